Context: an optimization exercise on an open-source flow, tuned for a short achievable clock period and few clock cycles. The choices shown serve that exercise and are no tape-out recipe.
In this exercise RTL edits were held to simulation tests only and were not proved equivalent to the original.
Order is by start time. A run may have started before the one above it ended, and the first run may already hold edits.
Not every run is shown, and edits may drop behaviour that the tests do not exercise.
Power and IR drop assume default switching activity.

$ cat flow/config.mk
export PLATFORM = sky130hd
export DESIGN_NAME = cpu
export DESIGN_NICKNAME = cpu
export VERILOG_FILES = /design/flow/design.v
export SDC_FILE = /design/flow/constraint.sdc
export NUM_CORES = 8
export LEC_CHECK = 0
export CAP_MARGIN = 40
export CORE_MARGIN = 2
export CORE_UTILIZATION = 40
export SETUP_SLACK_MARGIN = 0.4
export SLEW_MARGIN = 30
$ cat flow/constraint.sdc
create_clock -name core_clock -period 13.5 [get_ports {clk}]
set_input_delay 2.7000 -clock core_clock [delete_from_list [all_inputs] [get_ports {clk}]]
set_output_delay 2.7000 -clock core_clock [all_outputs]
set_load 0.01 [all_outputs]
$ cat flow/design.v
`timescale 1ns / 1ps
`timescale 1ns / 1ps
module booth_enc(input [32:0] b, output [16:0] one, output [16:0] two, output [16:0] neg);
  wire [35:0] x = {b[32], b[32], b, 1'b0};
  genvar i;
  generate for (i = 0; i < 17; i = i + 1) begin : g
    wire b0 = x[2*i], b1 = x[2*i+1], b2 = x[2*i+2];
    assign one[i] = b1 ^ b0;
    assign two[i] = (b2 & ~b1 & ~b0) | (~b2 & b1 & b0);
    assign neg[i] = b2;
  end endgenerate
endmodule
module mul_tree(input [32:0] a, input [16:0] one, input [16:0] two, input [16:0] neg, output [63:0] s, output [63:0] c);
  wire t1 = ((one[0] & a[0])) ^ neg[0];
  wire t2 = ((one[0] & a[1]) | (two[0] & a[0])) ^ neg[0];
  wire t3 = ((one[0] & a[2]) | (two[0] & a[1])) ^ neg[0];
  wire t4 = ((one[0] & a[3]) | (two[0] & a[2])) ^ neg[0];
  wire t5 = ((one[0] & a[4]) | (two[0] & a[3])) ^ neg[0];
  wire t6 = ((one[0] & a[5]) | (two[0] & a[4])) ^ neg[0];
  wire t7 = ((one[0] & a[6]) | (two[0] & a[5])) ^ neg[0];
  wire t8 = ((one[0] & a[7]) | (two[0] & a[6])) ^ neg[0];
  wire t9 = ((one[0] & a[8]) | (two[0] & a[7])) ^ neg[0];
  wire t10 = ((one[0] & a[9]) | (two[0] & a[8])) ^ neg[0];
  wire t11 = ((one[0] & a[10]) | (two[0] & a[9])) ^ neg[0];
  wire t12 = ((one[0] & a[11]) | (two[0] & a[10])) ^ neg[0];
  wire t13 = ((one[0] & a[12]) | (two[0] & a[11])) ^ neg[0];
  wire t14 = ((one[0] & a[13]) | (two[0] & a[12])) ^ neg[0];
  wire t15 = ((one[0] & a[14]) | (two[0] & a[13])) ^ neg[0];
  wire t16 = ((one[0] & a[15]) | (two[0] & a[14])) ^ neg[0];
  wire t17 = ((one[0] & a[16]) | (two[0] & a[15])) ^ neg[0];
  wire t18 = ((one[0] & a[17]) | (two[0] & a[16])) ^ neg[0];
  wire t19 = ((one[0] & a[18]) | (two[0] & a[17])) ^ neg[0];
  wire t20 = ((one[0] & a[19]) | (two[0] & a[18])) ^ neg[0];
  wire t21 = ((one[0] & a[20]) | (two[0] & a[19])) ^ neg[0];
  wire t22 = ((one[0] & a[21]) | (two[0] & a[20])) ^ neg[0];
  wire t23 = ((one[0] & a[22]) | (two[0] & a[21])) ^ neg[0];
  wire t24 = ((one[0] & a[23]) | (two[0] & a[22])) ^ neg[0];
  wire t25 = ((one[0] & a[24]) | (two[0] & a[23])) ^ neg[0];
  wire t26 = ((one[0] & a[25]) | (two[0] & a[24])) ^ neg[0];
  wire t27 = ((one[0] & a[26]) | (two[0] & a[25])) ^ neg[0];
  wire t28 = ((one[0] & a[27]) | (two[0] & a[26])) ^ neg[0];
  wire t29 = ((one[0] & a[28]) | (two[0] & a[27])) ^ neg[0];
  wire t30 = ((one[0] & a[29]) | (two[0] & a[28])) ^ neg[0];
  wire t31 = ((one[0] & a[30]) | (two[0] & a[29])) ^ neg[0];
  wire t32 = ((one[0] & a[31]) | (two[0] & a[30])) ^ neg[0];
  wire t33 = ((one[0] & a[32]) | (two[0] & a[31])) ^ neg[0];
  wire t34 = ~(((one[0] & a[32]) | (two[0] & a[32])) ^ neg[0]);
  wire t35 = ((one[1] & a[0])) ^ neg[1];
  wire t36 = ((one[1] & a[1]) | (two[1] & a[0])) ^ neg[1];
  wire t37 = ((one[1] & a[2]) | (two[1] & a[1])) ^ neg[1];
  wire t38 = ((one[1] & a[3]) | (two[1] & a[2])) ^ neg[1];
  wire t39 = ((one[1] & a[4]) | (two[1] & a[3])) ^ neg[1];
  wire t40 = ((one[1] & a[5]) | (two[1] & a[4])) ^ neg[1];
  wire t41 = ((one[1] & a[6]) | (two[1] & a[5])) ^ neg[1];
  wire t42 = ((one[1] & a[7]) | (two[1] & a[6])) ^ neg[1];
  wire t43 = ((one[1] & a[8]) | (two[1] & a[7])) ^ neg[1];
  wire t44 = ((one[1] & a[9]) | (two[1] & a[8])) ^ neg[1];
  wire t45 = ((one[1] & a[10]) | (two[1] & a[9])) ^ neg[1];
  wire t46 = ((one[1] & a[11]) | (two[1] & a[10])) ^ neg[1];
  wire t47 = ((one[1] & a[12]) | (two[1] & a[11])) ^ neg[1];
  wire t48 = ((one[1] & a[13]) | (two[1] & a[12])) ^ neg[1];
  wire t49 = ((one[1] & a[14]) | (two[1] & a[13])) ^ neg[1];
  wire t50 = ((one[1] & a[15]) | (two[1] & a[14])) ^ neg[1];
  wire t51 = ((one[1] & a[16]) | (two[1] & a[15])) ^ neg[1];
  wire t52 = ((one[1] & a[17]) | (two[1] & a[16])) ^ neg[1];
  wire t53 = ((one[1] & a[18]) | (two[1] & a[17])) ^ neg[1];
  wire t54 = ((one[1] & a[19]) | (two[1] & a[18])) ^ neg[1];
  wire t55 = ((one[1] & a[20]) | (two[1] & a[19])) ^ neg[1];
  wire t56 = ((one[1] & a[21]) | (two[1] & a[20])) ^ neg[1];
  wire t57 = ((one[1] & a[22]) | (two[1] & a[21])) ^ neg[1];
  wire t58 = ((one[1] & a[23]) | (two[1] & a[22])) ^ neg[1];
  wire t59 = ((one[1] & a[24]) | (two[1] & a[23])) ^ neg[1];
  wire t60 = ((one[1] & a[25]) | (two[1] & a[24])) ^ neg[1];
  wire t61 = ((one[1] & a[26]) | (two[1] & a[25])) ^ neg[1];
  wire t62 = ((one[1] & a[27]) | (two[1] & a[26])) ^ neg[1];
  wire t63 = ((one[1] & a[28]) | (two[1] & a[27])) ^ neg[1];
  wire t64 = ((one[1] & a[29]) | (two[1] & a[28])) ^ neg[1];
  wire t65 = ((one[1] & a[30]) | (two[1] & a[29])) ^ neg[1];
  wire t66 = ((one[1] & a[31]) | (two[1] & a[30])) ^ neg[1];
  wire t67 = ((one[1] & a[32]) | (two[1] & a[31])) ^ neg[1];
  wire t68 = ~(((one[1] & a[32]) | (two[1] & a[32])) ^ neg[1]);
  wire t69 = ((one[2] & a[0])) ^ neg[2];
  wire t70 = ((one[2] & a[1]) | (two[2] & a[0])) ^ neg[2];
  wire t71 = ((one[2] & a[2]) | (two[2] & a[1])) ^ neg[2];
  wire t72 = ((one[2] & a[3]) | (two[2] & a[2])) ^ neg[2];
  wire t73 = ((one[2] & a[4]) | (two[2] & a[3])) ^ neg[2];
  wire t74 = ((one[2] & a[5]) | (two[2] & a[4])) ^ neg[2];
  wire t75 = ((one[2] & a[6]) | (two[2] & a[5])) ^ neg[2];
  wire t76 = ((one[2] & a[7]) | (two[2] & a[6])) ^ neg[2];
  wire t77 = ((one[2] & a[8]) | (two[2] & a[7])) ^ neg[2];
  wire t78 = ((one[2] & a[9]) | (two[2] & a[8])) ^ neg[2];
  wire t79 = ((one[2] & a[10]) | (two[2] & a[9])) ^ neg[2];
  wire t80 = ((one[2] & a[11]) | (two[2] & a[10])) ^ neg[2];
  wire t81 = ((one[2] & a[12]) | (two[2] & a[11])) ^ neg[2];
  wire t82 = ((one[2] & a[13]) | (two[2] & a[12])) ^ neg[2];
  wire t83 = ((one[2] & a[14]) | (two[2] & a[13])) ^ neg[2];
  wire t84 = ((one[2] & a[15]) | (two[2] & a[14])) ^ neg[2];
  wire t85 = ((one[2] & a[16]) | (two[2] & a[15])) ^ neg[2];
  wire t86 = ((one[2] & a[17]) | (two[2] & a[16])) ^ neg[2];
  wire t87 = ((one[2] & a[18]) | (two[2] & a[17])) ^ neg[2];
  wire t88 = ((one[2] & a[19]) | (two[2] & a[18])) ^ neg[2];
  wire t89 = ((one[2] & a[20]) | (two[2] & a[19])) ^ neg[2];
  wire t90 = ((one[2] & a[21]) | (two[2] & a[20])) ^ neg[2];
  wire t91 = ((one[2] & a[22]) | (two[2] & a[21])) ^ neg[2];
  wire t92 = ((one[2] & a[23]) | (two[2] & a[22])) ^ neg[2];
  wire t93 = ((one[2] & a[24]) | (two[2] & a[23])) ^ neg[2];
  wire t94 = ((one[2] & a[25]) | (two[2] & a[24])) ^ neg[2];
  wire t95 = ((one[2] & a[26]) | (two[2] & a[25])) ^ neg[2];
  wire t96 = ((one[2] & a[27]) | (two[2] & a[26])) ^ neg[2];
  wire t97 = ((one[2] & a[28]) | (two[2] & a[27])) ^ neg[2];
  wire t98 = ((one[2] & a[29]) | (two[2] & a[28])) ^ neg[2];
  wire t99 = ((one[2] & a[30]) | (two[2] & a[29])) ^ neg[2];
  wire t100 = ((one[2] & a[31]) | (two[2] & a[30])) ^ neg[2];
  wire t101 = ((one[2] & a[32]) | (two[2] & a[31])) ^ neg[2];
  wire t102 = ~(((one[2] & a[32]) | (two[2] & a[32])) ^ neg[2]);
  wire t103 = ((one[3] & a[0])) ^ neg[3];
  wire t104 = ((one[3] & a[1]) | (two[3] & a[0])) ^ neg[3];
  wire t105 = ((one[3] & a[2]) | (two[3] & a[1])) ^ neg[3];
  wire t106 = ((one[3] & a[3]) | (two[3] & a[2])) ^ neg[3];
  wire t107 = ((one[3] & a[4]) | (two[3] & a[3])) ^ neg[3];
  wire t108 = ((one[3] & a[5]) | (two[3] & a[4])) ^ neg[3];
  wire t109 = ((one[3] & a[6]) | (two[3] & a[5])) ^ neg[3];
  wire t110 = ((one[3] & a[7]) | (two[3] & a[6])) ^ neg[3];
  wire t111 = ((one[3] & a[8]) | (two[3] & a[7])) ^ neg[3];
  wire t112 = ((one[3] & a[9]) | (two[3] & a[8])) ^ neg[3];
  wire t113 = ((one[3] & a[10]) | (two[3] & a[9])) ^ neg[3];
  wire t114 = ((one[3] & a[11]) | (two[3] & a[10])) ^ neg[3];
  wire t115 = ((one[3] & a[12]) | (two[3] & a[11])) ^ neg[3];
  wire t116 = ((one[3] & a[13]) | (two[3] & a[12])) ^ neg[3];
  wire t117 = ((one[3] & a[14]) | (two[3] & a[13])) ^ neg[3];
  wire t118 = ((one[3] & a[15]) | (two[3] & a[14])) ^ neg[3];
  wire t119 = ((one[3] & a[16]) | (two[3] & a[15])) ^ neg[3];
  wire t120 = ((one[3] & a[17]) | (two[3] & a[16])) ^ neg[3];
  wire t121 = ((one[3] & a[18]) | (two[3] & a[17])) ^ neg[3];
  wire t122 = ((one[3] & a[19]) | (two[3] & a[18])) ^ neg[3];
  wire t123 = ((one[3] & a[20]) | (two[3] & a[19])) ^ neg[3];
  wire t124 = ((one[3] & a[21]) | (two[3] & a[20])) ^ neg[3];
  wire t125 = ((one[3] & a[22]) | (two[3] & a[21])) ^ neg[3];
  wire t126 = ((one[3] & a[23]) | (two[3] & a[22])) ^ neg[3];
  wire t127 = ((one[3] & a[24]) | (two[3] & a[23])) ^ neg[3];
  wire t128 = ((one[3] & a[25]) | (two[3] & a[24])) ^ neg[3];
  wire t129 = ((one[3] & a[26]) | (two[3] & a[25])) ^ neg[3];
  wire t130 = ((one[3] & a[27]) | (two[3] & a[26])) ^ neg[3];
  wire t131 = ((one[3] & a[28]) | (two[3] & a[27])) ^ neg[3];
  wire t132 = ((one[3] & a[29]) | (two[3] & a[28])) ^ neg[3];
  wire t133 = ((one[3] & a[30]) | (two[3] & a[29])) ^ neg[3];
  wire t134 = ((one[3] & a[31]) | (two[3] & a[30])) ^ neg[3];
  wire t135 = ((one[3] & a[32]) | (two[3] & a[31])) ^ neg[3];
  wire t136 = ~(((one[3] & a[32]) | (two[3] & a[32])) ^ neg[3]);
  wire t137 = ((one[4] & a[0])) ^ neg[4];
  wire t138 = ((one[4] & a[1]) | (two[4] & a[0])) ^ neg[4];
  wire t139 = ((one[4] & a[2]) | (two[4] & a[1])) ^ neg[4];
  wire t140 = ((one[4] & a[3]) | (two[4] & a[2])) ^ neg[4];
  wire t141 = ((one[4] & a[4]) | (two[4] & a[3])) ^ neg[4];
  wire t142 = ((one[4] & a[5]) | (two[4] & a[4])) ^ neg[4];
  wire t143 = ((one[4] & a[6]) | (two[4] & a[5])) ^ neg[4];
  wire t144 = ((one[4] & a[7]) | (two[4] & a[6])) ^ neg[4];
  wire t145 = ((one[4] & a[8]) | (two[4] & a[7])) ^ neg[4];
  wire t146 = ((one[4] & a[9]) | (two[4] & a[8])) ^ neg[4];
  wire t147 = ((one[4] & a[10]) | (two[4] & a[9])) ^ neg[4];
  wire t148 = ((one[4] & a[11]) | (two[4] & a[10])) ^ neg[4];
  wire t149 = ((one[4] & a[12]) | (two[4] & a[11])) ^ neg[4];
  wire t150 = ((one[4] & a[13]) | (two[4] & a[12])) ^ neg[4];
  wire t151 = ((one[4] & a[14]) | (two[4] & a[13])) ^ neg[4];
  wire t152 = ((one[4] & a[15]) | (two[4] & a[14])) ^ neg[4];
  wire t153 = ((one[4] & a[16]) | (two[4] & a[15])) ^ neg[4];
  wire t154 = ((one[4] & a[17]) | (two[4] & a[16])) ^ neg[4];
  wire t155 = ((one[4] & a[18]) | (two[4] & a[17])) ^ neg[4];
  wire t156 = ((one[4] & a[19]) | (two[4] & a[18])) ^ neg[4];
  wire t157 = ((one[4] & a[20]) | (two[4] & a[19])) ^ neg[4];
  wire t158 = ((one[4] & a[21]) | (two[4] & a[20])) ^ neg[4];
  wire t159 = ((one[4] & a[22]) | (two[4] & a[21])) ^ neg[4];
  wire t160 = ((one[4] & a[23]) | (two[4] & a[22])) ^ neg[4];
  wire t161 = ((one[4] & a[24]) | (two[4] & a[23])) ^ neg[4];
  wire t162 = ((one[4] & a[25]) | (two[4] & a[24])) ^ neg[4];
  wire t163 = ((one[4] & a[26]) | (two[4] & a[25])) ^ neg[4];
  wire t164 = ((one[4] & a[27]) | (two[4] & a[26])) ^ neg[4];
  wire t165 = ((one[4] & a[28]) | (two[4] & a[27])) ^ neg[4];
  wire t166 = ((one[4] & a[29]) | (two[4] & a[28])) ^ neg[4];
  wire t167 = ((one[4] & a[30]) | (two[4] & a[29])) ^ neg[4];
  wire t168 = ((one[4] & a[31]) | (two[4] & a[30])) ^ neg[4];
  wire t169 = ((one[4] & a[32]) | (two[4] & a[31])) ^ neg[4];
  wire t170 = ~(((one[4] & a[32]) | (two[4] & a[32])) ^ neg[4]);
  wire t171 = ((one[5] & a[0])) ^ neg[5];
  wire t172 = ((one[5] & a[1]) | (two[5] & a[0])) ^ neg[5];
  wire t173 = ((one[5] & a[2]) | (two[5] & a[1])) ^ neg[5];
  wire t174 = ((one[5] & a[3]) | (two[5] & a[2])) ^ neg[5];
  wire t175 = ((one[5] & a[4]) | (two[5] & a[3])) ^ neg[5];
  wire t176 = ((one[5] & a[5]) | (two[5] & a[4])) ^ neg[5];
  wire t177 = ((one[5] & a[6]) | (two[5] & a[5])) ^ neg[5];
  wire t178 = ((one[5] & a[7]) | (two[5] & a[6])) ^ neg[5];
  wire t179 = ((one[5] & a[8]) | (two[5] & a[7])) ^ neg[5];
  wire t180 = ((one[5] & a[9]) | (two[5] & a[8])) ^ neg[5];
  wire t181 = ((one[5] & a[10]) | (two[5] & a[9])) ^ neg[5];
  wire t182 = ((one[5] & a[11]) | (two[5] & a[10])) ^ neg[5];
  wire t183 = ((one[5] & a[12]) | (two[5] & a[11])) ^ neg[5];
  wire t184 = ((one[5] & a[13]) | (two[5] & a[12])) ^ neg[5];
  wire t185 = ((one[5] & a[14]) | (two[5] & a[13])) ^ neg[5];
  wire t186 = ((one[5] & a[15]) | (two[5] & a[14])) ^ neg[5];
  wire t187 = ((one[5] & a[16]) | (two[5] & a[15])) ^ neg[5];
  wire t188 = ((one[5] & a[17]) | (two[5] & a[16])) ^ neg[5];
  wire t189 = ((one[5] & a[18]) | (two[5] & a[17])) ^ neg[5];
  wire t190 = ((one[5] & a[19]) | (two[5] & a[18])) ^ neg[5];
  wire t191 = ((one[5] & a[20]) | (two[5] & a[19])) ^ neg[5];
  wire t192 = ((one[5] & a[21]) | (two[5] & a[20])) ^ neg[5];
  wire t193 = ((one[5] & a[22]) | (two[5] & a[21])) ^ neg[5];
  wire t194 = ((one[5] & a[23]) | (two[5] & a[22])) ^ neg[5];
  wire t195 = ((one[5] & a[24]) | (two[5] & a[23])) ^ neg[5];
  wire t196 = ((one[5] & a[25]) | (two[5] & a[24])) ^ neg[5];
  wire t197 = ((one[5] & a[26]) | (two[5] & a[25])) ^ neg[5];
  wire t198 = ((one[5] & a[27]) | (two[5] & a[26])) ^ neg[5];
  wire t199 = ((one[5] & a[28]) | (two[5] & a[27])) ^ neg[5];
  wire t200 = ((one[5] & a[29]) | (two[5] & a[28])) ^ neg[5];
  wire t201 = ((one[5] & a[30]) | (two[5] & a[29])) ^ neg[5];
  wire t202 = ((one[5] & a[31]) | (two[5] & a[30])) ^ neg[5];
  wire t203 = ((one[5] & a[32]) | (two[5] & a[31])) ^ neg[5];
  wire t204 = ~(((one[5] & a[32]) | (two[5] & a[32])) ^ neg[5]);
  wire t205 = ((one[6] & a[0])) ^ neg[6];
  wire t206 = ((one[6] & a[1]) | (two[6] & a[0])) ^ neg[6];
  wire t207 = ((one[6] & a[2]) | (two[6] & a[1])) ^ neg[6];
  wire t208 = ((one[6] & a[3]) | (two[6] & a[2])) ^ neg[6];
  wire t209 = ((one[6] & a[4]) | (two[6] & a[3])) ^ neg[6];
  wire t210 = ((one[6] & a[5]) | (two[6] & a[4])) ^ neg[6];
  wire t211 = ((one[6] & a[6]) | (two[6] & a[5])) ^ neg[6];
  wire t212 = ((one[6] & a[7]) | (two[6] & a[6])) ^ neg[6];
  wire t213 = ((one[6] & a[8]) | (two[6] & a[7])) ^ neg[6];
  wire t214 = ((one[6] & a[9]) | (two[6] & a[8])) ^ neg[6];
  wire t215 = ((one[6] & a[10]) | (two[6] & a[9])) ^ neg[6];
  wire t216 = ((one[6] & a[11]) | (two[6] & a[10])) ^ neg[6];
  wire t217 = ((one[6] & a[12]) | (two[6] & a[11])) ^ neg[6];
  wire t218 = ((one[6] & a[13]) | (two[6] & a[12])) ^ neg[6];
  wire t219 = ((one[6] & a[14]) | (two[6] & a[13])) ^ neg[6];
  wire t220 = ((one[6] & a[15]) | (two[6] & a[14])) ^ neg[6];
  wire t221 = ((one[6] & a[16]) | (two[6] & a[15])) ^ neg[6];
  wire t222 = ((one[6] & a[17]) | (two[6] & a[16])) ^ neg[6];
  wire t223 = ((one[6] & a[18]) | (two[6] & a[17])) ^ neg[6];
  wire t224 = ((one[6] & a[19]) | (two[6] & a[18])) ^ neg[6];
  wire t225 = ((one[6] & a[20]) | (two[6] & a[19])) ^ neg[6];
  wire t226 = ((one[6] & a[21]) | (two[6] & a[20])) ^ neg[6];
  wire t227 = ((one[6] & a[22]) | (two[6] & a[21])) ^ neg[6];
  wire t228 = ((one[6] & a[23]) | (two[6] & a[22])) ^ neg[6];
  wire t229 = ((one[6] & a[24]) | (two[6] & a[23])) ^ neg[6];
  wire t230 = ((one[6] & a[25]) | (two[6] & a[24])) ^ neg[6];
  wire t231 = ((one[6] & a[26]) | (two[6] & a[25])) ^ neg[6];
  wire t232 = ((one[6] & a[27]) | (two[6] & a[26])) ^ neg[6];
  wire t233 = ((one[6] & a[28]) | (two[6] & a[27])) ^ neg[6];
  wire t234 = ((one[6] & a[29]) | (two[6] & a[28])) ^ neg[6];
  wire t235 = ((one[6] & a[30]) | (two[6] & a[29])) ^ neg[6];
  wire t236 = ((one[6] & a[31]) | (two[6] & a[30])) ^ neg[6];
  wire t237 = ((one[6] & a[32]) | (two[6] & a[31])) ^ neg[6];
  wire t238 = ~(((one[6] & a[32]) | (two[6] & a[32])) ^ neg[6]);
  wire t239 = ((one[7] & a[0])) ^ neg[7];
  wire t240 = ((one[7] & a[1]) | (two[7] & a[0])) ^ neg[7];
  wire t241 = ((one[7] & a[2]) | (two[7] & a[1])) ^ neg[7];
  wire t242 = ((one[7] & a[3]) | (two[7] & a[2])) ^ neg[7];
  wire t243 = ((one[7] & a[4]) | (two[7] & a[3])) ^ neg[7];
  wire t244 = ((one[7] & a[5]) | (two[7] & a[4])) ^ neg[7];
  wire t245 = ((one[7] & a[6]) | (two[7] & a[5])) ^ neg[7];
  wire t246 = ((one[7] & a[7]) | (two[7] & a[6])) ^ neg[7];
  wire t247 = ((one[7] & a[8]) | (two[7] & a[7])) ^ neg[7];
  wire t248 = ((one[7] & a[9]) | (two[7] & a[8])) ^ neg[7];
  wire t249 = ((one[7] & a[10]) | (two[7] & a[9])) ^ neg[7];
  wire t250 = ((one[7] & a[11]) | (two[7] & a[10])) ^ neg[7];
  wire t251 = ((one[7] & a[12]) | (two[7] & a[11])) ^ neg[7];
  wire t252 = ((one[7] & a[13]) | (two[7] & a[12])) ^ neg[7];
  wire t253 = ((one[7] & a[14]) | (two[7] & a[13])) ^ neg[7];
  wire t254 = ((one[7] & a[15]) | (two[7] & a[14])) ^ neg[7];
  wire t255 = ((one[7] & a[16]) | (two[7] & a[15])) ^ neg[7];
  wire t256 = ((one[7] & a[17]) | (two[7] & a[16])) ^ neg[7];
  wire t257 = ((one[7] & a[18]) | (two[7] & a[17])) ^ neg[7];
  wire t258 = ((one[7] & a[19]) | (two[7] & a[18])) ^ neg[7];
  wire t259 = ((one[7] & a[20]) | (two[7] & a[19])) ^ neg[7];
  wire t260 = ((one[7] & a[21]) | (two[7] & a[20])) ^ neg[7];
  wire t261 = ((one[7] & a[22]) | (two[7] & a[21])) ^ neg[7];
  wire t262 = ((one[7] & a[23]) | (two[7] & a[22])) ^ neg[7];
  wire t263 = ((one[7] & a[24]) | (two[7] & a[23])) ^ neg[7];
  wire t264 = ((one[7] & a[25]) | (two[7] & a[24])) ^ neg[7];
  wire t265 = ((one[7] & a[26]) | (two[7] & a[25])) ^ neg[7];
  wire t266 = ((one[7] & a[27]) | (two[7] & a[26])) ^ neg[7];
  wire t267 = ((one[7] & a[28]) | (two[7] & a[27])) ^ neg[7];
  wire t268 = ((one[7] & a[29]) | (two[7] & a[28])) ^ neg[7];
  wire t269 = ((one[7] & a[30]) | (two[7] & a[29])) ^ neg[7];
  wire t270 = ((one[7] & a[31]) | (two[7] & a[30])) ^ neg[7];
  wire t271 = ((one[7] & a[32]) | (two[7] & a[31])) ^ neg[7];
  wire t272 = ~(((one[7] & a[32]) | (two[7] & a[32])) ^ neg[7]);
  wire t273 = ((one[8] & a[0])) ^ neg[8];
  wire t274 = ((one[8] & a[1]) | (two[8] & a[0])) ^ neg[8];
  wire t275 = ((one[8] & a[2]) | (two[8] & a[1])) ^ neg[8];
  wire t276 = ((one[8] & a[3]) | (two[8] & a[2])) ^ neg[8];
  wire t277 = ((one[8] & a[4]) | (two[8] & a[3])) ^ neg[8];
  wire t278 = ((one[8] & a[5]) | (two[8] & a[4])) ^ neg[8];
  wire t279 = ((one[8] & a[6]) | (two[8] & a[5])) ^ neg[8];
  wire t280 = ((one[8] & a[7]) | (two[8] & a[6])) ^ neg[8];
  wire t281 = ((one[8] & a[8]) | (two[8] & a[7])) ^ neg[8];
  wire t282 = ((one[8] & a[9]) | (two[8] & a[8])) ^ neg[8];
  wire t283 = ((one[8] & a[10]) | (two[8] & a[9])) ^ neg[8];
  wire t284 = ((one[8] & a[11]) | (two[8] & a[10])) ^ neg[8];
  wire t285 = ((one[8] & a[12]) | (two[8] & a[11])) ^ neg[8];
  wire t286 = ((one[8] & a[13]) | (two[8] & a[12])) ^ neg[8];
  wire t287 = ((one[8] & a[14]) | (two[8] & a[13])) ^ neg[8];
  wire t288 = ((one[8] & a[15]) | (two[8] & a[14])) ^ neg[8];
  wire t289 = ((one[8] & a[16]) | (two[8] & a[15])) ^ neg[8];
  wire t290 = ((one[8] & a[17]) | (two[8] & a[16])) ^ neg[8];
  wire t291 = ((one[8] & a[18]) | (two[8] & a[17])) ^ neg[8];
  wire t292 = ((one[8] & a[19]) | (two[8] & a[18])) ^ neg[8];
  wire t293 = ((one[8] & a[20]) | (two[8] & a[19])) ^ neg[8];
  wire t294 = ((one[8] & a[21]) | (two[8] & a[20])) ^ neg[8];
  wire t295 = ((one[8] & a[22]) | (two[8] & a[21])) ^ neg[8];
  wire t296 = ((one[8] & a[23]) | (two[8] & a[22])) ^ neg[8];
  wire t297 = ((one[8] & a[24]) | (two[8] & a[23])) ^ neg[8];
  wire t298 = ((one[8] & a[25]) | (two[8] & a[24])) ^ neg[8];
  wire t299 = ((one[8] & a[26]) | (two[8] & a[25])) ^ neg[8];
  wire t300 = ((one[8] & a[27]) | (two[8] & a[26])) ^ neg[8];
  wire t301 = ((one[8] & a[28]) | (two[8] & a[27])) ^ neg[8];
  wire t302 = ((one[8] & a[29]) | (two[8] & a[28])) ^ neg[8];
  wire t303 = ((one[8] & a[30]) | (two[8] & a[29])) ^ neg[8];
  wire t304 = ((one[8] & a[31]) | (two[8] & a[30])) ^ neg[8];
  wire t305 = ((one[8] & a[32]) | (two[8] & a[31])) ^ neg[8];
  wire t306 = ~(((one[8] & a[32]) | (two[8] & a[32])) ^ neg[8]);
  wire t307 = ((one[9] & a[0])) ^ neg[9];
  wire t308 = ((one[9] & a[1]) | (two[9] & a[0])) ^ neg[9];
  wire t309 = ((one[9] & a[2]) | (two[9] & a[1])) ^ neg[9];
  wire t310 = ((one[9] & a[3]) | (two[9] & a[2])) ^ neg[9];
  wire t311 = ((one[9] & a[4]) | (two[9] & a[3])) ^ neg[9];
  wire t312 = ((one[9] & a[5]) | (two[9] & a[4])) ^ neg[9];
  wire t313 = ((one[9] & a[6]) | (two[9] & a[5])) ^ neg[9];
  wire t314 = ((one[9] & a[7]) | (two[9] & a[6])) ^ neg[9];
  wire t315 = ((one[9] & a[8]) | (two[9] & a[7])) ^ neg[9];
  wire t316 = ((one[9] & a[9]) | (two[9] & a[8])) ^ neg[9];
  wire t317 = ((one[9] & a[10]) | (two[9] & a[9])) ^ neg[9];
  wire t318 = ((one[9] & a[11]) | (two[9] & a[10])) ^ neg[9];
  wire t319 = ((one[9] & a[12]) | (two[9] & a[11])) ^ neg[9];
  wire t320 = ((one[9] & a[13]) | (two[9] & a[12])) ^ neg[9];
  wire t321 = ((one[9] & a[14]) | (two[9] & a[13])) ^ neg[9];
  wire t322 = ((one[9] & a[15]) | (two[9] & a[14])) ^ neg[9];
  wire t323 = ((one[9] & a[16]) | (two[9] & a[15])) ^ neg[9];
  wire t324 = ((one[9] & a[17]) | (two[9] & a[16])) ^ neg[9];
  wire t325 = ((one[9] & a[18]) | (two[9] & a[17])) ^ neg[9];
  wire t326 = ((one[9] & a[19]) | (two[9] & a[18])) ^ neg[9];
  wire t327 = ((one[9] & a[20]) | (two[9] & a[19])) ^ neg[9];
  wire t328 = ((one[9] & a[21]) | (two[9] & a[20])) ^ neg[9];
  wire t329 = ((one[9] & a[22]) | (two[9] & a[21])) ^ neg[9];
  wire t330 = ((one[9] & a[23]) | (two[9] & a[22])) ^ neg[9];
  wire t331 = ((one[9] & a[24]) | (two[9] & a[23])) ^ neg[9];
  wire t332 = ((one[9] & a[25]) | (two[9] & a[24])) ^ neg[9];
  wire t333 = ((one[9] & a[26]) | (two[9] & a[25])) ^ neg[9];
  wire t334 = ((one[9] & a[27]) | (two[9] & a[26])) ^ neg[9];
  wire t335 = ((one[9] & a[28]) | (two[9] & a[27])) ^ neg[9];
  wire t336 = ((one[9] & a[29]) | (two[9] & a[28])) ^ neg[9];
  wire t337 = ((one[9] & a[30]) | (two[9] & a[29])) ^ neg[9];
  wire t338 = ((one[9] & a[31]) | (two[9] & a[30])) ^ neg[9];
  wire t339 = ((one[9] & a[32]) | (two[9] & a[31])) ^ neg[9];
  wire t340 = ~(((one[9] & a[32]) | (two[9] & a[32])) ^ neg[9]);
  wire t341 = ((one[10] & a[0])) ^ neg[10];
  wire t342 = ((one[10] & a[1]) | (two[10] & a[0])) ^ neg[10];
  wire t343 = ((one[10] & a[2]) | (two[10] & a[1])) ^ neg[10];
  wire t344 = ((one[10] & a[3]) | (two[10] & a[2])) ^ neg[10];
  wire t345 = ((one[10] & a[4]) | (two[10] & a[3])) ^ neg[10];
  wire t346 = ((one[10] & a[5]) | (two[10] & a[4])) ^ neg[10];
  wire t347 = ((one[10] & a[6]) | (two[10] & a[5])) ^ neg[10];
  wire t348 = ((one[10] & a[7]) | (two[10] & a[6])) ^ neg[10];
  wire t349 = ((one[10] & a[8]) | (two[10] & a[7])) ^ neg[10];
  wire t350 = ((one[10] & a[9]) | (two[10] & a[8])) ^ neg[10];
  wire t351 = ((one[10] & a[10]) | (two[10] & a[9])) ^ neg[10];
  wire t352 = ((one[10] & a[11]) | (two[10] & a[10])) ^ neg[10];
  wire t353 = ((one[10] & a[12]) | (two[10] & a[11])) ^ neg[10];
  wire t354 = ((one[10] & a[13]) | (two[10] & a[12])) ^ neg[10];
  wire t355 = ((one[10] & a[14]) | (two[10] & a[13])) ^ neg[10];
  wire t356 = ((one[10] & a[15]) | (two[10] & a[14])) ^ neg[10];
  wire t357 = ((one[10] & a[16]) | (two[10] & a[15])) ^ neg[10];
  wire t358 = ((one[10] & a[17]) | (two[10] & a[16])) ^ neg[10];
  wire t359 = ((one[10] & a[18]) | (two[10] & a[17])) ^ neg[10];
  wire t360 = ((one[10] & a[19]) | (two[10] & a[18])) ^ neg[10];
  wire t361 = ((one[10] & a[20]) | (two[10] & a[19])) ^ neg[10];
  wire t362 = ((one[10] & a[21]) | (two[10] & a[20])) ^ neg[10];
  wire t363 = ((one[10] & a[22]) | (two[10] & a[21])) ^ neg[10];
  wire t364 = ((one[10] & a[23]) | (two[10] & a[22])) ^ neg[10];
  wire t365 = ((one[10] & a[24]) | (two[10] & a[23])) ^ neg[10];
  wire t366 = ((one[10] & a[25]) | (two[10] & a[24])) ^ neg[10];
  wire t367 = ((one[10] & a[26]) | (two[10] & a[25])) ^ neg[10];
  wire t368 = ((one[10] & a[27]) | (two[10] & a[26])) ^ neg[10];
  wire t369 = ((one[10] & a[28]) | (two[10] & a[27])) ^ neg[10];
  wire t370 = ((one[10] & a[29]) | (two[10] & a[28])) ^ neg[10];
  wire t371 = ((one[10] & a[30]) | (two[10] & a[29])) ^ neg[10];
  wire t372 = ((one[10] & a[31]) | (two[10] & a[30])) ^ neg[10];
  wire t373 = ((one[10] & a[32]) | (two[10] & a[31])) ^ neg[10];
  wire t374 = ~(((one[10] & a[32]) | (two[10] & a[32])) ^ neg[10]);
  wire t375 = ((one[11] & a[0])) ^ neg[11];
  wire t376 = ((one[11] & a[1]) | (two[11] & a[0])) ^ neg[11];
  wire t377 = ((one[11] & a[2]) | (two[11] & a[1])) ^ neg[11];
  wire t378 = ((one[11] & a[3]) | (two[11] & a[2])) ^ neg[11];
  wire t379 = ((one[11] & a[4]) | (two[11] & a[3])) ^ neg[11];
  wire t380 = ((one[11] & a[5]) | (two[11] & a[4])) ^ neg[11];
  wire t381 = ((one[11] & a[6]) | (two[11] & a[5])) ^ neg[11];
  wire t382 = ((one[11] & a[7]) | (two[11] & a[6])) ^ neg[11];
  wire t383 = ((one[11] & a[8]) | (two[11] & a[7])) ^ neg[11];
  wire t384 = ((one[11] & a[9]) | (two[11] & a[8])) ^ neg[11];
  wire t385 = ((one[11] & a[10]) | (two[11] & a[9])) ^ neg[11];
  wire t386 = ((one[11] & a[11]) | (two[11] & a[10])) ^ neg[11];
  wire t387 = ((one[11] & a[12]) | (two[11] & a[11])) ^ neg[11];
  wire t388 = ((one[11] & a[13]) | (two[11] & a[12])) ^ neg[11];
  wire t389 = ((one[11] & a[14]) | (two[11] & a[13])) ^ neg[11];
  wire t390 = ((one[11] & a[15]) | (two[11] & a[14])) ^ neg[11];
  wire t391 = ((one[11] & a[16]) | (two[11] & a[15])) ^ neg[11];
  wire t392 = ((one[11] & a[17]) | (two[11] & a[16])) ^ neg[11];
  wire t393 = ((one[11] & a[18]) | (two[11] & a[17])) ^ neg[11];
  wire t394 = ((one[11] & a[19]) | (two[11] & a[18])) ^ neg[11];
  wire t395 = ((one[11] & a[20]) | (two[11] & a[19])) ^ neg[11];
  wire t396 = ((one[11] & a[21]) | (two[11] & a[20])) ^ neg[11];
  wire t397 = ((one[11] & a[22]) | (two[11] & a[21])) ^ neg[11];
  wire t398 = ((one[11] & a[23]) | (two[11] & a[22])) ^ neg[11];
  wire t399 = ((one[11] & a[24]) | (two[11] & a[23])) ^ neg[11];
  wire t400 = ((one[11] & a[25]) | (two[11] & a[24])) ^ neg[11];
  wire t401 = ((one[11] & a[26]) | (two[11] & a[25])) ^ neg[11];
  wire t402 = ((one[11] & a[27]) | (two[11] & a[26])) ^ neg[11];
  wire t403 = ((one[11] & a[28]) | (two[11] & a[27])) ^ neg[11];
  wire t404 = ((one[11] & a[29]) | (two[11] & a[28])) ^ neg[11];
  wire t405 = ((one[11] & a[30]) | (two[11] & a[29])) ^ neg[11];
  wire t406 = ((one[11] & a[31]) | (two[11] & a[30])) ^ neg[11];
  wire t407 = ((one[11] & a[32]) | (two[11] & a[31])) ^ neg[11];
  wire t408 = ~(((one[11] & a[32]) | (two[11] & a[32])) ^ neg[11]);
  wire t409 = ((one[12] & a[0])) ^ neg[12];
  wire t410 = ((one[12] & a[1]) | (two[12] & a[0])) ^ neg[12];
  wire t411 = ((one[12] & a[2]) | (two[12] & a[1])) ^ neg[12];
  wire t412 = ((one[12] & a[3]) | (two[12] & a[2])) ^ neg[12];
  wire t413 = ((one[12] & a[4]) | (two[12] & a[3])) ^ neg[12];
  wire t414 = ((one[12] & a[5]) | (two[12] & a[4])) ^ neg[12];
  wire t415 = ((one[12] & a[6]) | (two[12] & a[5])) ^ neg[12];
  wire t416 = ((one[12] & a[7]) | (two[12] & a[6])) ^ neg[12];
  wire t417 = ((one[12] & a[8]) | (two[12] & a[7])) ^ neg[12];
  wire t418 = ((one[12] & a[9]) | (two[12] & a[8])) ^ neg[12];
  wire t419 = ((one[12] & a[10]) | (two[12] & a[9])) ^ neg[12];
  wire t420 = ((one[12] & a[11]) | (two[12] & a[10])) ^ neg[12];
  wire t421 = ((one[12] & a[12]) | (two[12] & a[11])) ^ neg[12];
  wire t422 = ((one[12] & a[13]) | (two[12] & a[12])) ^ neg[12];
  wire t423 = ((one[12] & a[14]) | (two[12] & a[13])) ^ neg[12];
  wire t424 = ((one[12] & a[15]) | (two[12] & a[14])) ^ neg[12];
  wire t425 = ((one[12] & a[16]) | (two[12] & a[15])) ^ neg[12];
  wire t426 = ((one[12] & a[17]) | (two[12] & a[16])) ^ neg[12];
  wire t427 = ((one[12] & a[18]) | (two[12] & a[17])) ^ neg[12];
  wire t428 = ((one[12] & a[19]) | (two[12] & a[18])) ^ neg[12];
  wire t429 = ((one[12] & a[20]) | (two[12] & a[19])) ^ neg[12];
  wire t430 = ((one[12] & a[21]) | (two[12] & a[20])) ^ neg[12];
  wire t431 = ((one[12] & a[22]) | (two[12] & a[21])) ^ neg[12];
  wire t432 = ((one[12] & a[23]) | (two[12] & a[22])) ^ neg[12];
  wire t433 = ((one[12] & a[24]) | (two[12] & a[23])) ^ neg[12];
  wire t434 = ((one[12] & a[25]) | (two[12] & a[24])) ^ neg[12];
  wire t435 = ((one[12] & a[26]) | (two[12] & a[25])) ^ neg[12];
  wire t436 = ((one[12] & a[27]) | (two[12] & a[26])) ^ neg[12];
  wire t437 = ((one[12] & a[28]) | (two[12] & a[27])) ^ neg[12];
  wire t438 = ((one[12] & a[29]) | (two[12] & a[28])) ^ neg[12];
  wire t439 = ((one[12] & a[30]) | (two[12] & a[29])) ^ neg[12];
  wire t440 = ((one[12] & a[31]) | (two[12] & a[30])) ^ neg[12];
  wire t441 = ((one[12] & a[32]) | (two[12] & a[31])) ^ neg[12];
  wire t442 = ~(((one[12] & a[32]) | (two[12] & a[32])) ^ neg[12]);
  wire t443 = ((one[13] & a[0])) ^ neg[13];
  wire t444 = ((one[13] & a[1]) | (two[13] & a[0])) ^ neg[13];
  wire t445 = ((one[13] & a[2]) | (two[13] & a[1])) ^ neg[13];
  wire t446 = ((one[13] & a[3]) | (two[13] & a[2])) ^ neg[13];
  wire t447 = ((one[13] & a[4]) | (two[13] & a[3])) ^ neg[13];
  wire t448 = ((one[13] & a[5]) | (two[13] & a[4])) ^ neg[13];
  wire t449 = ((one[13] & a[6]) | (two[13] & a[5])) ^ neg[13];
  wire t450 = ((one[13] & a[7]) | (two[13] & a[6])) ^ neg[13];
  wire t451 = ((one[13] & a[8]) | (two[13] & a[7])) ^ neg[13];
  wire t452 = ((one[13] & a[9]) | (two[13] & a[8])) ^ neg[13];
  wire t453 = ((one[13] & a[10]) | (two[13] & a[9])) ^ neg[13];
  wire t454 = ((one[13] & a[11]) | (two[13] & a[10])) ^ neg[13];
  wire t455 = ((one[13] & a[12]) | (two[13] & a[11])) ^ neg[13];
  wire t456 = ((one[13] & a[13]) | (two[13] & a[12])) ^ neg[13];
  wire t457 = ((one[13] & a[14]) | (two[13] & a[13])) ^ neg[13];
  wire t458 = ((one[13] & a[15]) | (two[13] & a[14])) ^ neg[13];
  wire t459 = ((one[13] & a[16]) | (two[13] & a[15])) ^ neg[13];
  wire t460 = ((one[13] & a[17]) | (two[13] & a[16])) ^ neg[13];
  wire t461 = ((one[13] & a[18]) | (two[13] & a[17])) ^ neg[13];
  wire t462 = ((one[13] & a[19]) | (two[13] & a[18])) ^ neg[13];
  wire t463 = ((one[13] & a[20]) | (two[13] & a[19])) ^ neg[13];
  wire t464 = ((one[13] & a[21]) | (two[13] & a[20])) ^ neg[13];
  wire t465 = ((one[13] & a[22]) | (two[13] & a[21])) ^ neg[13];
  wire t466 = ((one[13] & a[23]) | (two[13] & a[22])) ^ neg[13];
  wire t467 = ((one[13] & a[24]) | (two[13] & a[23])) ^ neg[13];
  wire t468 = ((one[13] & a[25]) | (two[13] & a[24])) ^ neg[13];
  wire t469 = ((one[13] & a[26]) | (two[13] & a[25])) ^ neg[13];
  wire t470 = ((one[13] & a[27]) | (two[13] & a[26])) ^ neg[13];
  wire t471 = ((one[13] & a[28]) | (two[13] & a[27])) ^ neg[13];
  wire t472 = ((one[13] & a[29]) | (two[13] & a[28])) ^ neg[13];
  wire t473 = ((one[13] & a[30]) | (two[13] & a[29])) ^ neg[13];
  wire t474 = ((one[13] & a[31]) | (two[13] & a[30])) ^ neg[13];
  wire t475 = ((one[13] & a[32]) | (two[13] & a[31])) ^ neg[13];
  wire t476 = ~(((one[13] & a[32]) | (two[13] & a[32])) ^ neg[13]);
  wire t477 = ((one[14] & a[0])) ^ neg[14];
  wire t478 = ((one[14] & a[1]) | (two[14] & a[0])) ^ neg[14];
  wire t479 = ((one[14] & a[2]) | (two[14] & a[1])) ^ neg[14];
  wire t480 = ((one[14] & a[3]) | (two[14] & a[2])) ^ neg[14];
  wire t481 = ((one[14] & a[4]) | (two[14] & a[3])) ^ neg[14];
  wire t482 = ((one[14] & a[5]) | (two[14] & a[4])) ^ neg[14];
  wire t483 = ((one[14] & a[6]) | (two[14] & a[5])) ^ neg[14];
  wire t484 = ((one[14] & a[7]) | (two[14] & a[6])) ^ neg[14];
  wire t485 = ((one[14] & a[8]) | (two[14] & a[7])) ^ neg[14];
  wire t486 = ((one[14] & a[9]) | (two[14] & a[8])) ^ neg[14];
  wire t487 = ((one[14] & a[10]) | (two[14] & a[9])) ^ neg[14];
  wire t488 = ((one[14] & a[11]) | (two[14] & a[10])) ^ neg[14];
  wire t489 = ((one[14] & a[12]) | (two[14] & a[11])) ^ neg[14];
  wire t490 = ((one[14] & a[13]) | (two[14] & a[12])) ^ neg[14];
  wire t491 = ((one[14] & a[14]) | (two[14] & a[13])) ^ neg[14];
  wire t492 = ((one[14] & a[15]) | (two[14] & a[14])) ^ neg[14];
  wire t493 = ((one[14] & a[16]) | (two[14] & a[15])) ^ neg[14];
  wire t494 = ((one[14] & a[17]) | (two[14] & a[16])) ^ neg[14];
  wire t495 = ((one[14] & a[18]) | (two[14] & a[17])) ^ neg[14];
  wire t496 = ((one[14] & a[19]) | (two[14] & a[18])) ^ neg[14];
  wire t497 = ((one[14] & a[20]) | (two[14] & a[19])) ^ neg[14];
  wire t498 = ((one[14] & a[21]) | (two[14] & a[20])) ^ neg[14];
  wire t499 = ((one[14] & a[22]) | (two[14] & a[21])) ^ neg[14];
  wire t500 = ((one[14] & a[23]) | (two[14] & a[22])) ^ neg[14];
  wire t501 = ((one[14] & a[24]) | (two[14] & a[23])) ^ neg[14];
  wire t502 = ((one[14] & a[25]) | (two[14] & a[24])) ^ neg[14];
  wire t503 = ((one[14] & a[26]) | (two[14] & a[25])) ^ neg[14];
  wire t504 = ((one[14] & a[27]) | (two[14] & a[26])) ^ neg[14];
  wire t505 = ((one[14] & a[28]) | (two[14] & a[27])) ^ neg[14];
  wire t506 = ((one[14] & a[29]) | (two[14] & a[28])) ^ neg[14];
  wire t507 = ((one[14] & a[30]) | (two[14] & a[29])) ^ neg[14];
  wire t508 = ((one[14] & a[31]) | (two[14] & a[30])) ^ neg[14];
  wire t509 = ((one[14] & a[32]) | (two[14] & a[31])) ^ neg[14];
  wire t510 = ~(((one[14] & a[32]) | (two[14] & a[32])) ^ neg[14]);
  wire t511 = ((one[15] & a[0])) ^ neg[15];
  wire t512 = ((one[15] & a[1]) | (two[15] & a[0])) ^ neg[15];
  wire t513 = ((one[15] & a[2]) | (two[15] & a[1])) ^ neg[15];
  wire t514 = ((one[15] & a[3]) | (two[15] & a[2])) ^ neg[15];
  wire t515 = ((one[15] & a[4]) | (two[15] & a[3])) ^ neg[15];
  wire t516 = ((one[15] & a[5]) | (two[15] & a[4])) ^ neg[15];
  wire t517 = ((one[15] & a[6]) | (two[15] & a[5])) ^ neg[15];
  wire t518 = ((one[15] & a[7]) | (two[15] & a[6])) ^ neg[15];
  wire t519 = ((one[15] & a[8]) | (two[15] & a[7])) ^ neg[15];
  wire t520 = ((one[15] & a[9]) | (two[15] & a[8])) ^ neg[15];
  wire t521 = ((one[15] & a[10]) | (two[15] & a[9])) ^ neg[15];
  wire t522 = ((one[15] & a[11]) | (two[15] & a[10])) ^ neg[15];
  wire t523 = ((one[15] & a[12]) | (two[15] & a[11])) ^ neg[15];
  wire t524 = ((one[15] & a[13]) | (two[15] & a[12])) ^ neg[15];
  wire t525 = ((one[15] & a[14]) | (two[15] & a[13])) ^ neg[15];
  wire t526 = ((one[15] & a[15]) | (two[15] & a[14])) ^ neg[15];
  wire t527 = ((one[15] & a[16]) | (two[15] & a[15])) ^ neg[15];
  wire t528 = ((one[15] & a[17]) | (two[15] & a[16])) ^ neg[15];
  wire t529 = ((one[15] & a[18]) | (two[15] & a[17])) ^ neg[15];
  wire t530 = ((one[15] & a[19]) | (two[15] & a[18])) ^ neg[15];
  wire t531 = ((one[15] & a[20]) | (two[15] & a[19])) ^ neg[15];
  wire t532 = ((one[15] & a[21]) | (two[15] & a[20])) ^ neg[15];
  wire t533 = ((one[15] & a[22]) | (two[15] & a[21])) ^ neg[15];
  wire t534 = ((one[15] & a[23]) | (two[15] & a[22])) ^ neg[15];
  wire t535 = ((one[15] & a[24]) | (two[15] & a[23])) ^ neg[15];
  wire t536 = ((one[15] & a[25]) | (two[15] & a[24])) ^ neg[15];
  wire t537 = ((one[15] & a[26]) | (two[15] & a[25])) ^ neg[15];
  wire t538 = ((one[15] & a[27]) | (two[15] & a[26])) ^ neg[15];
  wire t539 = ((one[15] & a[28]) | (two[15] & a[27])) ^ neg[15];
  wire t540 = ((one[15] & a[29]) | (two[15] & a[28])) ^ neg[15];
  wire t541 = ((one[15] & a[30]) | (two[15] & a[29])) ^ neg[15];
  wire t542 = ((one[15] & a[31]) | (two[15] & a[30])) ^ neg[15];
  wire t543 = ((one[15] & a[32]) | (two[15] & a[31])) ^ neg[15];
  wire t544 = ~(((one[15] & a[32]) | (two[15] & a[32])) ^ neg[15]);
  wire t545 = ((one[16] & a[0])) ^ neg[16];
  wire t546 = ((one[16] & a[1]) | (two[16] & a[0])) ^ neg[16];
  wire t547 = ((one[16] & a[2]) | (two[16] & a[1])) ^ neg[16];
  wire t548 = ((one[16] & a[3]) | (two[16] & a[2])) ^ neg[16];
  wire t549 = ((one[16] & a[4]) | (two[16] & a[3])) ^ neg[16];
  wire t550 = ((one[16] & a[5]) | (two[16] & a[4])) ^ neg[16];
  wire t551 = ((one[16] & a[6]) | (two[16] & a[5])) ^ neg[16];
  wire t552 = ((one[16] & a[7]) | (two[16] & a[6])) ^ neg[16];
  wire t553 = ((one[16] & a[8]) | (two[16] & a[7])) ^ neg[16];
  wire t554 = ((one[16] & a[9]) | (two[16] & a[8])) ^ neg[16];
  wire t555 = ((one[16] & a[10]) | (two[16] & a[9])) ^ neg[16];
  wire t556 = ((one[16] & a[11]) | (two[16] & a[10])) ^ neg[16];
  wire t557 = ((one[16] & a[12]) | (two[16] & a[11])) ^ neg[16];
  wire t558 = ((one[16] & a[13]) | (two[16] & a[12])) ^ neg[16];
  wire t559 = ((one[16] & a[14]) | (two[16] & a[13])) ^ neg[16];
  wire t560 = ((one[16] & a[15]) | (two[16] & a[14])) ^ neg[16];
  wire t561 = ((one[16] & a[16]) | (two[16] & a[15])) ^ neg[16];
  wire t562 = ((one[16] & a[17]) | (two[16] & a[16])) ^ neg[16];
  wire t563 = ((one[16] & a[18]) | (two[16] & a[17])) ^ neg[16];
  wire t564 = ((one[16] & a[19]) | (two[16] & a[18])) ^ neg[16];
  wire t565 = ((one[16] & a[20]) | (two[16] & a[19])) ^ neg[16];
  wire t566 = ((one[16] & a[21]) | (two[16] & a[20])) ^ neg[16];
  wire t567 = ((one[16] & a[22]) | (two[16] & a[21])) ^ neg[16];
  wire t568 = ((one[16] & a[23]) | (two[16] & a[22])) ^ neg[16];
  wire t569 = ((one[16] & a[24]) | (two[16] & a[23])) ^ neg[16];
  wire t570 = ((one[16] & a[25]) | (two[16] & a[24])) ^ neg[16];
  wire t571 = ((one[16] & a[26]) | (two[16] & a[25])) ^ neg[16];
  wire t572 = ((one[16] & a[27]) | (two[16] & a[26])) ^ neg[16];
  wire t573 = ((one[16] & a[28]) | (two[16] & a[27])) ^ neg[16];
  wire t574 = ((one[16] & a[29]) | (two[16] & a[28])) ^ neg[16];
  wire t575 = ((one[16] & a[30]) | (two[16] & a[29])) ^ neg[16];
  wire t576 = ((one[16] & a[31]) | (two[16] & a[30])) ^ neg[16];
  wire t577 = t25 ^ t57;
  wire t578 = t25 & t57;
  wire t579 = t26 ^ t58;
  wire t580 = t26 & t58;
  wire t581 = t27 ^ t59 ^ t91;
  wire t582 = (t27 & t59) | (t27 & t91) | (t59 & t91);
  wire t583 = t123 ^ t155;
  wire t584 = t123 & t155;
  wire t585 = t28 ^ t60 ^ t92;
  wire t586 = (t28 & t60) | (t28 & t92) | (t60 & t92);
  wire t587 = t124 ^ t156;
  wire t588 = t124 & t156;
  wire t589 = t29 ^ t61 ^ t93;
  wire t590 = (t29 & t61) | (t29 & t93) | (t61 & t93);
  wire t591 = t125 ^ t157 ^ t189;
  wire t592 = (t125 & t157) | (t125 & t189) | (t157 & t189);
  wire t593 = t221 ^ t253;
  wire t594 = t221 & t253;
  wire t595 = t30 ^ t62 ^ t94;
  wire t596 = (t30 & t62) | (t30 & t94) | (t62 & t94);
  wire t597 = t126 ^ t158 ^ t190;
  wire t598 = (t126 & t158) | (t126 & t190) | (t158 & t190);
  wire t599 = t222 ^ t254;
  wire t600 = t222 & t254;
  wire t601 = t31 ^ t63 ^ t95;
  wire t602 = (t31 & t63) | (t31 & t95) | (t63 & t95);
  wire t603 = t127 ^ t159 ^ t191;
  wire t604 = (t127 & t159) | (t127 & t191) | (t159 & t191);
  wire t605 = t223 ^ t255 ^ t287;
  wire t606 = (t223 & t255) | (t223 & t287) | (t255 & t287);
  wire t607 = t319 ^ t351;
  wire t608 = t319 & t351;
  wire t609 = t32 ^ t64 ^ t96;
  wire t610 = (t32 & t64) | (t32 & t96) | (t64 & t96);
  wire t611 = t128 ^ t160 ^ t192;
  wire t612 = (t128 & t160) | (t128 & t192) | (t160 & t192);
  wire t613 = t224 ^ t256 ^ t288;
  wire t614 = (t224 & t256) | (t224 & t288) | (t256 & t288);
  wire t615 = t320 ^ t352;
  wire t616 = t320 & t352;
  wire t617 = t33 ^ t65 ^ t97;
  wire t618 = (t33 & t65) | (t33 & t97) | (t65 & t97);
  wire t619 = t129 ^ t161 ^ t193;
  wire t620 = (t129 & t161) | (t129 & t193) | (t161 & t193);
  wire t621 = t225 ^ t257 ^ t289;
  wire t622 = (t225 & t257) | (t225 & t289) | (t257 & t289);
  wire t623 = t321 ^ t353 ^ t385;
  wire t624 = (t321 & t353) | (t321 & t385) | (t353 & t385);
  wire t625 = t417 ^ t449;
  wire t626 = t417 & t449;
  wire t627 = t34 ^ t66 ^ t98;
  wire t628 = (t34 & t66) | (t34 & t98) | (t66 & t98);
  wire t629 = t130 ^ t162 ^ t194;
  wire t630 = (t130 & t162) | (t130 & t194) | (t162 & t194);
  wire t631 = t226 ^ t258 ^ t290;
  wire t632 = (t226 & t258) | (t226 & t290) | (t258 & t290);
  wire t633 = t322 ^ t354 ^ t386;
  wire t634 = (t322 & t354) | (t322 & t386) | (t354 & t386);
  wire t635 = t418 ^ t450 ^ t482;
  wire t636 = (t418 & t450) | (t418 & t482) | (t450 & t482);
  wire t637 = t67 ^ t99 ^ t131;
  wire t638 = (t67 & t99) | (t67 & t131) | (t99 & t131);
  wire t639 = t163 ^ t195 ^ t227;
  wire t640 = (t163 & t195) | (t163 & t227) | (t195 & t227);
  wire t641 = t259 ^ t291 ^ t323;
  wire t642 = (t259 & t291) | (t259 & t323) | (t291 & t323);
  wire t643 = t355 ^ t387 ^ t419;
  wire t644 = (t355 & t387) | (t355 & t419) | (t387 & t419);
  wire t645 = t451 ^ t483;
  wire t646 = t451 & t483;
  wire t647 = t68 ^ t100 ^ t132;
  wire t648 = (t68 & t100) | (t68 & t132) | (t100 & t132);
  wire t649 = t164 ^ t196 ^ t228;
  wire t650 = (t164 & t196) | (t164 & t228) | (t196 & t228);
  wire t651 = t260 ^ t292 ^ t324;
  wire t652 = (t260 & t292) | (t260 & t324) | (t292 & t324);
  wire t653 = t356 ^ t388 ^ t420;
  wire t654 = (t356 & t388) | (t356 & t420) | (t388 & t420);
  wire t655 = t101 ^ t133 ^ t165;
  wire t656 = (t101 & t133) | (t101 & t165) | (t133 & t165);
  wire t657 = t197 ^ t229 ^ t261;
  wire t658 = (t197 & t229) | (t197 & t261) | (t229 & t261);
  wire t659 = t293 ^ t325 ^ t357;
  wire t660 = (t293 & t325) | (t293 & t357) | (t325 & t357);
  wire t661 = t389 ^ t421;
  wire t662 = t389 & t421;
  wire t663 = t102 ^ t134 ^ t166;
  wire t664 = (t102 & t134) | (t102 & t166) | (t134 & t166);
  wire t665 = t198 ^ t230 ^ t262;
  wire t666 = (t198 & t230) | (t198 & t262) | (t230 & t262);
  wire t667 = t294 ^ t326 ^ t358;
  wire t668 = (t294 & t326) | (t294 & t358) | (t326 & t358);
  wire t669 = t135 ^ t167 ^ t199;
  wire t670 = (t135 & t167) | (t135 & t199) | (t167 & t199);
  wire t671 = t231 ^ t263 ^ t295;
  wire t672 = (t231 & t263) | (t231 & t295) | (t263 & t295);
  wire t673 = t327 ^ t359;
  wire t674 = t327 & t359;
  wire t675 = t136 ^ t168 ^ t200;
  wire t676 = (t136 & t168) | (t136 & t200) | (t168 & t200);
  wire t677 = t232 ^ t264 ^ t296;
  wire t678 = (t232 & t264) | (t232 & t296) | (t264 & t296);
  wire t679 = t169 ^ t201 ^ t233;
  wire t680 = (t169 & t201) | (t169 & t233) | (t201 & t233);
  wire t681 = t265 ^ t297;
  wire t682 = t265 & t297;
  wire t683 = t170 ^ t202 ^ t234;
  wire t684 = (t170 & t202) | (t170 & t234) | (t202 & t234);
  wire t685 = t203 ^ t235;
  wire t686 = t203 & t235;
  wire t687 = t17 ^ t49;
  wire t688 = t17 & t49;
  wire t689 = t18 ^ t50;
  wire t690 = t18 & t50;
  wire t691 = t19 ^ t51 ^ t83;
  wire t692 = (t19 & t51) | (t19 & t83) | (t51 & t83);
  wire t693 = t115 ^ t147;
  wire t694 = t115 & t147;
  wire t695 = t20 ^ t52 ^ t84;
  wire t696 = (t20 & t52) | (t20 & t84) | (t52 & t84);
  wire t697 = t116 ^ t148;
  wire t698 = t116 & t148;
  wire t699 = t21 ^ t53 ^ t85;
  wire t700 = (t21 & t53) | (t21 & t85) | (t53 & t85);
  wire t701 = t117 ^ t149 ^ t181;
  wire t702 = (t117 & t149) | (t117 & t181) | (t149 & t181);
  wire t703 = t213 ^ t245;
  wire t704 = t213 & t245;
  wire t705 = t22 ^ t54 ^ t86;
  wire t706 = (t22 & t54) | (t22 & t86) | (t54 & t86);
  wire t707 = t118 ^ t150 ^ t182;
  wire t708 = (t118 & t150) | (t118 & t182) | (t150 & t182);
  wire t709 = t214 ^ t246;
  wire t710 = t214 & t246;
  wire t711 = t23 ^ t55 ^ t87;
  wire t712 = (t23 & t55) | (t23 & t87) | (t55 & t87);
  wire t713 = t119 ^ t151 ^ t183;
  wire t714 = (t119 & t151) | (t119 & t183) | (t151 & t183);
  wire t715 = t215 ^ t247 ^ t279;
  wire t716 = (t215 & t247) | (t215 & t279) | (t247 & t279);
  wire t717 = t311 ^ t343;
  wire t718 = t311 & t343;
  wire t719 = t24 ^ t56 ^ t88;
  wire t720 = (t24 & t56) | (t24 & t88) | (t56 & t88);
  wire t721 = t120 ^ t152 ^ t184;
  wire t722 = (t120 & t152) | (t120 & t184) | (t152 & t184);
  wire t723 = t216 ^ t248 ^ t280;
  wire t724 = (t216 & t248) | (t216 & t280) | (t248 & t280);
  wire t725 = t312 ^ t344;
  wire t726 = t312 & t344;
  wire t727 = t577 ^ t89 ^ t121;
  wire t728 = (t577 & t89) | (t577 & t121) | (t89 & t121);
  wire t729 = t153 ^ t185 ^ t217;
  wire t730 = (t153 & t185) | (t153 & t217) | (t185 & t217);
  wire t731 = t249 ^ t281 ^ t313;
  wire t732 = (t249 & t281) | (t249 & t313) | (t281 & t313);
  wire t733 = t345 ^ t377 ^ t409;
  wire t734 = (t345 & t377) | (t345 & t409) | (t377 & t409);
  wire t735 = t578 ^ t579 ^ t90;
  wire t736 = (t578 & t579) | (t578 & t90) | (t579 & t90);
  wire t737 = t122 ^ t154 ^ t186;
  wire t738 = (t122 & t154) | (t122 & t186) | (t154 & t186);
  wire t739 = t218 ^ t250 ^ t282;
  wire t740 = (t218 & t250) | (t218 & t282) | (t250 & t282);
  wire t741 = t314 ^ t346 ^ t378;
  wire t742 = (t314 & t346) | (t314 & t378) | (t346 & t378);
  wire t743 = t580 ^ t581 ^ t583;
  wire t744 = (t580 & t581) | (t580 & t583) | (t581 & t583);
  wire t745 = t187 ^ t219 ^ t251;
  wire t746 = (t187 & t219) | (t187 & t251) | (t219 & t251);
  wire t747 = t283 ^ t315 ^ t347;
  wire t748 = (t283 & t315) | (t283 & t347) | (t315 & t347);
  wire t749 = t379 ^ t411 ^ t443;
  wire t750 = (t379 & t411) | (t379 & t443) | (t411 & t443);
  wire t751 = t582 ^ t584 ^ t585;
  wire t752 = (t582 & t584) | (t582 & t585) | (t584 & t585);
  wire t753 = t587 ^ t188 ^ t220;
  wire t754 = (t587 & t188) | (t587 & t220) | (t188 & t220);
  wire t755 = t252 ^ t284 ^ t316;
  wire t756 = (t252 & t284) | (t252 & t316) | (t284 & t316);
  wire t757 = t348 ^ t380 ^ t412;
  wire t758 = (t348 & t380) | (t348 & t412) | (t380 & t412);
  wire t759 = t586 ^ t588 ^ t589;
  wire t760 = (t586 & t588) | (t586 & t589) | (t588 & t589);
  wire t761 = t591 ^ t593 ^ t285;
  wire t762 = (t591 & t593) | (t591 & t285) | (t593 & t285);
  wire t763 = t317 ^ t349 ^ t381;
  wire t764 = (t317 & t349) | (t317 & t381) | (t349 & t381);
  wire t765 = t413 ^ t445 ^ t477;
  wire t766 = (t413 & t445) | (t413 & t477) | (t445 & t477);
  wire t767 = t590 ^ t592 ^ t594;
  wire t768 = (t590 & t592) | (t590 & t594) | (t592 & t594);
  wire t769 = t595 ^ t597 ^ t599;
  wire t770 = (t595 & t597) | (t595 & t599) | (t597 & t599);
  wire t771 = t286 ^ t318 ^ t350;
  wire t772 = (t286 & t318) | (t286 & t350) | (t318 & t350);
  wire t773 = t382 ^ t414 ^ t446;
  wire t774 = (t382 & t414) | (t382 & t446) | (t414 & t446);
  wire t775 = t596 ^ t598 ^ t600;
  wire t776 = (t596 & t598) | (t596 & t600) | (t598 & t600);
  wire t777 = t601 ^ t603 ^ t605;
  wire t778 = (t601 & t603) | (t601 & t605) | (t603 & t605);
  wire t779 = t607 ^ t383 ^ t415;
  wire t780 = (t607 & t383) | (t607 & t415) | (t383 & t415);
  wire t781 = t447 ^ t479 ^ t511;
  wire t782 = (t447 & t479) | (t447 & t511) | (t479 & t511);
  wire t783 = t602 ^ t604 ^ t606;
  wire t784 = (t602 & t604) | (t602 & t606) | (t604 & t606);
  wire t785 = t608 ^ t609 ^ t611;
  wire t786 = (t608 & t609) | (t608 & t611) | (t609 & t611);
  wire t787 = t613 ^ t615 ^ t384;
  wire t788 = (t613 & t615) | (t613 & t384) | (t615 & t384);
  wire t789 = t416 ^ t448 ^ t480;
  wire t790 = (t416 & t448) | (t416 & t480) | (t448 & t480);
  wire t791 = t610 ^ t612 ^ t614;
  wire t792 = (t610 & t612) | (t610 & t614) | (t612 & t614);
  wire t793 = t616 ^ t617 ^ t619;
  wire t794 = (t616 & t617) | (t616 & t619) | (t617 & t619);
  wire t795 = t621 ^ t623 ^ t625;
  wire t796 = (t621 & t623) | (t621 & t625) | (t623 & t625);
  wire t797 = t481 ^ t513 ^ t545;
  wire t798 = (t481 & t513) | (t481 & t545) | (t513 & t545);
  wire t799 = t618 ^ t620 ^ t622;
  wire t800 = (t618 & t620) | (t618 & t622) | (t620 & t622);
  wire t801 = t624 ^ t626 ^ t627;
  wire t802 = (t624 & t626) | (t624 & t627) | (t626 & t627);
  wire t803 = t629 ^ t631 ^ t633;
  wire t804 = (t629 & t631) | (t629 & t633) | (t631 & t633);
  wire t805 = t635 ^ t514 ^ t546;
  wire t806 = (t635 & t514) | (t635 & t546) | (t514 & t546);
  wire t807 = t628 ^ t630 ^ t632;
  wire t808 = (t628 & t630) | (t628 & t632) | (t630 & t632);
  wire t809 = t634 ^ t636 ^ t637;
  wire t810 = (t634 & t636) | (t634 & t637) | (t636 & t637);
  wire t811 = t639 ^ t641 ^ t643;
  wire t812 = (t639 & t641) | (t639 & t643) | (t641 & t643);
  wire t813 = t645 ^ t515 ^ t547;
  wire t814 = (t645 & t515) | (t645 & t547) | (t515 & t547);
  wire t815 = t638 ^ t640 ^ t642;
  wire t816 = (t638 & t640) | (t638 & t642) | (t640 & t642);
  wire t817 = t644 ^ t646 ^ t647;
  wire t818 = (t644 & t646) | (t644 & t647) | (t646 & t647);
  wire t819 = t649 ^ t651 ^ t653;
  wire t820 = (t649 & t651) | (t649 & t653) | (t651 & t653);
  wire t821 = t452 ^ t484 ^ t516;
  wire t822 = (t452 & t484) | (t452 & t516) | (t484 & t516);
  wire t823 = t648 ^ t650 ^ t652;
  wire t824 = (t648 & t650) | (t648 & t652) | (t650 & t652);
  wire t825 = t654 ^ t655 ^ t657;
  wire t826 = (t654 & t655) | (t654 & t657) | (t655 & t657);
  wire t827 = t659 ^ t661 ^ t453;
  wire t828 = (t659 & t661) | (t659 & t453) | (t661 & t453);
  wire t829 = t485 ^ t517 ^ t549;
  wire t830 = (t485 & t517) | (t485 & t549) | (t517 & t549);
  wire t831 = t656 ^ t658 ^ t660;
  wire t832 = (t656 & t658) | (t656 & t660) | (t658 & t660);
  wire t833 = t662 ^ t663 ^ t665;
  wire t834 = (t662 & t663) | (t662 & t665) | (t663 & t665);
  wire t835 = t667 ^ t390 ^ t422;
  wire t836 = (t667 & t390) | (t667 & t422) | (t390 & t422);
  wire t837 = t454 ^ t486 ^ t518;
  wire t838 = (t454 & t486) | (t454 & t518) | (t486 & t518);
  wire t839 = t664 ^ t666 ^ t668;
  wire t840 = (t664 & t666) | (t664 & t668) | (t666 & t668);
  wire t841 = t669 ^ t671 ^ t673;
  wire t842 = (t669 & t671) | (t669 & t673) | (t671 & t673);
  wire t843 = t391 ^ t423 ^ t455;
  wire t844 = (t391 & t423) | (t391 & t455) | (t423 & t455);
  wire t845 = t487 ^ t519 ^ t551;
  wire t846 = (t487 & t519) | (t487 & t551) | (t519 & t551);
  wire t847 = t670 ^ t672 ^ t674;
  wire t848 = (t670 & t672) | (t670 & t674) | (t672 & t674);
  wire t849 = t675 ^ t677 ^ t328;
  wire t850 = (t675 & t677) | (t675 & t328) | (t677 & t328);
  wire t851 = t360 ^ t392 ^ t424;
  wire t852 = (t360 & t392) | (t360 & t424) | (t392 & t424);
  wire t853 = t456 ^ t488 ^ t520;
  wire t854 = (t456 & t488) | (t456 & t520) | (t488 & t520);
  wire t855 = t676 ^ t678 ^ t679;
  wire t856 = (t676 & t678) | (t676 & t679) | (t678 & t679);
  wire t857 = t681 ^ t329 ^ t361;
  wire t858 = (t681 & t329) | (t681 & t361) | (t329 & t361);
  wire t859 = t393 ^ t425 ^ t457;
  wire t860 = (t393 & t425) | (t393 & t457) | (t425 & t457);
  wire t861 = t489 ^ t521 ^ t553;
  wire t862 = (t489 & t521) | (t489 & t553) | (t521 & t553);
  wire t863 = t680 ^ t682 ^ t683;
  wire t864 = (t680 & t682) | (t680 & t683) | (t682 & t683);
  wire t865 = t266 ^ t298 ^ t330;
  wire t866 = (t266 & t298) | (t266 & t330) | (t298 & t330);
  wire t867 = t362 ^ t394 ^ t426;
  wire t868 = (t362 & t394) | (t362 & t426) | (t394 & t426);
  wire t869 = t458 ^ t490 ^ t522;
  wire t870 = (t458 & t490) | (t458 & t522) | (t490 & t522);
  wire t871 = t684 ^ t685 ^ t267;
  wire t872 = (t684 & t685) | (t684 & t267) | (t685 & t267);
  wire t873 = t299 ^ t331 ^ t363;
  wire t874 = (t299 & t331) | (t299 & t363) | (t331 & t363);
  wire t875 = t395 ^ t427 ^ t459;
  wire t876 = (t395 & t427) | (t395 & t459) | (t427 & t459);
  wire t877 = t491 ^ t523 ^ t555;
  wire t878 = (t491 & t523) | (t491 & t555) | (t523 & t555);
  wire t879 = t686 ^ t204 ^ t236;
  wire t880 = (t686 & t204) | (t686 & t236) | (t204 & t236);
  wire t881 = t268 ^ t300 ^ t332;
  wire t882 = (t268 & t300) | (t268 & t332) | (t300 & t332);
  wire t883 = t364 ^ t396 ^ t428;
  wire t884 = (t364 & t396) | (t364 & t428) | (t396 & t428);
  wire t885 = t460 ^ t492 ^ t524;
  wire t886 = (t460 & t492) | (t460 & t524) | (t492 & t524);
  wire t887 = t237 ^ t269 ^ t301;
  wire t888 = (t237 & t269) | (t237 & t301) | (t269 & t301);
  wire t889 = t333 ^ t365 ^ t397;
  wire t890 = (t333 & t365) | (t333 & t397) | (t365 & t397);
  wire t891 = t429 ^ t461 ^ t493;
  wire t892 = (t429 & t461) | (t429 & t493) | (t461 & t493);
  wire t893 = t525 ^ t557;
  wire t894 = t525 & t557;
  wire t895 = t238 ^ t270 ^ t302;
  wire t896 = (t238 & t270) | (t238 & t302) | (t270 & t302);
  wire t897 = t334 ^ t366 ^ t398;
  wire t898 = (t334 & t366) | (t334 & t398) | (t366 & t398);
  wire t899 = t430 ^ t462 ^ t494;
  wire t900 = (t430 & t462) | (t430 & t494) | (t462 & t494);
  wire t901 = t271 ^ t303 ^ t335;
  wire t902 = (t271 & t303) | (t271 & t335) | (t303 & t335);
  wire t903 = t367 ^ t399 ^ t431;
  wire t904 = (t367 & t399) | (t367 & t431) | (t399 & t431);
  wire t905 = t463 ^ t495;
  wire t906 = t463 & t495;
  wire t907 = t272 ^ t304 ^ t336;
  wire t908 = (t272 & t304) | (t272 & t336) | (t304 & t336);
  wire t909 = t368 ^ t400 ^ t432;
  wire t910 = (t368 & t400) | (t368 & t432) | (t400 & t432);
  wire t911 = t305 ^ t337 ^ t369;
  wire t912 = (t305 & t337) | (t305 & t369) | (t337 & t369);
  wire t913 = t401 ^ t433;
  wire t914 = t401 & t433;
  wire t915 = t306 ^ t338 ^ t370;
  wire t916 = (t306 & t338) | (t306 & t370) | (t338 & t370);
  wire t917 = t339 ^ t371;
  wire t918 = t339 & t371;
  wire t919 = t11 ^ t43;
  wire t920 = t11 & t43;
  wire t921 = t12 ^ t44;
  wire t922 = t12 & t44;
  wire t923 = t13 ^ t45 ^ t77;
  wire t924 = (t13 & t45) | (t13 & t77) | (t45 & t77);
  wire t925 = t109 ^ t141;
  wire t926 = t109 & t141;
  wire t927 = t14 ^ t46 ^ t78;
  wire t928 = (t14 & t46) | (t14 & t78) | (t46 & t78);
  wire t929 = t110 ^ t142;
  wire t930 = t110 & t142;
  wire t931 = t15 ^ t47 ^ t79;
  wire t932 = (t15 & t47) | (t15 & t79) | (t47 & t79);
  wire t933 = t111 ^ t143 ^ t175;
  wire t934 = (t111 & t143) | (t111 & t175) | (t143 & t175);
  wire t935 = t207 ^ t239;
  wire t936 = t207 & t239;
  wire t937 = t16 ^ t48 ^ t80;
  wire t938 = (t16 & t48) | (t16 & t80) | (t48 & t80);
  wire t939 = t112 ^ t144 ^ t176;
  wire t940 = (t112 & t144) | (t112 & t176) | (t144 & t176);
  wire t941 = t208 ^ t240;
  wire t942 = t208 & t240;
  wire t943 = t687 ^ t81 ^ t113;
  wire t944 = (t687 & t81) | (t687 & t113) | (t81 & t113);
  wire t945 = t145 ^ t177 ^ t209;
  wire t946 = (t145 & t177) | (t145 & t209) | (t177 & t209);
  wire t947 = t241 ^ t273 ^ neg[8];
  wire t948 = (t241 & t273) | (t241 & neg[8]) | (t273 & neg[8]);
  wire t949 = t688 ^ t689 ^ t82;
  wire t950 = (t688 & t689) | (t688 & t82) | (t689 & t82);
  wire t951 = t114 ^ t146 ^ t178;
  wire t952 = (t114 & t146) | (t114 & t178) | (t146 & t178);
  wire t953 = t210 ^ t242 ^ t274;
  wire t954 = (t210 & t242) | (t210 & t274) | (t242 & t274);
  wire t955 = t690 ^ t691 ^ t693;
  wire t956 = (t690 & t691) | (t690 & t693) | (t691 & t693);
  wire t957 = t179 ^ t211 ^ t243;
  wire t958 = (t179 & t211) | (t179 & t243) | (t211 & t243);
  wire t959 = t275 ^ t307 ^ neg[9];
  wire t960 = (t275 & t307) | (t275 & neg[9]) | (t307 & neg[9]);
  wire t961 = t692 ^ t694 ^ t695;
  wire t962 = (t692 & t694) | (t692 & t695) | (t694 & t695);
  wire t963 = t697 ^ t180 ^ t212;
  wire t964 = (t697 & t180) | (t697 & t212) | (t180 & t212);
  wire t965 = t244 ^ t276 ^ t308;
  wire t966 = (t244 & t276) | (t244 & t308) | (t276 & t308);
  wire t967 = t696 ^ t698 ^ t699;
  wire t968 = (t696 & t698) | (t696 & t699) | (t698 & t699);
  wire t969 = t701 ^ t703 ^ t277;
  wire t970 = (t701 & t703) | (t701 & t277) | (t703 & t277);
  wire t971 = t309 ^ t341 ^ neg[10];
  wire t972 = (t309 & t341) | (t309 & neg[10]) | (t341 & neg[10]);
  wire t973 = t700 ^ t702 ^ t704;
  wire t974 = (t700 & t702) | (t700 & t704) | (t702 & t704);
  wire t975 = t705 ^ t707 ^ t709;
  wire t976 = (t705 & t707) | (t705 & t709) | (t707 & t709);
  wire t977 = t278 ^ t310 ^ t342;
  wire t978 = (t278 & t310) | (t278 & t342) | (t310 & t342);
  wire t979 = t706 ^ t708 ^ t710;
  wire t980 = (t706 & t708) | (t706 & t710) | (t708 & t710);
  wire t981 = t711 ^ t713 ^ t715;
  wire t982 = (t711 & t713) | (t711 & t715) | (t713 & t715);
  wire t983 = t717 ^ t375 ^ neg[11];
  wire t984 = (t717 & t375) | (t717 & neg[11]) | (t375 & neg[11]);
  wire t985 = t712 ^ t714 ^ t716;
  wire t986 = (t712 & t714) | (t712 & t716) | (t714 & t716);
  wire t987 = t718 ^ t719 ^ t721;
  wire t988 = (t718 & t719) | (t718 & t721) | (t719 & t721);
  wire t989 = t723 ^ t725 ^ t376;
  wire t990 = (t723 & t725) | (t723 & t376) | (t725 & t376);
  wire t991 = t720 ^ t722 ^ t724;
  wire t992 = (t720 & t722) | (t720 & t724) | (t722 & t724);
  wire t993 = t726 ^ t727 ^ t729;
  wire t994 = (t726 & t727) | (t726 & t729) | (t727 & t729);
  wire t995 = t731 ^ t733 ^ neg[12];
  wire t996 = (t731 & t733) | (t731 & neg[12]) | (t733 & neg[12]);
  wire t997 = t728 ^ t730 ^ t732;
  wire t998 = (t728 & t730) | (t728 & t732) | (t730 & t732);
  wire t999 = t734 ^ t735 ^ t737;
  wire t1000 = (t734 & t735) | (t734 & t737) | (t735 & t737);
  wire t1001 = t739 ^ t741 ^ t410;
  wire t1002 = (t739 & t741) | (t739 & t410) | (t741 & t410);
  wire t1003 = t736 ^ t738 ^ t740;
  wire t1004 = (t736 & t738) | (t736 & t740) | (t738 & t740);
  wire t1005 = t742 ^ t743 ^ t745;
  wire t1006 = (t742 & t743) | (t742 & t745) | (t743 & t745);
  wire t1007 = t747 ^ t749 ^ neg[13];
  wire t1008 = (t747 & t749) | (t747 & neg[13]) | (t749 & neg[13]);
  wire t1009 = t744 ^ t746 ^ t748;
  wire t1010 = (t744 & t746) | (t744 & t748) | (t746 & t748);
  wire t1011 = t750 ^ t751 ^ t753;
  wire t1012 = (t750 & t751) | (t750 & t753) | (t751 & t753);
  wire t1013 = t755 ^ t757 ^ t444;
  wire t1014 = (t755 & t757) | (t755 & t444) | (t757 & t444);
  wire t1015 = t752 ^ t754 ^ t756;
  wire t1016 = (t752 & t754) | (t752 & t756) | (t754 & t756);
  wire t1017 = t758 ^ t759 ^ t761;
  wire t1018 = (t758 & t759) | (t758 & t761) | (t759 & t761);
  wire t1019 = t763 ^ t765 ^ neg[14];
  wire t1020 = (t763 & t765) | (t763 & neg[14]) | (t765 & neg[14]);
  wire t1021 = t760 ^ t762 ^ t764;
  wire t1022 = (t760 & t762) | (t760 & t764) | (t762 & t764);
  wire t1023 = t766 ^ t767 ^ t769;
  wire t1024 = (t766 & t767) | (t766 & t769) | (t767 & t769);
  wire t1025 = t771 ^ t773 ^ t478;
  wire t1026 = (t771 & t773) | (t771 & t478) | (t773 & t478);
  wire t1027 = t768 ^ t770 ^ t772;
  wire t1028 = (t768 & t770) | (t768 & t772) | (t770 & t772);
  wire t1029 = t774 ^ t775 ^ t777;
  wire t1030 = (t774 & t775) | (t774 & t777) | (t775 & t777);
  wire t1031 = t779 ^ t781 ^ neg[15];
  wire t1032 = (t779 & t781) | (t779 & neg[15]) | (t781 & neg[15]);
  wire t1033 = t776 ^ t778 ^ t780;
  wire t1034 = (t776 & t778) | (t776 & t780) | (t778 & t780);
  wire t1035 = t782 ^ t783 ^ t785;
  wire t1036 = (t782 & t783) | (t782 & t785) | (t783 & t785);
  wire t1037 = t787 ^ t789 ^ t512;
  wire t1038 = (t787 & t789) | (t787 & t512) | (t789 & t512);
  wire t1039 = t784 ^ t786 ^ t788;
  wire t1040 = (t784 & t786) | (t784 & t788) | (t786 & t788);
  wire t1041 = t790 ^ t791 ^ t793;
  wire t1042 = (t790 & t791) | (t790 & t793) | (t791 & t793);
  wire t1043 = t795 ^ t797 ^ neg[16];
  wire t1044 = (t795 & t797) | (t795 & neg[16]) | (t797 & neg[16]);
  wire t1045 = t792 ^ t794 ^ t796;
  wire t1046 = (t792 & t794) | (t792 & t796) | (t794 & t796);
  wire t1047 = t798 ^ t799 ^ t801;
  wire t1048 = (t798 & t799) | (t798 & t801) | (t799 & t801);
  wire t1049 = t803 ^ t805 ^ 1'b1;
  wire t1050 = (t803 & t805) | (t803 & 1'b1) | (t805 & 1'b1);
  wire t1051 = t800 ^ t802 ^ t804;
  wire t1052 = (t800 & t802) | (t800 & t804) | (t802 & t804);
  wire t1053 = t806 ^ t807 ^ t809;
  wire t1054 = (t806 & t807) | (t806 & t809) | (t807 & t809);
  wire t1055 = t811 ^ t813 ^ 1'b1;
  wire t1056 = (t811 & t813) | (t811 & 1'b1) | (t813 & 1'b1);
  wire t1057 = t808 ^ t810 ^ t812;
  wire t1058 = (t808 & t810) | (t808 & t812) | (t810 & t812);
  wire t1059 = t814 ^ t815 ^ t817;
  wire t1060 = (t814 & t815) | (t814 & t817) | (t815 & t817);
  wire t1061 = t819 ^ t821 ^ t548;
  wire t1062 = (t819 & t821) | (t819 & t548) | (t821 & t548);
  wire t1063 = t816 ^ t818 ^ t820;
  wire t1064 = (t816 & t818) | (t816 & t820) | (t818 & t820);
  wire t1065 = t822 ^ t823 ^ t825;
  wire t1066 = (t822 & t823) | (t822 & t825) | (t823 & t825);
  wire t1067 = t827 ^ t829 ^ 1'b1;
  wire t1068 = (t827 & t829) | (t827 & 1'b1) | (t829 & 1'b1);
  wire t1069 = t824 ^ t826 ^ t828;
  wire t1070 = (t824 & t826) | (t824 & t828) | (t826 & t828);
  wire t1071 = t830 ^ t831 ^ t833;
  wire t1072 = (t830 & t831) | (t830 & t833) | (t831 & t833);
  wire t1073 = t835 ^ t837 ^ t550;
  wire t1074 = (t835 & t837) | (t835 & t550) | (t837 & t550);
  wire t1075 = t832 ^ t834 ^ t836;
  wire t1076 = (t832 & t834) | (t832 & t836) | (t834 & t836);
  wire t1077 = t838 ^ t839 ^ t841;
  wire t1078 = (t838 & t839) | (t838 & t841) | (t839 & t841);
  wire t1079 = t843 ^ t845 ^ 1'b1;
  wire t1080 = (t843 & t845) | (t843 & 1'b1) | (t845 & 1'b1);
  wire t1081 = t840 ^ t842 ^ t844;
  wire t1082 = (t840 & t842) | (t840 & t844) | (t842 & t844);
  wire t1083 = t846 ^ t847 ^ t849;
  wire t1084 = (t846 & t847) | (t846 & t849) | (t847 & t849);
  wire t1085 = t851 ^ t853 ^ t552;
  wire t1086 = (t851 & t853) | (t851 & t552) | (t853 & t552);
  wire t1087 = t848 ^ t850 ^ t852;
  wire t1088 = (t848 & t850) | (t848 & t852) | (t850 & t852);
  wire t1089 = t854 ^ t855 ^ t857;
  wire t1090 = (t854 & t855) | (t854 & t857) | (t855 & t857);
  wire t1091 = t859 ^ t861 ^ 1'b1;
  wire t1092 = (t859 & t861) | (t859 & 1'b1) | (t861 & 1'b1);
  wire t1093 = t856 ^ t858 ^ t860;
  wire t1094 = (t856 & t858) | (t856 & t860) | (t858 & t860);
  wire t1095 = t862 ^ t863 ^ t865;
  wire t1096 = (t862 & t863) | (t862 & t865) | (t863 & t865);
  wire t1097 = t867 ^ t869 ^ t554;
  wire t1098 = (t867 & t869) | (t867 & t554) | (t869 & t554);
  wire t1099 = t864 ^ t866 ^ t868;
  wire t1100 = (t864 & t866) | (t864 & t868) | (t866 & t868);
  wire t1101 = t870 ^ t871 ^ t873;
  wire t1102 = (t870 & t871) | (t870 & t873) | (t871 & t873);
  wire t1103 = t875 ^ t877 ^ 1'b1;
  wire t1104 = (t875 & t877) | (t875 & 1'b1) | (t877 & 1'b1);
  wire t1105 = t872 ^ t874 ^ t876;
  wire t1106 = (t872 & t874) | (t872 & t876) | (t874 & t876);
  wire t1107 = t878 ^ t879 ^ t881;
  wire t1108 = (t878 & t879) | (t878 & t881) | (t879 & t881);
  wire t1109 = t883 ^ t885 ^ t556;
  wire t1110 = (t883 & t885) | (t883 & t556) | (t885 & t556);
  wire t1111 = t880 ^ t882 ^ t884;
  wire t1112 = (t880 & t882) | (t880 & t884) | (t882 & t884);
  wire t1113 = t886 ^ t887 ^ t889;
  wire t1114 = (t886 & t887) | (t886 & t889) | (t887 & t889);
  wire t1115 = t891 ^ t893 ^ 1'b1;
  wire t1116 = (t891 & t893) | (t891 & 1'b1) | (t893 & 1'b1);
  wire t1117 = t888 ^ t890 ^ t892;
  wire t1118 = (t888 & t890) | (t888 & t892) | (t890 & t892);
  wire t1119 = t894 ^ t895 ^ t897;
  wire t1120 = (t894 & t895) | (t894 & t897) | (t895 & t897);
  wire t1121 = t899 ^ t526 ^ t558;
  wire t1122 = (t899 & t526) | (t899 & t558) | (t526 & t558);
  wire t1123 = t896 ^ t898 ^ t900;
  wire t1124 = (t896 & t898) | (t896 & t900) | (t898 & t900);
  wire t1125 = t901 ^ t903 ^ t905;
  wire t1126 = (t901 & t903) | (t901 & t905) | (t903 & t905);
  wire t1127 = t527 ^ t559 ^ 1'b1;
  wire t1128 = (t527 & t559) | (t527 & 1'b1) | (t559 & 1'b1);
  wire t1129 = t902 ^ t904 ^ t906;
  wire t1130 = (t902 & t904) | (t902 & t906) | (t904 & t906);
  wire t1131 = t907 ^ t909 ^ t464;
  wire t1132 = (t907 & t909) | (t907 & t464) | (t909 & t464);
  wire t1133 = t496 ^ t528 ^ t560;
  wire t1134 = (t496 & t528) | (t496 & t560) | (t528 & t560);
  wire t1135 = t908 ^ t910 ^ t911;
  wire t1136 = (t908 & t910) | (t908 & t911) | (t910 & t911);
  wire t1137 = t913 ^ t465 ^ t497;
  wire t1138 = (t913 & t465) | (t913 & t497) | (t465 & t497);
  wire t1139 = t529 ^ t561 ^ 1'b1;
  wire t1140 = (t529 & t561) | (t529 & 1'b1) | (t561 & 1'b1);
  wire t1141 = t912 ^ t914 ^ t915;
  wire t1142 = (t912 & t914) | (t912 & t915) | (t914 & t915);
  wire t1143 = t402 ^ t434 ^ t466;
  wire t1144 = (t402 & t434) | (t402 & t466) | (t434 & t466);
  wire t1145 = t498 ^ t530 ^ t562;
  wire t1146 = (t498 & t530) | (t498 & t562) | (t530 & t562);
  wire t1147 = t916 ^ t917 ^ t403;
  wire t1148 = (t916 & t917) | (t916 & t403) | (t917 & t403);
  wire t1149 = t435 ^ t467 ^ t499;
  wire t1150 = (t435 & t467) | (t435 & t499) | (t467 & t499);
  wire t1151 = t531 ^ t563 ^ 1'b1;
  wire t1152 = (t531 & t563) | (t531 & 1'b1) | (t563 & 1'b1);
  wire t1153 = t918 ^ t340 ^ t372;
  wire t1154 = (t918 & t340) | (t918 & t372) | (t340 & t372);
  wire t1155 = t404 ^ t436 ^ t468;
  wire t1156 = (t404 & t436) | (t404 & t468) | (t436 & t468);
  wire t1157 = t500 ^ t532 ^ t564;
  wire t1158 = (t500 & t532) | (t500 & t564) | (t532 & t564);
  wire t1159 = t373 ^ t405 ^ t437;
  wire t1160 = (t373 & t405) | (t373 & t437) | (t405 & t437);
  wire t1161 = t469 ^ t501 ^ t533;
  wire t1162 = (t469 & t501) | (t469 & t533) | (t501 & t533);
  wire t1163 = t565 ^ 1'b1;
  wire t1164 = t565 & 1'b1;
  wire t1165 = t374 ^ t406 ^ t438;
  wire t1166 = (t374 & t406) | (t374 & t438) | (t406 & t438);
  wire t1167 = t470 ^ t502 ^ t534;
  wire t1168 = (t470 & t502) | (t470 & t534) | (t502 & t534);
  wire t1169 = t407 ^ t439 ^ t471;
  wire t1170 = (t407 & t439) | (t407 & t471) | (t439 & t471);
  wire t1171 = t503 ^ t535;
  wire t1172 = t503 & t535;
  wire t1173 = t408 ^ t440 ^ t472;
  wire t1174 = (t408 & t440) | (t408 & t472) | (t440 & t472);
  wire t1175 = t441 ^ t473;
  wire t1176 = t441 & t473;
  wire t1177 = t7 ^ t39;
  wire t1178 = t7 & t39;
  wire t1179 = t8 ^ t40;
  wire t1180 = t8 & t40;
  wire t1181 = t9 ^ t41 ^ t73;
  wire t1182 = (t9 & t41) | (t9 & t73) | (t41 & t73);
  wire t1183 = t105 ^ t137;
  wire t1184 = t105 & t137;
  wire t1185 = t10 ^ t42 ^ t74;
  wire t1186 = (t10 & t42) | (t10 & t74) | (t42 & t74);
  wire t1187 = t106 ^ t138;
  wire t1188 = t106 & t138;
  wire t1189 = t919 ^ t75 ^ t107;
  wire t1190 = (t919 & t75) | (t919 & t107) | (t75 & t107);
  wire t1191 = t139 ^ t171 ^ neg[5];
  wire t1192 = (t139 & t171) | (t139 & neg[5]) | (t171 & neg[5]);
  wire t1193 = t920 ^ t921 ^ t76;
  wire t1194 = (t920 & t921) | (t920 & t76) | (t921 & t76);
  wire t1195 = t108 ^ t140 ^ t172;
  wire t1196 = (t108 & t140) | (t108 & t172) | (t140 & t172);
  wire t1197 = t922 ^ t923 ^ t925;
  wire t1198 = (t922 & t923) | (t922 & t925) | (t923 & t925);
  wire t1199 = t173 ^ t205 ^ neg[6];
  wire t1200 = (t173 & t205) | (t173 & neg[6]) | (t205 & neg[6]);
  wire t1201 = t924 ^ t926 ^ t927;
  wire t1202 = (t924 & t926) | (t924 & t927) | (t926 & t927);
  wire t1203 = t929 ^ t174 ^ t206;
  wire t1204 = (t929 & t174) | (t929 & t206) | (t174 & t206);
  wire t1205 = t928 ^ t930 ^ t931;
  wire t1206 = (t928 & t930) | (t928 & t931) | (t930 & t931);
  wire t1207 = t933 ^ t935 ^ neg[7];
  wire t1208 = (t933 & t935) | (t933 & neg[7]) | (t935 & neg[7]);
  wire t1209 = t932 ^ t934 ^ t936;
  wire t1210 = (t932 & t934) | (t932 & t936) | (t934 & t936);
  wire t1211 = t937 ^ t939 ^ t941;
  wire t1212 = (t937 & t939) | (t937 & t941) | (t939 & t941);
  wire t1213 = t938 ^ t940 ^ t942;
  wire t1214 = (t938 & t940) | (t938 & t942) | (t940 & t942);
  wire t1215 = t943 ^ t945 ^ t947;
  wire t1216 = (t943 & t945) | (t943 & t947) | (t945 & t947);
  wire t1217 = t944 ^ t946 ^ t948;
  wire t1218 = (t944 & t946) | (t944 & t948) | (t946 & t948);
  wire t1219 = t949 ^ t951 ^ t953;
  wire t1220 = (t949 & t951) | (t949 & t953) | (t951 & t953);
  wire t1221 = t950 ^ t952 ^ t954;
  wire t1222 = (t950 & t952) | (t950 & t954) | (t952 & t954);
  wire t1223 = t955 ^ t957 ^ t959;
  wire t1224 = (t955 & t957) | (t955 & t959) | (t957 & t959);
  wire t1225 = t956 ^ t958 ^ t960;
  wire t1226 = (t956 & t958) | (t956 & t960) | (t958 & t960);
  wire t1227 = t961 ^ t963 ^ t965;
  wire t1228 = (t961 & t963) | (t961 & t965) | (t963 & t965);
  wire t1229 = t962 ^ t964 ^ t966;
  wire t1230 = (t962 & t964) | (t962 & t966) | (t964 & t966);
  wire t1231 = t967 ^ t969 ^ t971;
  wire t1232 = (t967 & t969) | (t967 & t971) | (t969 & t971);
  wire t1233 = t968 ^ t970 ^ t972;
  wire t1234 = (t968 & t970) | (t968 & t972) | (t970 & t972);
  wire t1235 = t973 ^ t975 ^ t977;
  wire t1236 = (t973 & t975) | (t973 & t977) | (t975 & t977);
  wire t1237 = t974 ^ t976 ^ t978;
  wire t1238 = (t974 & t976) | (t974 & t978) | (t976 & t978);
  wire t1239 = t979 ^ t981 ^ t983;
  wire t1240 = (t979 & t981) | (t979 & t983) | (t981 & t983);
  wire t1241 = t980 ^ t982 ^ t984;
  wire t1242 = (t980 & t982) | (t980 & t984) | (t982 & t984);
  wire t1243 = t985 ^ t987 ^ t989;
  wire t1244 = (t985 & t987) | (t985 & t989) | (t987 & t989);
  wire t1245 = t986 ^ t988 ^ t990;
  wire t1246 = (t986 & t988) | (t986 & t990) | (t988 & t990);
  wire t1247 = t991 ^ t993 ^ t995;
  wire t1248 = (t991 & t993) | (t991 & t995) | (t993 & t995);
  wire t1249 = t992 ^ t994 ^ t996;
  wire t1250 = (t992 & t994) | (t992 & t996) | (t994 & t996);
  wire t1251 = t997 ^ t999 ^ t1001;
  wire t1252 = (t997 & t999) | (t997 & t1001) | (t999 & t1001);
  wire t1253 = t998 ^ t1000 ^ t1002;
  wire t1254 = (t998 & t1000) | (t998 & t1002) | (t1000 & t1002);
  wire t1255 = t1003 ^ t1005 ^ t1007;
  wire t1256 = (t1003 & t1005) | (t1003 & t1007) | (t1005 & t1007);
  wire t1257 = t1004 ^ t1006 ^ t1008;
  wire t1258 = (t1004 & t1006) | (t1004 & t1008) | (t1006 & t1008);
  wire t1259 = t1009 ^ t1011 ^ t1013;
  wire t1260 = (t1009 & t1011) | (t1009 & t1013) | (t1011 & t1013);
  wire t1261 = t1010 ^ t1012 ^ t1014;
  wire t1262 = (t1010 & t1012) | (t1010 & t1014) | (t1012 & t1014);
  wire t1263 = t1015 ^ t1017 ^ t1019;
  wire t1264 = (t1015 & t1017) | (t1015 & t1019) | (t1017 & t1019);
  wire t1265 = t1016 ^ t1018 ^ t1020;
  wire t1266 = (t1016 & t1018) | (t1016 & t1020) | (t1018 & t1020);
  wire t1267 = t1021 ^ t1023 ^ t1025;
  wire t1268 = (t1021 & t1023) | (t1021 & t1025) | (t1023 & t1025);
  wire t1269 = t1022 ^ t1024 ^ t1026;
  wire t1270 = (t1022 & t1024) | (t1022 & t1026) | (t1024 & t1026);
  wire t1271 = t1027 ^ t1029 ^ t1031;
  wire t1272 = (t1027 & t1029) | (t1027 & t1031) | (t1029 & t1031);
  wire t1273 = t1028 ^ t1030 ^ t1032;
  wire t1274 = (t1028 & t1030) | (t1028 & t1032) | (t1030 & t1032);
  wire t1275 = t1033 ^ t1035 ^ t1037;
  wire t1276 = (t1033 & t1035) | (t1033 & t1037) | (t1035 & t1037);
  wire t1277 = t1034 ^ t1036 ^ t1038;
  wire t1278 = (t1034 & t1036) | (t1034 & t1038) | (t1036 & t1038);
  wire t1279 = t1039 ^ t1041 ^ t1043;
  wire t1280 = (t1039 & t1041) | (t1039 & t1043) | (t1041 & t1043);
  wire t1281 = t1040 ^ t1042 ^ t1044;
  wire t1282 = (t1040 & t1042) | (t1040 & t1044) | (t1042 & t1044);
  wire t1283 = t1045 ^ t1047 ^ t1049;
  wire t1284 = (t1045 & t1047) | (t1045 & t1049) | (t1047 & t1049);
  wire t1285 = t1046 ^ t1048 ^ t1050;
  wire t1286 = (t1046 & t1048) | (t1046 & t1050) | (t1048 & t1050);
  wire t1287 = t1051 ^ t1053 ^ t1055;
  wire t1288 = (t1051 & t1053) | (t1051 & t1055) | (t1053 & t1055);
  wire t1289 = t1052 ^ t1054 ^ t1056;
  wire t1290 = (t1052 & t1054) | (t1052 & t1056) | (t1054 & t1056);
  wire t1291 = t1057 ^ t1059 ^ t1061;
  wire t1292 = (t1057 & t1059) | (t1057 & t1061) | (t1059 & t1061);
  wire t1293 = t1058 ^ t1060 ^ t1062;
  wire t1294 = (t1058 & t1060) | (t1058 & t1062) | (t1060 & t1062);
  wire t1295 = t1063 ^ t1065 ^ t1067;
  wire t1296 = (t1063 & t1065) | (t1063 & t1067) | (t1065 & t1067);
  wire t1297 = t1064 ^ t1066 ^ t1068;
  wire t1298 = (t1064 & t1066) | (t1064 & t1068) | (t1066 & t1068);
  wire t1299 = t1069 ^ t1071 ^ t1073;
  wire t1300 = (t1069 & t1071) | (t1069 & t1073) | (t1071 & t1073);
  wire t1301 = t1070 ^ t1072 ^ t1074;
  wire t1302 = (t1070 & t1072) | (t1070 & t1074) | (t1072 & t1074);
  wire t1303 = t1075 ^ t1077 ^ t1079;
  wire t1304 = (t1075 & t1077) | (t1075 & t1079) | (t1077 & t1079);
  wire t1305 = t1076 ^ t1078 ^ t1080;
  wire t1306 = (t1076 & t1078) | (t1076 & t1080) | (t1078 & t1080);
  wire t1307 = t1081 ^ t1083 ^ t1085;
  wire t1308 = (t1081 & t1083) | (t1081 & t1085) | (t1083 & t1085);
  wire t1309 = t1082 ^ t1084 ^ t1086;
  wire t1310 = (t1082 & t1084) | (t1082 & t1086) | (t1084 & t1086);
  wire t1311 = t1087 ^ t1089 ^ t1091;
  wire t1312 = (t1087 & t1089) | (t1087 & t1091) | (t1089 & t1091);
  wire t1313 = t1088 ^ t1090 ^ t1092;
  wire t1314 = (t1088 & t1090) | (t1088 & t1092) | (t1090 & t1092);
  wire t1315 = t1093 ^ t1095 ^ t1097;
  wire t1316 = (t1093 & t1095) | (t1093 & t1097) | (t1095 & t1097);
  wire t1317 = t1094 ^ t1096 ^ t1098;
  wire t1318 = (t1094 & t1096) | (t1094 & t1098) | (t1096 & t1098);
  wire t1319 = t1099 ^ t1101 ^ t1103;
  wire t1320 = (t1099 & t1101) | (t1099 & t1103) | (t1101 & t1103);
  wire t1321 = t1100 ^ t1102 ^ t1104;
  wire t1322 = (t1100 & t1102) | (t1100 & t1104) | (t1102 & t1104);
  wire t1323 = t1105 ^ t1107 ^ t1109;
  wire t1324 = (t1105 & t1107) | (t1105 & t1109) | (t1107 & t1109);
  wire t1325 = t1106 ^ t1108 ^ t1110;
  wire t1326 = (t1106 & t1108) | (t1106 & t1110) | (t1108 & t1110);
  wire t1327 = t1111 ^ t1113 ^ t1115;
  wire t1328 = (t1111 & t1113) | (t1111 & t1115) | (t1113 & t1115);
  wire t1329 = t1112 ^ t1114 ^ t1116;
  wire t1330 = (t1112 & t1114) | (t1112 & t1116) | (t1114 & t1116);
  wire t1331 = t1117 ^ t1119 ^ t1121;
  wire t1332 = (t1117 & t1119) | (t1117 & t1121) | (t1119 & t1121);
  wire t1333 = t1118 ^ t1120 ^ t1122;
  wire t1334 = (t1118 & t1120) | (t1118 & t1122) | (t1120 & t1122);
  wire t1335 = t1123 ^ t1125 ^ t1127;
  wire t1336 = (t1123 & t1125) | (t1123 & t1127) | (t1125 & t1127);
  wire t1337 = t1124 ^ t1126 ^ t1128;
  wire t1338 = (t1124 & t1126) | (t1124 & t1128) | (t1126 & t1128);
  wire t1339 = t1129 ^ t1131 ^ t1133;
  wire t1340 = (t1129 & t1131) | (t1129 & t1133) | (t1131 & t1133);
  wire t1341 = t1130 ^ t1132 ^ t1134;
  wire t1342 = (t1130 & t1132) | (t1130 & t1134) | (t1132 & t1134);
  wire t1343 = t1135 ^ t1137 ^ t1139;
  wire t1344 = (t1135 & t1137) | (t1135 & t1139) | (t1137 & t1139);
  wire t1345 = t1136 ^ t1138 ^ t1140;
  wire t1346 = (t1136 & t1138) | (t1136 & t1140) | (t1138 & t1140);
  wire t1347 = t1141 ^ t1143 ^ t1145;
  wire t1348 = (t1141 & t1143) | (t1141 & t1145) | (t1143 & t1145);
  wire t1349 = t1142 ^ t1144 ^ t1146;
  wire t1350 = (t1142 & t1144) | (t1142 & t1146) | (t1144 & t1146);
  wire t1351 = t1147 ^ t1149 ^ t1151;
  wire t1352 = (t1147 & t1149) | (t1147 & t1151) | (t1149 & t1151);
  wire t1353 = t1148 ^ t1150 ^ t1152;
  wire t1354 = (t1148 & t1150) | (t1148 & t1152) | (t1150 & t1152);
  wire t1355 = t1153 ^ t1155 ^ t1157;
  wire t1356 = (t1153 & t1155) | (t1153 & t1157) | (t1155 & t1157);
  wire t1357 = t1154 ^ t1156 ^ t1158;
  wire t1358 = (t1154 & t1156) | (t1154 & t1158) | (t1156 & t1158);
  wire t1359 = t1159 ^ t1161 ^ t1163;
  wire t1360 = (t1159 & t1161) | (t1159 & t1163) | (t1161 & t1163);
  wire t1361 = t1160 ^ t1162 ^ t1164;
  wire t1362 = (t1160 & t1162) | (t1160 & t1164) | (t1162 & t1164);
  wire t1363 = t1165 ^ t1167 ^ t566;
  wire t1364 = (t1165 & t1167) | (t1165 & t566) | (t1167 & t566);
  wire t1365 = t1166 ^ t1168 ^ t1169;
  wire t1366 = (t1166 & t1168) | (t1166 & t1169) | (t1168 & t1169);
  wire t1367 = t1171 ^ t567 ^ 1'b1;
  wire t1368 = (t1171 & t567) | (t1171 & 1'b1) | (t567 & 1'b1);
  wire t1369 = t1170 ^ t1172 ^ t1173;
  wire t1370 = (t1170 & t1172) | (t1170 & t1173) | (t1172 & t1173);
  wire t1371 = t504 ^ t536 ^ t568;
  wire t1372 = (t504 & t536) | (t504 & t568) | (t536 & t568);
  wire t1373 = t1174 ^ t1175 ^ t505;
  wire t1374 = (t1174 & t1175) | (t1174 & t505) | (t1175 & t505);
  wire t1375 = t537 ^ t569 ^ 1'b1;
  wire t1376 = (t537 & t569) | (t537 & 1'b1) | (t569 & 1'b1);
  wire t1377 = t1176 ^ t442 ^ t474;
  wire t1378 = (t1176 & t442) | (t1176 & t474) | (t442 & t474);
  wire t1379 = t506 ^ t538 ^ t570;
  wire t1380 = (t506 & t538) | (t506 & t570) | (t538 & t570);
  wire t1381 = t475 ^ t507 ^ t539;
  wire t1382 = (t475 & t507) | (t475 & t539) | (t507 & t539);
  wire t1383 = t571 ^ 1'b1;
  wire t1384 = t571 & 1'b1;
  wire t1385 = t476 ^ t508 ^ t540;
  wire t1386 = (t476 & t508) | (t476 & t540) | (t508 & t540);
  wire t1387 = t509 ^ t541;
  wire t1388 = t509 & t541;
  wire t1389 = t5 ^ t37;
  wire t1390 = t5 & t37;
  wire t1391 = t6 ^ t38;
  wire t1392 = t6 & t38;
  wire t1393 = t1177 ^ t71 ^ t103;
  wire t1394 = (t1177 & t71) | (t1177 & t103) | (t71 & t103);
  wire t1395 = t1178 ^ t1179 ^ t72;
  wire t1396 = (t1178 & t1179) | (t1178 & t72) | (t1179 & t72);
  wire t1397 = t1180 ^ t1181 ^ t1183;
  wire t1398 = (t1180 & t1181) | (t1180 & t1183) | (t1181 & t1183);
  wire t1399 = t1182 ^ t1184 ^ t1185;
  wire t1400 = (t1182 & t1184) | (t1182 & t1185) | (t1184 & t1185);
  wire t1401 = t1186 ^ t1188 ^ t1189;
  wire t1402 = (t1186 & t1188) | (t1186 & t1189) | (t1188 & t1189);
  wire t1403 = t1190 ^ t1192 ^ t1193;
  wire t1404 = (t1190 & t1192) | (t1190 & t1193) | (t1192 & t1193);
  wire t1405 = t1194 ^ t1196 ^ t1197;
  wire t1406 = (t1194 & t1196) | (t1194 & t1197) | (t1196 & t1197);
  wire t1407 = t1198 ^ t1200 ^ t1201;
  wire t1408 = (t1198 & t1200) | (t1198 & t1201) | (t1200 & t1201);
  wire t1409 = t1202 ^ t1204 ^ t1205;
  wire t1410 = (t1202 & t1204) | (t1202 & t1205) | (t1204 & t1205);
  wire t1411 = t1206 ^ t1208 ^ t1209;
  wire t1412 = (t1206 & t1208) | (t1206 & t1209) | (t1208 & t1209);
  wire t1413 = t1210 ^ t1212 ^ t1213;
  wire t1414 = (t1210 & t1212) | (t1210 & t1213) | (t1212 & t1213);
  wire t1415 = t1214 ^ t1216 ^ t1217;
  wire t1416 = (t1214 & t1216) | (t1214 & t1217) | (t1216 & t1217);
  wire t1417 = t1218 ^ t1220 ^ t1221;
  wire t1418 = (t1218 & t1220) | (t1218 & t1221) | (t1220 & t1221);
  wire t1419 = t1222 ^ t1224 ^ t1225;
  wire t1420 = (t1222 & t1224) | (t1222 & t1225) | (t1224 & t1225);
  wire t1421 = t1226 ^ t1228 ^ t1229;
  wire t1422 = (t1226 & t1228) | (t1226 & t1229) | (t1228 & t1229);
  wire t1423 = t1230 ^ t1232 ^ t1233;
  wire t1424 = (t1230 & t1232) | (t1230 & t1233) | (t1232 & t1233);
  wire t1425 = t1234 ^ t1236 ^ t1237;
  wire t1426 = (t1234 & t1236) | (t1234 & t1237) | (t1236 & t1237);
  wire t1427 = t1238 ^ t1240 ^ t1241;
  wire t1428 = (t1238 & t1240) | (t1238 & t1241) | (t1240 & t1241);
  wire t1429 = t1242 ^ t1244 ^ t1245;
  wire t1430 = (t1242 & t1244) | (t1242 & t1245) | (t1244 & t1245);
  wire t1431 = t1246 ^ t1248 ^ t1249;
  wire t1432 = (t1246 & t1248) | (t1246 & t1249) | (t1248 & t1249);
  wire t1433 = t1250 ^ t1252 ^ t1253;
  wire t1434 = (t1250 & t1252) | (t1250 & t1253) | (t1252 & t1253);
  wire t1435 = t1254 ^ t1256 ^ t1257;
  wire t1436 = (t1254 & t1256) | (t1254 & t1257) | (t1256 & t1257);
  wire t1437 = t1258 ^ t1260 ^ t1261;
  wire t1438 = (t1258 & t1260) | (t1258 & t1261) | (t1260 & t1261);
  wire t1439 = t1262 ^ t1264 ^ t1265;
  wire t1440 = (t1262 & t1264) | (t1262 & t1265) | (t1264 & t1265);
  wire t1441 = t1266 ^ t1268 ^ t1269;
  wire t1442 = (t1266 & t1268) | (t1266 & t1269) | (t1268 & t1269);
  wire t1443 = t1270 ^ t1272 ^ t1273;
  wire t1444 = (t1270 & t1272) | (t1270 & t1273) | (t1272 & t1273);
  wire t1445 = t1274 ^ t1276 ^ t1277;
  wire t1446 = (t1274 & t1276) | (t1274 & t1277) | (t1276 & t1277);
  wire t1447 = t1278 ^ t1280 ^ t1281;
  wire t1448 = (t1278 & t1280) | (t1278 & t1281) | (t1280 & t1281);
  wire t1449 = t1282 ^ t1284 ^ t1285;
  wire t1450 = (t1282 & t1284) | (t1282 & t1285) | (t1284 & t1285);
  wire t1451 = t1286 ^ t1288 ^ t1289;
  wire t1452 = (t1286 & t1288) | (t1286 & t1289) | (t1288 & t1289);
  wire t1453 = t1290 ^ t1292 ^ t1293;
  wire t1454 = (t1290 & t1292) | (t1290 & t1293) | (t1292 & t1293);
  wire t1455 = t1294 ^ t1296 ^ t1297;
  wire t1456 = (t1294 & t1296) | (t1294 & t1297) | (t1296 & t1297);
  wire t1457 = t1298 ^ t1300 ^ t1301;
  wire t1458 = (t1298 & t1300) | (t1298 & t1301) | (t1300 & t1301);
  wire t1459 = t1302 ^ t1304 ^ t1305;
  wire t1460 = (t1302 & t1304) | (t1302 & t1305) | (t1304 & t1305);
  wire t1461 = t1306 ^ t1308 ^ t1309;
  wire t1462 = (t1306 & t1308) | (t1306 & t1309) | (t1308 & t1309);
  wire t1463 = t1310 ^ t1312 ^ t1313;
  wire t1464 = (t1310 & t1312) | (t1310 & t1313) | (t1312 & t1313);
  wire t1465 = t1314 ^ t1316 ^ t1317;
  wire t1466 = (t1314 & t1316) | (t1314 & t1317) | (t1316 & t1317);
  wire t1467 = t1318 ^ t1320 ^ t1321;
  wire t1468 = (t1318 & t1320) | (t1318 & t1321) | (t1320 & t1321);
  wire t1469 = t1322 ^ t1324 ^ t1325;
  wire t1470 = (t1322 & t1324) | (t1322 & t1325) | (t1324 & t1325);
  wire t1471 = t1326 ^ t1328 ^ t1329;
  wire t1472 = (t1326 & t1328) | (t1326 & t1329) | (t1328 & t1329);
  wire t1473 = t1330 ^ t1332 ^ t1333;
  wire t1474 = (t1330 & t1332) | (t1330 & t1333) | (t1332 & t1333);
  wire t1475 = t1334 ^ t1336 ^ t1337;
  wire t1476 = (t1334 & t1336) | (t1334 & t1337) | (t1336 & t1337);
  wire t1477 = t1338 ^ t1340 ^ t1341;
  wire t1478 = (t1338 & t1340) | (t1338 & t1341) | (t1340 & t1341);
  wire t1479 = t1342 ^ t1344 ^ t1345;
  wire t1480 = (t1342 & t1344) | (t1342 & t1345) | (t1344 & t1345);
  wire t1481 = t1346 ^ t1348 ^ t1349;
  wire t1482 = (t1346 & t1348) | (t1346 & t1349) | (t1348 & t1349);
  wire t1483 = t1350 ^ t1352 ^ t1353;
  wire t1484 = (t1350 & t1352) | (t1350 & t1353) | (t1352 & t1353);
  wire t1485 = t1354 ^ t1356 ^ t1357;
  wire t1486 = (t1354 & t1356) | (t1354 & t1357) | (t1356 & t1357);
  wire t1487 = t1358 ^ t1360 ^ t1361;
  wire t1488 = (t1358 & t1360) | (t1358 & t1361) | (t1360 & t1361);
  wire t1489 = t1362 ^ t1364 ^ t1365;
  wire t1490 = (t1362 & t1364) | (t1362 & t1365) | (t1364 & t1365);
  wire t1491 = t1366 ^ t1368 ^ t1369;
  wire t1492 = (t1366 & t1368) | (t1366 & t1369) | (t1368 & t1369);
  wire t1493 = t1370 ^ t1372 ^ t1373;
  wire t1494 = (t1370 & t1372) | (t1370 & t1373) | (t1372 & t1373);
  wire t1495 = t1374 ^ t1376 ^ t1377;
  wire t1496 = (t1374 & t1376) | (t1374 & t1377) | (t1376 & t1377);
  wire t1497 = t1378 ^ t1380 ^ t1381;
  wire t1498 = (t1378 & t1380) | (t1378 & t1381) | (t1380 & t1381);
  wire t1499 = t1382 ^ t1384 ^ t1385;
  wire t1500 = (t1382 & t1384) | (t1382 & t1385) | (t1384 & t1385);
  wire t1501 = t1386 ^ t1387 ^ t573;
  wire t1502 = (t1386 & t1387) | (t1386 & t573) | (t1387 & t573);
  wire t1503 = t1388 ^ t510 ^ t542;
  wire t1504 = (t1388 & t510) | (t1388 & t542) | (t510 & t542);
  wire t1505 = t543 ^ t575;
  wire t1506 = t543 & t575;
  wire t1507 = t3 ^ t35;
  wire t1508 = t3 & t35;
  wire t1509 = t4 ^ t36;
  wire t1510 = t4 & t36;
  wire t1511 = t1389 ^ t69 ^ neg[2];
  wire t1512 = (t1389 & t69) | (t1389 & neg[2]) | (t69 & neg[2]);
  wire t1513 = t1390 ^ t1391 ^ t70;
  wire t1514 = (t1390 & t1391) | (t1390 & t70) | (t1391 & t70);
  wire t1515 = t1392 ^ t1393 ^ neg[3];
  wire t1516 = (t1392 & t1393) | (t1392 & neg[3]) | (t1393 & neg[3]);
  wire t1517 = t1394 ^ t1395 ^ t104;
  wire t1518 = (t1394 & t1395) | (t1394 & t104) | (t1395 & t104);
  wire t1519 = t1396 ^ t1397 ^ neg[4];
  wire t1520 = (t1396 & t1397) | (t1396 & neg[4]) | (t1397 & neg[4]);
  wire t1521 = t1398 ^ t1399 ^ t1187;
  wire t1522 = (t1398 & t1399) | (t1398 & t1187) | (t1399 & t1187);
  wire t1523 = t1400 ^ t1401 ^ t1191;
  wire t1524 = (t1400 & t1401) | (t1400 & t1191) | (t1401 & t1191);
  wire t1525 = t1402 ^ t1403 ^ t1195;
  wire t1526 = (t1402 & t1403) | (t1402 & t1195) | (t1403 & t1195);
  wire t1527 = t1404 ^ t1405 ^ t1199;
  wire t1528 = (t1404 & t1405) | (t1404 & t1199) | (t1405 & t1199);
  wire t1529 = t1406 ^ t1407 ^ t1203;
  wire t1530 = (t1406 & t1407) | (t1406 & t1203) | (t1407 & t1203);
  wire t1531 = t1408 ^ t1409 ^ t1207;
  wire t1532 = (t1408 & t1409) | (t1408 & t1207) | (t1409 & t1207);
  wire t1533 = t1410 ^ t1411 ^ t1211;
  wire t1534 = (t1410 & t1411) | (t1410 & t1211) | (t1411 & t1211);
  wire t1535 = t1412 ^ t1413 ^ t1215;
  wire t1536 = (t1412 & t1413) | (t1412 & t1215) | (t1413 & t1215);
  wire t1537 = t1414 ^ t1415 ^ t1219;
  wire t1538 = (t1414 & t1415) | (t1414 & t1219) | (t1415 & t1219);
  wire t1539 = t1416 ^ t1417 ^ t1223;
  wire t1540 = (t1416 & t1417) | (t1416 & t1223) | (t1417 & t1223);
  wire t1541 = t1418 ^ t1419 ^ t1227;
  wire t1542 = (t1418 & t1419) | (t1418 & t1227) | (t1419 & t1227);
  wire t1543 = t1420 ^ t1421 ^ t1231;
  wire t1544 = (t1420 & t1421) | (t1420 & t1231) | (t1421 & t1231);
  wire t1545 = t1422 ^ t1423 ^ t1235;
  wire t1546 = (t1422 & t1423) | (t1422 & t1235) | (t1423 & t1235);
  wire t1547 = t1424 ^ t1425 ^ t1239;
  wire t1548 = (t1424 & t1425) | (t1424 & t1239) | (t1425 & t1239);
  wire t1549 = t1426 ^ t1427 ^ t1243;
  wire t1550 = (t1426 & t1427) | (t1426 & t1243) | (t1427 & t1243);
  wire t1551 = t1428 ^ t1429 ^ t1247;
  wire t1552 = (t1428 & t1429) | (t1428 & t1247) | (t1429 & t1247);
  wire t1553 = t1430 ^ t1431 ^ t1251;
  wire t1554 = (t1430 & t1431) | (t1430 & t1251) | (t1431 & t1251);
  wire t1555 = t1432 ^ t1433 ^ t1255;
  wire t1556 = (t1432 & t1433) | (t1432 & t1255) | (t1433 & t1255);
  wire t1557 = t1434 ^ t1435 ^ t1259;
  wire t1558 = (t1434 & t1435) | (t1434 & t1259) | (t1435 & t1259);
  wire t1559 = t1436 ^ t1437 ^ t1263;
  wire t1560 = (t1436 & t1437) | (t1436 & t1263) | (t1437 & t1263);
  wire t1561 = t1438 ^ t1439 ^ t1267;
  wire t1562 = (t1438 & t1439) | (t1438 & t1267) | (t1439 & t1267);
  wire t1563 = t1440 ^ t1441 ^ t1271;
  wire t1564 = (t1440 & t1441) | (t1440 & t1271) | (t1441 & t1271);
  wire t1565 = t1442 ^ t1443 ^ t1275;
  wire t1566 = (t1442 & t1443) | (t1442 & t1275) | (t1443 & t1275);
  wire t1567 = t1444 ^ t1445 ^ t1279;
  wire t1568 = (t1444 & t1445) | (t1444 & t1279) | (t1445 & t1279);
  wire t1569 = t1446 ^ t1447 ^ t1283;
  wire t1570 = (t1446 & t1447) | (t1446 & t1283) | (t1447 & t1283);
  wire t1571 = t1448 ^ t1449 ^ t1287;
  wire t1572 = (t1448 & t1449) | (t1448 & t1287) | (t1449 & t1287);
  wire t1573 = t1450 ^ t1451 ^ t1291;
  wire t1574 = (t1450 & t1451) | (t1450 & t1291) | (t1451 & t1291);
  wire t1575 = t1452 ^ t1453 ^ t1295;
  wire t1576 = (t1452 & t1453) | (t1452 & t1295) | (t1453 & t1295);
  wire t1577 = t1454 ^ t1455 ^ t1299;
  wire t1578 = (t1454 & t1455) | (t1454 & t1299) | (t1455 & t1299);
  wire t1579 = t1456 ^ t1457 ^ t1303;
  wire t1580 = (t1456 & t1457) | (t1456 & t1303) | (t1457 & t1303);
  wire t1581 = t1458 ^ t1459 ^ t1307;
  wire t1582 = (t1458 & t1459) | (t1458 & t1307) | (t1459 & t1307);
  wire t1583 = t1460 ^ t1461 ^ t1311;
  wire t1584 = (t1460 & t1461) | (t1460 & t1311) | (t1461 & t1311);
  wire t1585 = t1462 ^ t1463 ^ t1315;
  wire t1586 = (t1462 & t1463) | (t1462 & t1315) | (t1463 & t1315);
  wire t1587 = t1464 ^ t1465 ^ t1319;
  wire t1588 = (t1464 & t1465) | (t1464 & t1319) | (t1465 & t1319);
  wire t1589 = t1466 ^ t1467 ^ t1323;
  wire t1590 = (t1466 & t1467) | (t1466 & t1323) | (t1467 & t1323);
  wire t1591 = t1468 ^ t1469 ^ t1327;
  wire t1592 = (t1468 & t1469) | (t1468 & t1327) | (t1469 & t1327);
  wire t1593 = t1470 ^ t1471 ^ t1331;
  wire t1594 = (t1470 & t1471) | (t1470 & t1331) | (t1471 & t1331);
  wire t1595 = t1472 ^ t1473 ^ t1335;
  wire t1596 = (t1472 & t1473) | (t1472 & t1335) | (t1473 & t1335);
  wire t1597 = t1474 ^ t1475 ^ t1339;
  wire t1598 = (t1474 & t1475) | (t1474 & t1339) | (t1475 & t1339);
  wire t1599 = t1476 ^ t1477 ^ t1343;
  wire t1600 = (t1476 & t1477) | (t1476 & t1343) | (t1477 & t1343);
  wire t1601 = t1478 ^ t1479 ^ t1347;
  wire t1602 = (t1478 & t1479) | (t1478 & t1347) | (t1479 & t1347);
  wire t1603 = t1480 ^ t1481 ^ t1351;
  wire t1604 = (t1480 & t1481) | (t1480 & t1351) | (t1481 & t1351);
  wire t1605 = t1482 ^ t1483 ^ t1355;
  wire t1606 = (t1482 & t1483) | (t1482 & t1355) | (t1483 & t1355);
  wire t1607 = t1484 ^ t1485 ^ t1359;
  wire t1608 = (t1484 & t1485) | (t1484 & t1359) | (t1485 & t1359);
  wire t1609 = t1486 ^ t1487 ^ t1363;
  wire t1610 = (t1486 & t1487) | (t1486 & t1363) | (t1487 & t1363);
  wire t1611 = t1488 ^ t1489 ^ t1367;
  wire t1612 = (t1488 & t1489) | (t1488 & t1367) | (t1489 & t1367);
  wire t1613 = t1490 ^ t1491 ^ t1371;
  wire t1614 = (t1490 & t1491) | (t1490 & t1371) | (t1491 & t1371);
  wire t1615 = t1492 ^ t1493 ^ t1375;
  wire t1616 = (t1492 & t1493) | (t1492 & t1375) | (t1493 & t1375);
  wire t1617 = t1494 ^ t1495 ^ t1379;
  wire t1618 = (t1494 & t1495) | (t1494 & t1379) | (t1495 & t1379);
  wire t1619 = t1496 ^ t1497 ^ t1383;
  wire t1620 = (t1496 & t1497) | (t1496 & t1383) | (t1497 & t1383);
  wire t1621 = t1498 ^ t1499 ^ t572;
  wire t1622 = (t1498 & t1499) | (t1498 & t572) | (t1499 & t572);
  wire t1623 = t1500 ^ t1501 ^ 1'b1;
  wire t1624 = (t1500 & t1501) | (t1500 & 1'b1) | (t1501 & 1'b1);
  wire t1625 = t1502 ^ t1503 ^ t574;
  wire t1626 = (t1502 & t1503) | (t1502 & t574) | (t1503 & t574);
  wire t1627 = t1504 ^ t1505 ^ 1'b1;
  wire t1628 = (t1504 & t1505) | (t1504 & 1'b1) | (t1505 & 1'b1);
  wire t1629 = t1506 ^ t544 ^ t576;
  wire t1630 = (t1506 & t544) | (t1506 & t576) | (t544 & t576);
  assign s[0] = t1;
  assign c[0] = neg[0];
  assign s[1] = t2;
  assign c[1] = 1'b0;
  assign s[2] = t1507;
  assign c[2] = neg[1];
  assign s[3] = t1508;
  assign c[3] = t1509;
  assign s[4] = t1510;
  assign c[4] = t1511;
  assign s[5] = t1512;
  assign c[5] = t1513;
  assign s[6] = t1514;
  assign c[6] = t1515;
  assign s[7] = t1516;
  assign c[7] = t1517;
  assign s[8] = t1518;
  assign c[8] = t1519;
  assign s[9] = t1520;
  assign c[9] = t1521;
  assign s[10] = t1522;
  assign c[10] = t1523;
  assign s[11] = t1524;
  assign c[11] = t1525;
  assign s[12] = t1526;
  assign c[12] = t1527;
  assign s[13] = t1528;
  assign c[13] = t1529;
  assign s[14] = t1530;
  assign c[14] = t1531;
  assign s[15] = t1532;
  assign c[15] = t1533;
  assign s[16] = t1534;
  assign c[16] = t1535;
  assign s[17] = t1536;
  assign c[17] = t1537;
  assign s[18] = t1538;
  assign c[18] = t1539;
  assign s[19] = t1540;
  assign c[19] = t1541;
  assign s[20] = t1542;
  assign c[20] = t1543;
  assign s[21] = t1544;
  assign c[21] = t1545;
  assign s[22] = t1546;
  assign c[22] = t1547;
  assign s[23] = t1548;
  assign c[23] = t1549;
  assign s[24] = t1550;
  assign c[24] = t1551;
  assign s[25] = t1552;
  assign c[25] = t1553;
  assign s[26] = t1554;
  assign c[26] = t1555;
  assign s[27] = t1556;
  assign c[27] = t1557;
  assign s[28] = t1558;
  assign c[28] = t1559;
  assign s[29] = t1560;
  assign c[29] = t1561;
  assign s[30] = t1562;
  assign c[30] = t1563;
  assign s[31] = t1564;
  assign c[31] = t1565;
  assign s[32] = t1566;
  assign c[32] = t1567;
  assign s[33] = t1568;
  assign c[33] = t1569;
  assign s[34] = t1570;
  assign c[34] = t1571;
  assign s[35] = t1572;
  assign c[35] = t1573;
  assign s[36] = t1574;
  assign c[36] = t1575;
  assign s[37] = t1576;
  assign c[37] = t1577;
  assign s[38] = t1578;
  assign c[38] = t1579;
  assign s[39] = t1580;
  assign c[39] = t1581;
  assign s[40] = t1582;
  assign c[40] = t1583;
  assign s[41] = t1584;
  assign c[41] = t1585;
  assign s[42] = t1586;
  assign c[42] = t1587;
  assign s[43] = t1588;
  assign c[43] = t1589;
  assign s[44] = t1590;
  assign c[44] = t1591;
  assign s[45] = t1592;
  assign c[45] = t1593;
  assign s[46] = t1594;
  assign c[46] = t1595;
  assign s[47] = t1596;
  assign c[47] = t1597;
  assign s[48] = t1598;
  assign c[48] = t1599;
  assign s[49] = t1600;
  assign c[49] = t1601;
  assign s[50] = t1602;
  assign c[50] = t1603;
  assign s[51] = t1604;
  assign c[51] = t1605;
  assign s[52] = t1606;
  assign c[52] = t1607;
  assign s[53] = t1608;
  assign c[53] = t1609;
  assign s[54] = t1610;
  assign c[54] = t1611;
  assign s[55] = t1612;
  assign c[55] = t1613;
  assign s[56] = t1614;
  assign c[56] = t1615;
  assign s[57] = t1616;
  assign c[57] = t1617;
  assign s[58] = t1618;
  assign c[58] = t1619;
  assign s[59] = t1620;
  assign c[59] = t1621;
  assign s[60] = t1622;
  assign c[60] = t1623;
  assign s[61] = t1624;
  assign c[61] = t1625;
  assign s[62] = t1626;
  assign c[62] = t1627;
  assign s[63] = t1628;
  assign c[63] = t1629;
endmodule
`timescale 1ns / 1ps
 `timescale 1ns / 1ps
module cpu(
	input	clk,
	input	rst,
	input [31:0] rom_data_i,
	output [31:0] rom_addr_o,
	output rom_ce_o,
	input [31:0] ram_data_i,
	output [31:0] ram_addr_o,
	output [31:0] ram_data_o,
	output ram_we_o,
	output [3:0] ram_sel_o,
	output ram_ce_o
);
	localparam R_ADD = 4'd0, R_LOGIC = 4'd1, R_SHIFT = 4'd2, R_SLT = 4'd3,
	           R_SLTU = 4'd4, R_CLZ = 4'd5, R_CLO = 4'd6, R_PASSA = 4'd7,
	           R_HI = 4'd8, R_LO = 4'd9, R_LOAD = 4'd10, R_ZERO = 4'd11;
	localparam L_LB = 3'd0, L_LBU = 3'd1, L_LH = 3'd2, L_LHU = 3'd3,
	           L_LW = 3'd4, L_LWL = 3'd5, L_LWR = 3'd6;
	reg        ce;
	reg [31:0] pc;
	reg        d_valid;
	reg [31:0] d_inst;
	reg        e_valid;
	reg        e_wreg;        
	reg [4:0]  e_wd;
	reg [3:0]  e_rsel;
	reg [1:0]  e_lop;
	reg [1:0]  e_sop;
	reg        e_sub;
	reg        e_ovchk;
	reg        e_movz;
	reg        e_movn;
	reg        e_fadd;        
	reg        e_fslt;        
	reg        e_fsltu;       
	reg [31:0] e_a;
	reg [31:0] e_b;
	reg        e_fa;          
	reg        e_fb;          
	reg        e_mem;
	reg        e_store;
	reg [31:0] e_addr;
	reg [3:0]  e_sel;
	reg [31:0] e_sdata;
	reg        e_sfwd;        
	reg [2:0]  e_stype;
	reg [2:0]  e_ltype;
	reg [1:0]  e_boff;
	reg        e_mulgpr;
	reg        e_mul64;
	reg        e_acc;
	reg        e_msub;
	reg        e_mthi;
	reg        e_mtlo;
	reg [32:0] m_a;
	reg [16:0] m_one, m_two, m_neg;
	reg        w_valid;
	reg        w_wreg;        
	reg [4:0]  w_wd;
	reg [31:0] w_res;
	reg        w_mulgpr;
	reg        w_mul64;
	reg        w_acc;
	reg        w_msub;
	reg        w_mthi;
	reg        w_mtlo;
	reg [63:0] w_ms;
	reg [63:0] w_mc;
	reg [63:0] hs;            
	reg [63:0] hc;
	reg [31:0] rf [0:31];
	function [31:0] sfmt(input [2:0] st, input [1:0] bo, input [31:0] v);
		begin
			case (st)
				3'd0: sfmt = {v[7:0], v[7:0], v[7:0], v[7:0]};
				3'd1: sfmt = {v[15:0], v[15:0]};
				3'd3: case (bo)
					2'b00: sfmt = v;
					2'b01: sfmt = {8'b0, v[31:8]};
					2'b10: sfmt = {16'b0, v[31:16]};
					default: sfmt = {24'b0, v[31:24]};
				endcase
				3'd4: case (bo)
					2'b00: sfmt = {v[7:0], 24'b0};
					2'b01: sfmt = {v[15:0], 16'b0};
					2'b10: sfmt = {v[23:0], 8'b0};
					default: sfmt = v;
				endcase
				default: sfmt = v;
			endcase
		end
	endfunction
	wire [31:0] ea     = (e_fa & w_wreg) ? w_res : e_a;
	wire [31:0] eb     = (e_fb & w_wreg) ? w_res : e_b;
	wire [31:0] e_bx   = e_sub ? ~eb : eb;
	wire [32:0] e_sum  = {1'b0, ea} + {1'b0, e_bx} + {32'b0, e_sub};
	wire        e_bm31 = eb[31] ^ (e_sub & (|eb[30:0]));
	wire        e_ov   = (~ea[31] & ~e_bm31 & e_sum[31]) | (ea[31] & e_bm31 & ~e_sum[31]);
	wire        e_slt  = (ea[31] & ~eb[31]) | (~(ea[31] ^ eb[31]) & e_sum[31]);
	wire        e_sltu = ~e_sum[32];
	reg [31:0] e_logic;
	always @(*) begin
		case (e_lop)
			2'd0: e_logic = ea & eb;
			2'd1: e_logic = ea | eb;
			2'd2: e_logic = ea ^ eb;
			default: e_logic = ~(ea | eb);
		endcase
	end
	wire [63:0] e_sra = {{32{eb[31]}}, eb} >> ea[4:0];
	reg [31:0] e_shift;
	always @(*) begin
		case (e_sop)
			2'd0: e_shift = eb << ea[4:0];
			2'd1: e_shift = eb >> ea[4:0];
			default: e_shift = e_sra[31:0];
		endcase
	end
	function [5:0] clz32(input [31:0] x);
		integer k;
		begin
			clz32 = 6'd32;
			for (k = 0; k < 32; k = k + 1)
				if (x[k]) clz32 = 6'd31 - k[5:0];
		end
	endfunction
	reg [31:0] e_ld;
	always @(*) begin
		case (e_ltype)
			L_LB: case (e_boff)
				2'b00: e_ld = {{24{ram_data_i[31]}}, ram_data_i[31:24]};
				2'b01: e_ld = {{24{ram_data_i[23]}}, ram_data_i[23:16]};
				2'b10: e_ld = {{24{ram_data_i[15]}}, ram_data_i[15:8]};
				default: e_ld = {{24{ram_data_i[7]}}, ram_data_i[7:0]};
			endcase
			L_LBU: case (e_boff)
				2'b00: e_ld = {24'b0, ram_data_i[31:24]};
				2'b01: e_ld = {24'b0, ram_data_i[23:16]};
				2'b10: e_ld = {24'b0, ram_data_i[15:8]};
				default: e_ld = {24'b0, ram_data_i[7:0]};
			endcase
			L_LH: case (e_boff)
				2'b00: e_ld = {{16{ram_data_i[31]}}, ram_data_i[31:16]};
				2'b10: e_ld = {{16{ram_data_i[15]}}, ram_data_i[15:0]};
				default: e_ld = 32'b0;
			endcase
			L_LHU: case (e_boff)
				2'b00: e_ld = {16'b0, ram_data_i[31:16]};
				2'b10: e_ld = {16'b0, ram_data_i[15:0]};
				default: e_ld = 32'b0;
			endcase
			L_LWL: case (e_boff)
				2'b00: e_ld = ram_data_i;
				2'b01: e_ld = {ram_data_i[23:0], eb[7:0]};
				2'b10: e_ld = {ram_data_i[15:0], eb[15:0]};
				default: e_ld = {ram_data_i[7:0], eb[23:0]};
			endcase
			L_LWR: case (e_boff)
				2'b00: e_ld = {eb[31:8], ram_data_i[31:24]};
				2'b01: e_ld = {eb[31:16], ram_data_i[31:16]};
				2'b10: e_ld = {eb[31:24], ram_data_i[31:8]};
				default: e_ld = ram_data_i;
			endcase
			default: e_ld = ram_data_i;
		endcase
	end
	wire [63:0] hilo = hs + hc;
	reg [31:0] e_res;
	always @(*) begin
		case (e_rsel)
			R_ADD:   e_res = e_sum[31:0];
			R_LOGIC: e_res = e_logic;
			R_SHIFT: e_res = e_shift;
			R_SLT:   e_res = {31'b0, e_slt};
			R_SLTU:  e_res = {31'b0, e_sltu};
			R_CLZ:   e_res = {26'b0, clz32(ea)};
			R_CLO:   e_res = {26'b0, clz32(~ea)};
			R_PASSA: e_res = ea;
			R_HI:    e_res = hilo[63:32];
			R_LO:    e_res = hilo[31:0];
			R_LOAD:  e_res = e_ld;
			default: e_res = 32'b0;
		endcase
	end
	wire e_bz = (eb == 32'b0);
	wire e_wr = e_valid & e_wreg & ~(e_ovchk & e_ov) & ~(e_movz & ~e_bz) & ~(e_movn & e_bz);
	wire [63:0] e_ms, e_mc;
	mul_tree mt(.a(m_a), .one(m_one), .two(m_two), .neg(m_neg), .s(e_ms), .c(e_mc));
	assign rom_addr_o = pc;
	assign rom_ce_o   = ce;
	assign ram_addr_o = e_addr;
	assign ram_data_o = (e_sfwd & w_wreg) ? sfmt(e_stype, e_boff, w_res) : e_sdata;
	assign ram_sel_o  = e_sel;
	assign ram_ce_o   = e_mem;
	assign ram_we_o   = e_store & ~rst;
	wire [31:0] w_mlo = w_ms[31:0] + w_mc[31:0];
	wire [31:0] w_val = w_mulgpr ? w_mlo : w_res;
	wire [63:0] w_x  = w_msub ? ~w_ms : w_ms;
	wire [63:0] w_y  = w_msub ? ~w_mc : w_mc;
	wire [63:0] w_u  = hs ^ hc ^ w_x;
	wire [63:0] w_v  = {((hs[62:0] & hc[62:0]) | (hs[62:0] & w_x[62:0]) | (hc[62:0] & w_x[62:0])), w_msub};
	wire [63:0] w_s2 = w_u ^ w_v ^ w_y;
	wire [63:0] w_c2 = {((w_u[62:0] & w_v[62:0]) | (w_u[62:0] & w_y[62:0]) | (w_v[62:0] & w_y[62:0])), w_msub};
	always @(posedge clk) begin
		if (w_valid) begin
			if (w_mul64 & ~w_acc) begin
				hs <= w_ms;
				hc <= w_mc;
			end
			if (w_acc) begin
				hs <= w_s2;
				hc <= w_c2;
			end
			if (w_mthi) begin
				hs <= {w_res, hilo[31:0]};
				hc <= 64'b0;
			end
			if (w_mtlo) begin
				hs <= {hilo[63:32], w_res};
				hc <= 64'b0;
			end
		end
		if (w_wreg && w_wd != 5'd0) rf[w_wd] <= w_val;
	end
	wire [5:0]  op  = d_inst[31:26];
	wire [4:0]  rs  = d_inst[25:21];
	wire [4:0]  rt  = d_inst[20:16];
	wire [4:0]  rd  = d_inst[15:11];
	wire [4:0]  sa  = d_inst[10:6];
	wire [5:0]  fn  = d_inst[5:0];
	wire [15:0] imm = d_inst[15:0];
	wire [31:0] simm = {{16{imm[15]}}, imm};
	wire [31:0] zimm = {16'b0, imm};
	wire w_rs = w_wreg & (w_wd == rs);
	wire w_rt = w_wreg & (w_wd == rt);
	wire [31:0] va = (rs == 5'd0) ? 32'b0 : w_rs ? w_val : rf[rs];
	wire [31:0] vb = (rt == 5'd0) ? 32'b0 : w_rt ? w_val : rf[rt];
	wire [31:0] fa = (rs == 5'd0) ? 32'b0 : w_rs ? w_res : rf[rs];
	wire [31:0] fb = (rt == 5'd0) ? 32'b0 : w_rt ? w_res : rf[rt];
	wire e_rs = e_valid & e_wreg & (e_wd == rs) & (rs != 5'd0);
	wire e_rt = e_valid & e_wreg & (e_wd == rt) & (rt != 5'd0);
	reg        i_valid;       
	reg        i_wreg;
	reg [4:0]  i_wd;
	reg [3:0]  i_rsel;
	reg [1:0]  i_lop;
	reg [1:0]  i_sop;
	reg        i_sub;
	reg        i_ovchk;
	reg        i_movz, i_movn;
	reg [1:0]  i_asrc;        
	reg [1:0]  i_bsrc;        
	reg        i_rda, i_rdb;  
	reg        i_load, i_store;
	reg [2:0]  i_ltype;
	reg [2:0]  i_stype;       
	reg        i_mulgpr, i_mul64, i_acc, i_msub, i_msign, i_mthi, i_mtlo;
	reg        i_mfhl;
	reg [2:0]  i_br;          
	reg        i_j, i_jr;
	always @(*) begin
		i_valid = 1'b0; i_wreg = 1'b0; i_wd = rd; i_rsel = R_ZERO;
		i_lop = 2'd0; i_sop = 2'd0; i_sub = 1'b0; i_ovchk = 1'b0;
		i_movz = 1'b0; i_movn = 1'b0; i_asrc = 2'd0; i_bsrc = 2'd0;
		i_rda = 1'b0; i_rdb = 1'b0; i_load = 1'b0; i_store = 1'b0;
		i_ltype = L_LW; i_stype = 3'd2;
		i_mulgpr = 1'b0; i_mul64 = 1'b0; i_acc = 1'b0; i_msub = 1'b0;
		i_msign = 1'b0; i_mthi = 1'b0; i_mtlo = 1'b0; i_mfhl = 1'b0;
		i_br = 3'd0; i_j = 1'b0; i_jr = 1'b0;
		case (op)
			6'b000000: begin
				if (sa == 5'd0) begin
					case (fn)
						6'b100101: begin i_valid=1; i_wreg=1; i_rsel=R_LOGIC; i_lop=2'd1; i_rda=1; i_rdb=1; end  
						6'b100100: begin i_valid=1; i_wreg=1; i_rsel=R_LOGIC; i_lop=2'd0; i_rda=1; i_rdb=1; end  
						6'b100110: begin i_valid=1; i_wreg=1; i_rsel=R_LOGIC; i_lop=2'd2; i_rda=1; i_rdb=1; end  
						6'b100111: begin i_valid=1; i_wreg=1; i_rsel=R_LOGIC; i_lop=2'd3; i_rda=1; i_rdb=1; end  
						6'b000100: begin i_valid=1; i_wreg=1; i_rsel=R_SHIFT; i_sop=2'd0; i_rda=1; i_rdb=1; end  
						6'b000110: begin i_valid=1; i_wreg=1; i_rsel=R_SHIFT; i_sop=2'd1; i_rda=1; i_rdb=1; end  
						6'b000111: begin i_valid=1; i_wreg=1; i_rsel=R_SHIFT; i_sop=2'd2; i_rda=1; i_rdb=1; end  
						6'b010000: begin i_valid=1; i_wreg=1; i_rsel=R_HI; i_mfhl=1; end  
						6'b010010: begin i_valid=1; i_wreg=1; i_rsel=R_LO; i_mfhl=1; end  
						6'b010001: begin i_valid=1; i_rsel=R_PASSA; i_rda=1; i_mthi=1; end  
						6'b010011: begin i_valid=1; i_rsel=R_PASSA; i_rda=1; i_mtlo=1; end  
						6'b001011: begin i_valid=1; i_wreg=1; i_rsel=R_PASSA; i_movn=1; i_rda=1; i_rdb=1; end  
						6'b001010: begin i_valid=1; i_wreg=1; i_rsel=R_PASSA; i_movz=1; i_rda=1; i_rdb=1; end  
						6'b101010: begin i_valid=1; i_wreg=1; i_rsel=R_SLT; i_sub=1; i_rda=1; i_rdb=1; end  
						6'b101011: begin i_valid=1; i_wreg=1; i_rsel=R_SLTU; i_sub=1; i_rda=1; i_rdb=1; end  
						6'b100000: begin i_valid=1; i_wreg=1; i_rsel=R_ADD; i_ovchk=1; i_rda=1; i_rdb=1; end  
						6'b100001: begin i_valid=1; i_wreg=1; i_rsel=R_ADD; i_rda=1; i_rdb=1; end  
						6'b100010: begin i_valid=1; i_wreg=1; i_rsel=R_ADD; i_sub=1; i_ovchk=1; i_rda=1; i_rdb=1; end  
						6'b100011: begin i_valid=1; i_wreg=1; i_rsel=R_ADD; i_sub=1; i_rda=1; i_rdb=1; end  
						6'b011000: begin i_valid=1; i_mul64=1; i_msign=1; i_rda=1; i_rdb=1; end  
						6'b011001: begin i_valid=1; i_mul64=1; i_rda=1; i_rdb=1; end  
						6'b001000: begin i_valid=1; i_jr=1; i_rda=1; end  
						6'b001001: begin i_valid=1; i_jr=1; i_rda=1; i_wreg=1; i_rsel=R_PASSA; i_asrc=2'd2; end  
						default: ;
					endcase
				end
				if (d_inst[31:21] == 11'b0) begin
					if (fn == 6'b000000) begin i_valid=1; i_wreg=1; i_rsel=R_SHIFT; i_sop=2'd0; i_rda=0; i_rdb=1; i_asrc=2'd1; i_wd=rd; i_jr=0; i_mul64=0; i_msign=0; i_mfhl=0; i_mthi=0; i_mtlo=0; i_movz=0; i_movn=0; i_ovchk=0; i_sub=0; end
					else if (fn == 6'b000010) begin i_valid=1; i_wreg=1; i_rsel=R_SHIFT; i_sop=2'd1; i_rda=0; i_rdb=1; i_asrc=2'd1; i_wd=rd; end
					else if (fn == 6'b000011) begin i_valid=1; i_wreg=1; i_rsel=R_SHIFT; i_sop=2'd2; i_rda=0; i_rdb=1; i_asrc=2'd1; i_wd=rd; end
				end
			end
			6'b001101: begin i_valid=1; i_wreg=1; i_wd=rt; i_rsel=R_LOGIC; i_lop=2'd1; i_rda=1; i_bsrc=2'd2; end  
			6'b001100: begin i_valid=1; i_wreg=1; i_wd=rt; i_rsel=R_LOGIC; i_lop=2'd0; i_rda=1; i_bsrc=2'd2; end  
			6'b001110: begin i_valid=1; i_wreg=1; i_wd=rt; i_rsel=R_LOGIC; i_lop=2'd2; i_rda=1; i_bsrc=2'd2; end  
			6'b001111: begin i_valid=1; i_wreg=1; i_wd=rt; i_rsel=R_LOGIC; i_lop=2'd1; i_rda=1; i_bsrc=2'd3; end  
			6'b001010: begin i_valid=1; i_wreg=1; i_wd=rt; i_rsel=R_SLT; i_sub=1; i_rda=1; i_bsrc=2'd1; end  
			6'b001011: begin i_valid=1; i_wreg=1; i_wd=rt; i_rsel=R_SLTU; i_sub=1; i_rda=1; i_bsrc=2'd1; end  
			6'b001000: begin i_valid=1; i_wreg=1; i_wd=rt; i_rsel=R_ADD; i_ovchk=1; i_rda=1; i_bsrc=2'd1; end  
			6'b001001: begin i_valid=1; i_wreg=1; i_wd=rt; i_rsel=R_ADD; i_rda=1; i_bsrc=2'd1; end  
			6'b000010: begin i_valid=1; i_j=1; end  
			6'b000011: begin i_valid=1; i_j=1; i_wreg=1; i_wd=5'd31; i_rsel=R_PASSA; i_asrc=2'd2; end  
			6'b000100: begin i_valid=1; i_br=3'd1; i_rda=1; i_rdb=1; end  
			6'b000101: begin i_valid=1; i_br=3'd2; i_rda=1; i_rdb=1; end  
			6'b000110: begin i_valid=1; i_br=3'd3; i_rda=1; end  
			6'b000111: begin i_valid=1; i_br=3'd4; i_rda=1; end  
			6'b000001: begin
				case (rt)
					5'b00000: begin i_valid=1; i_br=3'd5; i_rda=1; end  
					5'b00001: begin i_valid=1; i_br=3'd6; i_rda=1; end  
					5'b10000: begin i_valid=1; i_br=3'd5; i_rda=1; i_wreg=1; i_wd=5'd31; i_rsel=R_PASSA; i_asrc=2'd2; end  
					5'b10001: begin i_valid=1; i_br=3'd6; i_rda=1; i_wreg=1; i_wd=5'd31; i_rsel=R_PASSA; i_asrc=2'd2; end  
					default: ;
				endcase
			end
			6'b100000: begin i_valid=1; i_wreg=1; i_wd=rt; i_rsel=R_LOAD; i_rda=1; i_load=1; i_ltype=L_LB; end
			6'b100100: begin i_valid=1; i_wreg=1; i_wd=rt; i_rsel=R_LOAD; i_rda=1; i_load=1; i_ltype=L_LBU; end
			6'b100001: begin i_valid=1; i_wreg=1; i_wd=rt; i_rsel=R_LOAD; i_rda=1; i_load=1; i_ltype=L_LH; end
			6'b100101: begin i_valid=1; i_wreg=1; i_wd=rt; i_rsel=R_LOAD; i_rda=1; i_load=1; i_ltype=L_LHU; end
			6'b100011: begin i_valid=1; i_wreg=1; i_wd=rt; i_rsel=R_LOAD; i_rda=1; i_load=1; i_ltype=L_LW; end
			6'b100010: begin i_valid=1; i_wreg=1; i_wd=rt; i_rsel=R_LOAD; i_rda=1; i_rdb=1; i_load=1; i_ltype=L_LWL; end
			6'b100110: begin i_valid=1; i_wreg=1; i_wd=rt; i_rsel=R_LOAD; i_rda=1; i_rdb=1; i_load=1; i_ltype=L_LWR; end
			6'b101000: begin i_valid=1; i_rda=1; i_rdb=1; i_store=1; i_stype=3'd0; end  
			6'b101001: begin i_valid=1; i_rda=1; i_rdb=1; i_store=1; i_stype=3'd1; end  
			6'b101011: begin i_valid=1; i_rda=1; i_rdb=1; i_store=1; i_stype=3'd2; end  
			6'b101010: begin i_valid=1; i_rda=1; i_rdb=1; i_store=1; i_stype=3'd3; end  
			6'b101110: begin i_valid=1; i_rda=1; i_rdb=1; i_store=1; i_stype=3'd4; end  
			6'b011100: begin
				case (fn)
					6'b100000: begin i_valid=1; i_wreg=1; i_rsel=R_CLZ; i_rda=1; end  
					6'b100001: begin i_valid=1; i_wreg=1; i_rsel=R_CLO; i_rda=1; end  
					6'b000010: begin i_valid=1; i_wreg=1; i_mulgpr=1; i_msign=1; i_rda=1; i_rdb=1; end  
					6'b000000: begin i_valid=1; i_mul64=1; i_acc=1; i_msign=1; i_rda=1; i_rdb=1; end  
					6'b000001: begin i_valid=1; i_mul64=1; i_acc=1; i_rda=1; i_rdb=1; end  
					6'b000100: begin i_valid=1; i_mul64=1; i_acc=1; i_msub=1; i_msign=1; i_rda=1; i_rdb=1; end  
					6'b000101: begin i_valid=1; i_mul64=1; i_acc=1; i_msub=1; i_rda=1; i_rdb=1; end  
					default: ;
				endcase
			end
			default: ;
		endcase
	end
	wire [31:0] link = pc + 32'd4;
	reg  [31:0] opa, opb;
	always @(*) begin
		case (i_asrc)
			2'd1: opa = {27'b0, sa};
			2'd2: opa = link;
			default: opa = va;
		endcase
		case (i_bsrc)
			2'd1: opb = simm;
			2'd2: opb = zimm;
			2'd3: opb = {imm, 16'b0};
			default: opb = vb;
		endcase
	end
	wire [16:0] b_one, b_two, b_neg;
	booth_enc be(.b({i_msign & vb[31], vb}), .one(b_one), .two(b_two), .neg(b_neg));
	wire [31:0] agu2 = fa + simm;
	wire [31:0] g_s  = ea ^ e_bx ^ simm;
	wire [31:0] g_c  = (ea & e_bx) | (ea & simm) | (e_bx & simm);
	wire [31:0] agu3 = g_s + {g_c[30:0], e_sub};
	wire [31:0] agu  = e_rs ? agu3 : agu2;
	wire [1:0]  boff = agu[1:0];
	reg  [3:0]  ssel;
	always @(*) begin
		case (i_stype)
			3'd0: case (boff)
				2'b00: ssel = 4'b1000;
				2'b01: ssel = 4'b0100;
				2'b10: ssel = 4'b0010;
				default: ssel = 4'b0001;
			endcase
			3'd1: case (boff)
				2'b00: ssel = 4'b1100;
				2'b10: ssel = 4'b0011;
				default: ssel = 4'b0000;
			endcase
			3'd2: ssel = 4'b1111;
			3'd3: case (boff)
				2'b00: ssel = 4'b1111;
				2'b01: ssel = 4'b0111;
				2'b10: ssel = 4'b0011;
				default: ssel = 4'b0001;
			endcase
			default: case (boff)
				2'b00: ssel = 4'b1000;
				2'b01: ssel = 4'b1100;
				2'b10: ssel = 4'b1110;
				default: ssel = 4'b1111;
			endcase
		endcase
	end
	wire d_aligned = (i_load & (i_ltype == L_LWL | i_ltype == L_LWR)) | (i_store & (i_stype == 3'd3 | i_stype == 3'd4));
	wire [31:0] maddr = d_aligned ? {agu[31:2], 2'b00} : agu;
	wire dep_a = i_rda & e_rs;
	wire dep_b = i_rdb & e_rt;
	wire [31:0] bx = dep_a ? fb : fa;       
	wire [32:0] fk  = {(ea & e_bx) | ((ea ^ e_bx) & ~bx), e_sub};
	wire        feq = ~|(ea ^ e_bx ^ bx ^ fk[31:0]);
	wire [32:0] fk0 = {ea | e_bx, e_sub};
	wire        feqz = ~|(ea ^ e_bx ^ fk0[31:0]);
	wire        e_lt = e_fslt ? e_slt : e_sltu;
	wire        seq = (bx[31:1] == 31'b0) & (bx[0] == e_lt);
	wire eq  = (dep_a | dep_b) ? (e_fadd ? feq : seq) : (fa == fb);
	wire eqz = dep_a ? (e_fadd ? feqz : ~e_lt) : (fa == 32'b0);
	wire ltz = dep_a ? (e_fadd & e_sum[31]) : fa[31];
	reg  btaken;
	always @(*) begin
		case (i_br)
			3'd1: btaken = eq;
			3'd2: btaken = ~eq;
			3'd3: btaken = ltz | eqz;
			3'd4: btaken = ~ltz & ~eqz;
			3'd5: btaken = ltz;
			3'd6: btaken = ~ltz;
			default: btaken = 1'b0;
		endcase
	end
	wire [31:0] btarget = pc + {simm[29:0], 2'b00};
	wire [31:0] jtarget = {pc[31:28], d_inst[25:0], 2'b00};
	wire e_fast = e_fadd | e_fslt | e_fsltu;
	wire w_mrs  = w_valid & w_mulgpr & w_rs & (rs != 5'd0);
	wire w_mrt  = w_valid & w_mulgpr & w_rt & (rt != 5'd0);
	wire hz_mul = e_valid & e_mulgpr & (dep_a | dep_b);
	wire hz_hl  = i_mfhl & ((e_valid & (e_mul64 | e_mthi | e_mtlo)) | (w_valid & (w_mul64 | w_mthi | w_mtlo)));
	wire hz_br  = (i_br != 3'd0) & ((dep_a & dep_b) | ((dep_a | dep_b) & ~e_fast) | w_mrs | (i_rdb & w_mrt));
	wire hz_jr  = i_jr & (dep_a | w_mrs);
	wire hz_ag  = (i_load | i_store) & ((dep_a & ~e_fadd) | w_mrs);
	wire hz_mop = (i_mulgpr | i_mul64) & (dep_a | dep_b);
	wire stall  = d_valid & (hz_mul | hz_hl | hz_br | hz_jr | hz_ag | hz_mop);
	wire go     = d_valid & ~stall & i_valid;
	wire redirect = d_valid & ~stall & (i_j | i_jr | (btaken & (i_br != 3'd0)));
	wire [31:0] rtarget = i_jr ? fa : (i_j ? jtarget : btarget);
	always @(posedge clk) begin
		ce <= ~rst;
		if (rst) begin
			pc <= 32'b0;
			d_valid <= 1'b0;
		end else if (~ce) begin
			pc <= 32'b0;
			d_valid <= 1'b0;
		end else if (~stall) begin
			pc <= redirect ? rtarget : pc + 32'd4;
			d_valid <= 1'b1;
			d_inst <= rom_data_i;
		end
	end
	always @(posedge clk) begin
		if (rst) begin
			e_valid <= 1'b0;
			e_mem <= 1'b0;
			e_store <= 1'b0;
		end else begin
			e_valid <= go;
			e_mem   <= go & (i_load | i_store);
			e_store <= go & i_store;
		end
		e_wreg  <= i_wreg;
		e_wd    <= i_wd;
		e_rsel  <= i_rsel;
		e_lop   <= i_lop;
		e_sop   <= i_sop;
		e_sub   <= i_sub;
		e_ovchk <= i_ovchk;
		e_movz  <= i_movz;
		e_movn  <= i_movn;
		e_fadd  <= (i_rsel == R_ADD) & ~i_ovchk;
		e_fslt  <= (i_rsel == R_SLT);
		e_fsltu <= (i_rsel == R_SLTU);
		e_a     <= opa;
		e_b     <= opb;
		e_fa    <= (i_asrc == 2'd0) & dep_a;
		e_fb    <= (i_bsrc == 2'd0) & dep_b;
		e_addr  <= maddr;
		e_sel   <= i_load ? 4'b1111 : ssel;
		e_sdata <= sfmt(i_stype, boff, vb);
		e_sfwd  <= i_store & dep_b;
		e_stype <= i_stype;
		e_ltype <= i_ltype;
		e_boff  <= boff;
		e_mulgpr <= i_mulgpr;
		e_mul64 <= i_mul64;
		e_acc   <= i_acc;
		e_msub  <= i_msub;
		e_mthi  <= i_mthi;
		e_mtlo  <= i_mtlo;
		m_a     <= {i_msign & va[31], va};
		m_one   <= b_one;
		m_two   <= b_two;
		m_neg   <= b_neg;
	end
	always @(posedge clk) begin
		if (rst) begin
			w_valid <= 1'b0;
			w_wreg <= 1'b0;
		end else begin
			w_valid <= e_valid;
			w_wreg <= e_wr;
		end
		w_wd     <= e_wd;
		w_res    <= e_res;
		w_mulgpr <= e_mulgpr;
		w_mul64  <= e_mul64;
		w_acc    <= e_acc;
		w_msub   <= e_msub;
		w_mthi   <= e_mthi;
		w_mtlo   <= e_mtlo;
		w_ms     <= e_ms;
		w_mc     <= e_mc;
	end
endmodule
$ cat flow/run.sh
#!/bin/bash
# synth_recipe.tcl (not shown) runs the flow's synth.tcl, then flattens the netlist and writes it again
# the make line also repeats each setting of config.mk as NAME=value (left out here)
make -C /OpenROAD-flow-scripts/flow DESIGN_CONFIG=/design/flow/config.mk WORK_HOME=/design/flow/orfs CLKGATE_MAP_FILE= SYNTH_SCRIPT=/design/flow/synth_recipe.tcl finish
==> results of run 1 <==
[metal layers]
layer | GRT usage (%) | wire (µm)
met5 | 0 | 177
met4 | 23.8 | 47500
met3 | 9.85 | 70500
met2 | 52.3 | 250000
met1 | 44.1 | 211000
[per-stage QoR]
stage / cells / power, mW
6_report: 16100 / 36.0
5_1_grt: 16100 / 38.9
4_1_cts: 16100 / 35.7
3_5_place_dp: 15700 / 30.5
3_3_place_gp: 15600 / 29.9
2_1_floorplan: 11800 / 22.1
[cells by family after synthesis]
family	count (synthesis)	synth area share (%)
other	1	0.00297
muxes	1050	13.2
DFF	1679	36.0
xor gates and xnor gates	1072	7.43
buffers and inverters	1867	5.85
AOI/OAI and AO/OA	2796	15.0
and+or+nand+nor	2323	8.56
adders and majority gates	1023	14.0
[area by class of cell]
type,count,area (µm²)
diodes,26,65.1
clock buffers,240,5210
clock inverters,108,907
fillers,28900,173000
inverters,903,3390
multi-input cells,8296,74200
flip-flops and latches,1679,45500
well taps,4160,5200
repair buffers,709,6670
[layout by cell type (no fill, tap or decap), types with 485 or more instances in the layout]
master | netlist | final
nor2_1 | 700 | 659
mux2i_1 | 516 | 486
fa_1 | 646 | 646
nand2_1 | 700 | 698
a21oi_1 | 560 | 556
edfxtp_1 | 1184 | 1184
a22oi_1 | 681 | 681
mux4_2 | 485 | 485
xnor2_1 | 536 | 531
inv_1 | 892 | 888
xor2_1 | 536 | 535
[power by group through the flow]
stage	registers [mW]	clock network, mW	logic (mW)
after floorplan	6.92	0	15.1
after global placement	7.26	0	22.6
after detailed placement	7.26	0	23.2
after CTS	7.15	5.27	23.3
after global routing	7.18	5.46	26.2
final	7.18	5.25	23.6
[state kept, by name, indices dropped and copies added, names as in the netlist, 32 cells and up, named ones only]
register,cells
hs,64
e_sdata,32
hc,64
pc,32
rf,1024
e_b,32
w_mc,63
d_inst,32
m_a,33
w_ms,64
e_a,32
w_res,32
e_addr,32
[worst paths after layout]
check | slack [ns] | to
setup reg to reg | 5.58 | pc[20]
hold reg to reg | 0.32 | w_acc
setup / recovery | 5.58 | pc[20]
hold / removal | 0.32 | w_acc
==> impl_metrics.toml, run 1 <==
[run_status]
status = "complete, no violations"

[drt]
drt_first_iter_violations = 16500
vias_per_cell = 6.62
drc = 0
ant_nets = 0
drt-total-wl_mm = 579
via_count = 107000
first_pass_iters = 7
drt-wirelength-per-cell_um = 35.9

[yosys]
synthMostInstantiatedCell = "edfxtp_1"
syn_area_per_cell_um2 = 10.7
synth.cell_area_mm2 = 0.126
synth_area_leaders = "edfxtp_1, fa_1, mux4_2"
syn_inst = 11800
async_reset_ff_share_pct = 0
ys_top_cells_by_count = "edfxtp_1, inv_1, clkbuf_1"
synth_seq_cells = 1679
synth_ff_type = "edfxtp_1"
synth-edff-count = 1184
synth_top_area_share_pct = 28.2
synth_top_area_cell = "edfxtp_1"
yosysUniqueCellTypes = 110
yosys_warnings = 1
seq_area_frac_synth_pct = 36.0

[layout]
syn_to_final_growth_pct = 11.8
final_util_pct = 44.9
layout-drive-gt1-share_pct = 13.4
finalInstanceArea_mm2 = 0.141
num-nets-final = 12900

[timing]
fin_ws_ns = 5.58
finalCritPeriodShare_pct = 58.7
tightest_slew_ns = 1.05
fmax_ghz = 0.126
finalSetupViolations = 0
finalCriticalPeriod_ns = 7.92
slew_headroom_pct = 30.1
whs_ns = 0.323
slew_viol_final = 0
hold_viol_final = 0
rsz0062_at_grt = "false"
fin_tns_setup_ns = 0
fin_skew_ns = 0.110

[placed_design]
post-place-ws_ns = 5.64
port_buffers = 168
globalplace.congestion = 1.04
dp_hpwl_mm = 408
dpl_cell_area_mm2 = 0.134

[pwr]
leakagePower_nw = 53.3
seq_power_share_pct = 19.9
swShare_pct = 48.2
p_sw_mw = 17.4
p_int_mw = 18.6
power_density_mw_per_mm2 = 255
vdd_drop_max_uv = 580
pwr-share-clk_pct = 14.6
combPwrFrac_pct = 65.5

[critical_path]
crit_path_top_delay_cell = "dfxtp_4"
crit_chain = "buf_4 -> buf_4 -> mux4_2 -> mux4_2 -> mux2i_1 -> nand2_1 -> o211ai_1 -> a21oi_1 -> fa_1 -> xor2_1 -> nand4_1 -> nor2_1 -> nand4_1 -> nor4_1 -> and3_1 -> or4_1 -> o21ba_2 -> o21ai_4 -> buf_16 -> mux2i_1 -> o311ai_1"
critPathMaxFanout = 48
path_delay_family = "multiplexers"
required_ns = 14.28
reg2reg_depth = 21
slowest_delay_ns = 0.86
startpoint_type = "register"
cp_num_buf_inv = 3
crit_type = "reg -> reg"
cp_num_cells = 21
end_kind = "register"
cp.arrival_ns = 8.70

[floorplan]
die-area_mm2 = 0.320
start_util_pct = 40.2
die_h_um = 566
ios = 169
core-area_mm2 = 0.314
die_w_um = 566
num_rows = 206

[clock_network]
clkTransAtPathRegs_ns = 0.06
hold_buffers = 0
clock-sinks = 1679
numCtsBuffers = 194
htree_levels = 4
cts_max_path_buffers = 4
cts.repair.resized = 0
cts_root_buffer = "clkbuf_16"
cts_setup_buffers = 0
tritoncts = "done"
insertion_delay_ns = 0.91

[global_route]
grtUsageTotal_pct = 35.0
antenna_found_initial = 40
grt_pass1_vias = 103000
grt_max_degree = 120
grt-ovfl-total = 0
grt_pass1_wl_mm = 802

[hold_path]
hold_path.startpoint = "e_acc"
min_path_type = "reg -> reg"
hold_depth = 0

[run]
maxCapViolations = 0
Testbench counts, summed over its fixed seeds: cycles 354,988.
==> run 2, diff against run 1 <==
--- a/flow/design.v
+++ b/flow/design.v
@@ -1,5 +1,36 @@
 `timescale 1ns / 1ps
 `timescale 1ns / 1ps
+module ks_add #(parameter N = 32, parameter L = 5) (
+	input  [N-1:0] a,
+	input  [N-1:0] b,
+	input          cin,
+	output [N-1:0] s,
+	output         cout
+);
+	wire [N-1:0] p = a ^ b;
+	wire [N-1:0] g0 = (a & b) | {{(N-1){1'b0}}, p[0] & cin};
+	wire [N-1:0] gl [0:L];
+	wire [N-1:0] pl [0:L];
+	assign gl[0] = g0;
+	assign pl[0] = p;
+	genvar i, j;
+	generate
+		for (j = 0; j < L; j = j + 1) begin : lv
+			for (i = 0; i < N; i = i + 1) begin : bt
+				if (i >= (1 << j)) begin : c
+					assign gl[j+1][i] = gl[j][i] | (pl[j][i] & gl[j][i - (1 << j)]);
+					assign pl[j+1][i] = pl[j][i] & pl[j][i - (1 << j)];
+				end else begin : n
+					assign gl[j+1][i] = gl[j][i];
+					assign pl[j+1][i] = pl[j][i];
+				end
+			end
+		end
+	endgenerate
+	assign s = p ^ {gl[L][N-2:0], cin};
+	assign cout = gl[L][N-1];
+endmodule
+`timescale 1ns / 1ps
 module booth_enc(input [32:0] b, output [16:0] one, output [16:0] two, output [16:0] neg);
   wire [35:0] x = {b[32], b[32], b, 1'b0};
   genvar i;
@@ -1794,6 +1825,8 @@
 	reg [31:0] pc;
 	reg        d_valid;
 	reg [31:0] d_inst;
+	reg [31:0] d_ohs;         
+	reg [31:0] d_oht;         
 	reg        e_valid;
 	reg        e_wreg;        
 	reg [4:0]  e_wd;
@@ -1809,14 +1842,11 @@
 	reg        e_fsltu;       
 	reg [31:0] e_a;
 	reg [31:0] e_b;
-	reg        e_fa;          
-	reg        e_fb;          
 	reg        e_mem;
 	reg        e_store;
 	reg [31:0] e_addr;
 	reg [3:0]  e_sel;
 	reg [31:0] e_sdata;
-	reg        e_sfwd;        
 	reg [2:0]  e_stype;
 	reg [2:0]  e_ltype;
 	reg [1:0]  e_boff;
@@ -1842,7 +1872,7 @@
 	reg [63:0] w_mc;
 	reg [63:0] hs;            
 	reg [63:0] hc;
-	reg [31:0] rf [0:31];
+	reg [1023:0] rfv;         
 	function [31:0] sfmt(input [2:0] st, input [1:0] bo, input [31:0] v);
 		begin
 			case (st)
@@ -1864,10 +1894,11 @@
 			endcase
 		end
 	endfunction
-	wire [31:0] ea     = (e_fa & w_wreg) ? w_res : e_a;
-	wire [31:0] eb     = (e_fb & w_wreg) ? w_res : e_b;
+	wire [31:0] ea     = e_a;
+	wire [31:0] eb     = e_b;
 	wire [31:0] e_bx   = e_sub ? ~eb : eb;
-	wire [32:0] e_sum  = {1'b0, ea} + {1'b0, e_bx} + {32'b0, e_sub};
+	wire [32:0] e_sum;
+	ks_add #(32, 5) e_add(.a(ea), .b(e_bx), .cin(e_sub), .s(e_sum[31:0]), .cout(e_sum[32]));
 	wire        e_bm31 = eb[31] ^ (e_sub & (|eb[30:0]));
 	wire        e_ov   = (~ea[31] & ~e_bm31 & e_sum[31]) | (ea[31] & e_bm31 & ~e_sum[31]);
 	wire        e_slt  = (ea[31] & ~eb[31]) | (~(ea[31] ^ eb[31]) & e_sum[31]);
@@ -1938,7 +1969,9 @@
 			default: e_ld = ram_data_i;
 		endcase
 	end
-	wire [63:0] hilo = hs + hc;
+	wire [63:0] hilo;
+	wire        hilo_co;
+	ks_add #(64, 6) h_add(.a(hs), .b(hc), .cin(1'b0), .s(hilo), .cout(hilo_co));
 	reg [31:0] e_res;
 	always @(*) begin
 		case (e_rsel)
@@ -1963,11 +1996,13 @@
 	assign rom_addr_o = pc;
 	assign rom_ce_o   = ce;
 	assign ram_addr_o = e_addr;
-	assign ram_data_o = (e_sfwd & w_wreg) ? sfmt(e_stype, e_boff, w_res) : e_sdata;
+	assign ram_data_o = e_sdata;
 	assign ram_sel_o  = e_sel;
 	assign ram_ce_o   = e_mem;
 	assign ram_we_o   = e_store & ~rst;
-	wire [31:0] w_mlo = w_ms[31:0] + w_mc[31:0];
+	wire [31:0] w_mlo;
+	wire        w_mco;
+	ks_add #(32, 5) w_add(.a(w_ms[31:0]), .b(w_mc[31:0]), .cin(1'b0), .s(w_mlo), .cout(w_mco));
 	wire [31:0] w_val = w_mulgpr ? w_mlo : w_res;
 	wire [63:0] w_x  = w_msub ? ~w_ms : w_ms;
 	wire [63:0] w_y  = w_msub ? ~w_mc : w_mc;
@@ -1994,7 +2029,6 @@
 				hc <= 64'b0;
 			end
 		end
-		if (w_wreg && w_wd != 5'd0) rf[w_wd] <= w_val;
 	end
 	wire [5:0]  op  = d_inst[31:26];
 	wire [4:0]  rs  = d_inst[25:21];
@@ -2005,12 +2039,32 @@
 	wire [15:0] imm = d_inst[15:0];
 	wire [31:0] simm = {{16{imm[15]}}, imm};
 	wire [31:0] zimm = {16'b0, imm};
-	wire w_rs = w_wreg & (w_wd == rs);
-	wire w_rt = w_wreg & (w_wd == rt);
-	wire [31:0] va = (rs == 5'd0) ? 32'b0 : w_rs ? w_val : rf[rs];
-	wire [31:0] vb = (rt == 5'd0) ? 32'b0 : w_rt ? w_val : rf[rt];
-	wire [31:0] fa = (rs == 5'd0) ? 32'b0 : w_rs ? w_res : rf[rs];
-	wire [31:0] fb = (rt == 5'd0) ? 32'b0 : w_rt ? w_res : rf[rt];
+	genvar gr;
+	generate
+		for (gr = 1; gr < 32; gr = gr + 1) begin : rfw
+			always @(posedge clk) begin
+				if (w_wreg && w_wd == gr) rfv[32*gr +: 32] <= w_val;
+			end
+		end
+	endgenerate
+	function [31:0] rfrd(input [31:0] oh);
+		integer k;
+		begin
+			rfrd = 32'b0;
+			for (k = 1; k < 32; k = k + 1)
+				rfrd = rfrd | ({32{oh[k]}} & rfv[32*k +: 32]);
+		end
+	endfunction
+	wire [31:0] ra = rfrd(d_ohs);
+	wire [31:0] rb = rfrd(d_oht);
+	wire w_rs  = w_wreg & (w_wd == rs) & (rs != 5'd0);
+	wire w_rt  = w_wreg & (w_wd == rt) & (rt != 5'd0);
+	wire w_mrs = w_rs & w_mulgpr;
+	wire w_mrt = w_rt & w_mulgpr;
+	wire [31:0] fa = w_rs ? w_res : ra;
+	wire [31:0] fb = w_rt ? w_res : rb;
+	wire [31:0] va = w_rs ? w_val : ra;
+	wire [31:0] vb = w_rt ? w_val : rb;
 	wire e_rs = e_valid & e_wreg & (e_wd == rs) & (rs != 5'd0);
 	wire e_rt = e_valid & e_wreg & (e_wd == rt) & (rt != 5'd0);
 	reg        i_valid;       
@@ -2144,10 +2198,14 @@
 	end
 	wire [16:0] b_one, b_two, b_neg;
 	booth_enc be(.b({i_msign & vb[31], vb}), .one(b_one), .two(b_two), .neg(b_neg));
-	wire [31:0] agu2 = fa + simm;
+	wire [31:0] agu2;
+	wire        agu2_co;
+	ks_add #(32, 5) a2_add(.a(fa), .b(simm), .cin(1'b0), .s(agu2), .cout(agu2_co));
 	wire [31:0] g_s  = ea ^ e_bx ^ simm;
 	wire [31:0] g_c  = (ea & e_bx) | (ea & simm) | (e_bx & simm);
-	wire [31:0] agu3 = g_s + {g_c[30:0], e_sub};
+	wire [31:0] agu3;
+	wire        agu3_co;
+	ks_add #(32, 5) a3_add(.a(g_s), .b({g_c[30:0], e_sub}), .cin(1'b0), .s(agu3), .cout(agu3_co));
 	wire [31:0] agu  = e_rs ? agu3 : agu2;
 	wire [1:0]  boff = agu[1:0];
 	reg  [3:0]  ssel;
@@ -2205,11 +2263,11 @@
 			default: btaken = 1'b0;
 		endcase
 	end
-	wire [31:0] btarget = pc + {simm[29:0], 2'b00};
+	wire [31:0] btarget;
+	wire        bt_co;
+	ks_add #(32, 5) b_add(.a(pc), .b({simm[29:0], 2'b00}), .cin(1'b0), .s(btarget), .cout(bt_co));
 	wire [31:0] jtarget = {pc[31:28], d_inst[25:0], 2'b00};
 	wire e_fast = e_fadd | e_fslt | e_fsltu;
-	wire w_mrs  = w_valid & w_mulgpr & w_rs & (rs != 5'd0);
-	wire w_mrt  = w_valid & w_mulgpr & w_rt & (rt != 5'd0);
 	wire hz_mul = e_valid & e_mulgpr & (dep_a | dep_b);
 	wire hz_hl  = i_mfhl & ((e_valid & (e_mul64 | e_mthi | e_mtlo)) | (w_valid & (w_mul64 | w_mthi | w_mtlo)));
 	wire hz_br  = (i_br != 3'd0) & ((dep_a & dep_b) | ((dep_a | dep_b) & ~e_fast) | w_mrs | (i_rdb & w_mrt));
@@ -2222,16 +2280,17 @@
 	wire [31:0] rtarget = i_jr ? fa : (i_j ? jtarget : btarget);
 	always @(posedge clk) begin
 		ce <= ~rst;
-		if (rst) begin
-			pc <= 32'b0;
-			d_valid <= 1'b0;
-		end else if (~ce) begin
+		if (rst | ~ce) begin
 			pc <= 32'b0;
 			d_valid <= 1'b0;
 		end else if (~stall) begin
 			pc <= redirect ? rtarget : pc + 32'd4;
 			d_valid <= 1'b1;
+		end
+		if (~stall) begin
 			d_inst <= rom_data_i;
+			d_ohs  <= 32'b1 << rom_data_i[25:21];
+			d_oht  <= 32'b1 << rom_data_i[20:16];
 		end
 	end
 	always @(posedge clk) begin
@@ -2256,14 +2315,11 @@
 		e_fadd  <= (i_rsel == R_ADD) & ~i_ovchk;
 		e_fslt  <= (i_rsel == R_SLT);
 		e_fsltu <= (i_rsel == R_SLTU);
-		e_a     <= opa;
-		e_b     <= opb;
-		e_fa    <= (i_asrc == 2'd0) & dep_a;
-		e_fb    <= (i_bsrc == 2'd0) & dep_b;
+		e_a     <= ((i_asrc == 2'd0) & dep_a & e_wr) ? e_res : opa;
+		e_b     <= ((i_bsrc == 2'd0) & dep_b & e_wr) ? e_res : opb;
 		e_addr  <= maddr;
 		e_sel   <= i_load ? 4'b1111 : ssel;
-		e_sdata <= sfmt(i_stype, boff, vb);
-		e_sfwd  <= i_store & dep_b;
+		e_sdata <= sfmt(i_stype, boff, (dep_b & e_wr) ? e_res : vb);
 		e_stype <= i_stype;
 		e_ltype <= i_ltype;
 		e_boff  <= boff;
==> impl_metrics.toml, run 2 <==
[timing]
finalSetupViolations = 0
finalCritPeriodShare_pct = 54.7
whs_ns = 0.330
slew_viol_final = 0
hold_viol_final = 0
slew_headroom_pct = 23.8
finalCriticalPeriod_ns = 7.38
fmax_ghz = 0.135
fin_tns_setup_ns = 0
fin_skew_ns = 0.116
tightest_slew_ns = 1.14
rsz0062_at_grt = "false"

[yosys]
ys_top_cells_by_count = "a22oi_1, edfxtp_1, inv_1"
async_reset_ff_share_pct = 0
synth_compound_area_share_pct = 18.9
synth_top_area_share_pct = 30.2
synthMostInstantiatedCell = "a22oi_1"
synth_ff_type = "edfxtp_1"
yosysUniqueCellTypes = 92
synthMuxAreaShare_pct = 4.74
synth-simple-area-share_pct = 9.99
synth_top_area_cell = "edfxtp_1"
synth.cell_area_mm2 = 0.121
synth_top_family_by_area = "compound AO/OA/AOI/OAI gates"
synthAdderAreaFrac_pct = 14.7
syn_inst = 11900
synth_seq_cells = 1693
synth_area_leaders = "edfxtp_1, fa_1, a22oi_1"
synth-edff-count = 1214
syn_area_per_cell_um2 = 10.2
seq_area_frac_synth_pct = 38.2
yosys_warnings = 3
synth_xor_area_share_pct = 7.78

[clock_network]
cts_root_buffer = "clkbuf_16"
cts.repair.resized = 0
htree_levels = 4
cts_max_path_buffers = 4
clkTransAtPathRegs_ns = 0.06
tritoncts = "done"
hold_buffers = 0
cts_setup_buffers = 0
numCtsBuffers = 192
insertion_delay_ns = 0.92
clock-sinks = 1693

[pwr]
vdd_drop_max_uv = 620
pwr-share-clk_pct = 16.1
power_density_mw_per_mm2 = 246
p_total_mw = 33.4
combPwrFrac_pct = 62.7
leakagePower_nw = 51.0
p_int_mw = 17.5
seq_power_share_pct = 21.2
swShare_pct = 47.5
p_sw_mw = 15.9

[drt]
drt-wirelength-per-cell_um = 40.4
drc = 0
via_count = 112000
ant_nets = 0
first_pass_iters = 14
vias_per_cell = 7.01
drt-total-wl_mm = 646
drt_first_iter_violations = 22200

[critical_path]
cp_num_buf_inv = 3
critPathMaxFanout = 75
end_kind = "register"
startpoint_type = "register"
crit_chain = "or4_1 -> o211ai_1 -> buf_4 -> or2_2 -> buf_4 -> a31oi_2 -> mux2i_1 -> fa_1 -> xor2_1 -> nand4_1 -> nor4_1 -> a31o_1 -> nor2_1 -> nand2_1 -> nand3_1 -> or3_1 -> o221ai_4 -> buf_4 -> nor4_1 -> a311o_1"
crit_path_start = "d_inst[24]"
r2r-start = "d_inst[24]"
slowest_delay_ns = 0.60
r2r_end = "pc[14]"
crit_type = "reg -> reg"
cp.arrival_ns = 8.17
path_delay_family = "simple AND/OR/NAND/NOR gates"
crit_path_top_delay_cell = "buf_4"
reg2reg_depth = 20
regToRegSetupSlack_ns = 6.12
crit_path_frequent_cell = "buf_4"
required_ns = 14.28

[layout]
top_register = "rfv"
final_cell_mix = "a22oi_1, edfxtp_1, inv_1"
layout_commonest_cell = "a22oi_1"
largest_reg_flops = 992
final_util_pct = 45.2
num-nets-final = 12900
fin_cells = 16000
layout-drive-gt1-share_pct = 10.2
syn_to_final_growth_pct = 12.5

[run]
maxCapViolations = 0

[placed_design]
dp_hpwl_mm = 444
port_buffers = 168
place_inst = 15600
globalplace.congestion = 1.06

[floorplan]
num_rows = 201
ios = 169
core-area_mm2 = 0.300
die-area_mm2 = 0.306
die_h_um = 553
start_util_pct = 40.2
die_w_um = 553

[global_route]
antenna_found_initial = 50
grt_pass1_vias = 107000
grt-ovfl-total = 0
grt_pass1_wl_mm = 874
grt_max_degree = 79
grtUsageTotal_pct = 40.6

[hold_path]
min_path_type = "reg -> reg"
hold_depth = 0
hold_path.startpoint = "e_mulgpr"
holdPathEnd = "w_mulgpr"

[run_status]
status = "complete, no violations"
## run 2: cell count changes in the layout (fill, tap and decap cells not counted), sizes merged, moves of 74 or more
cell,previous run,this run
mux2i,516,318
mux4,485,79
a22oi,682,1424
a21oi,561,487
nand4,84,294
o22ai,111,37
o21ai,506,383
nand2,700,507
nor2,702,843
## run 2: cells by family after synthesis
kind of cell | count (synthesis)
adder cells (fa/ha/maj) | 1026
AO/OA/AOI/OAI | 3257
XOR/XNOR | 1072
buffers and inverters | 1819
AND/OR/NAND/NOR | 2523
flip-flops | 1693
multiplexers | 463
## run 2: area by class of cell
cell class / instances / area, µm²
Antenna cell: 47 / 118
Inverter: 872 / 3280
Clock buffer: 231 / 5100
Sequential cell: 1693 / 46100
Fill cell: 28000 / 164000
Tap cell: 3958 / 4950
Clock inverter: 113 / 1090
Multi-Input combinational cell: 8341 / 68300
Timing Repair Buffer: 745 / 6700
## run 2: worst max path at each step
stage               slack, ns           to  cells after the start
CTS                      6.36       pc[14]                     21
finish                   6.12       pc[14]                     20
floorplan                7.17    d_inst[0]                     13
detailed placement       6.39       pc[14]                     21
global placement         6.20  e_sdata[24]                     15
global route             5.88       pc[14]                     20
## run 2: layer usage
metal	GRT usage, %	up-vias	wire length, µm
met2	59.2	10400	269000
li1	-	43700	-
met5	1.39	-	919
met3	14.3	3007	89300
met4	30.9	50	62600
met1	49.1	55100	225000
## run 2: worst reg2reg max path, stage by stage, from the launching register on
cell	delay [ns]
edfxtp_1	0.48
or4_1	0.56
o211ai_1	0.20
buf_4	0.40
or2_2	0.47
buf_4	0.60
a31oi_2	0.53
mux2i_1	0.55
fa_1	0.50
xor2_1	0.22
nand4_1	0.12
nor4_1	0.42
a31o_1	0.26
nor2_1	0.09
nand2_1	0.07
nand3_1	0.09
or3_1	0.43
o221ai_4	0.17
buf_4	0.59
nor4_1	0.16
a311o_1	0.35
## run 2: stage by stage
stage          instance area [µm²]  setup WS (ns)
5_1_grt                     136000           5.88
6_report                    136000           6.12
4_1_cts                     135000           6.36
2_1_floorplan               121000           7.17
3_3_place_gp                128000           6.20
3_5_place_dp                129000           6.39
## run 2: power groups by stage
stage	sequential, mW	clock [mW]	combinational, mW
6_report	7.09	5.36	20.9
5_1_grt	7.09	5.54	22.9
4_1_cts	7.07	5.35	20.7
3_5_place_dp	7.17	0	20.6
3_3_place_gp	7.18	0	20.0
2_1_floorplan	6.90	0	12.5
Testbench counts for the RTL of run 2, summed over its fixed seeds: cycles 354,988.
==> run 3, diff against run 2 <==
--- a/flow/design.v
+++ b/flow/design.v
@@ -1821,17 +1821,20 @@
 	           R_HI = 4'd8, R_LO = 4'd9, R_LOAD = 4'd10, R_ZERO = 4'd11;
 	localparam L_LB = 3'd0, L_LBU = 3'd1, L_LH = 3'd2, L_LHU = 3'd3,
 	           L_LW = 3'd4, L_LWL = 3'd5, L_LWR = 3'd6;
-	reg        ce;
+	reg        rst_q;         
 	reg [31:0] pc;
 	reg        d_valid;
 	reg [31:0] d_inst;
 	reg [31:0] d_ohs;         
 	reg [31:0] d_oht;         
+	reg        d_fws, d_fwt;  
+	reg        d_fes, d_fet;  
+	reg        d_depa, d_depb;  
 	reg        e_valid;
 	reg        e_wreg;        
 	reg [4:0]  e_wd;
-	reg [3:0]  e_rsel;
-	reg [1:0]  e_lop;
+	reg [10:0] e_rs1;         
+	reg [3:0]  e_lop1;        
 	reg [1:0]  e_sop;
 	reg        e_sub;
 	reg        e_ovchk;
@@ -1842,14 +1845,18 @@
 	reg        e_fsltu;       
 	reg [31:0] e_a;
 	reg [31:0] e_b;
+	reg [31:0] e_bx;          
+	reg        e_cw;          
+	reg        e_sfwd;        
 	reg        e_mem;
 	reg        e_store;
 	reg [31:0] e_addr;
 	reg [3:0]  e_sel;
 	reg [31:0] e_sdata;
-	reg [2:0]  e_stype;
-	reg [2:0]  e_ltype;
+	reg [15:0] e_ssel;        
 	reg [1:0]  e_boff;
+	reg [27:0] e_lsel;        
+	reg [3:0]  e_sgn;         
 	reg        e_mulgpr;
 	reg        e_mul64;
 	reg        e_acc;
@@ -1868,6 +1875,7 @@
 	reg        w_msub;
 	reg        w_mthi;
 	reg        w_mtlo;
+	reg        w_cw;
 	reg [63:0] w_ms;
 	reg [63:0] w_mc;
 	reg [63:0] hs;            
@@ -1896,22 +1904,14 @@
 	endfunction
 	wire [31:0] ea     = e_a;
 	wire [31:0] eb     = e_b;
-	wire [31:0] e_bx   = e_sub ? ~eb : eb;
 	wire [32:0] e_sum;
 	ks_add #(32, 5) e_add(.a(ea), .b(e_bx), .cin(e_sub), .s(e_sum[31:0]), .cout(e_sum[32]));
 	wire        e_bm31 = eb[31] ^ (e_sub & (|eb[30:0]));
 	wire        e_ov   = (~ea[31] & ~e_bm31 & e_sum[31]) | (ea[31] & e_bm31 & ~e_sum[31]);
 	wire        e_slt  = (ea[31] & ~eb[31]) | (~(ea[31] ^ eb[31]) & e_sum[31]);
 	wire        e_sltu = ~e_sum[32];
-	reg [31:0] e_logic;
-	always @(*) begin
-		case (e_lop)
-			2'd0: e_logic = ea & eb;
-			2'd1: e_logic = ea | eb;
-			2'd2: e_logic = ea ^ eb;
-			default: e_logic = ~(ea | eb);
-		endcase
-	end
+	wire [31:0] e_logic = ({32{e_lop1[0]}} & (ea & eb)) | ({32{e_lop1[1]}} & (ea | eb)) |
+	                      ({32{e_lop1[2]}} & (ea ^ eb)) | ({32{e_lop1[3]}} & ~(ea | eb));
 	wire [63:0] e_sra = {{32{eb[31]}}, eb} >> ea[4:0];
 	reg [31:0] e_shift;
 	always @(*) begin
@@ -1929,74 +1929,45 @@
 				if (x[k]) clz32 = 6'd31 - k[5:0];
 		end
 	endfunction
-	reg [31:0] e_ld;
+	wire        e_sx = |(e_sgn & {ram_data_i[31], ram_data_i[23], ram_data_i[15], ram_data_i[7]});
+	reg  [31:0] e_ld;
+	integer lk;
 	always @(*) begin
-		case (e_ltype)
-			L_LB: case (e_boff)
-				2'b00: e_ld = {{24{ram_data_i[31]}}, ram_data_i[31:24]};
-				2'b01: e_ld = {{24{ram_data_i[23]}}, ram_data_i[23:16]};
-				2'b10: e_ld = {{24{ram_data_i[15]}}, ram_data_i[15:8]};
-				default: e_ld = {{24{ram_data_i[7]}}, ram_data_i[7:0]};
-			endcase
-			L_LBU: case (e_boff)
-				2'b00: e_ld = {24'b0, ram_data_i[31:24]};
-				2'b01: e_ld = {24'b0, ram_data_i[23:16]};
-				2'b10: e_ld = {24'b0, ram_data_i[15:8]};
-				default: e_ld = {24'b0, ram_data_i[7:0]};
-			endcase
-			L_LH: case (e_boff)
-				2'b00: e_ld = {{16{ram_data_i[31]}}, ram_data_i[31:16]};
-				2'b10: e_ld = {{16{ram_data_i[15]}}, ram_data_i[15:0]};
-				default: e_ld = 32'b0;
-			endcase
-			L_LHU: case (e_boff)
-				2'b00: e_ld = {16'b0, ram_data_i[31:16]};
-				2'b10: e_ld = {16'b0, ram_data_i[15:0]};
-				default: e_ld = 32'b0;
-			endcase
-			L_LWL: case (e_boff)
-				2'b00: e_ld = ram_data_i;
-				2'b01: e_ld = {ram_data_i[23:0], eb[7:0]};
-				2'b10: e_ld = {ram_data_i[15:0], eb[15:0]};
-				default: e_ld = {ram_data_i[7:0], eb[23:0]};
-			endcase
-			L_LWR: case (e_boff)
-				2'b00: e_ld = {eb[31:8], ram_data_i[31:24]};
-				2'b01: e_ld = {eb[31:16], ram_data_i[31:16]};
-				2'b10: e_ld = {eb[31:24], ram_data_i[31:8]};
-				default: e_ld = ram_data_i;
-			endcase
-			default: e_ld = ram_data_i;
-		endcase
+		for (lk = 0; lk < 4; lk = lk + 1)
+			e_ld[8*lk +: 8] = ({8{e_lsel[7*lk+6]}} & ram_data_i[31:24]) |
+			                  ({8{e_lsel[7*lk+5]}} & ram_data_i[23:16]) |
+			                  ({8{e_lsel[7*lk+4]}} & ram_data_i[15:8]) |
+			                  ({8{e_lsel[7*lk+3]}} & ram_data_i[7:0]) |
+			                  ({8{e_lsel[7*lk+2]}} & eb[8*lk +: 8]) |
+			                  ({8{e_lsel[7*lk+1] & e_sx}});
 	end
 	wire [63:0] hilo;
 	wire        hilo_co;
 	ks_add #(64, 6) h_add(.a(hs), .b(hc), .cin(1'b0), .s(hilo), .cout(hilo_co));
-	reg [31:0] e_res;
-	always @(*) begin
-		case (e_rsel)
-			R_ADD:   e_res = e_sum[31:0];
-			R_LOGIC: e_res = e_logic;
-			R_SHIFT: e_res = e_shift;
-			R_SLT:   e_res = {31'b0, e_slt};
-			R_SLTU:  e_res = {31'b0, e_sltu};
-			R_CLZ:   e_res = {26'b0, clz32(ea)};
-			R_CLO:   e_res = {26'b0, clz32(~ea)};
-			R_PASSA: e_res = ea;
-			R_HI:    e_res = hilo[63:32];
-			R_LO:    e_res = hilo[31:0];
-			R_LOAD:  e_res = e_ld;
-			default: e_res = 32'b0;
-		endcase
-	end
+	wire [31:0] e_alu = ({32{e_rs1[0]}} & e_sum[31:0]) |
+	                    ({32{e_rs1[1]}} & e_logic) |
+	                    ({32{e_rs1[2]}} & e_shift) |
+	                    {31'b0, (e_rs1[3] & e_slt) | (e_rs1[4] & e_sltu)} |
+	                    {26'b0, ({6{e_rs1[5]}} & clz32(ea)) | ({6{e_rs1[6]}} & clz32(~ea))} |
+	                    ({32{e_rs1[7]}} & ea) |
+	                    ({32{e_rs1[8]}} & hilo[63:32]) |
+	                    ({32{e_rs1[9]}} & hilo[31:0]);
+	wire [31:0] e_res = e_alu | ({32{e_rs1[10]}} & e_ld);
 	wire e_bz = (eb == 32'b0);
 	wire e_wr = e_valid & e_wreg & ~(e_ovchk & e_ov) & ~(e_movz & ~e_bz) & ~(e_movn & e_bz);
 	wire [63:0] e_ms, e_mc;
 	mul_tree mt(.a(m_a), .one(m_one), .two(m_two), .neg(m_neg), .s(e_ms), .c(e_mc));
 	assign rom_addr_o = pc;
-	assign rom_ce_o   = ce;
+	assign rom_ce_o   = ~rst_q;
 	assign ram_addr_o = e_addr;
-	assign ram_data_o = e_sdata;
+	wire [31:0] e_sv = e_sfwd ? w_res : e_sdata;
+	genvar gs;
+	generate
+		for (gs = 0; gs < 4; gs = gs + 1) begin : sd
+			assign ram_data_o[8*gs +: 8] = ({8{e_ssel[4*gs+3]}} & e_sv[31:24]) | ({8{e_ssel[4*gs+2]}} & e_sv[23:16]) |
+			                               ({8{e_ssel[4*gs+1]}} & e_sv[15:8])  | ({8{e_ssel[4*gs+0]}} & e_sv[7:0]);
+		end
+	endgenerate
 	assign ram_sel_o  = e_sel;
 	assign ram_ce_o   = e_mem;
 	assign ram_we_o   = e_store & ~rst;
@@ -2057,16 +2028,16 @@
 	endfunction
 	wire [31:0] ra = rfrd(d_ohs);
 	wire [31:0] rb = rfrd(d_oht);
-	wire w_rs  = w_wreg & (w_wd == rs) & (rs != 5'd0);
-	wire w_rt  = w_wreg & (w_wd == rt) & (rt != 5'd0);
+	wire w_rs  = d_fws;
+	wire w_rt  = d_fwt;
 	wire w_mrs = w_rs & w_mulgpr;
 	wire w_mrt = w_rt & w_mulgpr;
 	wire [31:0] fa = w_rs ? w_res : ra;
 	wire [31:0] fb = w_rt ? w_res : rb;
 	wire [31:0] va = w_rs ? w_val : ra;
 	wire [31:0] vb = w_rt ? w_val : rb;
-	wire e_rs = e_valid & e_wreg & (e_wd == rs) & (rs != 5'd0);
-	wire e_rt = e_valid & e_wreg & (e_wd == rt) & (rt != 5'd0);
+	wire e_rs = d_fes;
+	wire e_rt = d_fet;
 	reg        i_valid;       
 	reg        i_wreg;
 	reg [4:0]  i_wd;
@@ -2239,8 +2210,67 @@
 	end
 	wire d_aligned = (i_load & (i_ltype == L_LWL | i_ltype == L_LWR)) | (i_store & (i_stype == 3'd3 | i_stype == 3'd4));
 	wire [31:0] maddr = d_aligned ? {agu[31:2], 2'b00} : agu;
-	wire dep_a = i_rda & e_rs;
-	wire dep_b = i_rdb & e_rt;
+	function [6:0] lane(input [1:0] m);    
+		lane = 7'b0001000 << m;
+	endfunction
+	localparam [6:0] LT = 7'b0000100, LS = 7'b0000010, LZ = 7'b0000001;
+	reg [27:0] lsel;
+	reg [3:0]  lsgn;
+	always @(*) begin
+		lsgn = 4'b0000;
+		case (i_ltype)
+			L_LB, L_LBU: begin
+				lsel = {(i_ltype == L_LB) ? {LS, LS, LS} : {LZ, LZ, LZ}, lane(2'd3 - boff)};
+				lsgn = 4'b0001 << (2'd3 - boff);
+			end
+			L_LH, L_LHU: begin
+				case (boff)
+					2'b00: begin lsel = {(i_ltype == L_LH) ? {LS, LS} : {LZ, LZ}, lane(2'd3), lane(2'd2)}; lsgn = 4'b1000; end
+					2'b10: begin lsel = {(i_ltype == L_LH) ? {LS, LS} : {LZ, LZ}, lane(2'd1), lane(2'd0)}; lsgn = 4'b0010; end
+					default: lsel = {LZ, LZ, LZ, LZ};
+				endcase
+			end
+			L_LWL: begin
+				case (boff)
+					2'b00: lsel = {lane(2'd3), lane(2'd2), lane(2'd1), lane(2'd0)};
+					2'b01: lsel = {lane(2'd2), lane(2'd1), lane(2'd0), LT};
+					2'b10: lsel = {lane(2'd1), lane(2'd0), LT, LT};
+					default: lsel = {lane(2'd0), LT, LT, LT};
+				endcase
+			end
+			L_LWR: begin
+				case (boff)
+					2'b00: lsel = {LT, LT, LT, lane(2'd3)};
+					2'b01: lsel = {LT, LT, lane(2'd3), lane(2'd2)};
+					2'b10: lsel = {LT, lane(2'd3), lane(2'd2), lane(2'd1)};
+					default: lsel = {lane(2'd3), lane(2'd2), lane(2'd1), lane(2'd0)};
+				endcase
+			end
+			default: lsel = {lane(2'd3), lane(2'd2), lane(2'd1), lane(2'd0)};
+		endcase
+	end
+	reg [15:0] sbyte;
+	always @(*) begin
+		case (i_stype)
+			3'd0: sbyte = 16'b0001_0001_0001_0001;
+			3'd1: sbyte = 16'b0010_0001_0010_0001;
+			3'd3: case (boff)
+				2'b00: sbyte = 16'b1000_0100_0010_0001;
+				2'b01: sbyte = 16'b0000_1000_0100_0010;
+				2'b10: sbyte = 16'b0000_0000_1000_0100;
+				default: sbyte = 16'b0000_0000_0000_1000;
+			endcase
+			3'd4: case (boff)
+				2'b00: sbyte = 16'b0001_0000_0000_0000;
+				2'b01: sbyte = 16'b0010_0001_0000_0000;
+				2'b10: sbyte = 16'b0100_0010_0001_0000;
+				default: sbyte = 16'b1000_0100_0010_0001;
+			endcase
+			default: sbyte = 16'b1000_0100_0010_0001;
+		endcase
+	end
+	wire dep_a = d_depa;
+	wire dep_b = d_depb;
 	wire [31:0] bx = dep_a ? fb : fa;       
 	wire [32:0] fk  = {(ea & e_bx) | ((ea ^ e_bx) & ~bx), e_sub};
 	wire        feq = ~|(ea ^ e_bx ^ bx ^ fk[31:0]);
@@ -2274,27 +2304,44 @@
 	wire hz_jr  = i_jr & (dep_a | w_mrs);
 	wire hz_ag  = (i_load | i_store) & ((dep_a & ~e_fadd) | w_mrs);
 	wire hz_mop = (i_mulgpr | i_mul64) & (dep_a | dep_b);
-	wire stall  = d_valid & (hz_mul | hz_hl | hz_br | hz_jr | hz_ag | hz_mop);
+	wire hz_cw  = ((dep_a | dep_b) & e_cw) | (w_cw & ((i_rda & d_fws) | (i_rdb & d_fwt)));
+	wire stall  = d_valid & (hz_mul | hz_hl | hz_br | hz_jr | hz_ag | hz_mop | hz_cw);
 	wire go     = d_valid & ~stall & i_valid;
-	wire redirect = d_valid & ~stall & (i_j | i_jr | (btaken & (i_br != 3'd0)));
-	wire [31:0] rtarget = i_jr ? fa : (i_j ? jtarget : btarget);
+	wire [5:0] f_op  = rom_data_i[31:26];
+	wire       f_rda = ~(f_op == 6'd2 | f_op == 6'd3);
+	wire       f_rdb = ~(f_op == 6'd1 | f_op == 6'd2 | f_op == 6'd3 | f_op == 6'd6 | f_op == 6'd7 |
+	                     f_op[5:3] == 3'b001 | f_op == 6'h20 | f_op == 6'h21 | f_op == 6'h23 |
+	                     f_op == 6'h24 | f_op == 6'h25);
+	wire [4:0] n_rs = stall ? rs : rom_data_i[25:21];
+	wire [4:0] n_rt = stall ? rt : rom_data_i[20:16];
+	wire        hold  = ~d_valid | stall;
+	wire        isbr  = d_valid & (i_br != 3'd0);
+	wire [31:0] pc4   = pc + 32'd4;
+	wire [31:0] pc_nt = (d_valid & ~stall & i_jr) ? fa : (d_valid & ~stall & i_j) ? jtarget : pc4;
+	wire [31:0] pc_tk = btarget;
 	always @(posedge clk) begin
-		ce <= ~rst;
-		if (rst | ~ce) begin
+		rst_q <= rst;
+		if (rst_q) begin
 			pc <= 32'b0;
 			d_valid <= 1'b0;
-		end else if (~stall) begin
-			pc <= redirect ? rtarget : pc + 32'd4;
-			d_valid <= 1'b1;
+		end else begin
+			if (~stall) pc <= (isbr & btaken) ? pc_tk : pc_nt;
+			if (~stall) d_valid <= 1'b1;
 		end
 		if (~stall) begin
 			d_inst <= rom_data_i;
 			d_ohs  <= 32'b1 << rom_data_i[25:21];
 			d_oht  <= 32'b1 << rom_data_i[20:16];
 		end
+		d_fws <= e_valid & e_wreg & (e_wd == n_rs) & (n_rs != 5'd0);
+		d_fwt <= e_valid & e_wreg & (e_wd == n_rt) & (n_rt != 5'd0);
+		d_fes <= go & i_wreg & (i_wd == rom_data_i[25:21]) & (rom_data_i[25:21] != 5'd0);
+		d_fet <= go & i_wreg & (i_wd == rom_data_i[20:16]) & (rom_data_i[20:16] != 5'd0);
+		d_depa <= go & i_wreg & (i_wd == rom_data_i[25:21]) & (rom_data_i[25:21] != 5'd0) & f_rda;
+		d_depb <= go & i_wreg & (i_wd == rom_data_i[20:16]) & (rom_data_i[20:16] != 5'd0) & f_rdb;
 	end
 	always @(posedge clk) begin
-		if (rst) begin
+		if (rst_q) begin
 			e_valid <= 1'b0;
 			e_mem <= 1'b0;
 			e_store <= 1'b0;
@@ -2305,8 +2352,10 @@
 		end
 		e_wreg  <= i_wreg;
 		e_wd    <= i_wd;
-		e_rsel  <= i_rsel;
-		e_lop   <= i_lop;
+		e_rs1   <= {i_rsel == R_LOAD, i_rsel == R_LO, i_rsel == R_HI, i_rsel == R_PASSA, i_rsel == R_CLO,
+		            i_rsel == R_CLZ, i_rsel == R_SLTU, i_rsel == R_SLT, i_rsel == R_SHIFT, i_rsel == R_LOGIC,
+		            i_rsel == R_ADD};
+		e_lop1  <= {i_lop == 2'd3, i_lop == 2'd2, i_lop == 2'd1, i_lop == 2'd0};
 		e_sop   <= i_sop;
 		e_sub   <= i_sub;
 		e_ovchk <= i_ovchk;
@@ -2315,14 +2364,18 @@
 		e_fadd  <= (i_rsel == R_ADD) & ~i_ovchk;
 		e_fslt  <= (i_rsel == R_SLT);
 		e_fsltu <= (i_rsel == R_SLTU);
-		e_a     <= ((i_asrc == 2'd0) & dep_a & e_wr) ? e_res : opa;
-		e_b     <= ((i_bsrc == 2'd0) & dep_b & e_wr) ? e_res : opb;
+		e_a     <= ((i_asrc == 2'd0) & dep_a) ? e_res : opa;
+		e_b     <= ((i_bsrc == 2'd0) & dep_b) ? e_res : opb;
+		e_bx    <= ((i_bsrc == 2'd0) & dep_b) ? (e_res ^ {32{i_sub}}) : (opb ^ {32{i_sub}});
+		e_cw    <= i_ovchk | i_movz | i_movn;
+		e_sfwd  <= i_store & dep_b;
 		e_addr  <= maddr;
 		e_sel   <= i_load ? 4'b1111 : ssel;
-		e_sdata <= sfmt(i_stype, boff, (dep_b & e_wr) ? e_res : vb);
-		e_stype <= i_stype;
-		e_ltype <= i_ltype;
+		e_sdata <= vb;
+		e_ssel  <= sbyte;
 		e_boff  <= boff;
+		e_lsel  <= lsel;
+		e_sgn   <= lsgn;
 		e_mulgpr <= i_mulgpr;
 		e_mul64 <= i_mul64;
 		e_acc   <= i_acc;
@@ -2335,7 +2388,7 @@
 		m_neg   <= b_neg;
 	end
 	always @(posedge clk) begin
-		if (rst) begin
+		if (rst_q) begin
 			w_valid <= 1'b0;
 			w_wreg <= 1'b0;
 		end else begin
@@ -2350,6 +2403,7 @@
 		w_msub   <= e_msub;
 		w_mthi   <= e_mthi;
 		w_mtlo   <= e_mtlo;
+		w_cw     <= e_cw;
 		w_ms     <= e_ms;
 		w_mc     <= e_mc;
 	end
==> flow/flow/run.sh (new file) <==
#!/bin/bash
# Layout flow: the standard flow (standard.sh, standard synthesis) with
#  - timing repair aiming for 7.5 ns of setup slack at the design's clock
#    period (the SDC is unchanged), so that repair works on the real paths,
#  - sizing not restricted to cells of the same footprint,
#  - port buffers of sky130_fd_sc_hd__buf_4.
# make's output goes to flow.log; ORFS's per-step logs are under orfs/logs.
set -o pipefail
bash standard.sh SETUP_SLACK_MARGIN=7.5 MATCH_CELL_FOOTPRINT=0 \
  "BUFFER_PORTS_ARGS=-buffer_cell sky130_fd_sc_hd__buf_4" finish > flow.log 2>&1
==> flow/standard.sh (new file) <==
#!/bin/bash
# synth_recipe.tcl (not shown) runs the flow's synth.tcl, then flattens the netlist and writes it again
# the make line also repeats each setting of config.mk as NAME=value (left out here)
make -C /OpenROAD-flow-scripts/flow DESIGN_CONFIG=/design/flow/config.mk WORK_HOME=/design/flow/orfs CLKGATE_MAP_FILE= SYNTH_SCRIPT=/design/flow/synth_recipe.tcl "${@:-finish}"
removed: flow/run.sh
==> impl_metrics.toml, run 3 <==
[clock_network]
insertion_delay_ns = 0.94
cts_max_path_buffers = 4
numCtsBuffers = 200
htree_levels = 4
hold_buffers = 0
clkTransAtPathRegs_ns = 0.07
cts_root_buffer = "clkbuf_16"
tritoncts = "done"
clock-sinks = 1750

[drt]
drc = 0
ant_nets = 0
first_pass_iters = 12
drt-total-wl_mm = 653
drt_first_iter_violations = 19700
vias_per_cell = 6.96
drt-wirelength-per-cell_um = 41.4
via_count = 110000

[floorplan]
start_util_pct = 40.3
die_w_um = 551
die_h_um = 551
core-area_mm2 = 0.297
num_rows = 200
die-area_mm2 = 0.304
ios = 169

[timing]
hold_viol_final = 0
fin_skew_ns = 0.111
tightest_slew_ns = 1.21
fmax_ghz = 0.166
slew_viol_final = 0
finalSetupViolations = 0
finalCriticalPeriod_ns = 6.04
rsz0062_at_grt = "true"
slew_headroom_pct = 19.2
fin_tns_setup_ns = 0
finalCritPeriodShare_pct = 44.7

[yosys]
synth.cell_area_mm2 = 0.120
synth-edff-count = 1214
yosys_warnings = 3
synthMostInstantiatedCell = "a22oi_1"
async_reset_ff_share_pct = 0
synth_top_area_share_pct = 30.5
ys_top_cells_by_count = "a22oi_1, edfxtp_1, nand2_1"
synth_seq_cells = 1750
syn_area_per_cell_um2 = 10.3
synth_top_area_cell = "edfxtp_1"
seq_area_frac_synth_pct = 39.4
synth_ff_type = "edfxtp_1"
synth_area_leaders = "edfxtp_1, fa_1, a22oi_1"
syn_inst = 11600
yosysUniqueCellTypes = 91

[layout]
final_cell_mix = "a22oi_1, edfxtp_1, nand2_1"
layout_commonest_cell = "a22oi_1"
largest_reg_flops = 992
top_register = "rfv"
num-nets-final = 12700
layout-drive-gt1-share_pct = 11.6
syn_to_final_growth_pct = 13.0

[global_route]
gr-max-usage-layer = "met2"
grt_pass1_vias = 105000
grt_max_degree = 75
grtUsageMet3_pct = 12.1
met2_usage_pct = 62.2
grt_pass1_wl_mm = 882
grtUsageTotal_pct = 41.9
antenna_found_initial = 40
grt_use_met1_pct = 51.8
grt-ovfl-total = 0

[placed_design]
port_buffers = 168
dp_hpwl_mm = 450
globalplace.congestion = 1.04

[critical_path]
cp.arrival_ns = 6.84
r2r_end = "pc[15]"
crit_path_start = "d_fws"
startpoint_type = "register"
critPathMaxFanout = 39
end_kind = "register"
regToRegSetupSlack_ns = 7.46
reg2reg_depth = 21
required_ns = 14.30
crit_type = "reg -> reg"
r2r-start = "d_fws"

[pwr]
vdd_drop_max_uv = 517
p_total_mw = 33.3
power_density_mw_per_mm2 = 246
leakagePower_nw = 52.5

[hold_path]
hold_depth = 0
min_path_type = "reg -> reg"
holdPathEnd = "w_msub"
hold_path.startpoint = "e_msub"

[run]
maxCapViolations = 0

[run_status]
status = "complete, no violations"
-- run 3: critical path, stage by stage, from the launching register on --
cell and delay (ns):
dfxtp_4 0.59, buf_6 0.41, buf_4 0.39, a21oi_1 0.08, nand4_1 0.12, nor3_1 0.12
a2bb2oi_1 0.50, buf_4 0.36, nand2_1 0.08, nand2_1 0.20, fa_1 0.43, xnor2_1 0.13
nor4_1 0.26, nand4_1 0.17, nor4_2 0.33, nor2_1 0.13, mux2_2 0.31, a41oi_4 0.23
buf_8 0.29, and2_1 0.30, buf_4 0.24, a211oi_1 0.09
-- run 3: how the worst max path moves through the flow --
stage                 endpoint  slack [ns]  cells after the start
floorplan               pc[10]        7.51                     13
global placement        pc[15]        6.32                     18
detailed placement    e_bx[10]        6.79                     13
CTS                      pc[2]        7.50                     22
global route        e_addr[31]        7.35                     23
finish                  pc[15]        7.46                     21
-- run 3: logic make-up after synthesis --
| logic type | share of synthesized area, % |
|---|---|
| flops | 39.4 |
| xor+xnor | 7.73 |
| buf+inv | 5.39 |
| fa+ha+maj | 14.8 |
| simple gates | 9.28 |
| mux | 3.66 |
| compound gates | 19.7 |
-- run 3: final cells by class --
class                           instances  area [µm²]
Multi-Input combinational cell       8180       66900
Fill cell                           27700      162000
Tap cell                             3939        4930
Inverter                              812        3050
Clock buffer                          239        5450
Sequential cell                      1750       47200
Antenna cell                           14        35.0
Clock inverter                        122        1350
Timing Repair Buffer                  708        6290
-- run 3: timing repair --
action                                  4_1_cts  5_1_grt
endpoints found under the setup margin       43       36
buffers inserted                             14        6
resized for setup                            40       46
pin swaps                                     1        8
-- run 3: per-layer routing --
layer  share of wire, %  vias up
met5              0.031        -
met4                9.4       22
met3                 13     2657
met2                 42     9783
met1                 36    54600
li1                   -    42700
-- run 3: power by group --
part / switching, mW / internal [mW] / total [mW]
sequential: 0.690 / 6.69 / 7.38
combinational: 12.3 / 7.79 / 20.1
clock: 2.46 / 3.33 / 5.79
-- run 3: through the flow --
step	setup WS (ns)	hold WS (ns)	instances	util (%)	instance area, µm²
floorplan	7.51	0.310	11600	-	120000
global placement	6.32	0.310	15300	42.4	126000
detailed placement	6.79	0.312	15300	42.9	127000
CTS	7.50	0.324	15700	45.3	135000
global route	7.35	0.328	15800	45.5	135000
finish	7.46	0.324	15800	45.5	135000
Testbench counts for the RTL of run 3, summed over its fixed seeds: cycles 354,988.

what the ideal ports hide:
In the flow no input, the clock included, has a driving cell. The finished layouts below were timed again as built, in two steps.
Step 1 assumes that a clkbuf_16 drives the clock port and a buf_2 every other input.
Step 2 times the ports against the registers' clock, not the clock port: input delays grow and output delays shrink by t, the midpoint of the rising clock arrivals with the driver on.
a / b / c = ideal / step 1 / step 2; a / b = the first two.
| run | shift t [ns] | setup slack, ns | worst slew at a driven data input, ns |
|---|---|---|---|
| run 1 | 0.963 | 5.576 / 5.576 / 5.576 | 0.07 |
| run 2 | 0.982 | 6.117 / 6.117 / 6.117 | 0.08 |
| run 3 | 0.989 | 7.463 / 7.413 / 6.584 | 0.07 |
After both steps every run listed still meets setup and hold. For run 3, which loses most, drivers alone change the setup slack by -0.050 ns; drivers and shift together by -0.879 ns.
